From an optimization exercise on the open Yosys and OpenROAD flow, aimed at small area, a short achievable clock period and few clock cycles; shortcuts taken in it are not production practice.
Where RTL was checked, it was by simulation tests only, not by an equivalence proof against the original.
Order is by start time. A run may have started before the one above it ended, and the first run may already hold edits.
Some runs may be left out. An edit can pass the tests and still lose a function that they never use.
Function not checked in runs 14, 15 and 27: the RTL went through the layout flow alone.

[flow/run.sh]
#!/bin/bash
# synth_recipe.tcl (not shown) runs the flow's synth.tcl, then flattens the netlist and writes it again
# the make line also repeats each setting of config.mk as NAME=value (left out here)
make -C /OpenROAD-flow-scripts/flow DESIGN_CONFIG=/design/flow/config.mk WORK_HOME=/design/flow/orfs CLKGATE_MAP_FILE= SYNTH_SCRIPT=/design/flow/synth_recipe.tcl finish
[flow/config.mk]
export PLATFORM = sky130hd
export DESIGN_NAME = CPU
export DESIGN_NICKNAME = CPU
export VERILOG_FILES = /design/flow/design.v
export SDC_FILE = /design/flow/constraint.sdc
export NUM_CORES = 4
export LEC_CHECK = 0
export CAP_MARGIN = 20
export CORE_MARGIN = 2
export CORE_UTILIZATION = 40
export SLEW_MARGIN = 20
[flow/constraint.sdc]
create_clock -name core_clock -period 40.0 [get_ports {clk}]
set_input_delay 8.0000 -clock core_clock [delete_from_list [all_inputs] [get_ports {clk}]]
set_output_delay 8.0000 -clock core_clock [all_outputs]
set_load 0.01 [all_outputs]
[flow/design.v]
module CPU (
	input signed [15:0] Mem_Data ,
	input clk ,
	input rst ,  
	output reg halt ,  
	output reg [6:0] Mem_Address ,
	output reg rd , wr, 
	output reg signed[15:0] Data_Out ,
	output reg fZ,
	output reg fO,
	output reg fN,
	output reg fC  
	);
reg signed [15:0] AC;  
reg [6:0] PC;   
reg [15:0] IR;  
reg [6:0] MAR;  
reg signed [15:0] MBR;  
reg [4:0] state;  
parameter Load = 1, Store = 2, ADD = 3, Sub = 4, Mul = 5, Div = 6, Branch = 7, BRZ = 8, Halt = 15;
reg [15:0] tempResult;
wire signed [15:0] quotM = AC / MBR;
wire [15:0] quotI = AC / IR[10:0];
always @(posedge clk) 
    begin
	if (rst) begin  
	PC <= 0;
	AC <= 0;
	state = 0;
	fZ = 0;
	fO = 0;
	fN = 0;
	fC = 0;
	rd = 0;
	wr = 0;
	halt <= 0;
	tempResult <= 0;
	end
	else
	case(state)
		0: begin 
			MAR <= PC ;
			state = 1 ;
		   end	
		1: begin
		    Mem_Address<= MAR[6:0];
		    rd = 1 ;
		    wr = 0 ;
			PC <= PC + 1 ;  
			state = 2;	
		   end
		2: state = 3; 
        3: begin 
		    MBR<= Mem_Data ;
		    state = 4;
		   end
		4: begin 
		    IR = MBR;
		    state = 5;
		   end
		5: begin
			if(IR[15:12]!=Store && IR[15:12]!=Branch && IR[15:12]!=BRZ && IR[11]!=0 )
                begin
                 MAR <= IR[6:0] ;
                 state = 6;
                end
		    else 
		        state = 8;	
		   end
		6: begin
		    Mem_Address<= MAR;
		    rd = 1;
		    wr = 0;
		    state = 7;
		   end
		7: state = 8;
		8: begin
            if(IR[15:12] == Store)
                begin 
                 MBR<= AC;
                 MAR <= IR[6:0];
                end
		    else if(IR[15:12]!=Store && IR[15:12]!=Branch && IR[15:12]!=BRZ)
		        MBR<= Mem_Data ;
		    state = 9;
		   end
		9: begin
            state = 0;  
            if(IR[15:12] == Load)
                begin
                 AC <= MBR;
                end
            else if(IR[15:12] == Store)
                begin
                 Mem_Address<= MAR[6:0];
                 Data_Out <= AC;
                 rd= 0 ; 
                 wr = 1;
                end
            else if(IR[15:12] == ADD)
                begin
                if(IR[11]==1)
                    begin
                     if(MBR> 0 && AC>0)   
                        begin
                         {fC , AC} <= AC + MBR;  
                         if (AC <= 0)
                             fO = 1 ;
                        end
                    else if(MBR < 0 && AC < 0)
                        begin 
                        {fC , AC} <= AC + MBR;  
                        if (AC>=0)
                            fO = 1 ;
                        end
                    else 
                        {fC , AC} <= AC + MBR;  
                    if(AC == 0)  
                        fZ = 1;
                    else 
						fZ=0;
                    if(AC < 0)  
                        fN = 1;
                    end
                else
                    begin
                        if(IR[10:0]> 0 && AC>0)
                            begin   
                                {fC , AC} <= AC + IR[10:0];  
                                if (AC<=0)
                                    fO = 1 ;
                            end
                        else if(IR[10:0]< 0 && AC<0)
                            begin 
                                {fC , AC} <= AC + IR[10:0];  
                                if (AC>=0)
                                    fO = 1 ;
                            end
                        else 
                            {fC , AC} <= AC + IR[10:0];  
                        if(AC == 0)  
                        fZ = 1;
                        else 
						fZ=0;
                        if(AC < 0)  
                        fN = 1;  
                        else 
								fN=0;   
                    end
                end
            else if(IR[15:12] == Sub)
                begin
                    if(IR[11] == 1)
                        begin
                            if(MBR< 0 && AC>0)
                                begin   
                                    {fC , AC} <= AC - MBR; 
                                    if (AC <= 0)
                                        fO = 1;
                                end
                            else if(MBR> 0 && AC<0)
                                begin 
                                    {fC , AC} <= AC - MBR;  
                                    if (AC >= 0)
                                        fO = 1;
                                end
                            else 
                                {fC , AC} <= AC - MBR; 
                            if(AC == 0)  
                            fZ = 1;
                            else 
								fZ=0;
                            if(AC < 0) 
                            fN = 1;
                            else 
								fN=0;
                        end
                    else 
                        begin
                            if(IR[10:0] < 0 && AC > 0)
                                begin   
                                    {fC , AC} <= AC - IR[10:0]; 
                                    if (AC <= 0)
                                        fO = 1; 
                                end
                            else if(IR[10:0] > 0 && AC < 0)
                                begin 
                                    {fC , AC} <= AC - IR[10:0];  
                                    if (AC >= 0)
                                        fO = 1;
                                end
                            else 
                                {fC , AC} <= AC - IR[10:0];  
                            if(AC == 0)  
                                fZ = 1;
                            else 
								fZ=0;
                            if(AC < 0)  
                                fN = 1;
                            else 
								fN=0;
                        end
                end
            else if(IR[15:12] == Mul)
                begin
                    if(IR[11] == 1)
                        begin
                            {tempResult , AC} <= AC * MBR;	 
                            if({tempResult , AC} != AC)
                                fO = 1;
                            if(AC == 0)  
                                fZ = 1;
                            else 
								fZ=0;
                            if(AC < 0) 
                                fN = 1;
                            else 
								fN=0;    
                        end
                    else 
                        begin
                            {tempResult , AC} <= AC *  IR[10:0];	 
                            if({tempResult , AC} != AC)
                                fO = 1;
                            if(AC == 0)  
                                fZ = 1;
                            else 
								fZ=0;
                            if(AC < 0)  
                                fN = 1;
                            else 
								fN=0;
                        end
                end
            else if(IR[15:12] == Div)
                begin
                    if(IR[11] == 1)
                        begin
                            AC <= (MBR == 0) ? 16'hFFFF : quotM;
                            if(AC == 0)
                                fZ = 1;
                             else 
								fZ=0;
                             if(AC < 0)  
                                fN = 1;
                            else 
								fN=0;    
                        end
                    else 
                        begin
                            AC <= (IR[10:0] == 0) ? 16'hFFFF : quotI;
                            if(AC == 0)  
                                fZ = 1;
                             else 
								fZ=0;
                            if(AC < 0)  
                                fN = 1;
                            else 
								fN=0;    
                        end
                end
            else if(IR[15:12] == Branch)
                begin
                    PC <= IR[6:0];
                end
            else if(IR[15:12] == BRZ)
                begin
                    if(fZ == 1)
                        PC <= IR[6:0];
                end     
            else if(IR[15:12] == Halt)
                begin
                    halt <= 1;
                    state = 10;
                end
           end
		10: state = 10;
    endcase
	end
endmodule	
==> run notes, run 1 <==
worst path required time ~40000 ps; DR pass1 iterations 7; layout cell share with drive strength beyond 1 under 10%; synth unique cells 87; CP startpoint MBR[1]$_DFFE_PP_; number of synthesized flops with an enable pin 62; Synth Flop Type edfxtp_1; crit path max fanout 25; fin cells 5558; max_slew headroom a little over a quarter; CTS max path bufs 2; Sink Count 112; CTS root buffer clkbuf_16; # DRC 0; FP Rows about 110; setup TNS 0 ps; Vias ~32000; Avg Vias per Cell 5.78; IO Port Bufs 47; count of pins over their slew limit 0; Tmin final 37070 ps; top cells by area, synth fa_1 (22%), ha_1 (16%), inv_1 (5.5%); CTS clk-pin slew, worst paths 100 ps; total of max-cap violations 0; Mapped Nets 5311; R2R Path Start MBR[1]$_DFFE_PP_; maximum number of pins on one net before global-route repair 56; later-pin clock latency in the skew report slightly above 400 ps; Setup crit end kind flop; final setup fails 0; worst setup path class flop to flop; P&R area growth vs syn 6.42%; asr flop ratio synth 0%; Die Height between 300 and 400 µm; ANT nets after route 0; Overflow after GRT 0; Hold Crit Start MAR[6]$_DFFE_PP_; status finished clean; HPWL Detailed a little over 90 mm; Post-Route Skew 21.4 ps; Layout Nets 5263; sequential area share after synthesis 8.04%; area of the multi-input gates 0.0301 mm²; H-tree levels 3; post-synth top area share 22.0%; crit path launch type flop; first-pass GRT wire length 187 mm; Initial DRC Count 3031; Cell Area, Synth 0.0356 mm²; slowest CP cell o41ai_1; Mapped Cells 4435; CTS Hold Bufs 0; post-DR wirelength/cell 21.6 µm; Die W between 300 and 400 µm; number of gates resized after CTS 0; initial antenna violation count 0; worst path arrival time 37340 ps; die area 0.0914 mm²; vias in the first global route 31500; Least-Margin Pin Slew 1100 ps; fmax 27.0 MHz; Ports 48; Starting Density 40.4%; Synth area leader fa_1; DRT Wirelength 120 mm; FF+latch area 0.00288 mm²; Max stage delay on crit path 840 ps; Final Hold Viols 0; routability congestion estimate 0.981; aggregate global-route resource usage 26.6%; Post-CTS Setup Inserts 0; placed instance count 5541; CTS tree built; synthesized flop and latch total 112; syn avg cell area roughly 8.0 µm²; Num CTS Buffers 9; crit share post-route 92.7%; fillcell total just under 9000; Hold Path Class flop to flop; most used cell, CP o21a_1; synth warn 1; core box area 0.0882 mm²; RSZ-0062 raised after global routing no
kinds of logic after synthesis:
kind of cell               Yosys count  synth area share, %
buffers and inverters              729                 7.72
AOI/OAI and AO/OA                  963                 17.9
xor gates and xnor gates           238                 5.85
adders and majority gates          859                 38.4
DFF                                112                 8.04
muxes                              110                 3.37
and+or+nand+nor                   1424                 18.7
worst max-delay path: cells and delay by family (launching register included):
family	cells	cell delay [ps]
buf+inv	7	1510
compound gates	91	21170
flops	1	370
simple gates	24	6280
xor+xnor	2	540
mux	8	2580
fa+ha+maj	16	4420
through the flow:
step                      utilization (%)  hold slack, ps  area, µm²  setup slack (ps)
after global placement               42.6             402      37600              4000
after global routing                 42.9             435      37900              80.9
final                                42.9             424      37900              2930
after CTS                            42.9             428      37900              2970
after detailed placement             42.6             406      37600              3140
after floorplan                         -             400      35600              5860
worst paths after layout:
check                        endpoint  slack [ps]  depth (start not counted)
max               AC[11]$_SDFFE_PP0P_        2930                        148
min          Mem_Address[6]$_DFFE_PP_         420                          0
max reg2reg       AC[11]$_SDFFE_PP0P_        2930                        148
min reg2reg  Mem_Address[6]$_DFFE_PP_         420                          0
cell usage in the layout, fill, tap and decap left out, drive strengths merged, types with 63 or more instances in the layout:
cell / Yosys / final
a21o: 63 / 63
a21oi: 228 / 228
mux2: 80 / 80
o21ai: 202 / 202
and2: 103 / 103
xor2: 73 / 73
nor2: 368 / 368
o21a: 98 / 98
nand2: 456 / 456
buf: 23 / 95
nand3: 77 / 77
ha: 467 / 467
xnor2: 165 / 165
nor3: 151 / 151
inv: 521 / 527
fa: 391 / 391
flip-flops by register name (all words and copies together), names as in the netlist, 7 cells and up:
signal	flops
AC	16
Data_Out	16
IR	16
MBR	16
tempResult	16
MAR	7
Mem_Address	7
PC	7
metal layers:
metal / share of wire [%] / vias to the layer above / global-route usage [%]
met5: 0 / - / 0
met4: 3.6 / 0 / 8.32
met3: 7.7 / 236 / 4.49
met2: 44 / 1198 / 42.0
met1: 45 / 15600 / 37.1
li1: - / 15100 / -
final cells by class:
cell class	instances	area share [%]
Inverter	529	5.24
Multi-Input combinational cell	3594	79.4
Tap cell	1165	3.85
Antenna cell	1	0.00660
Clock inverter	7	0.248
Clock buffer	9	0.594
Sequential cell	112	7.59
Timing Repair Buffer	141	3.09
cells in the mapped netlist (41+ instances only):
| cell | n |
|---|---|
| nor3_1 | 150 |
| and2_1 | 101 |
| nand2_1 | 456 |
| inv_1 | 521 |
| xor2_1 | 73 |
| xnor2_1 | 165 |
| a21oi_1 | 226 |
| fa_1 | 391 |
| clkbuf_1 | 177 |
| o21a_1 | 98 |
| o21ai_0 | 197 |
| mux2_2 | 80 |
| o211ai_1 | 41 |
| edfxtp_1 | 62 |
| dfxtp_1 | 50 |
| ha_1 | 467 |
| a31oi_1 | 47 |
| nor2_1 | 368 |
| nand2b_1 | 46 |
| nand3_1 | 76 |
| or3_1 | 60 |
| a21o_1 | 63 |
Testbench counts, summed over its fixed seeds: cycles 381,226.
Power of run 1 is not shown: the default activity estimate is doubtful for this run.
==> run 2, diff against run 1 <==
==> flow/design.v (replaced) <==
module CPU (
	input signed [15:0] Mem_Data ,
	input clk ,
	input rst ,  
	output reg halt ,  
	output reg [6:0] Mem_Address ,
	output reg rd , wr,
	output reg signed [15:0] Data_Out ,
	output reg fZ,
	output reg fO,
	output reg fN,
	output reg fC
	);
localparam K_NONE = 2'd0, K_INS = 2'd1, K_OPR = 2'd2;
localparam S_IDLE = 3'd0, S_WAIT = 3'd1, S_X = 3'd2, S_MD = 3'd3, S_FIX = 3'd4;
localparam OP_LOAD = 4'd1, OP_STORE = 4'd2, OP_ADD = 4'd3, OP_SUB = 4'd4,
           OP_MUL = 4'd5, OP_DIV = 4'd6, OP_BR = 4'd7, OP_BRZ = 4'd8, OP_HALT = 4'd15;
reg [15:0] AC;         
reg [15:0] T;          
reg [15:0] IR;         
reg [2:0]  st;         
reg [15:0] IB;         
reg        bv;         
reg [1:0]  a_k;        
reg [1:0]  c_k;        
reg [6:0]  fpc;        
reg [16:0] X;          
reg [16:0] R;          
reg [1:0]  cnt;        
reg        neg;        
wire [15:0] W = Mem_Data;
wire a_ins = (a_k == K_INS);
wire a_opr = (a_k == K_OPR);
wire [3:0] ir_op = IR[15:12];
wire       ir_m  = IR[11];
wire       ir_md = (ir_op == OP_MUL) || (ir_op == OP_DIV);
wire       exec  = (st == S_X) || (st == S_WAIT && a_opr);
wire [15:0] B16 = ir_m ? W : {5'b0, IR[10:0]};
wire [16:0] A17 = {ir_m & AC[15], AC};
wire [16:0] B17 = {ir_m & W[15], B16};
wire [16:0] sum = (ir_op == OP_SUB) ? A17 - B17 : A17 + B17;
wire [15:0] negAC = -AC;
wire [15:0] aa = (ir_m & AC[15]) ? negAC : AC;
wire [15:0] bb = (ir_m & W[15]) ? -W : B16;
wire        dz = (B16 == 16'd0);
wire [1:0]  sk = dz ? 2'd0 :
                 (aa[15:12] != 0) ? 2'd0 :
                 (aa[11:8]  != 0) ? 2'd1 :
                 (aa[7:4]   != 0) ? 2'd2 : 2'd3;
wire [15:0] aash = (sk == 2'd0) ? aa : (sk == 2'd1) ? {aa[11:0], 4'b0} :
                   (sk == 2'd2) ? {aa[7:0], 8'b0} : {aa[3:0], 12'b0};
reg [16:0] acc;
reg [15:0] q;
reg [17:0] s18;
reg [16:0] r2;
reg [17:0] dif;
integer j;
always @* begin
	acc = R;
	q = AC;
	for (j = 0; j < 4; j = j + 1) begin
		if (ir_op == OP_MUL) begin
			if (cnt == 2'd0 && j == 3)
				s18 = {acc[16], acc} - (q[0] ? {X[16], X} : 18'd0);
			else
				s18 = {acc[16], acc} + (q[0] ? {X[16], X} : 18'd0);
			acc = s18[17:1];
			q = {s18[0], q[15:1]};
		end else begin
			r2 = {acc[15:0], q[15]};
			dif = {1'b0, r2} - {2'b0, X[15:0]};
			acc = dif[17] ? {1'b0, r2[15:0]} : {1'b0, dif[15:0]};
			q = {q[14:0], ~dif[17]};
		end
	end
end
wire md_last = (st == S_MD) && (cnt == 2'd0);
wire hf = (exec && !ir_md) || (md_last && !(ir_op == OP_DIV && neg)) || (st == S_FIX);
wire hfree = (st == S_IDLE) || hf;
reg [15:0] AC_nx;
always @* begin
	AC_nx = AC;
	if (exec) begin
		case (ir_op)
			OP_LOAD: AC_nx = ir_m ? W : IR;
			OP_ADD, OP_SUB: AC_nx = sum[15:0];
			OP_MUL: AC_nx = B16;
			OP_DIV: AC_nx = aash;
			default: AC_nx = AC;
		endcase
	end else if (st == S_MD)
		AC_nx = q;
	else if (st == S_FIX)
		AC_nx = negAC;
end
wire ex_flags = exec && (ir_op == OP_ADD || ir_op == OP_SUB || ir_md);
wire fZ_nx = ex_flags ? (AC == 16'd0) : fZ;
wire [15:0] S = bv ? IB : W;
wire s_valid = bv || a_ins;
wire start = s_valid && hfree && !halt;
wire [3:0] s_op = S[15:12];
wire s_alu = (s_op == OP_LOAD) || (s_op == OP_ADD) || (s_op == OP_SUB) ||
             (s_op == OP_MUL) || (s_op == OP_DIV);
wire s_mem = s_alu && S[11];
wire s_store = (s_op == OP_STORE);
wire s_br = (s_op == OP_BR) || (s_op == OP_BRZ && fZ_nx);
wire s_halt = (s_op == OP_HALT);
wire yw = bv && a_ins;
wire yc = (c_k == K_INS);
wire [6:0] fpc1 = fpc - 7'd1;
wire [6:0] fpc2 = fpc - 7'd2;
wire st_hit = s_store && ((yc && S[6:0] == fpc1) || (yw && S[6:0] == (yc ? fpc2 : fpc1)));
wire flush = start && (s_br || st_hit);
wire ovf = !start && yw && !halt;    
wire kill_c = flush || ovf;
reg [6:0] fpc_b;
always @* begin
	if (start && s_br) fpc_b = S[6:0];
	else if (flush || ovf) fpc_b = fpc - {5'b0, yw} - {5'b0, yc};
	else fpc_b = fpc;
end
reg        bv_nx;
reg [2:0]  st_nx;
reg [15:0] IR_nx;
always @* begin
	bv_nx = bv;
	if (start && bv) bv_nx = a_ins && !flush;
	else if (!start && !bv && a_ins && !halt) bv_nx = 1'b1;
	st_nx = st;
	IR_nx = IR;
	if (exec && ir_md) st_nx = S_MD;
	else if (md_last) st_nx = (ir_op == OP_DIV && neg) ? S_FIX : S_IDLE;
	else if (hf) st_nx = S_IDLE;
	if (start && s_alu) begin
		st_nx = s_mem ? S_WAIT : S_X;
		IR_nx = S;
	end
end
wire [1:0] a_k_nx = (yc && kill_c) ? K_NONE : c_k;
wire halt_nx = halt || (start && s_halt);
wire [1:0] cnt_nx = (exec && ir_md) ? ((ir_op == OP_DIV) ? 2'd3 - sk : 2'd3) :
                    (st == S_MD) ? cnt - 2'd1 : cnt;
wire irnx_md = (IR_nx[15:12] == OP_MUL) || (IR_nx[15:12] == OP_DIV);
wire md_busy = (st_nx == S_MD && cnt_nx != 2'd0) ||
               ((st_nx == S_X || st_nx == S_WAIT) && irnx_md);
wire [1:0] n_nx = {1'b0, bv_nx} + {1'b0, a_k_nx == K_INS};
wire fetch_ok = !halt_nx && (n_nx == 2'd0 || (n_nx == 2'd1 && !md_busy));
always @(posedge clk) begin
	if (rst) begin
		halt <= 1'b0;
		AC <= 16'd0;
		T <= 16'd0;
		fZ <= 1'b0;
		fO <= 1'b0;
		fN <= 1'b0;
		fC <= 1'b0;
		st <= S_IDLE;
		bv <= 1'b0;
		Mem_Address <= 7'd0;
		rd <= 1'b1;
		wr <= 1'b0;
		a_k <= K_NONE;
		c_k <= K_INS;
		fpc <= 7'd1;
	end else begin
		halt <= halt_nx;
		AC <= AC_nx;
		st <= st_nx;
		IR <= IR_nx;
		bv <= bv_nx;
		if (a_ins && ((start && bv && !flush) || (!start && !bv))) IB <= W;
		cnt <= cnt_nx;
		a_k <= a_k_nx;
		if (ex_flags) begin
			fZ <= (AC == 16'd0);
			fN <= (ir_op == OP_ADD && ir_m) ? (fN | AC[15]) : AC[15];
		end
		if (exec && (ir_op == OP_ADD || ir_op == OP_SUB))
			fC <= sum[16];
		if (exec && ir_op == OP_MUL)
			fO <= fO | (T != 16'd0);
		if (exec && ir_md) begin
			R <= 17'd0;
			if (ir_op == OP_MUL)
				X <= A17;
			else
				X <= {1'b0, bb};
			neg <= ir_m & (AC[15] ^ W[15]) & !dz;
		end else if (st == S_MD) begin
			R <= acc;
			if (cnt == 2'd0 && ir_op == OP_MUL)
				T <= acc[15:0];
		end
		if (start && s_mem) begin
			Mem_Address <= S[6:0];
			rd <= 1'b1;
			wr <= 1'b0;
			c_k <= K_OPR;
			fpc <= fpc_b;
		end else if (start && s_store) begin
			Mem_Address <= S[6:0];
			Data_Out <= AC_nx;
			rd <= 1'b0;
			wr <= 1'b1;
			c_k <= K_NONE;
			fpc <= fpc_b;
		end else if (fetch_ok) begin
			Mem_Address <= fpc_b;
			rd <= 1'b1;
			wr <= 1'b0;
			c_k <= K_INS;
			fpc <= fpc_b + 7'd1;
		end else begin
			rd <= 1'b0;
			wr <= 1'b0;
			c_k <= K_NONE;
			fpc <= fpc_b;
		end
	end
end
endmodule
==> run notes, run 2 <==
number of synthesized flops with an enable pin 85 (was 62); DR pass1 iterations 8 (was 7); CTS root buffer clkbuf_16 (unchanged); flop-to-flop setup slack 26260 ps (was 2930 ps); CTS max path bufs 2 (unchanged); post-DR wirelength/cell 21.2 µm (was 21.6 µm); Setup crit end kind flop (unchanged); Synth area leader edfxtp_1 (was fa_1); Avg Vias per Cell 6.14 (was 5.78); H-tree levels 4 (was 3); Final Hold Viols 0 (unchanged); Tmin final 13740 ps (was 37070 ps); count leader, synth nand2_1 (was inv_1); ANT nets after route 0 (unchanged); die area 0.0461 mm² (was 0.0914 mm²); # DRC 0 (unchanged); Hold Path Class flop to flop (unchanged); total of max-cap violations 0 (unchanged); IO Port Bufs 47 (unchanged); Starting Density 40.4% (about the same); Cell Area, Synth 0.0178 mm² (was 0.0356 mm²); area share of and/or/nand/nor cells after synthesis 21.6% (was 18.7%); top cells by area, synth edfxtp_1 (14%), ha_1 (11%), dfxtp_1 (6.9%) (was fa_1 (22%), ha_1 (16%), inv_1 (5.5%)); adder-cell area share of the yosys netlist 12.4% (was 38.4%); layout cell share with drive strength beyond 1 5.79% (was 6.28%); synth warn 1 (unchanged); initial antenna violation count 0 (unchanged); Overflow after GRT 0 (unchanged); hold path cells 2 (was 0); P&R area growth vs syn 9.23% (was 6.42%); Crit Reg-Reg Endpoint R[13]$_SDFFCE_PP0P_ (was AC[11]$_SDFFE_PP0P_); Mapped Cells 2300 (was 4435); max_slew headroom 25.2% (was 26.6%); synthesized flop and latch total 146 (was 112); Hold Crit Start T[10]$_SDFFE_PP0P_ (was MAR[6]$_DFFE_PP_); most frequent cells in the layout nand2_1 (236), a21oi_1 (232), nor2_1 (230), ha_1 (160), o21ai_0 (147) (was inv_1 (521), ha_1 (467), nand2_1 (455), fa_1 (391), nor2_1 (366)); aggregate global-route resource usage 26.1% (was 26.6%); routability congestion estimate 0.955 (was 0.981); HPWL Detailed 47.4 mm (was 91.6 mm); RSZ-0062 raised after global routing no (unchanged); Sink Count 146 (was 112); number of gates resized after CTS 0 (unchanged); commonest non-fill, non-tap cell in the layout nand2_1 (was inv_1); largest family of logic cells by synthesized area compound AO/OA/AOI/OAI gates (was adder cells); Die W 215 µm (was 302 µm); Num CTS Buffers 17 (was 9); Post-Synth XOR/XNOR Area 9.29% (was 5.85%); Least-Margin Pin Slew 1110 ps (was 1100 ps); most instantiated cells after synthesis nand2_1 (236), a21oi_1 (233), nor2_1 (232), ha_1 (160), o21ai_0 (147) (was inv_1 (521), ha_1 (467), nand2_1 (456), fa_1 (391), nor2_1 (368)); status finished clean (unchanged); Synth Flop Type edfxtp_1 (unchanged); post-synthesis mux area share 4.70% (was 3.37%); worst path required time 40220 ps (was 40270 ps); fillcell total 4497 (was 8939); Mapped Nets 2488 (was 5311); Post-Route Skew 12.0 ps (was 21.4 ps); worst path arrival time 13960 ps (was 37340 ps); synth unique cells 102 (was 87); Reg2Reg Depth 50 (was 148); Max stage delay on crit path 900 ps (was 840 ps); Post-CTS Setup Inserts 0 (unchanged); asr flop ratio synth 0% (unchanged); FP Rows 77 (was 109); post-synthesis compound-gate area fraction 26.2% (was 17.9%); post-synth top area share 14.4% (was 22.0%); DRT Wirelength 61.4 mm (was 120 mm); CTS clk-pin slew, worst paths 60 ps (was 100 ps); syn avg cell area 7.73 µm² (was 8.03 µm²); count of pins over their slew limit 0 (unchanged); first-pass GRT wire length 95.6 mm (was 187 mm); setup TNS 0 ps (unchanged); fmax 72.8 MHz (was 27.0 MHz); vias in the first global route 16900 (was 31500); maximum number of pins on one net before global-route repair 55 (was 56); worst setup path class flop to flop (unchanged); largest registers R (17), X (17); Layout Nets 2473 (was 5263); Ports 48 (unchanged); R2R Path Start AC[0]$_SDFF_PP0_ (was MBR[1]$_DFFE_PP_); crit path launch type flop (unchanged); Die Height 215 µm (was 302 µm); core box area 0.0440 mm² (was 0.0882 mm²); sequential area share after synthesis 21.2% (was 8.04%); # diodes 0 (was 1); later-pin clock latency in the skew report 450 ps (was 410 ps); CTS tree built (unchanged); Hold EP T[10]$_SDFFE_PP0P_ (was Mem_Address[6]$_DFFE_PP_); crit share post-route 34.4% (was 92.7%); final setup fails 0 (unchanged); slowest CP cell clkinv_1 (was o41ai_1); Initial DRC Count 1802 (was 3031); Vias 17700 (was 32100); crit path max fanout 30 (was 25); CTS Hold Bufs 0 (unchanged)
## run 2: worst max-delay path, delay by kind of cell (launching register included)
family,cells,cell delay (ps)
DFF,1,860
buffers and inverters,3,1580
xor gates and xnor gates,3,570
AOI/OAI and AO/OA,25,6130
muxes,1,300
and+or+nand+nor,13,2310
adders and majority gates,5,1750
## run 2: layout make-up
type                    count  area [µm²]  area share [%]
repair buffers             75         679            3.50
flip-flops and latches    146        3770            19.4
multi-input cells        1962       13300            68.3
inverters                  83         312            1.61
clock inverters            14         223            1.15
well taps                 592         741            3.82
clock buffers              18         429            2.21
## run 2: cell families (layout without fill, tap and decap cells)
logic type | count (synthesis) | after routing
compound gates | 726 | 726
xor+xnor | 187 | 187
fa+ha+maj | 170 | 170
buf+inv | 192 | 190
flops | 146 | 146
mux | 80 | 80
simple gates | 799 | 799
## run 2: stage by stage
| stage | hold WS [ps] | area, µm² | worst slack (ps) | std cells | util (%) |
|---|---|---|---|---|---|
| 4_1_cts | 458 | 19400 | 26450 | 2889 | 44.0 |
| 5_1_grt | 479 | 19400 | 25320 | 2890 | 44.1 |
| 3_5_place_dp | 449 | 18700 | 26550 | 2857 | 42.6 |
| 2_1_floorplan | 436 | 17800 | 28510 | 2300 | - |
| 6_report | 454 | 19400 | 26260 | 2890 | 44.1 |
| 3_3_place_gp | 447 | 18700 | 26880 | 2857 | 42.5 |
## run 2: metal layers
metal	vias up	GRT usage, %	part of all wire, %
met5	-	0	0
met4	0	11.9	4.5
met3	148	3.10	6.2
met2	729	43.8	47
met1	8444	33.4	43
li1	8411	-	-
## run 2: how the worst max path moves through the flow
stage	startpoint	endpoint	slack, ps	cells after the start
global route	AC[0]$_SDFF_PP0_	R[16]$_SDFFCE_PP0P_	25320	51
global placement	AC[0]$_SDFF_PP0_	R[16]$_SDFFCE_PP0P_	26880	47
finish	AC[0]$_SDFF_PP0_	R[13]$_SDFFCE_PP0P_	26260	50
CTS	AC[0]$_SDFF_PP0_	R[16]$_SDFFCE_PP0P_	26450	48
floorplan	Mem_Data[4]	fpc[5]$_SDFF_PP0_	28510	16
detailed placement	AC[0]$_SDFF_PP0_	R[16]$_SDFFCE_PP0P_	26550	48
Testbench counts for the RTL of run 2, summed over its fixed seeds: cycles 89,337.
Power of run 2 is not shown: the default activity estimate is doubtful for this run.
==> run 3, diff against run 2 <==
--- a/flow/design.v
+++ b/flow/design.v
@@ -7,3 +7,3 @@
 	output reg rd , wr,
-	output reg signed [15:0] Data_Out ,
+	output signed [15:0] Data_Out ,
 	output reg fZ,
@@ -14,3 +14,3 @@
 localparam K_NONE = 2'd0, K_INS = 2'd1, K_OPR = 2'd2;
-localparam S_IDLE = 3'd0, S_WAIT = 3'd1, S_X = 3'd2, S_MD = 3'd3, S_FIX = 3'd4;
+localparam S_IDLE = 3'd0, S_WAIT = 3'd1, S_X = 3'd2, S_MD = 3'd3, S_FIX = 3'd4, S_ALN = 3'd5;
 localparam OP_LOAD = 4'd1, OP_STORE = 4'd2, OP_ADD = 4'd3, OP_SUB = 4'd4,
@@ -28,4 +28,6 @@
 reg [16:0] R;          
-reg [1:0]  cnt;        
+reg [3:0]  cnt;        
 reg        neg;        
+reg        dz;         
+assign Data_Out = AC;
 wire [15:0] W = Mem_Data;
@@ -33,2 +35,49 @@
 wire a_opr = (a_k == K_OPR);
+function [17:0] radd18;  
+	input [17:0] a, b;
+	input ci;
+	integer i;
+	reg c;
+	begin
+		c = ci;
+		for (i = 0; i < 18; i = i + 1) begin
+			radd18[i] = a[i] ^ b[i] ^ c;
+			c = (a[i] & b[i]) | (c & (a[i] ^ b[i]));
+		end
+	end
+endfunction
+function [16:0] radd17;  
+	input [16:0] a, b;
+	input ci;
+	integer i;
+	reg c;
+	begin
+		c = ci;
+		for (i = 0; i < 17; i = i + 1) begin
+			radd17[i] = a[i] ^ b[i] ^ c;
+			c = (a[i] & b[i]) | (c & (a[i] ^ b[i]));
+		end
+	end
+endfunction
+function [15:0] rneg16;  
+	input [15:0] a;
+	integer i;
+	reg c;
+	begin
+		c = 1'b1;
+		for (i = 0; i < 16; i = i + 1) begin
+			rneg16[i] = ~a[i] ^ c;
+			c = c & ~a[i];
+		end
+	end
+endfunction
+function [4:0] clz16;
+	input [15:0] a;
+	integer i;
+	begin
+		clz16 = 5'd16;
+		for (i = 0; i < 16; i = i + 1)
+			if (a[i]) clz16 = 5'd15 - i[4:0];
+	end
+endfunction
 wire [3:0] ir_op = IR[15:12];
@@ -36,2 +85,3 @@
 wire       ir_md = (ir_op == OP_MUL) || (ir_op == OP_DIV);
+wire       ir_div = (ir_op == OP_DIV);
 wire       exec  = (st == S_X) || (st == S_WAIT && a_opr);
@@ -40,13 +90,5 @@
 wire [16:0] B17 = {ir_m & W[15], B16};
-wire [16:0] sum = (ir_op == OP_SUB) ? A17 - B17 : A17 + B17;
-wire [15:0] negAC = -AC;
-wire [15:0] aa = (ir_m & AC[15]) ? negAC : AC;
-wire [15:0] bb = (ir_m & W[15]) ? -W : B16;
-wire        dz = (B16 == 16'd0);
-wire [1:0]  sk = dz ? 2'd0 :
-                 (aa[15:12] != 0) ? 2'd0 :
-                 (aa[11:8]  != 0) ? 2'd1 :
-                 (aa[7:4]   != 0) ? 2'd2 : 2'd3;
-wire [15:0] aash = (sk == 2'd0) ? aa : (sk == 2'd1) ? {aa[11:0], 4'b0} :
-                   (sk == 2'd2) ? {aa[7:0], 8'b0} : {aa[3:0], 12'b0};
+wire        alu_sub = (ir_op == OP_SUB);
+wire [16:0] sum = A17 + (B17 ^ {17{alu_sub}}) + {16'd0, alu_sub};
+wire [15:0] negAC = rneg16(AC);
 reg [16:0] acc;
@@ -54,4 +96,4 @@
 reg [17:0] s18;
-reg [16:0] r2;
-reg [17:0] dif;
+reg [17:0] t18;
+reg        rsub;
 integer j;
@@ -61,19 +103,19 @@
 	for (j = 0; j < 4; j = j + 1) begin
-		if (ir_op == OP_MUL) begin
-			if (cnt == 2'd0 && j == 3)
-				s18 = {acc[16], acc} - (q[0] ? {X[16], X} : 18'd0);
-			else
-				s18 = {acc[16], acc} + (q[0] ? {X[16], X} : 18'd0);
-			acc = s18[17:1];
-			q = {s18[0], q[15:1]};
-		end else begin
-			r2 = {acc[15:0], q[15]};
-			dif = {1'b0, r2} - {2'b0, X[15:0]};
-			acc = dif[17] ? {1'b0, r2[15:0]} : {1'b0, dif[15:0]};
-			q = {q[14:0], ~dif[17]};
-		end
-	end
-end
-wire md_last = (st == S_MD) && (cnt == 2'd0);
-wire hf = (exec && !ir_md) || (md_last && !(ir_op == OP_DIV && neg)) || (st == S_FIX);
+		rsub = (j == 3) && (cnt[1:0] == 2'd0);
+		t18 = q[0] ? {X[16], X} : 18'd0;
+		s18 = radd18({acc[16], acc}, t18 ^ {18{rsub}}, rsub);
+		acc = s18[17:1];
+		q = {s18[0], q[15:1]};
+	end
+end
+wire [15:0] xb = X[16] ? rneg16(X[15:0]) : X[15:0];
+wire [4:0]  la = clz16(R[15:0]);
+wire [4:0]  lb = clz16(xb);
+wire [4:0]  dd = lb - la;
+wire        qzero = (la > lb);         
+wire [15:0] xal = xb << dd[3:0];
+wire [16:0] rn = radd17(R, {1'b0, X[15:0]} ^ {17{~R[16]}}, ~R[16]);
+wire md_last = (st == S_MD) && (cnt == 4'd0);
+wire aln_done = (st == S_ALN) && (dz || qzero);
+wire hf = (exec && !ir_md) || (md_last && !(ir_div && neg)) || aln_done || (st == S_FIX);
 wire hfree = (st == S_IDLE) || hf;
@@ -87,3 +129,3 @@
 			OP_MUL: AC_nx = B16;
-			OP_DIV: AC_nx = aash;
+			OP_DIV: AC_nx = 16'd0;
 			default: AC_nx = AC;
@@ -91,3 +133,5 @@
 	end else if (st == S_MD)
-		AC_nx = q;
+		AC_nx = ir_div ? {AC[14:0], ~rn[16]} : q;
+	else if (st == S_ALN)
+		AC_nx = dz ? 16'hFFFF : AC;
 	else if (st == S_FIX)
@@ -124,2 +168,3 @@
 reg [15:0] IR_nx;
+reg [3:0]  cnt_nx;
 always @* begin
@@ -130,5 +175,15 @@
 	IR_nx = IR;
-	if (exec && ir_md) st_nx = S_MD;
-	else if (md_last) st_nx = (ir_op == OP_DIV && neg) ? S_FIX : S_IDLE;
-	else if (hf) st_nx = S_IDLE;
+	cnt_nx = cnt;
+	if (exec && ir_md) begin
+		st_nx = ir_div ? S_ALN : S_MD;
+		cnt_nx = 4'd3;
+	end else if (st == S_ALN) begin
+		st_nx = (dz || qzero) ? S_IDLE : S_MD;
+		cnt_nx = dd[3:0];
+	end else if (md_last)
+		st_nx = (ir_div && neg) ? S_FIX : S_IDLE;
+	else if (st == S_MD)
+		cnt_nx = cnt - 4'd1;
+	else if (hf)
+		st_nx = S_IDLE;
 	if (start && s_alu) begin
@@ -140,6 +195,4 @@
 wire halt_nx = halt || (start && s_halt);
-wire [1:0] cnt_nx = (exec && ir_md) ? ((ir_op == OP_DIV) ? 2'd3 - sk : 2'd3) :
-                    (st == S_MD) ? cnt - 2'd1 : cnt;
 wire irnx_md = (IR_nx[15:12] == OP_MUL) || (IR_nx[15:12] == OP_DIV);
-wire md_busy = (st_nx == S_MD && cnt_nx != 2'd0) ||
+wire md_busy = (st_nx == S_MD && cnt_nx != 4'd0) || (st_nx == S_ALN) ||
                ((st_nx == S_X || st_nx == S_WAIT) && irnx_md);
@@ -182,12 +235,22 @@
 		if (exec && ir_md) begin
-			R <= 17'd0;
-			if (ir_op == OP_MUL)
+			if (ir_div) begin
+				R <= {1'b0, (ir_m & AC[15]) ? negAC : AC};
+				X <= {ir_m & W[15], B16};
+			end else begin
+				R <= 17'd0;
 				X <= A17;
-			else
-				X <= {1'b0, bb};
-			neg <= ir_m & (AC[15] ^ W[15]) & !dz;
+			end
+			neg <= ir_m & (AC[15] ^ W[15]);
+			dz <= (B16 == 16'd0);
+		end else if (st == S_ALN) begin
+			X <= {1'b0, xal};
 		end else if (st == S_MD) begin
-			R <= acc;
-			if (cnt == 2'd0 && ir_op == OP_MUL)
-				T <= acc[15:0];
+			if (ir_div) begin
+				R <= rn;
+				X <= {1'b0, 1'b0, X[15:1]};
+			end else begin
+				R <= acc;
+				if (cnt[1:0] == 2'd0)
+					T <= acc[15:0];
+			end
 		end
@@ -201,3 +264,2 @@
 			Mem_Address <= S[6:0];
-			Data_Out <= AC_nx;
 			rd <= 1'b0;
==> run notes, run 3 <==
number of gates resized after CTS 0 (unchanged); Avg Vias per Cell 5.77 (was 6.14); CTS Hold Bufs 0 (unchanged); Mapped Nets 1673 (was 2488); P&R area growth vs syn 11.0% (was 9.23%); Tmin final 12130 ps (was 13740 ps); ANT nets after route 0 (unchanged); CTS clk-pin slew, worst paths 60 ps (about the same); max_slew headroom 34.7% (was 25.2%); post-synth top area share 16.6% (was 14.4%); # diodes 0 (unchanged); Synth Flop Type edfxtp_1 (unchanged); post-place setup slack 27450 ps (was 26550 ps); synthesized flop and latch total 133 (was 146); fin util 44.7% (was 44.1%); worst path arrival time 12440 ps (was 13960 ps); slowest CP cell or4bb_1 (was clkinv_1); cells along the critical path clkdlybuf4s50_1, mux2_4, xnor2_1, or4bb_1, a2111o_1, a21boi_0, or2_2, nand2_1, o21ai_0, a2bb2oi_1, ha_1, o21ai_0, nor3_1, a21o_1, a22oi_1, buf_4, nand2b_1, nor4_4, a31o_1, a21oi_1; aggregate global-route resource usage 24.7% (was 26.1%); fmax 82.4 MHz (was 72.8 MHz); largest registers R (17), X (17) (unchanged); Die Height 184 µm (was 215 µm); maximum number of pins on one net before global-route repair 60 (was 55); Hold Path Class flop to flop (unchanged); Synth area leader edfxtp_1 (unchanged); Starting Density 40.3% (was 40.4%); Overflow after GRT 0 (unchanged); CP delay by family, top simple AND/OR/NAND/NOR gates (was compound AO/OA/AOI/OAI gates); Worst path depth 20 (was 50); final worst slack 27870 ps (was 26260 ps); count of pins over their slew limit 0 (unchanged); CTS max path bufs 2 (unchanged); crit path launch type primary input (was flop); syn avg cell area 8.61 µm² (was 7.73 µm²); Max stage delay on crit path 510 ps (was 900 ps); CTS tree built (unchanged); synth unique cells 83 (was 102); most used cell, CP o21ai_0; Num CTS Buffers 17 (unchanged); layout cell share with drive strength beyond 1 7.45% (was 5.79%); Layout Nets 1666 (was 2473); vias in the first global route 11200 (was 16900); Vias 11300 (was 17700); Ports 48 (unchanged); DRT Wirelength 40.1 mm (was 61.4 mm); Least-Margin Pin Slew 980 ps (was 1110 ps); crit share post-route 30.3% (was 34.4%); most frequent cells in the layout nor2_1 (165), nand2_1 (162), inv_1 (122), fa_1 (82) (was nand2_1 (236), a21oi_1 (232), nor2_1 (230), ha_1 (160), o21ai_0 (147)); Setup crit end kind flop (unchanged); final setup fails 0 (unchanged); RSZ-0062 raised after global routing no (unchanged); Cell Area, Synth 0.0130 mm² (was 0.0178 mm²); Sink Count 133 (was 146); setup TNS 0 ps (unchanged); Post-Route Skew 15.2 ps (was 12.0 ps); H-tree levels 4 (unchanged); sequential area share after synthesis 26.0% (was 21.2%); IO Port Bufs 47 (unchanged); most instantiated cells after synthesis nor2_1 (166), nand2_1 (162), inv_1 (122), fa_1 (82) (was nand2_1 (236), a21oi_1 (233), nor2_1 (232), ha_1 (160), o21ai_0 (147)); Initial DRC Count 959 (was 1802); HPWL Detailed 29.8 mm (was 47.4 mm); # DRC 0 (unchanged); die area 0.0340 mm² (was 0.0461 mm²); first-pass GRT wire length 63.8 mm (was 95.6 mm); Bufs and invs on worst path 2 (was 3); status finished clean (unchanged); count leader, synth nor2_1 (was nand2_1); hold path cells 2 (unchanged); later-pin clock latency in the skew report 460 ps (was 450 ps); commonest non-fill, non-tap cell in the layout nor2_1 (was nand2_1); top cells by area, synth edfxtp_1 (17%), fa_1 (13%), dfxtp_1 (9.4%) (was edfxtp_1 (14%), ha_1 (11%), dfxtp_1 (6.9%)); synth warn 1 (unchanged); worst path required time 40310 ps (was 40220 ps); core box area 0.0323 mm² (was 0.0440 mm²); routability congestion estimate 0.903 (was 0.955); crit path max fanout 12 (was 30); total of max-cap violations 0 (unchanged); number of synthesized flops with an enable pin 72 (was 85); post-DR wirelength/cell 20.5 µm (was 21.2 µm); asr flop ratio synth 0% (unchanged); Mapped Cells 1511 (was 2300); initial antenna violation count 0 (unchanged); DR pass1 iterations 6 (was 8); Die W 184 µm (was 215 µm); fillcell total 3205 (was 4497); FP Rows 66 (was 77); Final Hold Viols 0 (unchanged); worst setup path class primary input to flop (was flop to flop); Post-CTS Setup Inserts 0 (unchanged); CTS root buffer clkbuf_16 (unchanged); Reg2Reg Depth 33 (was 50)
-- run 3: changes by cell type after synthesis, sizes merged, moves of 25 or more --
cell	before	now
a21o	38	8
a21oi	237	83
and2	48	15
fa	10	82
ha	160	62
inv	82	122
nand2	236	162
nand3	52	27
nor2	232	166
nor3	51	15
o21a	37	3
o21ai	165	81
xnor2	113	47
xor2	73	43
-- run 3: final cells by class --
class,instances,area [µm²],area share (%)
clock buffer,19,443,3.07
clock inverter,13,120,0.832
inverter,122,458,3.17
multi-input combinational,1152,8770,60.8
sequential,133,3380,23.4
tap,442,553,3.83
timing repair buffer,78,698,4.84
-- run 3: per-stage QoR --
stage | cells | instance area, µm² | hold slack [ps]
2_1_floorplan | 1511 | 13000 | 438
6_report | 1959 | 14400 | 481
3_3_place_gp | 1927 | 13900 | 455
4_1_cts | 1959 | 14400 | 484
5_1_grt | 1959 | 14400 | 499
3_5_place_dp | 1927 | 13900 | 469
-- run 3: logic make-up (layout without fill, tap and decap cells) --
logic type                 count (synthesis)  in the layout  synth area share (%)
xor gates and xnor gates                  90             90                  6.06
buffers and inverters                    226            232                  6.77
muxes                                     82             82                  7.25
adders and majority gates                144            144                  18.6
AOI/OAI and AO/OA                        360            360                  18.4
DFF                                      133            133                  26.0
and+or+nand+nor                          476            476                  16.9
-- run 3: worst paths after layout --
path,endpoint,start,slack (ps)
setup reg to reg,R[15]$_DFFE_PP_,X[0]$_DFFE_PP_,28920
hold / removal,fO$_SDFFE_PP0P_,fO$_SDFFE_PP0P_,480
hold reg to reg,fO$_SDFFE_PP0P_,fO$_SDFFE_PP0P_,480
setup / recovery,fpc[6]$_SDFF_PP0_,Mem_Data[0],27870
-- run 3: metal layers --
layer / global-route usage, % / up-vias / wire (µm)
met5: 0 / - / 0
met4: 8.77 / 0 / 1210
met3: 3.95 / 74 / 2430
met2: 39.1 / 421 / 18300
met1: 34.1 / 5506 / 18200
li1: - / 5305 / -
-- run 3: worst min-delay path, delay by kind of cell, from the launching register on --
family / cells / cell delay, ps
compound gates: 1 / 40
flops: 1 / 330
simple gates: 1 / 70
Testbench counts for the RTL of run 3, summed over its fixed seeds: cycles 91,178.
Power of run 3 is not shown: the default activity estimate is doubtful for this run.
==> run 4, diff against run 3 <==
--- a/flow/design.v
+++ b/flow/design.v
@@ -18,3 +18,3 @@
 reg [15:0] AC;         
-reg [15:0] T;          
+reg        tnz;        
 reg [15:0] IR;         
@@ -28,2 +28,3 @@
 reg [16:0] R;          
+reg        bp;         
 reg [3:0]  cnt;        
@@ -35,4 +36,4 @@
 wire a_opr = (a_k == K_OPR);
-function [17:0] radd18;  
-	input [17:0] a, b;
+function [18:0] radd19;  
+	input [18:0] a, b;
 	input ci;
@@ -42,4 +43,4 @@
 		c = ci;
-		for (i = 0; i < 18; i = i + 1) begin
-			radd18[i] = a[i] ^ b[i] ^ c;
+		for (i = 0; i < 19; i = i + 1) begin
+			radd19[i] = a[i] ^ b[i] ^ c;
 			c = (a[i] & b[i]) | (c & (a[i] ^ b[i]));
@@ -95,5 +96,6 @@
 reg [15:0] q;
-reg [17:0] s18;
-reg [17:0] t18;
-reg        rsub;
+reg        qb;
+reg [18:0] pp;
+reg [18:0] s19;
+reg        b_one, b_two, b_neg;
 integer j;
@@ -102,8 +104,12 @@
 	q = AC;
-	for (j = 0; j < 4; j = j + 1) begin
-		rsub = (j == 3) && (cnt[1:0] == 2'd0);
-		t18 = q[0] ? {X[16], X} : 18'd0;
-		s18 = radd18({acc[16], acc}, t18 ^ {18{rsub}}, rsub);
-		acc = s18[17:1];
-		q = {s18[0], q[15:1]};
+	qb = bp;
+	for (j = 0; j < 2; j = j + 1) begin
+		b_one = q[0] ^ qb;
+		b_two = (q[1] & ~q[0] & ~qb) | (~q[1] & q[0] & qb);
+		b_neg = q[1];
+		pp = ({19{b_one}} & {X[16], X[16], X}) | ({19{b_two}} & {X[16], X, 1'b0});
+		s19 = radd19({acc[16], acc[16], acc}, pp ^ {19{b_neg}}, b_neg);
+		qb = q[1];
+		acc = s19[18:2];
+		q = {s19[1:0], q[15:2]};
 	end
@@ -151,2 +157,3 @@
 wire s_halt = (s_op == OP_HALT);
+wire s_mdop = (s_op == OP_MUL) || (s_op == OP_DIV);
 wire yw = bv && a_ins;
@@ -155,2 +162,3 @@
 wire [6:0] fpc2 = fpc - 7'd2;
+wire [6:0] fpc_rw = fpc - {5'b0, yw} - {5'b0, yc};    
 wire st_hit = s_store && ((yc && S[6:0] == fpc1) || (yw && S[6:0] == (yc ? fpc2 : fpc1)));
@@ -159,8 +167,5 @@
 wire kill_c = flush || ovf;
-reg [6:0] fpc_b;
-always @* begin
-	if (start && s_br) fpc_b = S[6:0];
-	else if (flush || ovf) fpc_b = fpc - {5'b0, yw} - {5'b0, yc};
-	else fpc_b = fpc;
-end
+wire [6:0] fbase = ovf ? fpc_rw : fpc;
+wire [6:0] fbase1 = fbase + 7'd1;
+wire [6:0] s_tgt1 = S[6:0] + 7'd1;
 reg        bv_nx;
@@ -195,7 +200,8 @@
 wire halt_nx = halt || (start && s_halt);
-wire irnx_md = (IR_nx[15:12] == OP_MUL) || (IR_nx[15:12] == OP_DIV);
-wire md_busy = (st_nx == S_MD && cnt_nx != 4'd0) || (st_nx == S_ALN) ||
-               ((st_nx == S_X || st_nx == S_WAIT) && irnx_md);
+wire md_busy = (start && s_alu) ? s_mdop :
+               (((st == S_WAIT) || (st == S_X)) && ir_md) || (st == S_ALN) ||
+               (st == S_MD && cnt_nx != 4'd0);
 wire [1:0] n_nx = {1'b0, bv_nx} + {1'b0, a_k_nx == K_INS};
 wire fetch_ok = !halt_nx && (n_nx == 2'd0 || (n_nx == 2'd1 && !md_busy));
+wire use_s = start && (s_mem || s_store || s_br);    
 always @(posedge clk) begin
@@ -204,3 +210,3 @@
 		AC <= 16'd0;
-		T <= 16'd0;
+		tnz <= 1'b0;
 		fZ <= 1'b0;
@@ -233,3 +239,3 @@
 		if (exec && ir_op == OP_MUL)
-			fO <= fO | (T != 16'd0);
+			fO <= fO | tnz;
 		if (exec && ir_md) begin
@@ -242,2 +248,3 @@
 			end
+			bp <= 1'b0;
 			neg <= ir_m & (AC[15] ^ W[15]);
@@ -252,20 +259,15 @@
 				R <= acc;
+				bp <= qb;
 				if (cnt[1:0] == 2'd0)
-					T <= acc[15:0];
+					tnz <= (acc[15:0] != 16'd0);
 			end
 		end
-		if (start && s_mem) begin
+		if (use_s) begin
 			Mem_Address <= S[6:0];
-			rd <= 1'b1;
-			wr <= 1'b0;
-			c_k <= K_OPR;
-			fpc <= fpc_b;
-		end else if (start && s_store) begin
-			Mem_Address <= S[6:0];
-			rd <= 1'b0;
-			wr <= 1'b1;
-			c_k <= K_NONE;
-			fpc <= fpc_b;
+			rd <= !s_store;
+			wr <= s_store;
+			c_k <= s_mem ? K_OPR : s_store ? K_NONE : K_INS;
+			fpc <= s_br ? s_tgt1 : st_hit ? fpc_rw : fpc;
 		end else if (fetch_ok) begin
-			Mem_Address <= fpc_b;
+			Mem_Address <= fbase;
 			rd <= 1'b1;
@@ -273,3 +275,3 @@
 			c_k <= K_INS;
-			fpc <= fpc_b + 7'd1;
+			fpc <= fbase1;
 		end else begin
@@ -278,3 +280,3 @@
 			c_k <= K_NONE;
-			fpc <= fpc_b;
+			fpc <= fbase;
 		end
==> run notes, run 4 <==
status finished clean (unchanged); P&R area growth vs syn 10.1% (was 11.0%); synth warn 1 (unchanged); first-pass GRT wire length 67.8 mm (was 63.8 mm); fillcell total 3284 (was 3205); sequential area share after synthesis 23.8% (was 26.0%); Least-Margin Pin Slew 1070 ps (was 980 ps); CTS tree built (unchanged); total of max-cap violations 0 (unchanged); Mapped Cells 1543 (was 1511); FP Rows 66 (unchanged); H-tree levels 4 (unchanged); vias in the first global route 11500 (was 11200); Avg Vias per Cell 6.16 (was 5.77); Overflow after GRT 0 (unchanged); synth unique cells 107 (was 83); crit share post-route 29.0% (was 30.3%); number of synthesized flops with an enable pin 73 (was 72); syn avg cell area 8.49 µm² (was 8.61 µm²); DR pass1 iterations 5 (was 6); setup TNS 0 ps (unchanged); hold path cells 1 (was 2); Synth Flop Type edfxtp_1 (unchanged); Final Hold Viols 0 (unchanged); ANT nets after route 0 (unchanged); Reg2Reg Depth 33 (unchanged); Die Height 185 µm (was 184 µm); HPWL Detailed 31.7 mm (was 29.8 mm); crit path max fanout 19 (was 12); routability congestion estimate 0.909 (was 0.903); most frequent cells in the layout a21oi_1 (132), nand2_1 (125), nor2_1 (119), o21ai_0 (102), inv_1 (89) (was nor2_1 (165), nand2_1 (162), inv_1 (122), fa_1 (82)); CTS max path bufs 2 (unchanged); count of pins over their slew limit 0 (unchanged); commonest non-fill, non-tap cell in the layout a21oi_1 (was nor2_1); met3 routed WL 3.54 mm (was 2.43 mm); aggregate global-route resource usage 25.8% (was 24.7%); Initial DRC Count 1286 (was 959); Sink Count 119 (was 133); die area 0.0342 mm² (was 0.0340 mm²); wire length on met2 19.1 mm (was 18.3 mm); Tmin final 11610 ps (was 12130 ps); Post-Route Skew 13.1 ps (was 15.2 ps); DRT Wirelength 43.6 mm (was 40.1 mm); RSZ-0062 raised after global routing no (unchanged); post-synth top area share 16.7% (was 16.6%); cells along the critical path clkdlybuf4s50_1, mux2i_4, inv_4, xnor2_2, mux2i_1, o2111ai_1, o32ai_4, nor2_1, a221oi_1, ha_1, a41oi_1, nor2b_1, nor2_4, nor2_1, a221o_1 (was clkdlybuf4s50_1, mux2_4, xnor2_1, or4bb_1, a2111o_1, a21boi_0, or2_2, nand2_1, o21ai_0, a2bb2oi_1, ha_1, o21ai_0, nor3_1, a21o_1, a22oi_1, buf_4, nand2b_1, nor4_4, a31o_1, a21oi_1); crit path launch type primary input (unchanged); Hold Path Class flop to flop (unchanged); maximum number of pins on one net before global-route repair 73 (was 60); Bufs and invs on worst path 2 (unchanged); CTS root buffer clkbuf_16 (unchanged); flop-to-flop setup slack 29000 ps (was 28920 ps); worst path arrival time 11940 ps (was 12440 ps); most used cell, CP nor2_1 (was o21ai_0); Hold Crit Start c_k[0]$_SDFF_PP1_ (was fO$_SDFFE_PP0P_); post-DR wirelength/cell 22.1 µm (was 20.5 µm); CTS Hold Bufs 0 (unchanged); fmax 86.1 MHz (was 82.4 MHz); Synth area leader edfxtp_1 (unchanged); layout cell share with drive strength beyond 1 8.62% (was 7.45%); Ports 48 (unchanged); CP delay by family, top compound AO/OA/AOI/OAI gates (was simple AND/OR/NAND/NOR gates); Setup crit end kind flop (unchanged); largest registers R (17), X (17) (unchanged); Cell Area, Synth 0.0131 mm² (was 0.0130 mm²); worst setup path class primary input to flop (unchanged); Die W 185 µm (was 184 µm); # DRC 0 (unchanged); Mapped Nets 1674 (was 1673); worst path required time 40320 ps (was 40310 ps); asr flop ratio synth 0% (unchanged); slowest CP cell clkdlybuf4s50_1 (was or4bb_1); initial antenna violation count 0 (unchanged); Hold EP a_k[0]$_SDFF_PP0_ (was fO$_SDFFE_PP0P_); max_slew headroom 29.0% (was 34.7%); Post-CTS Setup Inserts 0 (unchanged); Crit Reg-Reg Endpoint tnz$_SDFFE_PP0P_ (was R[15]$_DFFE_PP_); CTS clk-pin slew, worst paths 60 ps (about the same); number of gates resized after CTS 0 (unchanged); most instantiated cells after synthesis a21oi_1 (133), nand2_1 (125), nor2_1 (119), o21ai_0 (102), inv_1 (89) (was nor2_1 (166), nand2_1 (162), inv_1 (122), fa_1 (82)); synthesized flop and latch total 119 (was 133); final setup fails 0 (unchanged); count leader, synth a21oi_1 (was nor2_1); Vias 12200 (was 11300); top cells by area, synth edfxtp_1 (17%), fa_1 (7.6%), dfxtp_1 (7.0%) (was edfxtp_1 (17%), fa_1 (13%), dfxtp_1 (9.4%)); later-pin clock latency in the skew report 440 ps (was 460 ps); DR top layer met4 (unchanged); core box area 0.0324 mm² (was 0.0323 mm²); Num CTS Buffers 17 (unchanged); Hold WS 466 ps (was 481 ps); Max stage delay on crit path 490 ps (was 510 ps); Layout Nets 1649 (was 1666); R2R Path Start AC[0]$_SDFFE_PP0P_ (was X[0]$_DFFE_PP_); Starting Density 40.4% (was 40.3%); wire length on met1 19.5 mm (was 18.2 mm); # diodes 0 (unchanged); IO Port Bufs 47 (unchanged)
==> run 4: per-layer routing <==
layer / vias up / global-route usage, %
met5: - / 0
met4: 0 / 9.65
met3: 91 / 5.25
met2: 545 / 38.6
met1: 5903 / 36.7
li1: 5617 / -
==> run 4: worst max-delay path by stage <==
stage	start	endpoint	slack, ps	cells after the start
after floorplan	Mem_Data[4]	IB[0]$_DFFE_PP_	28920	9
after global placement	Mem_Data[15]	fpc[3]$_SDFFE_PP0P_	28060	14
after detailed placement	Mem_Data[15]	fpc[3]$_SDFFE_PP0P_	28010	15
after CTS	Mem_Data[15]	fpc[3]$_SDFFE_PP0P_	28450	14
after global routing	Mem_Data[15]	fpc[3]$_SDFFE_PP0P_	28030	14
final	Mem_Data[3]	fpc[3]$_SDFFE_PP0P_	28390	15
==> run 4: worst reg2reg max path: cells and delay by family, from the launching register on <==
kind / cells / cell delay (ps)
AOI/OAI and AO/OA: 2 / 330
xor gates and xnor gates: 1 / 120
adders and majority gates: 21 / 7750
buffers and inverters: 5 / 460
DFF: 1 / 680
muxes: 1 / 410
and+or+nand+nor: 3 / 1120
==> run 4: logic make-up after synthesis <==
| family | Yosys count | synth area share, % |
|---|---|---|
| AO/OA/AOI/OAI | 480 | 24.4 |
| XOR/XNOR | 102 | 6.94 |
| adder cells (fa/ha/maj) | 115 | 13.8 |
| buffers and inverters | 211 | 6.60 |
| flip-flops | 119 | 23.8 |
| multiplexers | 92 | 8.82 |
| AND/OR/NAND/NOR | 424 | 15.7 |
==> run 4: cell type report <==
class	count	area [µm²]	area share [%]
Clock buffer	17	425	2.95
Multi-Input combinational cell	1213	9150	63.5
Clock inverter	15	154	1.07
Inverter	95	359	2.49
Timing Repair Buffer	72	658	4.56
Tap cell	442	553	3.84
Sequential cell	119	3120	21.6
==> run 4: through the flow <==
step	worst slack, ps	area, µm²	utilization [%]	instances
2_1_floorplan	28920	13100	-	1543
3_3_place_gp	28060	13800	42.8	1941
3_5_place_dp	28010	13800	42.8	1941
4_1_cts	28450	14400	44.5	1973
5_1_grt	28030	14400	44.5	1973
6_report	28390	14400	44.5	1973
Testbench counts for the RTL of run 4, summed over its fixed seeds: cycles 91,308.
Power of run 4 is not shown: the default activity estimate is doubtful for this run.
==> run 5, diff against run 4 <==
--- a/flow/config.mk
+++ b/flow/config.mk
@@ -9,3 +9,3 @@
 export CORE_MARGIN = 2
-export CORE_UTILIZATION = 40
+export CORE_UTILIZATION = 60
 export SLEW_MARGIN = 20
==> run notes, run 5 <==
Cell Area, Synth 0.0131 mm² (unchanged); post-synth top area share 16.7% (unchanged); cells along the critical path clkdlybuf4s50_1, mux2i_1, o41ai_2, nor2_1, a221oi_1, ha_1, a41oi_1, nor2b_1, nor2_4, nor2_1, a221o_1 (was clkdlybuf4s50_1, mux2i_4, inv_4, xnor2_2, mux2i_1, o2111ai_1, o32ai_4, nor2_1, a221oi_1, ha_1, a41oi_1, nor2b_1, nor2_4, nor2_1, a221o_1); crit share post-route 28.9% (was 29.0%); Hold Path Class flop to flop (unchanged); hold path cells 1 (unchanged); Vias 12200 (about the same); DR top layer met4 (unchanged); aggregate global-route resource usage 37.0% (was 25.8%); DR pass1 iterations 6 (was 5); worst setup path class primary input to flop (unchanged); P&R area growth vs syn 8.97% (was 10.1%); final setup fails 0 (unchanged); synthesized flop and latch total 119 (unchanged); synth warn 1 (unchanged); initial antenna violation count 0 (unchanged); CTS clk-pin slew, worst paths 60 ps (about the same); Layout Nets 1656 (was 1649); syn avg cell area 8.49 µm² (unchanged); Max stage delay on crit path 900 ps (was 490 ps); fmax 86.4 MHz (was 86.1 MHz); wire length on met1 17.6 mm (was 19.5 mm); Avg Vias per Cell 6.70 (was 6.16); worst path required time 40320 ps (about the same); top cells by area, synth edfxtp_1 (17%), fa_1 (7.6%), dfxtp_1 (7.0%) (unchanged); Post-CTS Setup Inserts 0 (unchanged); met3 routed WL 3.83 mm (was 3.54 mm); Mapped Cells 1543 (unchanged); Hold EP a_k[0]$_SDFF_PP0_ (unchanged); Bufs and invs on worst path 1 (was 2); crit path max fanout 19 (unchanged); Num CTS Buffers 17 (unchanged); later-pin clock latency in the skew report 430 ps (was 440 ps); layout cell share with drive strength beyond 1 9.17% (was 8.62%); RSZ-0062 raised after global routing no (unchanged); ANT nets after route 0 (unchanged); slowest CP cell o41ai_2 (was clkdlybuf4s50_1); flop-to-flop setup slack 29250 ps (was 29000 ps); sequential area share after synthesis 23.8% (unchanged); # DRC 0 (unchanged); HPWL Detailed 31.1 mm (was 31.7 mm); total of max-cap violations 0 (unchanged); Mapped Nets 1674 (unchanged); number of synthesized flops with an enable pin 73 (unchanged); Overflow after GRT 0 (unchanged); Initial DRC Count 1391 (was 1286); largest registers R (17), X (17) (unchanged); die area 0.0230 mm² (was 0.0342 mm²); most used cell, CP nor2_1 (unchanged); # diodes 0 (unchanged); CTS max path bufs 2 (unchanged); IO Port Bufs 47 (unchanged); synth unique cells 107 (unchanged); commonest non-fill, non-tap cell in the layout a21oi_1 (unchanged); CTS tree built (unchanged); Tmin final 11570 ps (was 11610 ps); vias in the first global route 11000 (was 11500); DRT Wirelength 42.5 mm (was 43.6 mm); Post-Route Skew 13.3 ps (was 13.1 ps); Die Height 152 µm (was 185 µm); Least-Margin Pin Slew 967 ps (was 1070 ps); CTS Hold Bufs 0 (unchanged); Synth area leader edfxtp_1 (unchanged); most frequent cells in the layout a21oi_1 (133), nand2_1 (125), nor2_1 (119), o21ai_0 (102), inv_1 (89) (was a21oi_1 (132), nand2_1 (125), nor2_1 (119), o21ai_0 (102), inv_1 (89)); Reg2Reg Depth 33 (unchanged); R2R Path Start AC[0]$_SDFFE_PP0P_ (unchanged); wire length on met2 19.6 mm (was 19.1 mm); count leader, synth a21oi_1 (unchanged); routability congestion estimate 0.956 (was 0.909); CTS root buffer clkbuf_16 (unchanged); asr flop ratio synth 0% (unchanged); worst path arrival time 11890 ps (was 11940 ps); post-DR wirelength/cell 23.4 µm (was 22.1 µm); maximum number of pins on one net before global-route repair 64 (was 73); Crit Reg-Reg Endpoint tnz$_SDFFE_PP0P_ (unchanged); Die W 152 µm (was 185 µm); Synth Flop Type edfxtp_1 (unchanged); count of pins over their slew limit 0 (unchanged); crit path launch type primary input (unchanged); Sink Count 119 (unchanged); Setup crit end kind flop (unchanged); H-tree levels 4 (unchanged); most instantiated cells after synthesis a21oi_1 (133), nand2_1 (125), nor2_1 (119), o21ai_0 (102), inv_1 (89) (unchanged); FP Rows 54 (was 66); Ports 48 (unchanged); first-pass GRT wire length 63.7 mm (was 67.8 mm); max_slew headroom 33.7% (was 29.0%); setup TNS 0 ps (unchanged); CP delay by family, top compound AO/OA/AOI/OAI gates (unchanged); Final Hold Viols 0 (unchanged); core box area 0.0216 mm² (was 0.0324 mm²); Hold Crit Start c_k[0]$_SDFF_PP1_ (unchanged); number of gates resized after CTS 0 (unchanged); Starting Density 60.6% (was 40.4%); status finished clean (unchanged)
## run 5: cell counts after synthesis
Identical to the previous run, type by type.
## run 5: per-layer routing
metal | global-route usage [%] | up-vias
met3 | 7.84 | 94
met4 | 13.8 | 0
met1 | 49.9 | 5863
met2 | 58.5 | 588
li1 | - | 5638
met5 | 0 | -
## run 5: worst reg2reg max path, delay by kind of cell (launching register included)
| kind | cells | cell delay (ps) |
|---|---|---|
| buf+inv | 5 | 490 |
| flops | 1 | 660 |
| fa+ha+maj | 21 | 7680 |
| simple gates | 3 | 950 |
| mux | 1 | 420 |
| compound gates | 2 | 330 |
| xor+xnor | 1 | 110 |
## run 5: final cells by class
class                           instances  area [µm²]
Fill cell                            1845        7350
Sequential cell                       119        3120
Tap cell                              280         350
Clock buffer                           21         503
Clock inverter                         11        80.1
Timing Repair Buffer                   79         711
Multi-Input combinational cell       1213        9150
Inverter                               95         359
## run 5: how the worst max path moves through the flow
| stage | cells after the start | end | start | slack, ps |
|---|---|---|---|---|
| after floorplan | 9 | IB[0]$_DFFE_PP_ | Mem_Data[4] | 28920 |
| final | 11 | fpc[3]$_SDFFE_PP0P_ | Mem_Data[15] | 28430 |
| after detailed placement | 11 | fpc[3]$_SDFFE_PP0P_ | Mem_Data[15] | 28040 |
| after global routing | 15 | fpc[3]$_SDFFE_PP0P_ | Mem_Data[0] | 28080 |
| after global placement | 11 | fpc[3]$_SDFFE_PP0P_ | Mem_Data[15] | 28100 |
| after CTS | 11 | fpc[3]$_SDFFE_PP0P_ | Mem_Data[15] | 28490 |
## run 5: through the flow
step / hold WS (ps) / util (%) / instances / setup WS (ps) / instance area (µm²)
after floorplan: 430 / - / 1543 / 28920 / 13100
after global placement: 463 / 63.3 / 1786 / 28100 / 13700
after detailed placement: 454 / 63.3 / 1786 / 28040 / 13700
after CTS: 473 / 66.0 / 1818 / 28490 / 14300
after global routing: 486 / 66.0 / 1818 / 28080 / 14300
final: 474 / 66.0 / 1818 / 28430 / 14300
## run 5: cells by family after synthesis
logic type      count (synthesis)  synth area share, %
xor+xnor                      102                 6.94
compound gates                480                 24.4
mux                            92                 8.82
flops                         119                 23.8
fa+ha+maj                     115                 13.8
simple gates                  424                 15.7
buf+inv                       211                 6.60
Power of run 5 is not shown: the default activity estimate is doubtful for this run.
==> run 6, diff against run 5 <==
==> flow/flow/run.sh (new file) <==
#!/bin/bash
# Standard ORFS layout, with timing repair asked to reach a setup slack of
# 29 ns against the design's clock (the SDC is unchanged).
set -euo pipefail
bash standard.sh SETUP_SLACK_MARGIN=29 finish > flow_make.log 2>&1
==> flow/standard.sh (new file) <==
#!/bin/bash
# synth_recipe.tcl (not shown) runs the flow's synth.tcl, then flattens the netlist and writes it again
# the make line also repeats each setting of config.mk as NAME=value (left out here)
make -C /OpenROAD-flow-scripts/flow DESIGN_CONFIG=/design/flow/config.mk WORK_HOME=/design/flow/orfs CLKGATE_MAP_FILE= SYNTH_SCRIPT=/design/flow/synth_recipe.tcl "${@:-finish}"
--- a/flow/config.mk
+++ b/flow/config.mk
@@ -9,3 +9,3 @@
 export CORE_MARGIN = 2
-export CORE_UTILIZATION = 60
+export CORE_UTILIZATION = 40
 export SLEW_MARGIN = 20
removed: flow/run.sh
==> run notes, run 6 <==
core box area 0.0324 mm² (was 0.0216 mm²); CTS root buffer clkbuf_16 (unchanged); # DRC 0 (unchanged); Mapped Nets 1674 (unchanged); GR Util met3 4.48% (was 7.84%); Cell Area, Synth 0.0131 mm² (unchanged); DR pass1 iterations 6 (unchanged); layout cell share with drive strength beyond 1 13.0% (was 9.17%); fmax 91.3 MHz (was 86.4 MHz); Initial DRC Count 1372 (was 1391); IO Port Bufs 47 (unchanged); CP startpoint Mem_Data[14] (was Mem_Data[15]); Synth Flop Type edfxtp_1 (unchanged); setup TNS 0 ps (unchanged); first-pass GRT wire length 69.1 mm (was 63.7 mm); # diodes 0 (unchanged); Hold Path Class flop to flop (unchanged); vias in the first global route 11600 (was 11000); Final Hold Viols 0 (unchanged); post-synth top area share 16.7% (unchanged); Num CTS Buffers 17 (unchanged); syn avg cell area 8.49 µm² (unchanged); Overflow after GRT 0 (unchanged); CTS max path bufs 2 (unchanged); worst setup path class primary input to flop (unchanged); CTS clk-pin slew, worst paths 60 ps (about the same); DRT Wirelength 45.0 mm (was 42.5 mm); Setup crit end kind flop (unchanged); HPWL Detailed 31.9 mm (was 31.1 mm); synth unique cells 107 (unchanged); Layout Nets 1683 (was 1656); R2R Path Start AC[1]$_SDFFE_PP0P_ (was AC[0]$_SDFFE_PP0P_); Hold WS 469 ps (was 474 ps); number of synthesized flops with an enable pin 73 (unchanged); Least-Margin Pin Slew 1070 ps (was 967 ps); later-pin clock latency in the skew report 440 ps (was 430 ps); met1 usage 36.9% (was 49.9%); Mapped Cells 1543 (unchanged); count leader, synth a21oi_1 (unchanged); Avg Vias per Cell 6.16 (was 6.70); crit path max fanout 7 (was 19); most used routing layer met2 (unchanged); Die W 185 µm (was 152 µm); status finished clean (unchanged); top cells by area, synth edfxtp_1 (17%), fa_1 (7.6%), dfxtp_1 (7.0%) (unchanged); Die Height 185 µm (was 152 µm); Hold Crit Start c_k[0]$_SDFF_PP1_ (unchanged); count of pins over their slew limit 0 (unchanged); RSZ-0062 raised after global routing yes (was no); crit path launch type primary input (unchanged); Synth area leader edfxtp_1 (unchanged); aggregate global-route resource usage 26.4% (was 37.0%); ANT nets after route 0 (unchanged); post-DR wirelength/cell 22.4 µm (was 23.4 µm); largest registers R (17), X (17) (unchanged); Starting Density 40.4% (was 60.6%); worst path arrival time 11330 ps (was 11890 ps); crit share post-route 27.4% (was 28.9%); Ports 48 (unchanged); die area 0.0342 mm² (was 0.0230 mm²); synthesized flop and latch total 119 (unchanged); final setup fails 0 (unchanged); Tmin final 10960 ps (was 11570 ps); most instantiated cells after synthesis a21oi_1 (133), nand2_1 (125), nor2_1 (119), o21ai_0 (102), inv_1 (89) (unchanged); Sink Count 119 (unchanged); H-tree levels 4 (unchanged); P&R area growth vs syn 14.4% (was 8.97%); CTS Hold Bufs 0 (unchanged); routability congestion estimate 0.905 (was 0.956); Vias 12400 (was 12200); total of max-cap violations 0 (unchanged); CTS tree built (unchanged); maximum number of pins on one net before global-route repair 73 (was 64); synth warn 1 (unchanged); commonest non-fill, non-tap cell in the layout a21oi_1 (unchanged); FP Rows 66 (was 54); worst path required time 40370 ps (was 40320 ps); Post-Route Skew 13.3 ps (about the same); asr flop ratio synth 0% (unchanged); initial antenna violation count 1 (was 0); most frequent cells in the layout a21oi_1 (131), nand2_1 (124), nor2_1 (118), o21ai_0 (101), inv_1 (88) (was a21oi_1 (133), nand2_1 (125), nor2_1 (119), o21ai_0 (102), inv_1 (89)); M2 GR Usage 41.2% (was 58.5%); sequential area share after synthesis 23.8% (unchanged); max_slew headroom 28.6% (was 33.7%)
-- run 6: cell type report --
type | count | area (µm²)
clock buffers | 17 | 425
clock inverters | 15 | 188
fillers | 3220 | 17400
inverters | 95 | 364
multi-input cells | 1214 | 9430
flip-flops and latches | 119 | 3120
well taps | 442 | 553
repair buffers | 105 | 900
-- run 6: what timing repair did --
| action | 4_1_cts | 5_1_grt |
|---|---|---|
| setup buffers | 21 | 14 |
| gates resized for setup | 36 | 34 |
| endpoints found under the setup margin | 20 | 23 |
| pin swaps | 9 | 13 |
| gates cloned | 1 | 0 |
-- run 6: layer usage --
metal / part of all wire, % / wire length (µm) / vias up
met1: 44 / 19900 / 6038
met5: 0 / 0 / -
met3: 7.5 / 3370 / 86
met4: 3.2 / 1430 / 0
li1: - / - / 5683
met2: 45 / 20300 / 554
-- run 6: logic make-up after synthesis --
family	count (synthesis)	share of synthesized area, %
compound gates	480	24.4
simple gates	424	15.7
buf+inv	211	6.60
flops	119	23.8
fa+ha+maj	115	13.8
xor+xnor	102	6.94
mux	92	8.82
-- run 6: worst paths after layout --
| path | end | slack [ps] | cells after the start |
|---|---|---|---|
| setup / recovery | bv$_SDFF_PP0_ | 29040 | 22 |
| setup reg to reg | tnz$_SDFFE_PP0P_ | 29260 | 33 |
| hold reg to reg | a_k[0]$_SDFF_PP0_ | 470 | 1 |
| hold / removal | a_k[0]$_SDFF_PP0_ | 470 | 1 |
-- run 6: worst max-delay path, stage by stage --
cell	delay [ps]
dlygate4sd2_1	330
mux2_2	330
and3_1	250
nand2_2	130
o41ai_4	90
buf_4	190
nor2_4	180
a221oi_4	100
buf_4	160
buf_4	130
buf_4	130
buf_4	120
buf_4	120
buf_4	120
buf_4	120
buf_4	120
buf_4	130
buf_4	130
buf_4	120
buf_4	120
buf_4	130
nor2_1	70
-- run 6: stage by stage --
| step | cells | instance area [µm²] | utilization, % | setup slack [ps] |
|---|---|---|---|---|
| after floorplan | 1543 | 13100 | - | 29000 |
| after global placement | 1939 | 13800 | 42.7 | 28090 |
| after detailed placement | 1939 | 13800 | 42.7 | 27980 |
| after CTS | 1993 | 14700 | 45.6 | 29010 |
| after global routing | 2007 | 15000 | 46.3 | 28930 |
| final | 2007 | 15000 | 46.3 | 29040 |
Power of run 6 is not shown: the default activity estimate is doubtful for this run.
==> run 7, diff against run 6 <==
--- a/flow/design.v
+++ b/flow/design.v
@@ -14,3 +14,3 @@
 localparam K_NONE = 2'd0, K_INS = 2'd1, K_OPR = 2'd2;
-localparam S_IDLE = 3'd0, S_WAIT = 3'd1, S_X = 3'd2, S_MD = 3'd3, S_FIX = 3'd4, S_ALN = 3'd5;
+localparam S_IDLE = 3'd0, S_WAIT = 3'd1, S_X = 3'd2, S_MD = 3'd3, S_ALN = 3'd5;
 localparam OP_LOAD = 4'd1, OP_STORE = 4'd2, OP_ADD = 4'd3, OP_SUB = 4'd4,
@@ -19,3 +19,3 @@
 reg        tnz;        
-reg [15:0] IR;         
+reg [4:0]  IR;         
 reg [2:0]  st;         
@@ -28,3 +28,2 @@
 reg [16:0] R;          
-reg        bp;         
 reg [3:0]  cnt;        
@@ -36,4 +35,4 @@
 wire a_opr = (a_k == K_OPR);
-function [18:0] radd19;  
-	input [18:0] a, b;
+function [17:0] radd18;  
+	input [17:0] a, b;
 	input ci;
@@ -43,4 +42,4 @@
 		c = ci;
-		for (i = 0; i < 19; i = i + 1) begin
-			radd19[i] = a[i] ^ b[i] ^ c;
+		for (i = 0; i < 18; i = i + 1) begin
+			radd18[i] = a[i] ^ b[i] ^ c;
 			c = (a[i] & b[i]) | (c & (a[i] ^ b[i]));
@@ -83,4 +82,4 @@
 endfunction
-wire [3:0] ir_op = IR[15:12];
-wire       ir_m  = IR[11];
+wire [3:0] ir_op = IR[4:1];
+wire       ir_m  = IR[0];
 wire       ir_md = (ir_op == OP_MUL) || (ir_op == OP_DIV);
@@ -88,3 +87,3 @@
 wire       exec  = (st == S_X) || (st == S_WAIT && a_opr);
-wire [15:0] B16 = ir_m ? W : {5'b0, IR[10:0]};
+wire [15:0] B16 = ir_m ? W : {5'b0, X[10:0]};
 wire [16:0] A17 = {ir_m & AC[15], AC};
@@ -93,9 +92,9 @@
 wire [16:0] sum = A17 + (B17 ^ {17{alu_sub}}) + {16'd0, alu_sub};
-wire [15:0] negAC = rneg16(AC);
+wire [15:0] negv = rneg16((st == S_ALN) ? X[15:0] : AC);
+wire [15:0] negAC = negv;
 reg [16:0] acc;
 reg [15:0] q;
-reg        qb;
-reg [18:0] pp;
-reg [18:0] s19;
-reg        b_one, b_two, b_neg;
+reg [17:0] s18;
+reg [17:0] t18;
+reg        rsub;
 integer j;
@@ -104,15 +103,11 @@
 	q = AC;
-	qb = bp;
-	for (j = 0; j < 2; j = j + 1) begin
-		b_one = q[0] ^ qb;
-		b_two = (q[1] & ~q[0] & ~qb) | (~q[1] & q[0] & qb);
-		b_neg = q[1];
-		pp = ({19{b_one}} & {X[16], X[16], X}) | ({19{b_two}} & {X[16], X, 1'b0});
-		s19 = radd19({acc[16], acc[16], acc}, pp ^ {19{b_neg}}, b_neg);
-		qb = q[1];
-		acc = s19[18:2];
-		q = {s19[1:0], q[15:2]};
-	end
-end
-wire [15:0] xb = X[16] ? rneg16(X[15:0]) : X[15:0];
+	for (j = 0; j < 4; j = j + 1) begin
+		rsub = (j == 3) && (cnt[1:0] == 2'd0);
+		t18 = q[0] ? {X[16], X} : 18'd0;
+		s18 = radd18({acc[16], acc}, t18 ^ {18{rsub}}, rsub);
+		acc = s18[17:1];
+		q = {s18[0], q[15:1]};
+	end
+end
+wire [15:0] xb = X[16] ? negv : X[15:0];
 wire [4:0]  la = clz16(R[15:0]);
@@ -125,3 +120,3 @@
 wire aln_done = (st == S_ALN) && (dz || qzero);
-wire hf = (exec && !ir_md) || (md_last && !(ir_div && neg)) || aln_done || (st == S_FIX);
+wire hf = (exec && !ir_md) || md_last || aln_done;
 wire hfree = (st == S_IDLE) || hf;
@@ -132,3 +127,3 @@
 		case (ir_op)
-			OP_LOAD: AC_nx = ir_m ? W : IR;
+			OP_LOAD: AC_nx = ir_m ? W : X[15:0];
 			OP_ADD, OP_SUB: AC_nx = sum[15:0];
@@ -138,8 +133,11 @@
 		endcase
-	end else if (st == S_MD)
-		AC_nx = ir_div ? {AC[14:0], ~rn[16]} : q;
-	else if (st == S_ALN)
+	end else if (st == S_MD) begin
+		if (!ir_div)
+			AC_nx = q;
+		else if (cnt == 4'd0 && neg)     
+			AC_nx = rn[16] ? {negAC[14:0], 1'b0} : {~AC[14:0], 1'b1};
+		else
+			AC_nx = {AC[14:0], ~rn[16]};
+	end else if (st == S_ALN)
 		AC_nx = dz ? 16'hFFFF : AC;
-	else if (st == S_FIX)
-		AC_nx = negAC;
 end
@@ -172,3 +170,3 @@
 reg [2:0]  st_nx;
-reg [15:0] IR_nx;
+reg [4:0]  IR_nx;
 reg [3:0]  cnt_nx;
@@ -188,3 +186,3 @@
 	end else if (md_last)
-		st_nx = (ir_div && neg) ? S_FIX : S_IDLE;
+		st_nx = S_IDLE;
 	else if (st == S_MD)
@@ -195,3 +193,3 @@
 		st_nx = s_mem ? S_WAIT : S_X;
-		IR_nx = S;
+		IR_nx = S[15:11];
 	end
@@ -248,3 +246,2 @@
 			end
-			bp <= 1'b0;
 			neg <= ir_m & (AC[15] ^ W[15]);
@@ -259,3 +256,2 @@
 				R <= acc;
-				bp <= qb;
 				if (cnt[1:0] == 2'd0)
@@ -264,2 +260,4 @@
 		end
+		if (start && s_alu && !s_mem)
+			X <= {1'b0, S};
 		if (use_s) begin
==> flow/run.sh (new file) <==
#!/bin/bash
# synth_recipe.tcl (not shown) runs the flow's synth.tcl, then flattens the netlist and writes it again
# the make line also repeats each setting of config.mk as NAME=value (left out here)
make -C /OpenROAD-flow-scripts/flow DESIGN_CONFIG=/design/flow/config.mk WORK_HOME=/design/flow/orfs CLKGATE_MAP_FILE= SYNTH_SCRIPT=/design/flow/synth_recipe.tcl finish
removed: flow/flow/run.sh
removed: flow/standard.sh
==> run notes, run 7 <==
CTS tree built (unchanged); most instantiated cells after synthesis nand2_1 (151), nor2_1 (147), o21ai_0 (105), a21oi_1 (102), inv_1 (98) (was a21oi_1 (133), nand2_1 (125), nor2_1 (119), o21ai_0 (102), inv_1 (89)); Tmin final 11810 ps (was 10960 ps); R2R Path Start X[0]$_DFFE_PP_ (was AC[1]$_SDFFE_PP0P_); Setup crit end kind flop (unchanged); total of max-cap violations 0 (unchanged); FP Rows 65 (was 66); Num CTS Buffers 9 (was 17); P&R area growth vs syn 9.25% (was 14.4%); status finished clean (unchanged); sequential area share after synthesis 21.6% (was 23.8%); Hold EP a_k[0]$_SDFF_PP0_ (unchanged); Vias 11800 (was 12400); top cells by area, synth edfxtp_1 (14%), fa_1 (13%), dfxtp_1 (7.2%) (was edfxtp_1 (17%), fa_1 (7.6%), dfxtp_1 (7.0%)); Post-CTS Setup Inserts 0 (was 21); CTS Hold Bufs 0 (unchanged); aggregate global-route resource usage 27.0% (was 26.4%); flop-to-flop setup slack 28320 ps (was 29260 ps); commonest non-fill, non-tap cell in the layout nand2_1 (was a21oi_1); crit path max fanout 17 (was 7); initial antenna violation count 0 (was 1); synth warn 1 (unchanged); Die W 183 µm (was 185 µm); IO Port Bufs 47 (unchanged); asr flop ratio synth 0% (unchanged); Ports 48 (unchanged); core box area 0.0315 mm² (was 0.0324 mm²); most frequent cells in the layout nand2_1 (151), nor2_1 (146), o21ai_0 (105), a21oi_1 (101), inv_1 (98) (was a21oi_1 (131), nand2_1 (124), nor2_1 (118), o21ai_0 (101), inv_1 (88)); # DRC 0 (unchanged); Cell Area, Synth 0.0128 mm² (was 0.0131 mm²); first-pass GRT wire length 68.8 mm (was 69.1 mm); Mapped Cells 1529 (was 1543); # diodes 0 (unchanged); Post-Route Skew 10.3 ps (was 13.3 ps); max_slew headroom 28.5% (was 28.6%); crit share post-route 29.5% (was 27.4%); crit path launch type primary input (unchanged); Sink Count 107 (was 119); Least-Margin Pin Slew 1070 ps (about the same); ANT nets after route 0 (unchanged); Mapped Nets 1677 (was 1674); Overflow after GRT 0 (unchanged); hold path cells 2 (was 1); DRT Wirelength 44.3 mm (was 45.0 mm); Initial DRC Count 1309 (was 1372); number of gates resized after CTS 0 (was 36); post-synth top area share 14.4% (was 16.7%); count leader, synth nand2_1 (was a21oi_1); vias in the first global route 11500 (was 11600); DR pass1 iterations 6 (unchanged); layout cell share with drive strength beyond 1 6.77% (was 13.0%); synthesized flop and latch total 107 (was 119); HPWL Detailed 33.1 mm (was 31.9 mm); setup TNS 0 ps (unchanged); Die Height 183 µm (was 185 µm); maximum number of pins on one net before global-route repair 51 (was 73); worst setup path class primary input to flop (unchanged); Hold Crit Start c_k[0]$_SDFF_PP1_ (unchanged); Max stage delay on crit path 560 ps (was 330 ps); Avg Vias per Cell 6.14 (was 6.16); die area 0.0333 mm² (was 0.0342 mm²); Starting Density 40.5% (was 40.4%); Crit Reg-Reg Endpoint tnz$_SDFFE_PP0P_ (unchanged); slowest CP cell mux2i_1 (was dlygate4sd2_1); Final Hold Viols 0 (unchanged); fmax 84.7 MHz (was 91.3 MHz); final setup fails 0 (unchanged); routability congestion estimate 0.940 (was 0.905); Synth Flop Type edfxtp_1 (unchanged); RSZ-0062 raised after global routing no (was yes); Hold Path Class flop to flop (unchanged); worst path required time 40290 ps (was 40370 ps); CTS clk-pin slew, worst paths 90 ps (was 60 ps); later-pin clock latency in the skew report 380 ps (was 440 ps); largest registers R (17), X (17) (unchanged); CTS max path bufs 2 (unchanged); Reg2Reg Depth 34 (was 33); worst path arrival time 12100 ps (was 11330 ps); Synth area leader edfxtp_1 (unchanged); Layout Nets 1665 (was 1683); number of synthesized flops with an enable pin 61 (was 73); CTS root buffer clkbuf_16 (unchanged); H-tree levels 3 (was 4); post-DR wirelength/cell 23.0 µm (was 22.4 µm); syn avg cell area 8.35 µm² (was 8.49 µm²); cells along the critical path clkdlybuf4s50_1, mux2i_1, xor2_1, nor4_1, nand2_1, a221oi_2, nor3_1, o21ai_0, or2_2, ha_1, nand4_1, a21boi_1, nand2_2, and2_1, o32ai_1 (was dlygate4sd2_1, mux2_2, and3_1, nand2_2, o41ai_4, buf_4, nor2_4, a221oi_4, buf_4, buf_4, buf_4, buf_4, buf_4, buf_4, buf_4, buf_4, buf_4, buf_4, buf_4, buf_4, buf_4, nor2_1); synth unique cells 88 (was 107); count of pins over their slew limit 0 (unchanged)
run 7: cell type report:
| cell class | count | area [µm²] |
|---|---|---|
| repair buffers | 86 | 763 |
| flip-flops and latches | 107 | 2750 |
| multi-input cells | 1214 | 9230 |
| well taps | 402 | 503 |
| clock buffers | 9 | 225 |
| fillers | 3128 | 17500 |
| inverters | 99 | 372 |
| clock inverters | 7 | 93.8 |
run 7: worst max path at each step:
| stage | end | depth (start not counted) | from | slack [ps] |
|---|---|---|---|---|
| detailed placement | fpc[5]$_SDFFE_PP0P_ | 15 | Mem_Data[5] | 27860 |
| finish | Mem_Address[4]$_SDFFE_PP0P_ | 15 | Mem_Data[5] | 28190 |
| global placement | Mem_Address[4]$_SDFFE_PP0P_ | 15 | Mem_Data[5] | 28040 |
| floorplan | Mem_Address[3]$_SDFFE_PP0P_ | 15 | Mem_Data[5] | 29100 |
| global route | fpc[5]$_SDFFE_PP0P_ | 15 | Mem_Data[4] | 27850 |
| CTS | Mem_Address[4]$_SDFFE_PP0P_ | 15 | Mem_Data[5] | 28230 |
run 7: cells by family after synthesis:
kind of cell,share of synthesized area [%]
DFF,21.6
xor gates and xnor gates,6.58
adders and majority gates,17.6
and+or+nand+nor,18.1
buffers and inverters,6.55
muxes,9.84
AOI/OAI and AO/OA,19.8
run 7: routing by layer:
metal,wire length (µm),GRT usage (%)
met4,1430,9.48
met5,0,0
met2,20000,42.3
met3,3960,4.93
met1,18900,37.3
run 7: worst max-delay path: cells and delay by family:
| family | cells | cell delay, ps |
|---|---|---|
| simple gates | 7 | 1490 |
| compound gates | 4 | 1140 |
| mux | 1 | 560 |
| buf+inv | 1 | 460 |
| fa+ha+maj | 1 | 230 |
| xor+xnor | 1 | 220 |
run 7: stage by stage:
stage / cells / hold slack, ps / utilization (%) / setup WS, ps / area, µm²
floorplan: 1529 / 412 / - / 29100 / 12800
global placement: 1908 / 456 / 43.2 / 28040 / 13600
detailed placement: 1908 / 450 / 43.2 / 27860 / 13600
CTS: 1924 / 463 / 44.2 / 28230 / 13900
global route: 1924 / 473 / 44.3 / 27850 / 13900
finish: 1924 / 463 / 44.3 / 28190 / 13900
Testbench counts for the RTL of run 7, summed over its fixed seeds: cycles 91,104.
Power of run 7 is not shown: the default activity estimate is doubtful for this run.
==> run 8, diff against run 7 <==
==> flow/flow/run.sh (new file) <==
#!/bin/bash
# Standard ORFS layout, with timing repair asked to reach a setup slack of
# 29 ns against the design's clock (the SDC is unchanged).
set -euo pipefail
bash standard.sh SETUP_SLACK_MARGIN=29 finish > flow_make.log 2>&1
==> flow/standard.sh (new file) <==
#!/bin/bash
# synth_recipe.tcl (not shown) runs the flow's synth.tcl, then flattens the netlist and writes it again
# the make line also repeats each setting of config.mk as NAME=value (left out here)
make -C /OpenROAD-flow-scripts/flow DESIGN_CONFIG=/design/flow/config.mk WORK_HOME=/design/flow/orfs CLKGATE_MAP_FILE= SYNTH_SCRIPT=/design/flow/synth_recipe.tcl "${@:-finish}"
removed: flow/run.sh
==> run notes, run 8 <==
status finished clean (unchanged); routability congestion estimate 0.940 (unchanged); area post-placement 0.0136 mm² (unchanged); hold path cells 2 (unchanged); Post-Route Skew 11.2 ps (was 10.3 ps); first-pass GRT wire length 69.7 mm (was 68.8 mm); number of synthesized flops with an enable pin 61 (unchanged); Overflow after GRT 0 (unchanged); Bufs and invs on worst path 1 (unchanged); synthesized flop and latch total 107 (unchanged); initial antenna violation count 1 (was 0); core box area 0.0315 mm² (unchanged); Sink Count 107 (unchanged); Hold Path Class flop to flop (unchanged); CTS max path bufs 2 (unchanged); HPWL Detailed 33.1 mm (unchanged); Worst path depth 14 (was 15); crit path max fanout 6 (was 17); sequential area share after synthesis 21.6% (unchanged); Die W 183 µm (unchanged); count of pins over their slew limit 0 (unchanged); commonest non-fill, non-tap cell in the layout nand2_1 (unchanged); slowest CP cell clkdlybuf4s50_1 (was mux2i_1); maximum number of pins on one net before global-route repair 51 (unchanged); top cells by area, synth edfxtp_1 (14%), fa_1 (13%), dfxtp_1 (7.2%) (unchanged); Initial DRC Count 1268 (was 1309); synth unique cells 88 (unchanged); Final Hold Viols 0 (unchanged); setup TNS 0 ps (unchanged); layout cell share with drive strength beyond 1 12.0% (was 6.77%); worst path required time 40330 ps (was 40290 ps); FP Rows 65 (unchanged); ANT nets after route 0 (unchanged); RSZ-0062 raised after global routing no (unchanged); IO Port Bufs 47 (unchanged); Cell Area, Synth 0.0128 mm² (unchanged); Starting Density 40.5% (unchanged); count leader, synth nand2_1 (unchanged); Die Height 183 µm (unchanged); Avg Vias per Cell 6.15 (was 6.14); synth warn 1 (unchanged); post-synth top area share 14.4% (unchanged); Mapped Nets 1677 (unchanged); most frequent cells in the layout nand2_1 (150), nor2_1 (145), o21ai_0 (102), a21oi_1 (99), inv_1 (97) (was nand2_1 (151), nor2_1 (146), o21ai_0 (105), a21oi_1 (101), inv_1 (98)); DRT Wirelength 45.3 mm (was 44.3 mm); Layout Nets 1686 (was 1665); Mapped Cells 1529 (unchanged); Synth area leader edfxtp_1 (unchanged); Tmin final 10810 ps (was 11810 ps); syn avg cell area 8.35 µm² (unchanged); most instantiated cells after synthesis nand2_1 (151), nor2_1 (147), o21ai_0 (105), a21oi_1 (102), inv_1 (98) (unchanged); post-place setup slack 27860 ps (unchanged); worst setup path class primary input to flop (unchanged); final setup fails 0 (unchanged); post-layout instance area 0.0145 mm² (was 0.0139 mm²); CP delay by family, top compound AO/OA/AOI/OAI gates (was simple AND/OR/NAND/NOR gates); # DRC 0 (unchanged); later-pin clock latency in the skew report 390 ps (was 380 ps); CTS root buffer clkbuf_16 (unchanged); largest registers R (17), X (17) (unchanged); H-tree levels 3 (unchanged); Synth Flop Type edfxtp_1 (unchanged); Reg2Reg Depth 34 (unchanged); asr flop ratio synth 0% (unchanged); CTS tree built (unchanged); crit share post-route 27.0% (was 29.5%); fillcell total 3064 (was 3128); crit path launch type primary input (unchanged); Least-Margin Pin Slew 1090 ps (was 1070 ps); P&R area growth vs syn 13.7% (was 9.25%); Max stage delay on crit path 500 ps (was 560 ps); Num CTS Buffers 9 (unchanged); final worst slack 29190 ps (was 28190 ps); worst path arrival time 11130 ps (was 12100 ps); total of max-cap violations 0 (unchanged); fmax 92.5 MHz (was 84.7 MHz); Setup crit end kind flop (unchanged); cells along the critical path clkdlybuf4s50_1, mux2i_4, xor2_1, o2111ai_2, a221oi_4, nor3_4, a21oi_1, o21a_1, ha_1, nand4_1, a21boi_4, nand2_2, a211o_1, nand3_1 (was clkdlybuf4s50_1, mux2i_1, xor2_1, nor4_1, nand2_1, a221oi_2, nor3_1, o21ai_0, or2_2, ha_1, nand4_1, a21boi_1, nand2_2, and2_1, o32ai_1); die area 0.0333 mm² (unchanged); vias in the first global route 11600 (was 11500); Vias 12000 (was 11800); aggregate global-route resource usage 27.4% (was 27.0%); Ports 48 (unchanged); CTS clk-pin slew, worst paths 90 ps (about the same); max_slew headroom 27.3% (was 28.5%); DR pass1 iterations 6 (unchanged); post-DR wirelength/cell 23.3 µm (was 23.0 µm)
-- run 8: worst paths after layout --
kind | to | from | slack [ps]
hold / removal | a_k[0]$_SDFF_PP0_ | c_k[0]$_SDFF_PP1_ | 460
setup reg to reg | tnz$_SDFFE_PP0P_ | X[0]$_DFFE_PP_ | 29290
hold reg to reg | a_k[0]$_SDFF_PP0_ | c_k[0]$_SDFF_PP1_ | 460
setup / recovery | fpc[2]$_SDFFE_PP0P_ | Mem_Data[2] | 29190
-- run 8: what timing repair did --
item | in CTS | in global routing
setup endpoints to repair | 52 | 41
gates cloned | 1 | 1
setup buffers | 11 | 8
pin swaps | 6 | 19
gates resized for setup | 39 | 59
hold buffers | 0 | 0
-- run 8: worst min-delay path: stages, from the launching register on --
cell,delay (ps)
dfxtp_1,320
nand2_1,50
a21oi_1,40
-- run 8: per-stage QoR --
stage	utilization (%)	hold WS, ps	cells
floorplan	-	412	1529
global placement	43.2	456	1908
detailed placement	43.2	450	1908
CTS	45.1	463	1936
global route	46.1	473	1945
finish	46.1	461	1947
-- run 8: final cells by class --
cell class                 instances  area, µm²  area share (%)
antenna                            2       5.00          0.0345
clock buffer                       9        225            1.55
clock inverter                     7       93.8           0.647
inverter                          99        372            2.56
multi-input combinational       1216       9630            66.4
sequential                       107       2750            19.0
tap                              402        503            3.47
timing repair buffer             105        927            6.39
-- run 8: metal layers --
metal	GRT usage, %	vias to the layer above	share of wire, %
met4	9.61	0	3.3
li1	-	5459	-
met3	5.19	100	7.9
met2	43.3	558	46
met1	37.5	5849	43
met5	0	-	0
-- run 8: kinds of logic (layout without fill, tap and decap cells) --
kind of cell	count (synthesis)	count (layout)	synth area share, %
AOI/OAI and AO/OA	394	394	19.8
xor gates and xnor gates	95	95	6.58
adders and majority gates	130	130	17.6
buffers and inverters	208	220	6.55
DFF	107	107	21.6
muxes	111	111	9.84
other	0	2	0
and+or+nand+nor	484	486	18.1
Power of run 8 is not shown: the default activity estimate is doubtful for this run.
==> run 9, diff against run 8 <==
==> flow/flow/run.sh (replaced) <==
#!/bin/bash
# Standard ORFS layout, with timing repair asked to reach a setup slack of
# 30 ns against the design's clock (the SDC is unchanged).
set -euo pipefail
bash standard.sh SETUP_SLACK_MARGIN=30 finish > flow_make.log 2>&1
==> run notes, run 9 <==
status finished clean (unchanged); Mapped Cells 1529 (unchanged); Tmin final 10650 ps (was 10810 ps); # DRC 0 (unchanged); FP Rows 65 (unchanged); DR pass1 iterations 6 (unchanged); Least-Margin Pin Slew 1160 ps (was 1090 ps); top cells by area, synth edfxtp_1 (14%), fa_1 (13%), dfxtp_1 (7.2%) (unchanged); synthesized flop and latch total 107 (unchanged); Cell Area, Synth 0.0128 mm² (unchanged); ANT nets after route 0 (unchanged); later-pin clock latency in the skew report 380 ps (was 390 ps); aggregate global-route resource usage 28.2% (was 27.4%); count of pins over their slew limit 0 (unchanged); Initial DRC Count 1410 (was 1268); Synth area leader edfxtp_1 (unchanged); P&R area growth vs syn 19.8% (was 13.7%); CTS max path bufs 2 (unchanged); syn avg cell area 8.35 µm² (unchanged); CTS root buffer clkbuf_16 (unchanged); Die Height 183 µm (unchanged); crit path max fanout 6 (unchanged); number of synthesized flops with an enable pin 61 (unchanged); Max stage delay on crit path 330 ps (was 500 ps); crit path launch type primary input (unchanged); synth unique cells 88 (unchanged); HPWL Detailed 33.7 mm (was 33.1 mm); H-tree levels 3 (unchanged); worst path arrival time 10900 ps (was 11130 ps); asr flop ratio synth 0% (unchanged); die area 0.0333 mm² (unchanged); largest registers R (17), X (17) (unchanged); DRT Wirelength 46.6 mm (was 45.3 mm); Mapped Nets 1677 (unchanged); Starting Density 40.5% (unchanged); setup TNS 0 ps (unchanged); worst setup path class primary input to flop (unchanged); CTS tree built (unchanged); final setup fails 0 (unchanged); crit share post-route 26.6% (was 27.0%); commonest non-fill, non-tap cell in the layout nand2_1 (unchanged); flop-to-flop setup slack 29830 ps (was 29290 ps); RSZ-0062 raised after global routing yes (was no); Vias 12400 (was 12000); worst path required time 40250 ps (was 40330 ps); Setup crit end kind flop (unchanged); count leader, synth nand2_1 (unchanged); Layout Nets 1737 (was 1686); Ports 48 (unchanged); slowest CP cell nor4_4 (was clkdlybuf4s50_1); Synth Flop Type edfxtp_1 (unchanged); initial antenna violation count 1 (unchanged); max_slew headroom 22.6% (was 27.3%); total of max-cap violations 0 (unchanged); Sink Count 107 (unchanged); Final Hold Viols 0 (unchanged); most instantiated cells after synthesis nand2_1 (151), nor2_1 (147), o21ai_0 (105), a21oi_1 (102), inv_1 (98) (unchanged); first-pass GRT wire length 71.9 mm (was 69.7 mm); vias in the first global route 12000 (was 11600); post-synth top area share 14.4% (unchanged); Post-Route Skew 23.2 ps (was 11.2 ps); synth warn 1 (unchanged); Overflow after GRT 0 (unchanged); Num CTS Buffers 9 (unchanged); cells along the critical path clkdlybuf4s15_1, mux2i_4, nor3_4, nand4_1, nor4_4, nor3_4, buf_6, a21oi_2, o21a_1, ha_4, nand4_1, a21boi_4, buf_4, nand2_4, mux2i_1, o2bb2ai_1 (was clkdlybuf4s50_1, mux2i_4, xor2_1, o2111ai_2, a221oi_4, nor3_4, a21oi_1, o21a_1, ha_1, nand4_1, a21boi_4, nand2_2, a211o_1, nand3_1); # diodes 0 (was 2); Die W 183 µm (unchanged); most frequent cells in the layout nand2_1 (146), nor2_1 (141), buf_4 (104), o21ai_0 (96), inv_1 (95) (was nand2_1 (150), nor2_1 (145), o21ai_0 (102), a21oi_1 (99), inv_1 (97)); IO Port Bufs 47 (unchanged); fmax 93.9 MHz (was 92.5 MHz); routability congestion estimate 0.937 (was 0.940); sequential area share after synthesis 21.6% (unchanged); Hold Path Class flop to flop (unchanged); layout cell share with drive strength beyond 1 19.4% (was 12.0%); CTS clk-pin slew, worst paths 80 ps (was 90 ps); Avg Vias per Cell 6.20 (was 6.15); CTS Hold Bufs 0 (unchanged); post-DR wirelength/cell 23.3 µm (about the same); core box area 0.0315 mm² (unchanged); maximum number of pins on one net before global-route repair 35 (was 51)
[run 9: path summary, 6_finish.rpt]
check,to,startpoint,cells past startpoint
worst max-delay path,Mem_Address[2]$_SDFFE_PP0P_,Mem_Data[13],16
worst min-delay path,a_k[0]$_SDFF_PP0_,c_k[0]$_SDFF_PP1_,2
worst max register to register,tnz$_SDFFE_PP0P_,X[0]$_DFFE_PP_,34
worst min register to register,a_k[0]$_SDFF_PP0_,c_k[0]$_SDFF_PP1_,2
[run 9: layout make-up]
type	instances	area [µm²]
multi-input cells	1215	9990
repair buffers	157	1370
fillers	2962	16200
clock inverters	7	73.8
well taps	402	503
clock buffers	9	225
flip-flops and latches	107	2760
inverters	99	372
[run 9: per-stage QoR]
stage	utilization, %	cell area (µm²)	instances	hold WS [ps]	setup slack [ps]
6_report	48.6	15300	1996	445	29350
5_1_grt	48.6	15300	1996	483	29210
4_1_cts	47.4	14900	1978	441	29380
3_5_place_dp	44.0	13900	1909	429	28190
3_3_place_gp	44.0	13900	1909	445	28320
2_1_floorplan	-	13100	1529	412	29340
[run 9: cells by family after synthesis]
family	after synthesis	share of synthesized area, %
AND/OR/NAND/NOR	484	18.1
multiplexers	111	9.84
adder cells (fa/ha/maj)	130	17.6
buffers and inverters	208	6.55
XOR/XNOR	95	6.58
flip-flops	107	21.6
AO/OA/AOI/OAI	394	19.8
[run 9: metal layers]
layer	GRT usage [%]	part of all wire (%)	wire length, µm	vias to the layer above
li1	-	-	-	5567
met1	37.4	42	19400	6078
met2	45.4	45	21000	610
met3	6.19	9.2	4290	122
met4	10.1	4.0	1890	2
met5	0	0.026	12	-
[run 9: timing repair]
action | CTS | global route
resized for setup | 119 | 57
setup buffers | 52 | 18
setup endpoints to repair | 89 | 73
gates cloned | 1 | 0
pin swaps | 72 | 50
[run 9: critical path: cells and delay by family]
kind	cells	cell delay, ps
fa+ha+maj	1	210
compound gates	4	700
simple gates	6	1100
mux	2	270
buf+inv	3	590
Power of run 9 is not shown: the default activity estimate is doubtful for this run.
==> run 10, diff against run 9 <==
==> flow/flow/run.sh (replaced) <==
#!/bin/bash
# Standard ORFS layout, with timing repair asked to reach a setup slack of
# 29 ns against the design's clock (the SDC is unchanged), and the ports
# buffered with buf_2 cells.
set -euo pipefail
bash standard.sh SETUP_SLACK_MARGIN=29 "BUFFER_PORTS_ARGS=-buffer_cell sky130_fd_sc_hd__buf_2" finish > flow_make.log 2>&1
==> run notes, run 10 <==
status finished clean (unchanged); CTS root buffer clkbuf_16 (unchanged); routability congestion estimate 0.937 (about the same); post-synthesis mux area share 9.84% (unchanged); Num CTS Buffers 9 (unchanged); crit path launch type primary input (unchanged); Starting Density 40.5% (unchanged); Mapped Cells 1529 (unchanged); Synth area leader edfxtp_1 (unchanged); Ports 48 (unchanged); worst path required time 40290 ps (was 40250 ps); aggregate global-route resource usage 26.8% (was 28.2%); vias in the first global route 11400 (was 12000); Final Hold Viols 0 (unchanged); Setup crit end kind flop (unchanged); setup TNS 0 ps (unchanged); fillcell total 3086 (was 2962); synth unique cells 88 (unchanged); Cell Area, Synth 0.0128 mm² (unchanged); most frequent cells in the layout nand2_1 (150), nor2_1 (145), o21ai_0 (105), a21oi_1 (100), inv_1 (98) (was nand2_1 (146), nor2_1 (141), buf_4 (104), o21ai_0 (96), inv_1 (95)); first-pass GRT wire length 68.5 mm (was 71.9 mm); sequential area share after synthesis 21.6% (unchanged); Hold WS 462 ps (was 445 ps); H-tree levels 3 (unchanged); RSZ-0062 raised after global routing no (was yes); core box area 0.0315 mm² (unchanged); number of synthesized flops with an enable pin 61 (unchanged); Post-Synth XOR/XNOR Area 6.58% (unchanged); largest registers R (17), X (17) (unchanged); area share of and/or/nand/nor cells after synthesis 18.1% (unchanged); syn avg cell area 8.35 µm² (unchanged); top cells by area, synth edfxtp_1 (14%), fa_1 (13%), dfxtp_1 (7.2%) (unchanged); initial antenna violation count 0 (was 1); most instantiated cells after synthesis nand2_1 (151), nor2_1 (147), o21ai_0 (105), a21oi_1 (102), inv_1 (98) (unchanged); Initial DRC Count 1241 (was 1410); Tmin final 10800 ps (was 10650 ps); Overflow after GRT 0 (unchanged); Die Height 183 µm (unchanged); ANT nets after route 0 (unchanged); IO Port Bufs 47 (unchanged); count of pins over their slew limit 0 (unchanged); DR pass1 iterations 9 (was 6); Post-Route Skew 17.5 ps (was 23.2 ps); max_slew headroom 25.2% (was 22.6%); synth warn 1 (unchanged); P&R area growth vs syn 9.38% (was 19.8%); area post-placement 0.0134 mm² (was 0.0139 mm²); Sink Count 107 (unchanged); Layout Nets 1676 (was 1737); crit path max fanout 17 (was 6); Least-Margin Pin Slew 1120 ps (was 1160 ps); post-synthesis compound-gate area fraction 19.8% (unchanged); HPWL Detailed 33.2 mm (was 33.7 mm); post-synth top area share 14.4% (unchanged); largest family of logic cells by synthesized area compound AO/OA/AOI/OAI gates (unchanged); # diodes 0 (unchanged); CTS Hold Bufs 0 (unchanged); fmax 92.6 MHz (was 93.9 MHz); CTS max path bufs 2 (unchanged); Mapped Nets 1677 (unchanged); Vias 12000 (was 12400); later-pin clock latency in the skew report 370 ps (was 380 ps); die area 0.0333 mm² (unchanged); CTS clk-pin slew, worst paths 80 ps (about the same); adder-cell area share of the yosys netlist 17.6% (unchanged); synthesized flop and latch total 107 (unchanged); layout cell share with drive strength beyond 1 12.5% (was 19.4%); CTS tree built (unchanged); total of max-cap violations 0 (unchanged); crit share post-route 27.0% (was 26.6%); final setup fails 0 (unchanged); worst setup path class primary input to flop (unchanged); # DRC 0 (unchanged); count leader, synth nand2_1 (unchanged); worst path arrival time 11090 ps (was 10900 ps); Avg Vias per Cell 6.18 (was 6.20); post-DR wirelength/cell 23.0 µm (was 23.3 µm); asr flop ratio synth 0% (unchanged); Hold Path Class flop to flop (unchanged); commonest non-fill, non-tap cell in the layout nand2_1 (unchanged); Synth Flop Type edfxtp_1 (unchanged); FP Rows 65 (unchanged); maximum number of pins on one net before global-route repair 51 (was 35); post-layout instance area 0.0140 mm² (was 0.0153 mm²); Die W 183 µm (unchanged); DRT Wirelength 44.5 mm (was 46.6 mm)
[run 10: changes by cell type in the layout (fill, tap and decap cells not counted), sizes merged]
cell,change
dlygate4sd2,-3
nand2,-1
clkdlybuf4s15,-3
bufinv,+1
clkdlybuf4s50,-32
buf,-21
clkinv,-1
inv,-1
[run 10: cell type report]
type	instances	area, µm²	share of cell area (%)
clock inverter	6	68.8	0.493
timing repair buffer	97	623	4.46
multi-input combinational	1214	9390	67.2
inverter	99	372	2.66
sequential	107	2760	19.7
clock buffer	10	250	1.79
tap	402	503	3.60
[run 10: worst paths after layout]
kind                startpoint                           to  slack, ps  cells past startpoint
min reg2reg  c_k[0]$_SDFF_PP1_            a_k[0]$_SDFF_PP0_        460                      2
max               Mem_Data[12]  Mem_Address[4]$_SDFFE_PP0P_      29200                     15
max reg2reg     X[0]$_DFFE_PP_             tnz$_SDFFE_PP0P_      29270                     34
min          c_k[0]$_SDFF_PP1_            a_k[0]$_SDFF_PP0_        460                      2
[run 10: kinds of logic after synthesis]
| group | count (synthesis) |
|---|---|
| fa+ha+maj | 130 |
| flops | 107 |
| xor+xnor | 95 |
| buf+inv | 208 |
| simple gates | 484 |
| mux | 111 |
| compound gates | 394 |
[run 10: repair_timing]
item / CTS / global route
buffers inserted: 1 / 9
pin swaps: 2 / 5
endpoints found under the setup margin: 17 / 18
gates resized for setup: 11 / 32
hold endpoints to repair: 0 / 0
[run 10: stage by stage]
step,utilization (%),instances,setup slack (ps)
2_1_floorplan,-,1529,29100
3_3_place_gp,42.5,1909,28430
3_5_place_dp,42.5,1909,28210
4_1_cts,43.7,1926,29010
5_1_grt,44.3,1935,29000
6_report,44.3,1935,29200
[run 10: critical path: stages]
cell	delay, ps
buf_2	140
nor3_1	80
a21oi_2	260
nor3_1	80
o21ai_0	290
nand2_2	230
nor3_2	330
o21ai_0	150
or2_2	310
ha_1	290
nand4_1	80
a21boi_4	250
nand2_4	190
and2_1	200
o32ai_1	200
[run 10: routing by layer]
layer	global-route usage (%)	share of wire, %	vias up
li1	-	-	5444
met1	36.2	42	5794
met2	42.0	45	591
met3	5.17	8.4	130
met4	11.1	4.3	0
met5	0	0	-
Power of run 10 is not shown: the default activity estimate is doubtful for this run.
==> run 11, diff against run 10 <==
==> flow/flow/run.sh (replaced) <==
#!/bin/bash
# Standard ORFS layout, with timing repair asked to reach a setup slack of
# 28 ns against the design's clock (the SDC is unchanged).
set -euo pipefail
bash standard.sh SETUP_SLACK_MARGIN=28 finish > flow_make.log 2>&1
==> run notes, run 11 <==
P&R area growth vs syn 9.61% (was 9.38%); CTS clk-pin slew, worst paths 90 ps (was 80 ps); R2R Path Start X[1]$_DFFE_PP_ (was X[0]$_DFFE_PP_); DR pass1 iterations 6 (was 9); CTS max path bufs 2 (unchanged); later-pin clock latency in the skew report 380 ps (was 370 ps); Ports 48 (unchanged); status finished clean (unchanged); Avg Vias per Cell 6.12 (was 6.18); Mapped Cells 1529 (unchanged); Reg2Reg Depth 32 (was 34); synth unique cells 88 (unchanged); HPWL Detailed 33.1 mm (was 33.2 mm); count of pins over their slew limit 0 (unchanged); worst path required time 40290 ps (about the same); maximum number of pins on one net before global-route repair 51 (unchanged); fin cells 1929 (was 1935); DRT Wirelength 44.3 mm (was 44.5 mm); die area 0.0333 mm² (unchanged); FP Rows 65 (unchanged); initial antenna violation count 0 (unchanged); synth warn 1 (unchanged); Die Height 183 µm (unchanged); Final Hold Viols 0 (unchanged); most instantiated cells after synthesis nand2_1 (151), nor2_1 (147), o21ai_0 (105), a21oi_1 (102), inv_1 (98) (unchanged); hold path cells 2 (unchanged); post-DR wirelength/cell 23.0 µm (about the same); fillcell total 3126 (was 3086); Overflow after GRT 0 (unchanged); crit path launch type primary input (unchanged); Sink Count 107 (unchanged); worst path arrival time 11880 ps (was 11090 ps); commonest non-fill, non-tap cell in the layout nand2_1 (unchanged); CP startpoint Mem_Data[5] (was Mem_Data[12]); CTS tree built (unchanged); H-tree levels 3 (unchanged); # diodes 0 (unchanged); placed instance count 1908 (was 1909); post-layout instance area 0.0140 mm² (about the same); Layout Nets 1670 (was 1676); Die W 183 µm (unchanged); Setup crit end kind flop (unchanged); sequential area share after synthesis 21.6% (unchanged); final setup fails 0 (unchanged); syn avg cell area 8.35 µm² (unchanged); first-pass GRT wire length 68.8 mm (was 68.5 mm); IO Port Bufs 47 (unchanged); Hold Path Class flop to flop (unchanged); largest registers R (17), X (17) (unchanged); ANT nets after route 0 (unchanged); synthesized flop and latch total 107 (unchanged); # DRC 0 (unchanged); top cells by area, synth edfxtp_1 (14%), fa_1 (13%), dfxtp_1 (7.2%) (unchanged); layout cell share with drive strength beyond 1 7.14% (was 12.5%); Post-Route Skew 13.3 ps (was 17.5 ps); setup TNS 0 ps (unchanged); Synth area leader edfxtp_1 (unchanged); Cell Area, Synth 0.0128 mm² (unchanged); Tmin final 11590 ps (was 10800 ps); area post-placement 0.0136 mm² (was 0.0134 mm²); routability congestion estimate 0.940 (was 0.937); RSZ-0062 raised after global routing no (unchanged); crit path max fanout 17 (unchanged); Least-Margin Pin Slew 1090 ps (was 1120 ps); Hold Crit Start c_k[0]$_SDFF_PP1_ (unchanged); total of max-cap violations 0 (unchanged); Mapped Nets 1677 (unchanged); CTS root buffer clkbuf_16 (unchanged); asr flop ratio synth 0% (unchanged); most frequent cells in the layout nand2_1 (151), nor2_1 (146), o21ai_0 (105), a21oi_1 (101), inv_1 (98) (was nand2_1 (150), nor2_1 (145), o21ai_0 (105), a21oi_1 (100), inv_1 (98)); Starting Density 40.5% (unchanged); post-synth top area share 14.4% (unchanged); Vias 11800 (was 12000); count leader, synth nand2_1 (unchanged); max_slew headroom 27.4% (was 25.2%); aggregate global-route resource usage 27.0% (was 26.8%); vias in the first global route 11500 (was 11400); fmax 86.3 MHz (was 92.6 MHz); core box area 0.0315 mm² (unchanged); worst setup path class primary input to flop (unchanged); number of synthesized flops with an enable pin 61 (unchanged); Initial DRC Count 1334 (was 1241); crit share post-route 29.0% (was 27.0%); Synth Flop Type edfxtp_1 (unchanged); Num CTS Buffers 9 (unchanged)
run 11: cell counts after synthesis:
Identical to the previous run, type by type.
run 11: kinds of logic after synthesis:
family | Yosys count | synth area share, %
AO/OA/AOI/OAI | 394 | 19.8
XOR/XNOR | 95 | 6.58
adder cells (fa/ha/maj) | 130 | 17.6
buffers and inverters | 208 | 6.55
flip-flops | 107 | 21.6
multiplexers | 111 | 9.84
AND/OR/NAND/NOR | 484 | 18.1
run 11: layout make-up:
| cell class | instances | area [µm²] | share of cell area (%) |
|---|---|---|---|
| flip-flops and latches | 107 | 2750 | 19.7 |
| repair buffers | 91 | 801 | 5.73 |
| inverters | 99 | 372 | 2.66 |
| multi-input cells | 1214 | 9240 | 66.1 |
| clock inverters | 7 | 93.8 | 0.671 |
| well taps | 402 | 503 | 3.60 |
| clock buffers | 9 | 225 | 1.61 |
run 11: per-layer routing:
metal | vias to the layer above | track usage [%] | wire, µm
met1 | 5732 | 37.3 | 19200
met2 | 570 | 42.3 | 20000
met5 | - | 0 | 0
li1 | 5417 | - | -
met3 | 94 | 4.93 | 3660
met4 | 0 | 9.48 | 1490
run 11: final timing paths:
check                           slack (ps)                           to
worst max-delay path                 28410  Mem_Address[4]$_SDFFE_PP0P_
worst min register to register         460            a_k[0]$_SDFF_PP0_
worst max register to register       28550             tnz$_SDFFE_PP0P_
worst min-delay path                   460            a_k[0]$_SDFF_PP0_
run 11: metrics by stage:
stage	hold slack, ps	utilization (%)	worst slack (ps)
6_report	465	44.4	28410
5_1_grt	473	44.4	28100
4_1_cts	463	44.2	28230
3_5_place_dp	450	43.2	27860
3_3_place_gp	456	43.2	28040
2_1_floorplan	412	-	29100
run 11: timing repair:
item	in CTS	in global routing
gates resized for setup	0	2
setup buffers	0	5
hold buffers	0	0
endpoints found under the setup margin	0	15
run 11: worst max-delay path, stage by stage:
cell	delay [ps]
clkdlybuf4s50_1	460
mux2i_1	540
xor2_1	220
nor4_1	390
nand2_1	120
a221oi_2	430
nor3_1	170
o21ai_0	230
or2_2	150
ha_1	230
nand4_1	70
a21boi_2	260
nand2_4	210
and2_1	200
o32ai_1	200
Power of run 11 is not shown: the default activity estimate is doubtful for this run.
==> run 12, diff against run 11 <==
==> flow/flow/run.sh (replaced) <==
#!/bin/bash
# Standard ORFS layout, with timing repair asked to reach a setup slack of
# 30 ns against the design's clock (the SDC is unchanged), and the ports
# buffered with buf_2 cells.
set -euo pipefail
bash standard.sh SETUP_SLACK_MARGIN=30 "BUFFER_PORTS_ARGS=-buffer_cell sky130_fd_sc_hd__buf_2" finish > flow_make.log 2>&1
--- a/flow/config.mk
+++ b/flow/config.mk
@@ -7,2 +7,3 @@
 export LEC_CHECK = 0
+export ABC_AREA = 1
 export CAP_MARGIN = 20
==> run notes, run 12 <==
status finished clean (unchanged); crit path launch type primary input (unchanged); DR pass1 iterations 6 (unchanged); Mapped Cells 1820 (was 1529); Starting Density 40.5% (about the same); Overflow after GRT 0 (unchanged); Cell Area, Synth 0.0128 mm² (about the same); crit share post-route 25.5% (was 29.0%); synth warn 1 (unchanged); Final Hold Viols 0 (unchanged); fmax 98.0 MHz (was 86.3 MHz); placed instance count 2202 (was 1908); ANT nets after route 0 (unchanged); routability congestion estimate 0.985 (was 0.940); setup TNS 0 ps (unchanged); # DRC 0 (unchanged); vias in the first global route 12400 (was 11500); area of the multi-input gates 0.00916 mm² (was 0.00924 mm²); worst setup path class primary input to flop (unchanged); layout cell share with drive strength beyond 1 17.3% (was 7.14%); initial antenna violation count 1 (was 0); top cells by area, synth edfxtp_1 (14%), nand2_1 (14%), fa_1 (13%) (was edfxtp_1 (14%), fa_1 (13%), dfxtp_1 (7.2%)); DR top layer met4 (unchanged); Sink Count 107 (unchanged); later-pin clock latency in the skew report 380 ps (about the same); synthesized flop and latch total 107 (unchanged); worst path arrival time 10510 ps (was 11880 ps); CTS Hold Bufs 0 (unchanged); Post-Route Skew 12.5 ps (was 13.3 ps); count leader, synth nand2_1 (unchanged); Die W 183 µm (about the same); FP Rows 65 (unchanged); Layout Nets 1998 (was 1670); count of pins over their slew limit 0 (unchanged); final setup fails 0 (unchanged); wire length on met2 22.0 mm (was 20.0 mm); most frequent cells in the layout nand2_1 (432), inv_1 (230), o21ai_0 (203), nor2_1 (113), a21oi_1 (77) (was nand2_1 (151), nor2_1 (146), o21ai_0 (105), a21oi_1 (101), inv_1 (98)); met3 routed WL 3.62 mm (was 3.66 mm); DRT Wirelength 46.4 mm (was 44.3 mm); asr flop ratio synth 0% (unchanged); CTS root buffer clkbuf_16 (unchanged); Avg Vias per Cell 5.71 (was 6.12); wire length on met1 19.0 mm (was 19.2 mm); Initial DRC Count 1223 (was 1334); commonest non-fill, non-tap cell in the layout nand2_1 (unchanged); fillcell total 3258 (was 3126); P&R area growth vs syn 13.3% (was 9.61%); HPWL Detailed 35.2 mm (was 33.1 mm); Vias 12900 (was 11800); Least-Margin Pin Slew 1110 ps (was 1090 ps); post-place setup slack 29020 ps (was 27860 ps); Setup crit end kind flop (unchanged); worst path required time 40310 ps (was 40290 ps); synth unique cells 60 (was 88); Mapped Nets 1968 (was 1677); die area 0.0333 mm² (about the same); max_slew headroom 26.2% (was 27.4%); Ports 48 (unchanged); FF+latch area 0.00276 mm² (was 0.00275 mm²); Hold WS 447 ps (was 465 ps); Num CTS Buffers 9 (unchanged); final worst slack 29800 ps (was 28410 ps); post-DR wirelength/cell 20.6 µm (was 23.0 µm); RSZ-0062 raised after global routing yes (was no); Die Height 183 µm (about the same); core box area 0.0315 mm² (unchanged); largest registers R (17), X (17) (unchanged); total of max-cap violations 0 (unchanged); post-synth top area share 14.4% (about the same); aggregate global-route resource usage 27.7% (was 27.0%); IO Port Bufs 47 (unchanged); fin cells 2258 (was 1929); syn avg cell area 7.01 µm² (was 8.35 µm²); Synth Flop Type edfxtp_1 (unchanged); sequential area share after synthesis 21.6% (about the same); Synth area leader edfxtp_1 (unchanged); CTS max path bufs 2 (unchanged); crit path max fanout 7 (was 17); number of synthesized flops with an enable pin 61 (unchanged); Tmin final 10200 ps (was 11590 ps); CTS tree built (unchanged); Hold Path Class flop to flop (unchanged); H-tree levels 3 (unchanged); CTS clk-pin slew, worst paths 90 ps (about the same); first-pass GRT wire length 70.7 mm (was 68.8 mm); most instantiated cells after synthesis nand2_1 (460), inv_1 (238), o21ai_0 (220), nor2_1 (116), a21oi_1 (90) (was nand2_1 (151), nor2_1 (147), o21ai_0 (105), a21oi_1 (102), inv_1 (98)); maximum number of pins on one net before global-route repair 47 (was 51)
==> run 12: cell types whose count changed after synthesis, sizes merged, moves of 15 or more <==
cell	delta
nand2	+328
inv	+158
o21ai	+132
mux2i	-90
nand3	+41
xnor2	-33
a211oi	-25
and2	-24
xor2	+22
nor2	-21
nor3	-15
==> run 12: cells by family after synthesis <==
kind of cell,Yosys count,synth area share [%]
fa+ha+maj,130,17.6
simple gates,729,24.7
buf+inv,345,10.7
flops,107,21.6
compound gates,419,19.0
mux,6,0.471
xor+xnor,84,5.88
==> run 12: what timing repair did <==
item / 4_1_cts / 5_1_grt
endpoints found under the hold margin: 0 / 0
setup buffers: 22 / 17
gates cloned: 0 / 0
pin swaps: 30 / 53
gates resized for setup: 72 / 77
endpoints found under the setup margin: 48 / 47
==> run 12: per-layer routing <==
metal	vias to the layer above	GRT usage (%)
met3	115	4.83
li1	6014	-
met5	-	0
met2	530	46.7
met4	0	10.9
met1	6231	35.4
==> run 12: worst max-delay path, stage by stage <==
cell and delay, ps:
buf_12 100, inv_12 30, o21ai_4 220, xor2_2 210, xor2_1 160, nand3b_1 90
nor2_1 110, nand3_1 80, nand2_2 90, nand2_2 60, nand2_2 80, nand2_2 70
nand2_2 80, o21ai_2 60, inv_2 70, ha_4 190, o21ai_2 50, inv_2 50
nand2_4 70, nand2_4 60, nand2_8 120, buf_4 130, nand2_2 30, nand2_1 60
nand2_1 50, a21oi_1 170
==> run 12: final timing paths <==
check             cells after the start  slack, ps                   startpoint                          end
hold reg to reg                       2        450  Mem_Address[3]$_SDFFE_PP0P_  Mem_Address[3]$_SDFFE_PP0P_
setup / recovery                     26      29800                  Mem_Data[3]          fpc[2]$_SDFFE_PP0P_
setup reg to reg                     33      30050               X[0]$_DFFE_PP_              R[15]$_DFFE_PP_
hold / removal                        2        450  Mem_Address[3]$_SDFFE_PP0P_  Mem_Address[3]$_SDFFE_PP0P_
==> run 12: area by class of cell <==
class	count	share of cell area [%]
Inverter	258	6.90
Sequential cell	107	19.1
Timing Repair Buffer	106	5.29
Tap cell	402	3.48
Multi-Input combinational cell	1368	63.3
Clock buffer	10	1.58
Antenna cell	1	0.0173
Clock inverter	6	0.337
==> run 12: per-stage QoR <==
stage,cell area [µm²],util (%)
6_report,14500,45.9
5_1_grt,14500,45.9
3_3_place_gp,13400,42.5
3_5_place_dp,13400,42.5
2_1_floorplan,12900,-
4_1_cts,14100,44.7
Power of run 12 is not shown: the default activity estimate is doubtful for this run.
==> run 13, diff against run 12 <==
==> flow/flow/run.sh (replaced) <==
#!/bin/bash
# Standard ORFS layout, with timing repair asked to reach a setup slack of
# 31 ns against the design's clock (the SDC is unchanged), and the ports
# buffered with buf_2 cells.
set -euo pipefail
bash standard.sh SETUP_SLACK_MARGIN=31 "BUFFER_PORTS_ARGS=-buffer_cell sky130_fd_sc_hd__buf_2" finish > flow_make.log 2>&1
==> run notes, run 13 <==
setup TNS 0 ps (unchanged); H-tree levels 3 (unchanged); Synth Flop Type edfxtp_1 (unchanged); synthesized flop and latch total 107 (unchanged); # DRC 0 (unchanged); Starting Density 40.5% (unchanged); worst path required time 40320 ps (was 40310 ps); IO Port Bufs 47 (unchanged); commonest non-fill, non-tap cell in the layout nand2_1 (unchanged); Ports 48 (unchanged); CTS Hold Bufs 0 (unchanged); Overflow after GRT 0 (unchanged); CTS max path bufs 2 (unchanged); core box area 0.0315 mm² (unchanged); Die W 183 µm (unchanged); maximum number of pins on one net before global-route repair 47 (unchanged); Hold Path Class flop to flop (unchanged); Avg Vias per Cell 5.71 (about the same); Layout Nets 2062 (was 1998); crit share post-route 25.5% (about the same); later-pin clock latency in the skew report 370 ps (was 380 ps); Die Height 183 µm (unchanged); top cells by area, synth edfxtp_1 (14%), nand2_1 (14%), fa_1 (13%) (unchanged); asr flop ratio synth 0% (unchanged); CTS tree built (unchanged); area of the multi-input gates 0.00969 mm² (was 0.00916 mm²); status finished clean (unchanged); first-pass GRT wire length 73.4 mm (was 70.7 mm); synth warn 1 (unchanged); RSZ-0062 raised after global routing yes (unchanged); post-DR wirelength/cell 20.9 µm (was 20.6 µm); Initial DRC Count 1230 (was 1223); largest registers R (17), X (17) (unchanged); syn avg cell area 7.01 µm² (unchanged); synth unique cells 60 (unchanged); Vias 13200 (was 12900); initial antenna violation count 1 (unchanged); die area 0.0333 mm² (unchanged); fillcell total 3119 (was 3258); aggregate global-route resource usage 28.7% (was 27.7%); routability congestion estimate 0.971 (was 0.985); Synth area leader edfxtp_1 (unchanged); CTS root buffer clkbuf_16 (unchanged); HPWL Detailed 35.5 mm (was 35.2 mm); number of synthesized flops with an enable pin 61 (unchanged); ANT nets after route 0 (unchanged); post-synth top area share 14.4% (unchanged); max_slew headroom 39.1% (was 26.2%); fmax 98.2 MHz (was 98.0 MHz); worst setup path class primary input to flop (unchanged); most frequent cells in the layout nand2_1 (418), inv_1 (204), o21ai_0 (188), nor2_1 (109), buf_4 (95) (was nand2_1 (432), inv_1 (230), o21ai_0 (203), nor2_1 (113), a21oi_1 (77)); Mapped Nets 1968 (unchanged); FF+latch area 0.00279 mm² (was 0.00276 mm²); crit path launch type primary input (unchanged); final setup fails 0 (unchanged); Num CTS Buffers 9 (unchanged); CTS clk-pin slew, worst paths 90 ps (about the same); P&R area growth vs syn 23.7% (was 13.3%); worst path arrival time 10510 ps (about the same); count of pins over their slew limit 0 (unchanged); Sink Count 107 (unchanged); DRT Wirelength 48.6 mm (was 46.4 mm); Post-Route Skew 17.1 ps (was 12.5 ps); total of max-cap violations 0 (unchanged); DR pass1 iterations 9 (was 6); crit path max fanout 3 (was 7); most instantiated cells after synthesis nand2_1 (460), inv_1 (238), o21ai_0 (220), nor2_1 (116), a21oi_1 (90) (unchanged); layout cell share with drive strength beyond 1 26.1% (was 17.3%); Tmin final 10190 ps (was 10200 ps); Least-Margin Pin Slew 906 ps (was 1110 ps); count leader, synth nand2_1 (unchanged); sequential area share after synthesis 21.6% (unchanged); Final Hold Viols 0 (unchanged); FP Rows 65 (unchanged); vias in the first global route 12400 (about the same); Cell Area, Synth 0.0128 mm² (unchanged); Mapped Cells 1820 (unchanged); Setup crit end kind flop (unchanged)
## run 13: through the flow
step / instance area [µm²] / utilization [%] / hold slack (ps) / setup WS [ps] / std cells
finish: 15800 / 50.1 / 453 / 29810 / 2322
global route: 15800 / 50.1 / 463 / 29680 / 2321
CTS: 15200 / 48.3 / 451 / 29900 / 2285
detailed placement: 13600 / 43.3 / 436 / 29030 / 2196
global placement: 13600 / 43.3 / 428 / 29150 / 2196
floorplan: 13200 / - / 421 / 29710 / 1820
## run 13: worst paths after layout
check / cells past startpoint / slack [ps] / startpoint / to
hold / removal: 2 / 450 / Mem_Address[3]$_SDFFE_PP0P_ / Mem_Address[3]$_SDFFE_PP0P_
setup / recovery: 28 / 29810 / Mem_Data[0] / bv$_SDFF_PP0_
setup reg to reg: 33 / 30070 / X[0]$_DFFE_PP_ / R[15]$_DFFE_PP_
hold reg to reg: 2 / 450 / Mem_Address[3]$_SDFFE_PP0P_ / Mem_Address[3]$_SDFFE_PP0P_
## run 13: cell families (layout without fill, tap and decap cells)
| family | count (synthesis) | in the layout | share of synthesized area, % |
|---|---|---|---|
| compound gates | 419 | 419 | 19.0 |
| buf+inv | 345 | 444 | 10.7 |
| simple gates | 729 | 729 | 24.7 |
| xor+xnor | 84 | 84 | 5.88 |
| flops | 107 | 107 | 21.6 |
| mux | 6 | 6 | 0.471 |
| other cells | 0 | 1 | 0 |
| fa+ha+maj | 130 | 130 | 17.6 |
## run 13: timing repair
item                       CTS  global route
gates resized for setup    181            70
buffers inserted            70            36
gates cloned                 3             0
setup endpoints to repair  119           109
pin swaps                   88            49
hold endpoints to repair     0             0
## run 13: per-layer routing
layer / wire (µm) / share of wire (%) / global-route usage [%]
met3: 4030 / 8.3 / 4.79
met5: 0 / 0 / 0
met4: 1900 / 3.9 / 10.1
met2: 23100 / 47 / 48.5
met1: 19600 / 40 / 37.1
## run 13: critical path: stages
cell and delay [ps]:
buf_8 80, inv_4 30, o21ai_4 170, buf_6 130, nand2_4 40, nand2_2 60
nand2_1 50, nand2_1 70, nand3b_1 90, nor2_1 40, nand3_1 70, nand2_1 60
nand2_2 80, nand2_2 60, nand2_2 80, nand2_2 60, o21ai_2 130, inv_2 70
buf_4 130, buf_6 100, buf_4 120, buf_4 120, buf_4 120, buf_4 120
buf_4 130, buf_6 100, buf_6 110, nor2_4 50
## run 13: area by class of cell
class / count / share of cell area (%)
multi-input cells: 1368 / 61.4
flip-flops and latches: 107 / 17.7
repair buffers: 170 / 9.32
inverters: 258 / 6.37
well taps: 402 / 3.19
clock buffers: 11 / 1.67
clock inverters: 5 / 0.325
diodes: 1 / 0.0159
Power of run 13 is not shown: the default activity estimate is doubtful for this run.
==> run 14, diff against run 13 <==
--- a/flow/design.v
+++ b/flow/design.v
@@ -19,2 +19,3 @@
 reg        tnz;        
+reg        tpend;      
 reg [4:0]  IR;         
@@ -201,4 +202,5 @@
                (st == S_MD && cnt_nx != 4'd0);
-wire [1:0] n_nx = {1'b0, bv_nx} + {1'b0, a_k_nx == K_INS};
-wire fetch_ok = !halt_nx && (n_nx == 2'd0 || (n_nx == 2'd1 && !md_busy));
+wire cins_nx = (a_k_nx == K_INS);
+wire fetch_ok = !halt_nx && !(bv_nx && cins_nx) && (!(bv_nx || cins_nx) || !md_busy);
+wire t_nz = tpend ? (R[15:0] != 16'd0) : tnz;
 wire use_s = start && (s_mem || s_store || s_br);    
@@ -209,2 +211,3 @@
 		tnz <= 1'b0;
+		tpend <= 1'b0;
 		fZ <= 1'b0;
@@ -237,3 +240,3 @@
 		if (exec && ir_op == OP_MUL)
-			fO <= fO | tnz;
+			fO <= fO | t_nz;
 		if (exec && ir_md) begin
@@ -247,2 +250,4 @@
 			neg <= ir_m & (AC[15] ^ W[15]);
+			tnz <= t_nz;
+			tpend <= 1'b0;
 			dz <= (B16 == 16'd0);
@@ -257,3 +262,3 @@
 				if (cnt[1:0] == 2'd0)
-					tnz <= (acc[15:0] != 16'd0);
+					tpend <= 1'b1;
 			end
==> flow/flow/run.sh (replaced) <==
#!/bin/bash
# Standard ORFS layout, with timing repair asked to reach a setup slack of
# 30 ns against the design's clock (the SDC is unchanged), and the ports
# buffered with buf_2 cells.
set -euo pipefail
bash standard.sh SETUP_SLACK_MARGIN=30 "BUFFER_PORTS_ARGS=-buffer_cell sky130_fd_sc_hd__buf_2" finish > flow_make.log 2>&1
==> run notes, run 14 <==
Num CTS Buffers 9 (unchanged); crit path max fanout 8 (was 3); count leader, synth nand2_1 (unchanged); number of synthesized flops with an enable pin 61 (unchanged); sequential area share after synthesis 21.7% (was 21.6%); Mapped Cells 1858 (was 1820); fillcell total 3225 (was 3119); Vias 12800 (was 13200); most used cell, CP fa_2 (was buf_4); later-pin clock latency in the skew report 370 ps (about the same); first-pass GRT wire length 67.7 mm (was 73.4 mm); Die Height 183 µm (about the same); Starting Density 40.5% (about the same); syn avg cell area 6.86 µm² (was 7.01 µm²); placed instance count 2228 (was 2196); Reg2Reg Depth 31 (was 33); asr flop ratio synth 0% (unchanged); CTS tree built (unchanged); RSZ-0062 raised after global routing yes (unchanged); final setup fails 0 (unchanged); HPWL Detailed 34.0 mm (was 35.5 mm); worst path required time 40130 ps (was 40320 ps); maximum number of pins on one net before global-route repair 61 (was 47); Mapped Nets 2005 (was 1968); max_slew headroom 35.1% (was 39.1%); Tmin final 10090 ps (was 10190 ps); die area 0.0333 mm² (about the same); flop-to-flop setup slack 29910 ps (was 30070 ps); Cell Area, Synth 0.0128 mm² (about the same); commonest non-fill, non-tap cell in the layout nand2_1 (unchanged); initial antenna violation count 1 (unchanged); ANT nets after route 0 (unchanged); core box area 0.0315 mm² (unchanged); Hold Crit Start fO$_SDFFE_PP0P_ (was Mem_Address[3]$_SDFFE_PP0P_); slowest CP cell edfxtp_1 (was o21ai_4); CTS max path bufs 2 (unchanged); top cells by area, synth edfxtp_1 (14%), nand2_1 (14%), fa_1 (13%) (unchanged); vias in the first global route 12000 (was 12400); DR pass1 iterations 7 (was 9); status finished clean (unchanged); FP Rows 65 (unchanged); Final Hold Viols 0 (unchanged); worst path arrival time 10220 ps (was 10510 ps); total of max-cap violations 0 (unchanged); H-tree levels 3 (unchanged); R2R Path Start X[1]$_DFFE_PP_ (was X[0]$_DFFE_PP_); hold path cells 2 (unchanged); Ports 48 (unchanged); Crit Reg-Reg Endpoint R[15]$_DFFE_PP_ (unchanged); synth unique cells 63 (was 60); Post-Route Skew 7.70 ps (was 17.1 ps); Setup crit end kind flop (unchanged); routability congestion estimate 1.01 (was 0.971); count of pins over their slew limit 0 (unchanged); Least-Margin Pin Slew 974 ps (was 906 ps); crit share post-route 25.2% (was 25.5%); largest registers R (17), X (17) (unchanged); CTS clk-pin slew, worst paths 80 ps (was 90 ps); Hold Path Class flop to flop (unchanged); layout cell share with drive strength beyond 1 16.4% (was 26.1%); CTS root buffer clkbuf_16 (unchanged); P&R area growth vs syn 13.7% (was 23.7%); Avg Vias per Cell 5.60 (was 5.71); Synth area leader edfxtp_1 (unchanged); aggregate global-route resource usage 26.2% (was 28.7%); worst setup path class flop to flop (was primary input to flop); Sink Count 108 (was 107); # diodes 0 (was 1); Initial DRC Count 1265 (was 1230); DRT Wirelength 43.8 mm (was 48.6 mm); setup TNS 0 ps (unchanged); synth warn 1 (unchanged); Die W 183 µm (about the same); Synth Flop Type edfxtp_1 (unchanged); crit path launch type flop (was primary input); post-synth top area share 14.4% (about the same); Max stage delay on crit path 640 ps (was 170 ps); IO Port Bufs 47 (unchanged); Overflow after GRT 0 (unchanged); synthesized flop and latch total 108 (was 107); fin cells 2278 (was 2322); Layout Nets 2018 (was 2062); most frequent cells in the layout nand2_1 (464), inv_1 (235), o21ai_0 (202), nor2_1 (112), a21oi_1 (90) (was nand2_1 (418), inv_1 (204), o21ai_0 (188), nor2_1 (109), buf_4 (95)); CTS Hold Bufs 0 (unchanged); # DRC 0 (unchanged); post-DR wirelength/cell 19.2 µm (was 20.9 µm); Hold EP fO$_SDFFE_PP0P_ (was Mem_Address[3]$_SDFFE_PP0P_); most instantiated cells after synthesis nand2_1 (482), inv_1 (243), o21ai_0 (218), nor2_1 (116), a21oi_1 (102) (was nand2_1 (460), inv_1 (238), o21ai_0 (220), nor2_1 (116), a21oi_1 (90)); fmax 99.1 MHz (was 98.2 MHz)
## run 14: cell count changes after synthesis, sizes merged, moves of 4 or more
cell,previous run,this run
nor3,11,15
nand2,480,497
a21oi,92,104
o21ai,240,234
clkbuf,62,74
xor2,68,58
nor4,10,5
o211ai,18,11
nor2,126,122
mux2i,6,2
nand3,69,96
## run 14: worst max path at each step
stage,end,startpoint,slack [ps]
6_report,R[15]$_DFFE_PP_,X[1]$_DFFE_PP_,29910
3_5_place_dp,X[10]$_DFFE_PP_,Mem_Data[15],28940
5_1_grt,R[15]$_DFFE_PP_,X[0]$_DFFE_PP_,29630
2_1_floorplan,R[15]$_DFFE_PP_,AC[0]$_SDFFE_PP0P_,29920
3_3_place_gp,X[10]$_DFFE_PP_,Mem_Data[14],29100
4_1_cts,R[15]$_DFFE_PP_,X[0]$_DFFE_PP_,29950
## run 14: through the flow
step | area (µm²) | setup slack (ps) | hold WS [ps] | util [%]
global placement | 13300 | 29100 | 449 | 42.4
CTS | 14100 | 29950 | 458 | 44.8
finish | 14500 | 29910 | 453 | 46.1
detailed placement | 13300 | 28940 | 445 | 42.4
global route | 14500 | 29630 | 495 | 46.1
floorplan | 12900 | 29920 | 435 | -
## run 14: logic make-up after synthesis
group,Yosys count,synth area share (%)
XOR/XNOR,75,5.15
buffers and inverters,354,10.8
AND/OR/NAND/NOR,766,25.8
adder cells (fa/ha/maj),129,17.5
multiplexers,2,0.157
flip-flops,108,21.7
AO/OA/AOI/OAI,424,18.9
## run 14: repair_timing
action / 4_1_cts / 5_1_grt
buffers inserted: 22 / 10
gates cloned: 0 / 0
pin swaps: 67 / 60
setup endpoints to repair: 66 / 48
endpoints found under the hold margin: 0 / 0
gates resized for setup: 74 / 69
## run 14: layer usage
layer	global-route usage [%]	wire [µm]	up-vias
met5	0	0	-
met4	8.55	1390	0
met3	4.55	3440	82
met2	43.9	20400	538
met1	34.2	18600	6044
li1	-	-	6090
## run 14: area by class of cell
type / instances / area (µm²) / area share, %
well taps: 402 / 503 / 3.47
clock buffers: 9 / 225 / 1.55
flip-flops and latches: 108 / 2780 / 19.1
inverters: 257 / 973 / 6.71
clock inverters: 7 / 92.6 / 0.638
repair buffers: 99 / 722 / 4.98
multi-input cells: 1396 / 9210 / 63.5
## run 14: critical path, delay by kind of cell (launching register included)
kind	cells	cell delay (ps)
simple gates	2	210
compound gates	2	310
buf+inv	5	290
flops	1	640
fa+ha+maj	22	8390
Power of run 14 is not shown: the default activity estimate is doubtful for this run.
==> run 15, diff against run 14 <==
==> flow/flow/run.sh (replaced) <==
#!/bin/bash
# Standard ORFS layout, with timing repair asked to reach a setup slack of
# 29.5 ns against the design's clock (the SDC is unchanged), and the ports
# buffered with buf_2 cells.
set -euo pipefail
bash standard.sh SETUP_SLACK_MARGIN=29.5 "BUFFER_PORTS_ARGS=-buffer_cell sky130_fd_sc_hd__buf_2" finish > flow_make.log 2>&1
==> run notes, run 15 <==
area of the multi-input gates 0.00871 mm² (was 0.00921 mm²); crit path launch type primary input (was flop); aggregate global-route resource usage 26.4% (was 26.2%); Die W 183 µm (unchanged); crit path max fanout 5 (was 8); maximum number of pins on one net before global-route repair 62 (was 61); synth unique cells 63 (unchanged); synthesized flop and latch total 108 (unchanged); commonest non-fill, non-tap cell in the layout nand2_1 (unchanged); worst path required time 40230 ps (was 40130 ps); vias in the first global route 11800 (was 12000); # diodes 0 (unchanged); syn avg cell area 6.86 µm² (unchanged); Sink Count 108 (unchanged); initial antenna violation count 0 (was 1); CTS Hold Bufs 0 (unchanged); H-tree levels 3 (unchanged); Initial DRC Count 1393 (was 1265); Mapped Nets 2005 (unchanged); count of pins over their slew limit 0 (unchanged); Setup crit end kind flop (unchanged); status finished clean (unchanged); top cells by area, synth edfxtp_1 (14%), nand2_1 (14%), fa_1 (13%) (unchanged); later-pin clock latency in the skew report 370 ps (about the same); asr flop ratio synth 0% (unchanged); Vias 12600 (was 12800); FP Rows 65 (unchanged); CTS clk-pin slew, worst paths 90 ps (was 80 ps); Synth area leader edfxtp_1 (unchanged); CP delay by family, top compound AO/OA/AOI/OAI gates (was adder cells); DR pass1 iterations 7 (unchanged); fillcell total 3297 (was 3225); Least-Margin Pin Slew 1140 ps (was 974 ps); ANT nets after route 0 (unchanged); total of max-cap violations 0 (unchanged); die area 0.0333 mm² (unchanged); Starting Density 40.5% (unchanged); CTS max path bufs 2 (unchanged); number of synthesized flops with an enable pin 61 (unchanged); CTS tree built (unchanged); final setup fails 0 (unchanged); adder-cell area share of the yosys netlist 17.5% (unchanged); fmax 96.8 MHz (was 99.1 MHz); Ports 48 (unchanged); Die Height 183 µm (unchanged); synth warn 1 (unchanged); post-synth top area share 14.4% (unchanged); layout cell share with drive strength beyond 1 10.2% (was 16.4%); post-synthesis compound-gate area fraction 18.9% (unchanged); Mapped Cells 1858 (unchanged); # DRC 0 (unchanged); max_slew headroom 23.4% (was 35.1%); HPWL Detailed 34.4 mm (was 34.0 mm); CTS root buffer clkbuf_16 (unchanged); largest registers R (17), X (17) (unchanged); Bufs and invs on worst path 1 (was 5); fin cells 2253 (was 2278); routability congestion estimate 0.954 (was 1.01); fin util 43.5% (was 46.1%); Max stage delay on crit path 440 ps (was 640 ps); most instantiated cells after synthesis nand2_1 (482), inv_1 (243), o21ai_0 (218), nor2_1 (116), a21oi_1 (102) (unchanged); area share of and/or/nand/nor cells after synthesis 25.8% (unchanged); post-synthesis mux area share 0.157% (unchanged); worst path arrival time 10560 ps (was 10220 ps); worst setup path class primary input to flop (was flop to flop); setup TNS 0 ps (unchanged); cells along the critical path buf_2, nand2_1, o21ai_1, xnor2_1, fa_1, nand3_1, nand2_1, a21oi_1, or2_2, nand2_1, a21oi_1, xor2_1, o22ai_1, nor3_1, a211oi_1; Synth Flop Type edfxtp_1 (unchanged); sequential area share after synthesis 21.7% (unchanged); Final Hold Viols 0 (unchanged); Num CTS Buffers 9 (unchanged); Post-Route Skew 11.5 ps (was 7.70 ps); Hold WS 455 ps (was 453 ps); Tmin final 10330 ps (was 10090 ps); IO Port Bufs 47 (unchanged); DRT Wirelength 43.7 mm (was 43.8 mm); P&R area growth vs syn 7.36% (was 13.7%); FF+latch area 0.00278 mm² (unchanged); slowest CP cell fa_1 (was edfxtp_1); crit share post-route 25.8% (was 25.2%); first-pass GRT wire length 68.2 mm (was 67.7 mm); RSZ-0062 raised after global routing yes (unchanged); most frequent cells in the layout nand2_1 (482), inv_1 (242), o21ai_0 (214), nor2_1 (116), a21oi_1 (102) (was nand2_1 (464), inv_1 (235), o21ai_0 (202), nor2_1 (112), a21oi_1 (90)); count leader, synth nand2_1 (unchanged); placed instance count 2231 (was 2228); Overflow after GRT 0 (unchanged); Post-Synth XOR/XNOR Area 5.15% (unchanged); core box area 0.0315 mm² (unchanged); Layout Nets 1993 (was 2018); most used cell, CP nand2_1 (was fa_2); largest family of logic cells by synthesized area simple AND/OR/NAND/NOR gates (unchanged); Cell Area, Synth 0.0128 mm² (unchanged); Hold Path Class flop to flop (unchanged); post-DR wirelength/cell 19.4 µm (was 19.2 µm); Avg Vias per Cell 5.61 (was 5.60)
-- run 15: final timing paths --
path / from / endpoint / slack [ps] / cells past startpoint
worst max-delay path: Mem_Data[1] / AC[10]$_SDFFE_PP0P_ / 29670 / 15
worst min-delay path: fO$_SDFFE_PP0P_ / fO$_SDFFE_PP0P_ / 450 / 2
worst max register to register: X[0]$_DFFE_PP_ / R[15]$_DFFE_PP_ / 29680 / 34
worst min register to register: fO$_SDFFE_PP0P_ / fO$_SDFFE_PP0P_ / 450 / 2
-- run 15: metrics by stage --
stage	worst slack [ps]	cell area (µm²)
2_1_floorplan	29400	12800
5_1_grt	29350	13700
3_3_place_gp	28960	13300
6_report	29670	13700
4_1_cts	29510	13600
3_5_place_dp	28910	13300
-- run 15: what timing repair did --
item	in CTS	in global routing
gates cloned	0	0
pin swaps	7	9
endpoints found under the setup margin	4	9
resized for setup	13	17
setup buffers	4	2
hold endpoints to repair	0	0
-- run 15: kinds of logic after synthesis --
group | count (synthesis)
and+or+nand+nor | 766
xor gates and xnor gates | 75
adders and majority gates | 129
DFF | 108
AOI/OAI and AO/OA | 424
buffers and inverters | 354
muxes | 2
-- run 15: layout make-up --
cell class                 instances  area share, %
clock buffer                      11           1.85
multi-input combinational       1396           63.6
inverter                         257           7.08
timing repair buffer              74           3.20
sequential                       108           20.3
clock inverter                     5          0.338
tap                              402           3.67
-- run 15: tightest hold or removal path: cells and delay by family (launching register included) --
kind                   cells  cell delay, ps
buffers and inverters      1              40
flip-flops                 1             320
AO/OA/AOI/OAI              1              50
-- run 15: routing by layer --
| layer | wire length (µm) | part of all wire (%) | global-route usage (%) |
|---|---|---|---|
| met1 | 18600 | 43 | 36.1 |
| met2 | 20300 | 46 | 43.8 |
| met3 | 3760 | 8.6 | 3.99 |
| met4 | 1040 | 2.4 | 6.52 |
| met5 | 0 | 0 | 0 |
Power of run 15 is not shown: the default activity estimate is doubtful for this run.
==> run 16, diff against run 15 <==
--- a/flow/design.v
+++ b/flow/design.v
@@ -145,6 +145,6 @@
 wire ex_flags = exec && (ir_op == OP_ADD || ir_op == OP_SUB || ir_md);
-wire fZ_nx = ex_flags ? (AC == 16'd0) : fZ;
+wire fZ_nx = ((st == S_WAIT || st == S_X) && (ir_op == OP_ADD || ir_op == OP_SUB || ir_md)) ?
+             (AC == 16'd0) : fZ;
 wire [15:0] S = bv ? IB : W;
 wire s_valid = bv || a_ins;
-wire start = s_valid && hfree && !halt;
 wire [3:0] s_op = S[15:12];
@@ -156,3 +156,5 @@
 wire s_halt = (s_op == OP_HALT);
-wire s_mdop = (s_op == OP_MUL) || (s_op == OP_DIV);
+wire s_nop = (s_op == 4'd0) || (s_op >= 4'd9 && s_op <= 4'd14);
+wire s_free = (s_op == OP_BR) || (s_op == OP_BRZ) || s_nop;
+wire start = s_valid && (hfree || s_free) && !halt;
 wire yw = bv && a_ins;
@@ -199,7 +201,3 @@
 wire halt_nx = halt || (start && s_halt);
-wire md_busy = (start && s_alu) ? s_mdop :
-               (((st == S_WAIT) || (st == S_X)) && ir_md) || (st == S_ALN) ||
-               (st == S_MD && cnt_nx != 4'd0);
-wire cins_nx = (a_k_nx == K_INS);
-wire fetch_ok = !halt_nx && !(bv_nx && cins_nx) && (!(bv_nx || cins_nx) || !md_busy);
+wire fetch_ok = !halt_nx;
 wire t_nz = tpend ? (R[15:0] != 16'd0) : tnz;
==> run notes, run 16 <==
slowest CP cell edfxtp_1 (was fa_1); fin cells 2224 (was 2253); Tmin final 10300 ps (was 10330 ps); Initial DRC Count 1427 (was 1393); aggregate global-route resource usage 25.6% (was 26.4%); Max stage delay on crit path 680 ps (was 440 ps); syn avg cell area 6.87 µm² (was 6.86 µm²); first-pass GRT wire length 65.6 mm (was 68.2 mm); RSZ-0062 raised after global routing yes (unchanged); count leader, synth nand2_1 (unchanged); ANT nets after route 0 (unchanged); layout cell share with drive strength beyond 1 9.68% (was 10.2%); Sink Count 108 (unchanged); CTS max path bufs 2 (unchanged); core box area 0.0308 mm² (was 0.0315 mm²); Vias 12300 (was 12600); setup TNS 0 ps (unchanged); Starting Density 40.8% (was 40.5%); Hold WS 430 ps (was 455 ps); Post-Route Skew 13.7 ps (was 11.5 ps); post-synth top area share 14.5% (was 14.4%); Hold Path Class flop to flop (unchanged); Layout Nets 1970 (was 1993); Avg Vias per Cell 5.53 (was 5.61); Mapped Cells 1833 (was 1858); DR pass1 iterations 6 (was 7); Die Height 181 µm (was 183 µm); H-tree levels 3 (unchanged); Mapped Nets 1980 (was 2005); max_slew headroom 30.4% (was 23.4%); synth warn 1 (unchanged); final setup fails 0 (unchanged); IO Port Bufs 47 (unchanged); Overflow after GRT 0 (unchanged); Ports 48 (unchanged); worst path arrival time 10430 ps (was 10560 ps); later-pin clock latency in the skew report 380 ps (was 370 ps); count of pins over their slew limit 0 (unchanged); worst path required time 40130 ps (was 40230 ps); number of synthesized flops with an enable pin 61 (unchanged); top cells by area, synth edfxtp_1 (15%), nand2_1 (14%), fa_1 (13%) (was edfxtp_1 (14%), nand2_1 (14%), fa_1 (13%)); synthesized flop and latch total 108 (unchanged); most instantiated cells after synthesis nand2_1 (459), inv_1 (240), o21ai_0 (203), nor2_1 (144), a21oi_1 (102) (was nand2_1 (482), inv_1 (243), o21ai_0 (218), nor2_1 (116), a21oi_1 (102)); Cell Area, Synth 0.0126 mm² (was 0.0128 mm²); worst setup path class flop to flop (was primary input to flop); crit path max fanout 7 (was 5); Synth area leader edfxtp_1 (unchanged); asr flop ratio synth 0% (unchanged); crit share post-route 25.7% (was 25.8%); # DRC 0 (unchanged); CTS clk-pin slew, worst paths 90 ps (about the same); Final Hold Viols 0 (unchanged); HPWL Detailed 33.3 mm (was 34.4 mm); Num CTS Buffers 9 (unchanged); # diodes 0 (unchanged); status finished clean (unchanged); routability congestion estimate 1.01 (was 0.954); most used cell, CP fa_1 (was nand2_1); P&R area growth vs syn 6.66% (was 7.36%); CTS Hold Bufs 0 (unchanged); fmax 97.1 MHz (was 96.8 MHz); post-DR wirelength/cell 18.9 µm (was 19.4 µm); most frequent cells in the layout nand2_1 (457), inv_1 (239), o21ai_0 (199), nor2_1 (142), a21oi_1 (101) (was nand2_1 (482), inv_1 (242), o21ai_0 (214), nor2_1 (116), a21oi_1 (102)); CTS tree built (unchanged); Synth Flop Type edfxtp_1 (unchanged); CTS root buffer clkbuf_16 (unchanged); Die W 181 µm (was 183 µm); vias in the first global route 11700 (was 11800); largest registers R (17), X (17) (unchanged); synth unique cells 61 (was 63); total of max-cap violations 0 (unchanged); placed instance count 2206 (was 2231); Least-Margin Pin Slew 1040 ps (was 1140 ps); Setup crit end kind flop (unchanged); DRT Wirelength 41.9 mm (was 43.7 mm); maximum number of pins on one net before global-route repair 58 (was 62); die area 0.0329 mm² (was 0.0333 mm²); FP Rows 64 (was 65); crit path launch type flop (was primary input); commonest non-fill, non-tap cell in the layout nand2_1 (unchanged); initial antenna violation count 1 (was 0); sequential area share after synthesis 22.0% (was 21.7%)
run 16: kinds of logic after synthesis:
family                     synth area share (%)
muxes                                     0.268
and+or+nand+nor                            25.1
buffers and inverters                      10.9
adders and majority gates                  17.7
DFF                                        22.0
AOI/OAI and AO/OA                          18.7
xor gates and xnor gates                   5.41
run 16: path summary, 6_finish.rpt:
path | start | end | slack [ps] | cells after the start
worst min-delay path | c_k[0]$_SDFF_PP1_ | a_k[0]$_SDFF_PP0_ | 430 | 2
worst min register to register | c_k[0]$_SDFF_PP1_ | a_k[0]$_SDFF_PP0_ | 430 | 2
worst max register to register | X[1]$_DFFE_PP_ | R[15]$_DFFE_PP_ | 29700 | 30
worst max-delay path | X[1]$_DFFE_PP_ | R[15]$_DFFE_PP_ | 29700 | 30
run 16: area by class of cell:
cell class                      instances  area [µm²]
Clock buffer                            9         225
Fill cell                            3301       17400
Inverter                              261         982
Multi-Input combinational cell       1376        8510
Sequential cell                       108        2780
Clock inverter                          7        56.3
Tap cell                              396         495
Timing Repair Buffer                   67         385
run 16: layer usage:
layer / part of all wire, % / vias to the layer above / global-route usage (%)
met4: 3.4 / 2 / 8.85
met2: 45 / 469 / 40.7
met5: 0.031 / - / 0
li1: - / 5920 / -
met1: 43 / 5838 / 35.1
met3: 8.3 / 80 / 4.79
run 16: metrics by stage:
step | worst slack (ps) | area [µm²] | utilization [%]
2_1_floorplan | 29580 | 12600 | -
3_5_place_dp | 28970 | 13100 | 42.4
3_3_place_gp | 29220 | 13100 | 42.4
4_1_cts | 29500 | 13400 | 43.4
5_1_grt | 29390 | 13400 | 43.6
6_report | 29700 | 13400 | 43.6
run 16: worst max-delay path, delay by kind of cell (launching register included):
family	cells	cell delay, ps
buf+inv	5	310
simple gates	1	140
flops	1	680
fa+ha+maj	22	8630
compound gates	2	280
run 16: repair_timing:
action | in CTS | in global routing
pin swaps | 0 | 3
cloned | 0 | 0
setup buffers | 2 | 0
endpoints found under the setup margin | 3 | 31
resized for setup | 3 | 24
Testbench counts for the RTL of run 16, summed over its fixed seeds: cycles 86,076.
Power of run 16 is not shown: the default activity estimate is doubtful for this run.
==> run 17, diff against run 16 <==
==> flow/flow/run.sh (replaced) <==
#!/bin/bash
# Standard ORFS layout, with timing repair asked to reach a setup slack of
# 30 ns against the design's clock (the SDC is unchanged), and the ports
# buffered with buf_2 cells.
set -euo pipefail
bash standard.sh SETUP_SLACK_MARGIN=30 "BUFFER_PORTS_ARGS=-buffer_cell sky130_fd_sc_hd__buf_2" finish > flow_make.log 2>&1
==> run notes, run 17 <==
CTS clk-pin slew, worst paths 90 ps (about the same); asr flop ratio synth 0% (unchanged); Synth area leader edfxtp_1 (unchanged); Sink Count 108 (unchanged); Layout Nets 1994 (was 1970); post-synthesis mux area share 0.268% (unchanged); FP Rows 64 (unchanged); placed instance count 2208 (was 2206); Avg Vias per Cell 5.58 (was 5.53); synth unique cells 61 (unchanged); aggregate global-route resource usage 26.5% (was 25.6%); Final Hold Viols 0 (unchanged); R2R Path Start X[1]$_DFFE_PP_ (unchanged); flop-to-flop setup slack 29990 ps (was 29700 ps); most instantiated cells after synthesis nand2_1 (459), inv_1 (240), o21ai_0 (203), nor2_1 (144), a21oi_1 (102) (unchanged); largest registers R (17), X (17) (unchanged); core box area 0.0308 mm² (unchanged); crit share post-route 25.0% (was 25.7%); hold path cells 2 (unchanged); count of pins over their slew limit 0 (unchanged); largest family of logic cells by synthesized area simple AND/OR/NAND/NOR gates (unchanged); count leader, synth nand2_1 (unchanged); Overflow after GRT 0 (unchanged); Num CTS Buffers 9 (unchanged); post-DR wirelength/cell 19.4 µm (was 18.9 µm); syn avg cell area 6.87 µm² (unchanged); ANT nets after route 0 (unchanged); # DRC 0 (unchanged); post-place setup slack 29370 ps (was 28970 ps); Synth Flop Type edfxtp_1 (unchanged); adder-cell area share of the yosys netlist 17.7% (unchanged); CTS tree built (unchanged); Starting Density 40.8% (unchanged); Crit Reg-Reg Endpoint R[15]$_DFFE_PP_ (unchanged); Hold Crit Start c_k[0]$_SDFF_PP1_ (unchanged); number of synthesized flops with an enable pin 61 (unchanged); die area 0.0329 mm² (unchanged); fmax 99.9 MHz (was 97.1 MHz); worst path arrival time 10150 ps (was 10430 ps); Max stage delay on crit path 610 ps (was 680 ps); Hold EP a_k[0]$_SDFF_PP0_ (unchanged); Post-Synth XOR/XNOR Area 5.41% (unchanged); DR pass1 iterations 5 (was 6); most frequent cells in the layout nand2_1 (437), inv_1 (237), o21ai_0 (190), nor2_1 (141), a21oi_1 (91) (was nand2_1 (457), inv_1 (239), o21ai_0 (199), nor2_1 (142), a21oi_1 (101)); Tmin final 10010 ps (was 10300 ps); vias in the first global route 12000 (was 11700); first-pass GRT wire length 67.8 mm (was 65.6 mm); Cell Area, Synth 0.0126 mm² (unchanged); fin cells 2248 (was 2224); post-synthesis compound-gate area fraction 18.7% (unchanged); H-tree levels 3 (unchanged); Die W 181 µm (unchanged); status finished clean (unchanged); synth warn 1 (unchanged); area share of and/or/nand/nor cells after synthesis 25.1% (unchanged); total of max-cap violations 0 (unchanged); # diodes 0 (unchanged); most used cell, CP fa_2 (was fa_1); Least-Margin Pin Slew 1080 ps (was 1040 ps); CTS root buffer clkbuf_16 (unchanged); Post-Route Skew 15.0 ps (was 13.7 ps); crit path launch type flop (unchanged); final worst slack 29990 ps (was 29700 ps); setup TNS 0 ps (unchanged); Hold Path Class flop to flop (unchanged); Setup crit end kind flop (unchanged); routability congestion estimate 0.983 (was 1.01); P&R area growth vs syn 11.7% (was 6.66%); slowest CP cell edfxtp_1 (unchanged); Die Height 181 µm (unchanged); worst setup path class flop to flop (unchanged); layout cell share with drive strength beyond 1 15.1% (was 9.68%); Ports 48 (unchanged); initial antenna violation count 0 (was 1); post-synth top area share 14.5% (unchanged); Initial DRC Count 1269 (was 1427); worst path required time 40140 ps (was 40130 ps); CTS max path bufs 2 (unchanged); max_slew headroom 28.0% (was 30.4%); Reg2Reg Depth 30 (unchanged); maximum number of pins on one net before global-route repair 57 (was 58); crit path max fanout 7 (unchanged); RSZ-0062 raised after global routing yes (unchanged); IO Port Bufs 47 (unchanged); DRT Wirelength 43.7 mm (was 41.9 mm); final setup fails 0 (unchanged); Mapped Cells 1833 (unchanged); commonest non-fill, non-tap cell in the layout nand2_1 (unchanged); Mapped Nets 1980 (unchanged); top cells by area, synth edfxtp_1 (15%), nand2_1 (14%), fa_1 (13%) (unchanged); later-pin clock latency in the skew report 380 ps (about the same); sequential area share after synthesis 22.0% (unchanged); synthesized flop and latch total 108 (unchanged); fillcell total 3193 (was 3301); Vias 12500 (was 12300); HPWL Detailed 34.1 mm (was 33.3 mm)
-- run 17: cell counts after synthesis --
No cell type changed its count.
-- run 17: worst max path at each step --
stage,start,to,slack [ps],depth (start not counted)
6_report,X[1]$_DFFE_PP_,R[15]$_DFFE_PP_,29990,30
5_1_grt,X[0]$_DFFE_PP_,R[15]$_DFFE_PP_,29730,33
4_1_cts,X[0]$_DFFE_PP_,R[15]$_DFFE_PP_,29770,33
3_5_place_dp,Mem_Data[13],IB[0]$_DFFE_PP_,29370,13
3_3_place_gp,Mem_Data[9],fC$_SDFFE_PP0P_,29450,18
2_1_floorplan,AC[0]$_SDFFE_PP0P_,R[15]$_DFFE_PP_,29920,34
-- run 17: metal layers --
layer / GRT usage, % / share of wire (%)
met2: 42.7 / 46
met4: 9.27 / 3.6
met5: 0 / 0
met1: 36.1 / 42
met3: 4.41 / 8.4
-- run 17: cells by family after synthesis --
| logic type | Yosys count |
|---|---|
| muxes | 3 |
| adders and majority gates | 129 |
| buffers and inverters | 349 |
| DFF | 108 |
| and+or+nand+nor | 744 |
| xor gates and xnor gates | 77 |
| AOI/OAI and AO/OA | 423 |
-- run 17: per-stage QoR --
| stage | utilization (%) | hold slack (ps) | cell area [µm²] |
|---|---|---|---|
| floorplan | - | 408 | 12600 |
| global placement | 42.5 | 418 | 13100 |
| detailed placement | 42.5 | 424 | 13100 |
| CTS | 44.0 | 439 | 13600 |
| global route | 45.6 | 446 | 14100 |
| finish | 45.6 | 443 | 14100 |
-- run 17: cell type report --
| class | count | area [µm²] | area share [%] |
|---|---|---|---|
| multi-input combinational | 1376 | 8890 | 63.2 |
| sequential | 108 | 2780 | 19.7 |
| inverter | 261 | 986 | 7.01 |
| timing repair buffer | 91 | 598 | 4.25 |
| tap | 396 | 495 | 3.52 |
| clock buffer | 9 | 225 | 1.60 |
| clock inverter | 7 | 97.6 | 0.694 |
-- run 17: what timing repair did --
action                                  4_1_cts  5_1_grt
hold buffers                                  0        0
buffers inserted                              5       19
pin swaps                                     3       36
resized for setup                            31       98
endpoints found under the setup margin       48       62
-- run 17: worst max-delay path: cells and delay by family (launching register included) --
| kind | cells | cell delay [ps] |
|---|---|---|
| fa+ha+maj | 22 | 8440 |
| compound gates | 2 | 240 |
| flops | 1 | 610 |
| buf+inv | 5 | 320 |
| simple gates | 1 | 130 |
Power of run 17 is not shown: the default activity estimate is doubtful for this run.
==> run 18, diff against run 17 <==
--- a/flow/design.v
+++ b/flow/design.v
@@ -49,15 +49,2 @@
 endfunction
-function [16:0] radd17;  
-	input [16:0] a, b;
-	input ci;
-	integer i;
-	reg c;
-	begin
-		c = ci;
-		for (i = 0; i < 17; i = i + 1) begin
-			radd17[i] = a[i] ^ b[i] ^ c;
-			c = (a[i] & b[i]) | (c & (a[i] ^ b[i]));
-		end
-	end
-endfunction
 function [15:0] rneg16;  
@@ -95,2 +82,6 @@
 wire [15:0] negAC = negv;
+wire        dstep = ir_div;
+wire        dsub = dstep & ~R[16];
+wire [17:0] s0 = radd18({R[16], R}, ({X[16], X} & {18{AC[0] | dstep}}) ^ {18{dsub}}, dsub);
+wire [16:0] rn = s0[16:0];
 reg [16:0] acc;
@@ -102,5 +93,5 @@
 always @* begin
-	acc = R;
-	q = AC;
-	for (j = 0; j < 4; j = j + 1) begin
+	acc = s0[17:1];
+	q = {s0[0], AC[15:1]};
+	for (j = 1; j < 4; j = j + 1) begin
 		rsub = (j == 3) && (cnt[1:0] == 2'd0);
@@ -118,3 +109,2 @@
 wire [15:0] xal = xb << dd[3:0];
-wire [16:0] rn = radd17(R, {1'b0, X[15:0]} ^ {17{~R[16]}}, ~R[16]);
 wire md_last = (st == S_MD) && (cnt == 4'd0);
==> flow/flow/run.sh (replaced) <==
#!/bin/bash
# Standard ORFS layout, with timing repair asked to reach a setup slack of
# 29.5 ns against the design's clock (the SDC is unchanged), and the ports
# buffered with buf_2 cells.
set -euo pipefail
bash standard.sh SETUP_SLACK_MARGIN=29.5 "BUFFER_PORTS_ARGS=-buffer_cell sky130_fd_sc_hd__buf_2" finish > flow_make.log 2>&1
==> run notes, run 18 <==
status finished clean (unchanged); crit path launch type flop (unchanged); Synth area leader edfxtp_1 (unchanged); Setup crit end kind flop (unchanged); CTS max path bufs 2 (unchanged); Tmin final 10740 ps (was 10010 ps); DRT Wirelength 43.9 mm (was 43.7 mm); Initial DRC Count 1399 (was 1269); worst setup path class flop to flop (unchanged); Layout Nets 1922 (was 1994); post-DR wirelength/cell 20.1 µm (was 19.4 µm); worst path arrival time 10900 ps (was 10150 ps); DR pass1 iterations 6 (was 5); count leader, synth nand2_1 (unchanged); Avg Vias per Cell 5.65 (was 5.58); Vias 12300 (was 12500); commonest non-fill, non-tap cell in the layout nand2_1 (unchanged); initial antenna violation count 0 (unchanged); layout cell share with drive strength beyond 1 13.1% (was 15.1%); later-pin clock latency in the skew report 400 ps (was 380 ps); Max stage delay on crit path 540 ps (was 610 ps); Mapped Nets 1903 (was 1980); # diodes 0 (unchanged); die area 0.0318 mm² (was 0.0329 mm²); most used cell, CP fa_2 (unchanged); first-pass GRT wire length 67.4 mm (was 67.8 mm); Mapped Cells 1772 (was 1833); Post-Route Skew 15.4 ps (was 15.0 ps); P&R area growth vs syn 10.7% (was 11.7%); most frequent cells in the layout nand2_1 (470), inv_1 (214), o21ai_0 (200), nor2_1 (121), a21oi_1 (87) (was nand2_1 (437), inv_1 (237), o21ai_0 (190), nor2_1 (141), a21oi_1 (91)); # DRC 0 (unchanged); sequential area share after synthesis 22.8% (was 22.0%); most instantiated cells after synthesis nand2_1 (475), inv_1 (221), o21ai_0 (205), nor2_1 (122), a21oi_1 (89) (was nand2_1 (459), inv_1 (240), o21ai_0 (203), nor2_1 (144), a21oi_1 (102)); post-layout instance area 0.0135 mm² (was 0.0141 mm²); fmax 93.1 MHz (was 99.9 MHz); CTS clk-pin slew, worst paths 90 ps (about the same); fin util 45.2% (was 45.6%); CTS root buffer clkbuf_16 (unchanged); Die W 178 µm (was 181 µm); IO Port Bufs 47 (unchanged); HPWL Detailed 33.9 mm (was 34.1 mm); Die Height 178 µm (was 181 µm); hold path cells 2 (unchanged); count of pins over their slew limit 0 (unchanged); Sink Count 108 (unchanged); routability congestion estimate 0.993 (was 0.983); Cell Area, Synth 0.0122 mm² (was 0.0126 mm²); asr flop ratio synth 0% (unchanged); syn avg cell area 6.87 µm² (about the same); crit share post-route 26.8% (was 25.0%); CTS tree built (unchanged); Ports 48 (unchanged); max_slew headroom 30.8% (was 28.0%); largest registers R (17), X (17) (unchanged); Final Hold Viols 0 (unchanged); synthesized flop and latch total 108 (unchanged); aggregate global-route resource usage 28.0% (was 26.5%); crit path max fanout 7 (unchanged); synth warn 1 (unchanged); Hold Path Class flop to flop (unchanged); area post-placement 0.0128 mm² (was 0.0131 mm²); setup TNS 0 ps (unchanged); fillcell total 3088 (was 3193); slowest CP cell fa_2 (was edfxtp_1); H-tree levels 3 (unchanged); ANT nets after route 0 (unchanged); final setup fails 0 (unchanged); Reg2Reg Depth 39 (was 30); total of max-cap violations 0 (unchanged); Num CTS Buffers 9 (unchanged); Least-Margin Pin Slew 1040 ps (was 1080 ps); vias in the first global route 11700 (was 12000); synth unique cells 60 (was 61); number of synthesized flops with an enable pin 61 (unchanged); RSZ-0062 raised after global routing yes (unchanged); Overflow after GRT 0 (unchanged); post-synth top area share 15.0% (was 14.5%); Synth Flop Type edfxtp_1 (unchanged); maximum number of pins on one net before global-route repair 37 (was 57); core box area 0.0298 mm² (was 0.0308 mm²); FP Rows 63 (was 64); top cells by area, synth edfxtp_1 (15%), nand2_1 (15%), fa_1 (11%) (was edfxtp_1 (15%), nand2_1 (14%), fa_1 (13%)); worst path required time 40160 ps (was 40140 ps); Starting Density 40.9% (was 40.8%)
-- run 18: cell count changes after synthesis, sizes merged, moves of 5 or more --
cell    before  now
fa          82   67
nor3        17   23
clkbuf      66   54
mux2i        3    8
nand2      477  487
a21oi      105   96
inv        258  235
xor2        59   66
a31oi       28   21
o21ai      233  225
nor2       156  131
nand4       13   22
o22ai        3    8
-- run 18: layout make-up --
cell class / count / area (µm²) / share of cell area (%)
clock buffer: 9 / 225 / 1.67
clock inverter: 7 / 86.3 / 0.641
inverter: 238 / 925 / 6.86
multi-input combinational: 1349 / 8350 / 62.0
sequential: 108 / 2770 / 20.6
tap: 390 / 488 / 3.62
timing repair buffer: 84 / 613 / 4.55
timing repair inverter: 1 / 11.3 / 0.0836
-- run 18: repair_timing --
item | CTS | global route
hold buffers | 0 | 0
gates resized for setup | 22 | 27
cloned | 3 | 1
setup buffers | 6 | 11
pin swaps | 4 | 6
endpoints found under the hold margin | 0 | 0
setup endpoints to repair | 7 | 29
-- run 18: worst max-delay path: cells and delay by family, from the launching register on --
kind	cells	cell delay (ps)
buffers and inverters	9	710
AND/OR/NAND/NOR	5	580
adder cells (fa/ha/maj)	22	8420
flip-flops	1	410
AO/OA/AOI/OAI	3	340
-- run 18: final timing paths --
path | from | slack (ps) | endpoint
max reg2reg | IR[4]$_DFFE_PP_ | 29260 | R[15]$_DFFE_PP_
max | IR[4]$_DFFE_PP_ | 29260 | R[15]$_DFFE_PP_
min | c_k[0]$_SDFF_PP1_ | 440 | a_k[0]$_SDFF_PP0_
min reg2reg | c_k[0]$_SDFF_PP1_ | 440 | a_k[0]$_SDFF_PP0_
-- run 18: cell families (layout without fill, tap and decap cells) --
logic type,after synthesis,after routing,share of synthesized area [%]
buf+inv,315,339,10.4
compound gates,409,409,19.1
fa+ha+maj,113,113,15.7
simple gates,735,735,25.2
flops,108,108,22.8
xor+xnor,84,84,6.11
mux,8,8,0.658
-- run 18: routing by layer --
metal | up-vias | part of all wire [%] | GRT usage (%)
met5 | - | 0 | 0
met4 | 0 | 3.9 | 11.2
met3 | 100 | 8.3 | 5.01
met2 | 539 | 45 | 44.0
met1 | 5863 | 43 | 37.9
li1 | 5844 | - | -
-- run 18: per-stage QoR --
stage	instances	setup WS, ps	hold WS (ps)
after floorplan	1772	29380	408
after global placement	2149	28020	434
after detailed placement	2149	27830	445
after CTS	2174	29140	452
after global routing	2186	28980	477
final	2186	29260	441
Testbench counts for the RTL of run 18, summed over its fixed seeds: cycles 86,076.
Power of run 18 is not shown: the default activity estimate is doubtful for this run.
==> run 19, diff against run 18 <==
--- a/flow/design.v
+++ b/flow/design.v
@@ -32,2 +32,3 @@
 reg        dz;         
+reg        dv;         
 assign Data_Out = AC;
@@ -82,3 +83,3 @@
 wire [15:0] negAC = negv;
-wire        dstep = ir_div;
+wire        dstep = dv;
 wire        dsub = dstep & ~R[16];
@@ -238,2 +239,3 @@
 			neg <= ir_m & (AC[15] ^ W[15]);
+			dv <= ir_div;
 			tnz <= t_nz;
==> flow/flow/run.sh (replaced) <==
#!/bin/bash
# Standard ORFS layout, with timing repair asked to reach a setup slack of
# 29 ns against the design's clock (the SDC is unchanged), and the ports
# buffered with buf_2 cells.
set -euo pipefail
bash standard.sh SETUP_SLACK_MARGIN=29 "BUFFER_PORTS_ARGS=-buffer_cell sky130_fd_sc_hd__buf_2" finish > flow_make.log 2>&1
==> run notes, run 19 <==
slowest CP cell fa_1 (was fa_2); # diodes 0 (unchanged); most used routing layer met2 (unchanged); max_slew headroom 31.3% (was 30.8%); P&R area growth vs syn 8.23% (was 10.7%); synth warn 1 (unchanged); HPWL Detailed 33.2 mm (was 33.9 mm); FP Rows 63 (unchanged); post-synth top area share 15.3% (was 15.0%); commonest non-fill, non-tap cell in the layout nand2_1 (unchanged); worst path arrival time 10740 ps (was 10900 ps); Initial DRC Count 1341 (was 1399); Hold Path Class flop to flop (unchanged); sequential area share after synthesis 23.0% (was 22.8%); syn avg cell area 6.92 µm² (was 6.87 µm²); Synth Flop Type edfxtp_1 (unchanged); synthesized flop and latch total 109 (was 108); asr flop ratio synth 0% (unchanged); Layout Nets 1910 (was 1922); ANT nets after route 0 (unchanged); Mapped Cells 1761 (was 1772); largest registers R (17), X (17) (unchanged); total of max-cap violations 0 (unchanged); routability congestion estimate 0.979 (was 0.993); initial antenna violation count 0 (unchanged); Vias 12100 (was 12300); worst setup path class flop to flop (unchanged); maximum number of pins on one net before global-route repair 70 (was 37); CTS Hold Bufs 0 (unchanged); DR pass1 iterations 6 (unchanged); later-pin clock latency in the skew report 390 ps (was 400 ps); fmax 94.2 MHz (was 93.1 MHz); crit path max fanout 10 (was 7); post-place setup slack 28900 ps (was 27830 ps); setup TNS 0 ps (unchanged); # DRC 0 (unchanged); met1 usage 37.0% (was 37.9%); first-pass GRT wire length 65.8 mm (was 67.4 mm); H-tree levels 3 (unchanged); Overflow after GRT 0 (unchanged); most used cell, CP fa_1 (was fa_2); final worst slack 29380 ps (was 29260 ps); Avg Vias per Cell 5.56 (was 5.65); CTS max path bufs 2 (unchanged); IO Port Bufs 47 (unchanged); most frequent cells in the layout nand2_1 (470), inv_1 (207), o21ai_0 (204), nor2_1 (114), a21oi_1 (94) (was nand2_1 (470), inv_1 (214), o21ai_0 (200), nor2_1 (121), a21oi_1 (87)); count leader, synth nand2_1 (unchanged); aggregate global-route resource usage 27.2% (was 28.0%); count of pins over their slew limit 0 (unchanged); worst path required time 40120 ps (was 40160 ps); Least-Margin Pin Slew 1030 ps (was 1040 ps); DRT Wirelength 42.8 mm (was 43.9 mm); Ports 48 (unchanged); GR Util met3 4.18% (was 5.01%); Starting Density 40.9% (about the same); top cells by area, synth edfxtp_1 (15%), nand2_1 (14%), fa_1 (11%) (was edfxtp_1 (15%), nand2_1 (15%), fa_1 (11%)); Max stage delay on crit path 490 ps (was 540 ps); crit share post-route 26.6% (was 26.8%); RSZ-0062 raised after global routing no (was yes); Die W 179 µm (was 178 µm); Die Height 179 µm (was 178 µm); Sink Count 109 (was 108); number of synthesized flops with an enable pin 62 (was 61); layout cell share with drive strength beyond 1 10.9% (was 13.1%); post-DR wirelength/cell 19.7 µm (was 20.1 µm); final setup fails 0 (unchanged); Tmin final 10620 ps (was 10740 ps); crit path launch type flop (unchanged); Synth area leader edfxtp_1 (unchanged); Final Hold Viols 0 (unchanged); M2 GR Usage 43.4% (was 44.0%); CTS clk-pin slew, worst paths 90 ps (about the same); Setup crit end kind flop (unchanged); CTS tree built (unchanged); most instantiated cells after synthesis nand2_1 (470), inv_1 (207), o21ai_0 (205), nor2_1 (117), a21oi_1 (96) (was nand2_1 (475), inv_1 (221), o21ai_0 (205), nor2_1 (122), a21oi_1 (89)); Cell Area, Synth 0.0122 mm² (about the same); CTS root buffer clkbuf_16 (unchanged); vias in the first global route 11500 (was 11700); core box area 0.0298 mm² (unchanged); Num CTS Buffers 9 (unchanged); Mapped Nets 1892 (was 1903); synth unique cells 58 (was 60); Post-Route Skew 12.1 ps (was 15.4 ps); status finished clean (unchanged); die area 0.0319 mm² (was 0.0318 mm²)
run 19: layout make-up:
cell class / count / area, µm²
clock buffers: 9 / 225
clock inverters: 7 / 93.8
fillers: 3181 / 16600
inverters: 234 / 883
multi-input cells: 1349 / 8240
flip-flops and latches: 109 / 2800
well taps: 390 / 488
repair buffers: 76 / 457
run 19: worst paths after layout:
check	startpoint	to	slack (ps)	depth (start not counted)
setup / recovery	dv$_DFFE_PP_	R[15]$_DFFE_PP_	29380	35
hold / removal	c_k[1]$_SDFF_PP0_	a_k[1]$_SDFF_PP0_	440	2
setup reg to reg	dv$_DFFE_PP_	R[15]$_DFFE_PP_	29380	35
hold reg to reg	c_k[1]$_SDFF_PP0_	a_k[1]$_SDFF_PP0_	440	2
run 19: cell families after synthesis:
family          synth area share [%]
buf+inv                         9.82
flops                           23.0
mux                            0.493
compound gates                  20.4
simple gates                    25.6
fa+ha+maj                       15.7
xor+xnor                        4.96
run 19: per-stage QoR:
stage               utilization (%)  cells  hold WS, ps  area, µm²
floorplan                         -   1761          408      12200
global placement               42.8   2149          420      12700
detailed placement             42.8   2149          427      12700
CTS                            43.9   2165          437      13100
global route                   44.3   2174          475      13200
finish                         44.3   2174          441      13200
run 19: worst max-delay path: cells and delay by family (launching register included):
kind	cells	cell delay, ps
AOI/OAI and AO/OA	3	420
and+or+nand+nor	2	320
adders and majority gates	22	8570
buffers and inverters	8	580
DFF	1	450
run 19: what timing repair did:
action	in CTS	in global routing
pin swaps	0	4
hold endpoints to repair	0	0
endpoints found under the setup margin	1	3
resized for setup	2	17
buffers inserted	0	8
run 19: per-layer routing:
| layer | part of all wire [%] | vias to the layer above | wire length (µm) |
|---|---|---|---|
| met4 | 3.7 | 0 | 1600 |
| met2 | 45 | 555 | 19200 |
| li1 | - | 5829 | - |
| met5 | 0 | - | 0 |
| met3 | 8.1 | 92 | 3480 |
| met1 | 43 | 5615 | 18400 |
Testbench counts for the RTL of run 19, summed over its fixed seeds: cycles 86,076.
Power of run 19 is not shown: the default activity estimate is doubtful for this run.
==> run 20, diff against run 19 <==
==> flow/flow/run.sh (replaced) <==
#!/bin/bash
# Standard ORFS layout, with timing repair asked to reach a setup slack of
# 29.5 ns against the design's clock (the SDC is unchanged), and the ports
# buffered with buf_2 cells.
set -euo pipefail
bash standard.sh SETUP_SLACK_MARGIN=29.5 "BUFFER_PORTS_ARGS=-buffer_cell sky130_fd_sc_hd__buf_2" finish > flow_make.log 2>&1
==> run notes, run 20 <==
status finished clean (unchanged); Final Hold Viols 0 (unchanged); later-pin clock latency in the skew report 380 ps (was 390 ps); asr flop ratio synth 0% (unchanged); Synth area leader edfxtp_1 (unchanged); ANT nets after route 0 (unchanged); Reg2Reg Depth 34 (was 35); synth unique cells 58 (unchanged); count of pins over their slew limit 0 (unchanged); worst path required time 40110 ps (was 40120 ps); Sink Count 109 (unchanged); count leader, synth nand2_1 (unchanged); FP Rows 63 (unchanged); Die W 179 µm (unchanged); Synth Flop Type edfxtp_1 (unchanged); number of synthesized flops with an enable pin 62 (unchanged); total of max-cap violations 0 (unchanged); Starting Density 40.9% (unchanged); Post-Route Skew 12.9 ps (was 12.1 ps); synth warn 1 (unchanged); CTS root buffer clkbuf_16 (unchanged); Vias 12200 (was 12100); largest registers R (17), X (17) (unchanged); crit path launch type flop (unchanged); slowest CP cell fa_2 (was fa_1); Least-Margin Pin Slew 1140 ps (was 1030 ps); worst setup path class flop to flop (unchanged); DRT Wirelength 43.5 mm (was 42.8 mm); crit path max fanout 3 (was 10); Cell Area, Synth 0.0122 mm² (unchanged); sequential area share after synthesis 23.0% (unchanged); hold path cells 2 (unchanged); Overflow after GRT 0 (unchanged); Num CTS Buffers 9 (unchanged); syn avg cell area 6.92 µm² (unchanged); crit share post-route 25.9% (was 26.6%); die area 0.0319 mm² (unchanged); fmax 96.6 MHz (was 94.2 MHz); DR pass1 iterations 5 (was 6); core box area 0.0298 mm² (unchanged); final setup fails 0 (unchanged); maximum number of pins on one net before global-route repair 70 (unchanged); top cells by area, synth edfxtp_1 (15%), nand2_1 (14%), fa_1 (11%) (unchanged); aggregate global-route resource usage 27.8% (was 27.2%); Ports 48 (unchanged); most instantiated cells after synthesis nand2_1 (470), inv_1 (207), o21ai_0 (205), nor2_1 (117), a21oi_1 (96) (unchanged); Setup crit end kind flop (unchanged); CTS max path bufs 2 (unchanged); synthesized flop and latch total 109 (unchanged); H-tree levels 3 (unchanged); CTS tree built (unchanged); initial antenna violation count 1 (was 0); Mapped Nets 1892 (unchanged); worst path arrival time 10460 ps (was 10740 ps); max_slew headroom 23.8% (was 31.3%); Mapped Cells 1761 (unchanged); Max stage delay on crit path 570 ps (was 490 ps); Hold WS 436 ps (was 441 ps); IO Port Bufs 47 (unchanged); layout cell share with drive strength beyond 1 11.7% (was 10.9%); fin util 44.3% (about the same); HPWL Detailed 33.6 mm (was 33.2 mm); vias in the first global route 11500 (about the same); Die Height 179 µm (unchanged); Avg Vias per Cell 5.61 (was 5.56); most used cell, CP fa_1 (unchanged); P&R area growth vs syn 8.28% (was 8.23%); first-pass GRT wire length 67.4 mm (was 65.8 mm); setup TNS 0 ps (unchanged); # DRC 0 (unchanged); CTS clk-pin slew, worst paths 90 ps (about the same); Layout Nets 1909 (was 1910); most frequent cells in the layout nand2_1 (470), inv_1 (207), o21ai_0 (203), nor2_1 (113), a21oi_1 (94) (was nand2_1 (470), inv_1 (207), o21ai_0 (204), nor2_1 (114), a21oi_1 (94)); post-DR wirelength/cell 20.0 µm (was 19.7 µm); commonest non-fill, non-tap cell in the layout nand2_1 (unchanged); Hold Path Class flop to flop (unchanged); post-synth top area share 15.3% (unchanged); Initial DRC Count 1351 (was 1341); routability congestion estimate 0.979 (about the same); # diodes 0 (unchanged); Tmin final 10350 ps (was 10620 ps); RSZ-0062 raised after global routing yes (was no)
run 20: cell count changes in the layout (fill, tap and decap cells not counted), sizes merged:
cell	previous run	this run
clkinv	9	4
inv	232	236
buf	76	75
clkbuf	9	10
run 20: worst paths after layout:
check | slack, ps | endpoint | start
min | 440 | a_k[0]$_SDFF_PP0_ | c_k[0]$_SDFF_PP1_
max reg2reg | 29650 | R[15]$_DFFE_PP_ | dv$_DFFE_PP_
max | 29650 | R[15]$_DFFE_PP_ | dv$_DFFE_PP_
min reg2reg | 440 | a_k[0]$_SDFF_PP0_ | c_k[0]$_SDFF_PP1_
run 20: cell families (layout without fill, tap and decap cells):
| family | Yosys count | count (layout) | share of synthesized area [%] |
|---|---|---|---|
| flops | 109 | 109 | 23.0 |
| xor+xnor | 69 | 69 | 4.96 |
| simple gates | 728 | 728 | 25.6 |
| fa+ha+maj | 113 | 113 | 15.7 |
| buf+inv | 303 | 325 | 9.82 |
| compound gates | 433 | 433 | 20.4 |
| mux | 6 | 6 | 0.493 |
run 20: final cells by class:
type / instances / area, µm²
clock buffers: 10 / 229
clock inverters: 6 / 62.6
fillers: 3163 / 16600
inverters: 234 / 881
multi-input cells: 1349 / 8280
flip-flops and latches: 109 / 2800
well taps: 390 / 488
repair buffers: 75 / 449
run 20: metal layers:
layer  up-vias  global-route usage (%)  wire [µm]
met5         -                       0          0
met4         0                    10.8       1720
met3        98                    3.18       3240
met2       503                    44.5      19800
met1      5750                    38.3      18800
li1       5845                       -          -
run 20: per-stage QoR:
step / setup slack, ps / std cells / cell area, µm²
final: 29650 / 2173 / 13200
after global routing: 29300 / 2173 / 13200
after CTS: 29520 / 2172 / 13200
after detailed placement: 28880 / 2149 / 12700
after global placement: 29110 / 2149 / 12700
after floorplan: 29510 / 1761 / 12200
run 20: repair_timing:
action / CTS / global route
hold endpoints to repair: 0 / 0
buffers inserted: 7 / 1
hold buffers: 0 / 0
endpoints found under the setup margin: 4 / 11
pin swaps: 5 / 3
gates resized for setup: 23 / 14
run 20: critical path: cells and delay by family, from the launching register on:
family,cells,cell delay (ps)
adders and majority gates,22,8620
buffers and inverters,7,580
DFF,1,400
AOI/OAI and AO/OA,3,290
and+or+nand+nor,2,180
Power of run 20 is not shown: the default activity estimate is doubtful for this run.
==> run 21, diff against run 20 <==
==> flow/flow/run.sh (replaced) <==
#!/bin/bash
# Standard ORFS layout, with timing repair asked to reach a setup slack of
# 30 ns against the design's clock (the SDC is unchanged), and the ports
# buffered with buf_2 cells.
set -euo pipefail
bash standard.sh SETUP_SLACK_MARGIN=30 "BUFFER_PORTS_ARGS=-buffer_cell sky130_fd_sc_hd__buf_2" finish > flow_make.log 2>&1
==> run notes, run 21 <==
CP startpoint dv$_DFFE_PP_ (unchanged); commonest non-fill, non-tap cell in the layout nand2_1 (unchanged); top cells by area, synth edfxtp_1 (15%), nand2_1 (14%), fa_1 (11%) (unchanged); most used routing layer met2 (unchanged); # DRC 0 (unchanged); Initial DRC Count 1417 (was 1351); die area 0.0319 mm² (unchanged); Starting Density 40.9% (unchanged); worst path arrival time 10140 ps (was 10460 ps); ANT nets after route 0 (unchanged); DR pass1 iterations 6 (was 5); crit path max fanout 3 (unchanged); M2 GR Usage 43.4% (was 44.5%); post-synth top area share 15.3% (unchanged); Sink Count 109 (unchanged); Overflow after GRT 0 (unchanged); most used cell, CP fa_2 (was fa_1); fmax 99.8 MHz (was 96.6 MHz); Cell Area, Synth 0.0122 mm² (unchanged); Mapped Cells 1761 (unchanged); first-pass GRT wire length 67.2 mm (was 67.4 mm); synth warn 1 (unchanged); count leader, synth nand2_1 (unchanged); synthesized flop and latch total 109 (unchanged); CTS root buffer clkbuf_16 (unchanged); GR Util met3 4.35% (was 3.18%); initial antenna violation count 0 (was 1); Die W 179 µm (unchanged); flop-to-flop setup slack 29980 ps (was 29650 ps); R2R Path Start dv$_DFFE_PP_ (unchanged); number of synthesized flops with an enable pin 62 (unchanged); CTS max path bufs 2 (unchanged); met1 usage 37.8% (was 38.3%); Hold Path Class flop to flop (unchanged); Vias 12500 (was 12200); P&R area growth vs syn 13.3% (was 8.28%); slowest CP cell fa_2 (unchanged); routability congestion estimate 0.964 (was 0.979); Max stage delay on crit path 570 ps (about the same); Synth area leader edfxtp_1 (unchanged); Hold EP a_k[0]$_SDFF_PP0_ (unchanged); FP Rows 63 (unchanged); worst setup path class flop to flop (unchanged); later-pin clock latency in the skew report 380 ps (about the same); Synth Flop Type edfxtp_1 (unchanged); aggregate global-route resource usage 27.7% (was 27.8%); Crit Reg-Reg Endpoint R[15]$_DFFE_PP_ (unchanged); Final Hold Viols 0 (unchanged); sequential area share after synthesis 23.0% (unchanged); post-DR wirelength/cell 19.9 µm (was 20.0 µm); status finished clean (unchanged); max_slew headroom 32.5% (was 23.8%); Avg Vias per Cell 5.67 (was 5.61); setup TNS 0 ps (unchanged); Ports 48 (unchanged); CTS tree built (unchanged); IO Port Bufs 47 (unchanged); Layout Nets 1937 (was 1909); HPWL Detailed 33.2 mm (was 33.6 mm); CTS Hold Bufs 0 (unchanged); vias in the first global route 11800 (was 11500); Setup crit end kind flop (unchanged); DRT Wirelength 43.8 mm (was 43.5 mm); RSZ-0062 raised after global routing yes (unchanged); asr flop ratio synth 0% (unchanged); largest registers R (17), X (17) (unchanged); # diodes 0 (unchanged); most instantiated cells after synthesis nand2_1 (470), inv_1 (207), o21ai_0 (205), nor2_1 (117), a21oi_1 (96) (unchanged); count of pins over their slew limit 0 (unchanged); final setup fails 0 (unchanged); most frequent cells in the layout nand2_1 (457), inv_1 (202), o21ai_0 (185), nor2_1 (110), a21oi_1 (85) (was nand2_1 (470), inv_1 (207), o21ai_0 (203), nor2_1 (113), a21oi_1 (94)); Die Height 179 µm (unchanged); Hold Crit Start c_k[0]$_SDFF_PP1_ (unchanged); Tmin final 10020 ps (was 10350 ps); crit share post-route 25.1% (was 25.9%); Mapped Nets 1892 (unchanged); H-tree levels 3 (unchanged); core box area 0.0298 mm² (unchanged); CTS clk-pin slew, worst paths 90 ps (about the same); hold path cells 2 (unchanged); Reg2Reg Depth 34 (unchanged); syn avg cell area 6.92 µm² (unchanged); Post-Route Skew 16.4 ps (was 12.9 ps); worst path required time 40120 ps (was 40110 ps); Least-Margin Pin Slew 1010 ps (was 1140 ps); Num CTS Buffers 9 (unchanged); crit path launch type flop (unchanged); synth unique cells 58 (unchanged); maximum number of pins on one net before global-route repair 70 (unchanged); total of max-cap violations 0 (unchanged); layout cell share with drive strength beyond 1 17.5% (was 11.7%)
-- run 21: cell counts after synthesis --
No cell type changed its count.
-- run 21: cells by family (layout without fill, tap and decap cells) --
group / after synthesis / in the layout / synth area share [%]
xor+xnor: 69 / 69 / 4.96
mux: 6 / 6 / 0.493
compound gates: 433 / 433 / 20.4
fa+ha+maj: 113 / 113 / 15.7
simple gates: 728 / 728 / 25.6
buf+inv: 303 / 353 / 9.82
flops: 109 / 109 / 23.0
-- run 21: worst max-delay path by stage --
| stage | end | slack (ps) |
|---|---|---|
| floorplan | R[15]$_DFFE_PP_ | 29860 |
| global placement | R[15]$_DFFE_PP_ | 29390 |
| detailed placement | R[15]$_DFFE_PP_ | 29130 |
| CTS | R[15]$_DFFE_PP_ | 29820 |
| global route | R[15]$_DFFE_PP_ | 29620 |
| finish | R[15]$_DFFE_PP_ | 29980 |
-- run 21: per-stage QoR --
stage          instance area [µm²]  setup WS [ps]  util (%)  hold slack [ps]  cells
6_report                     13800          29980      46.3              457   2201
5_1_grt                      13800          29620      46.3              485   2201
4_1_cts                      13300          29820      44.7              446   2175
3_5_place_dp                 12800          29130      43.0              424   2149
3_3_place_gp                 12800          29390      43.0              424   2149
2_1_floorplan                12300          29860         -              408   1761
-- run 21: per-layer routing --
layer	share of wire, %	wire length [µm]
met5	0	0
met4	4.3	1870
met3	8.8	3840
met2	44	19400
met1	43	18600
-- run 21: worst max-delay path, delay by kind of cell (launching register included) --
family	cells	cell delay (ps)
compound gates	3	290
flops	1	450
buf+inv	7	550
fa+ha+maj	22	8310
simple gates	2	150
-- run 21: area by class of cell --
cell class	count	area [µm²]
fill	3056	16000
multi-input combinational	1349	8630
sequential	109	2800
inverter	234	883
tap	390	488
clock buffer	10	250
timing repair buffer	103	689
clock inverter	6	58.8
-- run 21: what timing repair did --
item                       in CTS  in global routing
buffers inserted               10                 26
setup endpoints to repair      28                 50
pin swaps                       9                 32
resized for setup              50                 76
Power of run 21 is not shown: the default activity estimate is doubtful for this run.
==> run 22, diff against run 21 <==
--- a/flow/design.v
+++ b/flow/design.v
@@ -24,2 +24,3 @@
 reg        bv;         
+reg        ipf;        
 reg [1:0]  a_k;        
@@ -194,3 +195,5 @@
 wire t_nz = tpend ? (R[15:0] != 16'd0) : tnz;
-wire use_s = start && (s_mem || s_store || s_br);    
+wire use_s = start && ((s_mem && !(bv && ipf)) || s_store || s_br);    
+wire head_next = (st == S_MD && cnt == 4'd1) || (st == S_WAIT && c_k == K_OPR && !ir_md);
+wire epf = bv && !ipf && !start && s_mem && head_next && !halt;
 always @(posedge clk) begin
@@ -207,2 +210,3 @@
 		bv <= 1'b0;
+		ipf <= 1'b0;
 		Mem_Address <= 7'd0;
@@ -220,2 +224,4 @@
 		if (a_ins && ((start && bv && !flush) || (!start && !bv))) IB <= W;
+		if (start && bv) ipf <= 1'b0;
+		else if (epf) ipf <= 1'b1;
 		cnt <= cnt_nx;
@@ -263,2 +269,8 @@
 			fpc <= s_br ? s_tgt1 : st_hit ? fpc_rw : fpc;
+		end else if (epf) begin
+			Mem_Address <= S[6:0];
+			rd <= 1'b1;
+			wr <= 1'b0;
+			c_k <= K_OPR;
+			fpc <= fbase;
 		end else if (fetch_ok) begin
==> flow/flow/run.sh (replaced) <==
#!/bin/bash
# Standard ORFS layout, with timing repair asked to reach a setup slack of
# 29.5 ns against the design's clock (the SDC is unchanged), and the ports
# buffered with buf_2 cells.
set -euo pipefail
bash standard.sh SETUP_SLACK_MARGIN=29.5 "BUFFER_PORTS_ARGS=-buffer_cell sky130_fd_sc_hd__buf_2" finish > flow_make.log 2>&1
==> run notes, run 22 <==
status finished clean (unchanged); Avg Vias per Cell 5.64 (was 5.67); R2R Path Start dv$_DFFE_PP_ (unchanged); largest registers R (17), X (17) (unchanged); FP Rows 64 (was 63); Post-Route Skew 11.8 ps (was 16.4 ps); total of max-cap violations 0 (unchanged); Mapped Nets 1911 (was 1892); aggregate global-route resource usage 27.7% (about the same); core box area 0.0304 mm² (was 0.0298 mm²); # DRC 0 (unchanged); Least-Margin Pin Slew 1170 ps (was 1010 ps); CTS max path bufs 2 (unchanged); synth unique cells 64 (was 58); maximum number of pins on one net before global-route repair 52 (was 70); CTS tree built (unchanged); crit share post-route 25.9% (was 25.1%); die area 0.0321 mm² (was 0.0319 mm²); fmax 96.7 MHz (was 99.8 MHz); top cells by area, synth edfxtp_1 (15%), nand2_1 (14%), fa_1 (11%) (unchanged); Overflow after GRT 0 (unchanged); CTS Hold Bufs 0 (unchanged); setup TNS 0 ps (unchanged); crit path launch type flop (unchanged); flop-to-flop setup slack 29660 ps (was 29980 ps); Hold EP a_k[0]$_SDFF_PP0_ (unchanged); most instantiated cells after synthesis nand2_1 (460), inv_1 (224), o21ai_0 (220), nor2_1 (122), a21oi_1 (86) (was nand2_1 (470), inv_1 (207), o21ai_0 (205), nor2_1 (117), a21oi_1 (96)); H-tree levels 3 (unchanged); count leader, synth nand2_1 (unchanged); Starting Density 40.3% (was 40.9%); worst path arrival time 10470 ps (was 10140 ps); commonest non-fill, non-tap cell in the layout nand2_1 (unchanged); Synth area leader edfxtp_1 (unchanged); most frequent cells in the layout nand2_1 (460), inv_1 (221), o21ai_0 (214), nor2_1 (118), a21oi_1 (82) (was nand2_1 (457), inv_1 (202), o21ai_0 (185), nor2_1 (110), a21oi_1 (85)); syn avg cell area 6.90 µm² (was 6.92 µm²); ANT nets after route 0 (unchanged); worst setup path class flop to flop (unchanged); Tmin final 10340 ps (was 10020 ps); Setup crit end kind flop (unchanged); Max stage delay on crit path 570 ps (about the same); GR Util met3 3.86% (was 4.35%); asr flop ratio synth 0% (unchanged); synthesized flop and latch total 110 (was 109); IO Port Bufs 47 (unchanged); Vias 12400 (was 12500); slowest CP cell fa_2 (unchanged); CTS clk-pin slew, worst paths 90 ps (about the same); final setup fails 0 (unchanged); met1 usage 37.8% (about the same); layout cell share with drive strength beyond 1 12.0% (was 17.5%); DRT Wirelength 44.3 mm (was 43.8 mm); Reg2Reg Depth 35 (was 34); CTS root buffer clkbuf_16 (unchanged); later-pin clock latency in the skew report 380 ps (about the same); Crit Reg-Reg Endpoint R[15]$_DFFE_PP_ (unchanged); Initial DRC Count 1131 (was 1417); count of pins over their slew limit 0 (unchanged); DR pass1 iterations 6 (unchanged); number of synthesized flops with an enable pin 62 (unchanged); # diodes 0 (unchanged); sequential area share after synthesis 23.0% (about the same); Mapped Cells 1779 (was 1761); routability congestion estimate 0.995 (was 0.964); most used cell, CP fa_2 (unchanged); max_slew headroom 22.1% (was 32.5%); synth warn 1 (unchanged); post-DR wirelength/cell 20.2 µm (was 19.9 µm); post-synth top area share 15.2% (was 15.3%); Hold Path Class flop to flop (unchanged); RSZ-0062 raised after global routing yes (unchanged); Num CTS Buffers 9 (unchanged); HPWL Detailed 34.3 mm (was 33.2 mm); M2 GR Usage 43.7% (was 43.4%); Sink Count 110 (was 109); Ports 48 (unchanged); Die Height 179 µm (about the same); Die W 179 µm (about the same); Final Hold Viols 0 (unchanged); worst path required time 40130 ps (was 40120 ps); first-pass GRT wire length 66.9 mm (was 67.2 mm); crit path max fanout 4 (was 3); Layout Nets 1923 (was 1937); Cell Area, Synth 0.0123 mm² (was 0.0122 mm²); initial antenna violation count 0 (unchanged); Synth Flop Type edfxtp_1 (unchanged); vias in the first global route 11800 (about the same); P&R area growth vs syn 8.69% (was 13.3%); Hold Crit Start c_k[0]$_SDFF_PP1_ (unchanged); hold path cells 2 (unchanged); most used routing layer met2 (unchanged)
## run 22: worst max-delay path, delay by kind of cell, from the launching register on
kind	cells	cell delay (ps)
AOI/OAI and AO/OA	3	410
adders and majority gates	22	8380
buffers and inverters	7	570
DFF	1	480
and+or+nand+nor	3	230
## run 22: per-stage QoR
step           util (%)  setup WS, ps  hold WS [ps]  area, µm²  std cells
6_report           43.8         29660           462      13300       2192
5_1_grt            43.8         29370           491      13300       2192
4_1_cts            43.6         29400           463      13300       2190
3_5_place_dp       42.1         28710           450      12800       2164
3_3_place_gp       42.1         28850           447      12800       2164
2_1_floorplan         -         29510           422      12300       1779
## run 22: what timing repair did
item	CTS	global route
resized for setup	29	29
pin swaps	6	8
cloned	1	0
setup buffers	9	2
endpoints found under the setup margin	13	4
## run 22: area by class of cell
class	count	area [µm²]
Multi-Input combinational cell	1355	8370
Fill cell	3250	17100
Inverter	239	902
Tap cell	396	495
Clock buffer	9	225
Timing Repair Buffer	75	445
Timing Repair inverter	1	5.00
Sequential cell	110	2820
Clock inverter	7	71.3
## run 22: worst max-delay path by stage
| stage | startpoint | end | slack (ps) | cells after the start |
|---|---|---|---|---|
| 3_3_place_gp | dv$_DFFE_PP_ | R[15]$_DFFE_PP_ | 28850 | 35 |
| 6_report | dv$_DFFE_PP_ | R[15]$_DFFE_PP_ | 29660 | 35 |
| 5_1_grt | dv$_DFFE_PP_ | R[15]$_DFFE_PP_ | 29370 | 35 |
| 3_5_place_dp | AC[0]$_SDFFE_PP0P_ | R[15]$_DFFE_PP_ | 28710 | 33 |
| 4_1_cts | dv$_DFFE_PP_ | R[15]$_DFFE_PP_ | 29400 | 35 |
| 2_1_floorplan | AC[0]$_SDFFE_PP0P_ | R[15]$_DFFE_PP_ | 29510 | 37 |
## run 22: logic make-up after synthesis
logic type                 Yosys count  share of synthesized area, %
DFF                                110                          23.0
xor gates and xnor gates            71                          5.19
buffers and inverters              314                          10.1
and+or+nand+nor                    742                          25.6
adders and majority gates          114                          15.7
muxes                                9                         0.734
AOI/OAI and AO/OA                  419                          19.7
## run 22: metal layers
layer,part of all wire (%),wire [µm]
met1,43,19000
met2,45,19900
met3,7.7,3430
met4,4.3,1900
met5,0,0
Testbench counts for the RTL of run 22, summed over its fixed seeds: cycles 85,193.
Power of run 22 is not shown: the default activity estimate is doubtful for this run.
==> run 23, diff against run 22 <==
--- a/flow/design.v
+++ b/flow/design.v
@@ -24,3 +24,2 @@
 reg        bv;         
-reg        ipf;        
 reg [1:0]  a_k;        
@@ -195,5 +194,3 @@
 wire t_nz = tpend ? (R[15:0] != 16'd0) : tnz;
-wire use_s = start && ((s_mem && !(bv && ipf)) || s_store || s_br);    
-wire head_next = (st == S_MD && cnt == 4'd1) || (st == S_WAIT && c_k == K_OPR && !ir_md);
-wire epf = bv && !ipf && !start && s_mem && head_next && !halt;
+wire use_s = start && (s_mem || s_store || s_br);    
 always @(posedge clk) begin
@@ -210,3 +207,2 @@
 		bv <= 1'b0;
-		ipf <= 1'b0;
 		Mem_Address <= 7'd0;
@@ -224,4 +220,2 @@
 		if (a_ins && ((start && bv && !flush) || (!start && !bv))) IB <= W;
-		if (start && bv) ipf <= 1'b0;
-		else if (epf) ipf <= 1'b1;
 		cnt <= cnt_nx;
@@ -269,8 +263,2 @@
 			fpc <= s_br ? s_tgt1 : st_hit ? fpc_rw : fpc;
-		end else if (epf) begin
-			Mem_Address <= S[6:0];
-			rd <= 1'b1;
-			wr <= 1'b0;
-			c_k <= K_OPR;
-			fpc <= fbase;
 		end else if (fetch_ok) begin
--- a/flow/config.mk
+++ b/flow/config.mk
@@ -11,2 +11,3 @@
 export CORE_UTILIZATION = 40
+export GPL_TIMING_DRIVEN = 1
 export SLEW_MARGIN = 20
==> run notes, run 23 <==
DR pass1 iterations 5 (was 6); initial antenna violation count 1 (was 0); CTS clk-pin slew, worst paths 90 ps (about the same); Final Hold Viols 0 (unchanged); CTS root buffer clkbuf_16 (unchanged); worst setup path class flop to flop (unchanged); Hold Crit Start c_k[0]$_SDFF_PP1_ (unchanged); Ports 48 (unchanged); adder-cell area share of the yosys netlist 15.7% (about the same); Sink Count 109 (was 110); area post-placement 0.0127 mm² (was 0.0128 mm²); HPWL Detailed 33.6 mm (was 34.3 mm); worst path required time 40110 ps (was 40130 ps); total of max-cap violations 0 (unchanged); later-pin clock latency in the skew report 380 ps (about the same); Cell Area, Synth 0.0122 mm² (was 0.0123 mm²); maximum number of pins on one net before global-route repair 70 (was 52); DRT Wirelength 43.5 mm (was 44.3 mm); placed instance count 2149 (was 2164); Avg Vias per Cell 5.61 (was 5.64); fmax 96.6 MHz (was 96.7 MHz); most frequent cells in the layout nand2_1 (470), inv_1 (207), o21ai_0 (203), nor2_1 (113), a21oi_1 (94) (was nand2_1 (460), inv_1 (221), o21ai_0 (214), nor2_1 (118), a21oi_1 (82)); area share of and/or/nand/nor cells after synthesis 25.6% (about the same); Num CTS Buffers 9 (unchanged); IO Port Bufs 47 (unchanged); RSZ-0062 raised after global routing yes (unchanged); layout cell share with drive strength beyond 1 11.7% (was 12.0%); commonest non-fill, non-tap cell in the layout nand2_1 (unchanged); # diodes 0 (unchanged); post-layout instance area 0.0132 mm² (was 0.0133 mm²); CTS max path bufs 2 (unchanged); max_slew headroom 23.8% (was 22.1%); synthesized flop and latch total 109 (was 110); worst path arrival time 10460 ps (was 10470 ps); Die Height 179 µm (about the same); ANT nets after route 0 (unchanged); most used cell, CP fa_1 (was fa_2); crit path launch type flop (unchanged); GR Util met3 3.18% (was 3.86%); Mapped Cells 1761 (was 1779); Layout Nets 1909 (was 1923); most used routing layer met2 (unchanged); fin cells 2173 (was 2192); synth warn 1 (unchanged); largest registers R (17), X (17) (unchanged); P&R area growth vs syn 8.28% (was 8.69%); number of synthesized flops with an enable pin 62 (unchanged); Initial DRC Count 1351 (was 1131); Vias 12200 (was 12400); slowest CP cell fa_2 (unchanged); # DRC 0 (unchanged); Reg2Reg Depth 34 (was 35); Mapped Nets 1892 (was 1911); asr flop ratio synth 0% (unchanged); met1 usage 38.3% (was 37.8%); count of pins over their slew limit 0 (unchanged); syn avg cell area 6.92 µm² (was 6.90 µm²); setup TNS 0 ps (unchanged); Post-Route Skew 12.9 ps (was 11.8 ps); aggregate global-route resource usage 27.8% (was 27.7%); most instantiated cells after synthesis nand2_1 (470), inv_1 (207), o21ai_0 (205), nor2_1 (117), a21oi_1 (96) (was nand2_1 (460), inv_1 (224), o21ai_0 (220), nor2_1 (122), a21oi_1 (86)); Hold EP a_k[0]$_SDFF_PP0_ (unchanged); M2 GR Usage 44.5% (was 43.7%); Die W 179 µm (about the same); CTS tree built (unchanged); post-DR wirelength/cell 20.0 µm (was 20.2 µm); Tmin final 10350 ps (was 10340 ps); Least-Margin Pin Slew 1140 ps (was 1170 ps); Synth Flop Type edfxtp_1 (unchanged); hold path cells 2 (unchanged); post-synthesis mux area share 0.493% (was 0.734%); die area 0.0319 mm² (was 0.0321 mm²); Overflow after GRT 0 (unchanged); largest family of logic cells by synthesized area simple AND/OR/NAND/NOR gates (unchanged); FP Rows 63 (was 64); first-pass GRT wire length 67.4 mm (was 66.9 mm); crit path max fanout 3 (was 4); sequential area share after synthesis 23.0% (about the same); Max stage delay on crit path 570 ps (about the same); flop-to-flop setup slack 29650 ps (was 29660 ps); post-synthesis compound-gate area fraction 20.4% (was 19.7%); Hold Path Class flop to flop (unchanged); H-tree levels 3 (unchanged); synth unique cells 58 (was 64); Synth area leader edfxtp_1 (unchanged); post-synth top area share 15.3% (was 15.2%); crit share post-route 25.9% (about the same); top cells by area, synth edfxtp_1 (15%), nand2_1 (14%), fa_1 (11%) (unchanged); CTS Hold Bufs 0 (unchanged); count leader, synth nand2_1 (unchanged); core box area 0.0298 mm² (was 0.0304 mm²); routability congestion estimate 0.979 (was 0.995); Setup crit end kind flop (unchanged); Starting Density 40.9% (was 40.3%); status finished clean (unchanged); final setup fails 0 (unchanged); vias in the first global route 11500 (was 11800); Post-Synth XOR/XNOR Area 4.96% (was 5.19%); R2R Path Start dv$_DFFE_PP_ (unchanged); Crit Reg-Reg Endpoint R[15]$_DFFE_PP_ (unchanged)
run 23: changes by cell type in the layout (fill, tap and decap cells not counted), moves of 7 or more:
cell / before / now
a21oi_1: 82 / 94
nand2_4: 3 / 10
nand2_1: 460 / 470
fa_1: 26 / 45
inv_1: 221 / 207
o21ai_1: 15 / 24
inv_2: 14 / 23
o21ai_0: 214 / 203
nor3_1: 17 / 9
fa_2: 41 / 22
nand3_1: 70 / 53
run 23: what timing repair did:
item,in CTS,in global routing
pin swaps,5,3
buffers inserted,7,1
gates resized for setup,23,14
setup endpoints to repair,4,11
run 23: cells by family (layout without fill, tap and decap cells):
family                     Yosys count  count (layout)
and+or+nand+nor                    728             728
DFF                                109             109
AOI/OAI and AO/OA                  433             433
xor gates and xnor gates            69              69
adders and majority gates          113             113
muxes                                6               6
buffers and inverters              303             325
run 23: worst max path at each step:
| stage | startpoint | end | slack [ps] | cells after the start |
|---|---|---|---|---|
| final | dv$_DFFE_PP_ | R[15]$_DFFE_PP_ | 29650 | 34 |
| after global routing | dv$_DFFE_PP_ | R[15]$_DFFE_PP_ | 29300 | 34 |
| after CTS | R[16]$_SDFFCE_PP0P_ | R[15]$_DFFE_PP_ | 29520 | 33 |
| after detailed placement | AC[0]$_SDFFE_PP0P_ | R[15]$_DFFE_PP_ | 28880 | 32 |
| after global placement | AC[0]$_SDFFE_PP0P_ | R[15]$_DFFE_PP_ | 29110 | 32 |
| after floorplan | AC[0]$_SDFFE_PP0P_ | R[15]$_DFFE_PP_ | 29510 | 34 |
run 23: area by class of cell:
| cell class | instances | area, µm² |
|---|---|---|
| multi-input combinational | 1349 | 8280 |
| tap | 390 | 488 |
| sequential | 109 | 2800 |
| clock inverter | 6 | 62.6 |
| fill | 3163 | 16600 |
| inverter | 234 | 881 |
| clock buffer | 10 | 229 |
| timing repair buffer | 75 | 449 |
run 23: worst max-delay path, delay by kind of cell, from the launching register on:
kind                       cells  cell delay, ps
DFF                            1             400
and+or+nand+nor                2             180
buffers and inverters          7             580
adders and majority gates     22            8620
AOI/OAI and AO/OA              3             290
run 23: metrics by stage:
step           hold slack (ps)  setup slack [ps]  utilization [%]
2_1_floorplan              408             29510                -
3_3_place_gp               420             29110             42.8
3_5_place_dp               419             28880             42.8
4_1_cts                    438             29520             44.1
5_1_grt                    468             29300             44.3
6_report                   436             29650             44.3
run 23: per-layer routing:
layer / share of wire [%] / vias to the layer above
li1: - / 5845
met1: 43 / 5750
met2: 45 / 503
met3: 7.4 / 98
met4: 4.0 / 0
met5: 0 / -
Testbench counts for the RTL of run 23, summed over its fixed seeds: cycles 86,076.
Power of run 23 is not shown: the default activity estimate is doubtful for this run.
==> run 24, diff against run 23 <==
--- a/flow/config.mk
+++ b/flow/config.mk
@@ -8,6 +8,5 @@
 export ABC_AREA = 1
-export CAP_MARGIN = 20
+export CAP_MARGIN = 0
 export CORE_MARGIN = 2
 export CORE_UTILIZATION = 40
-export GPL_TIMING_DRIVEN = 1
-export SLEW_MARGIN = 20
+export SLEW_MARGIN = 0
==> run notes, run 24 <==
worst path arrival time 10460 ps (about the same); Die W 179 µm (unchanged); RSZ-0062 raised after global routing yes (unchanged); Overflow after GRT 0 (unchanged); # DRC 0 (unchanged); most used cell, CP fa_1 (unchanged); R2R Path Start dv$_DFFE_PP_ (unchanged); Synth Flop Type edfxtp_1 (unchanged); most frequent cells in the layout nand2_1 (470), inv_1 (207), o21ai_0 (203), nor2_1 (113), a21oi_1 (94) (unchanged); wire length on met1 18.8 mm (unchanged); Starting Density 40.9% (unchanged); final setup fails 0 (unchanged); Layout Nets 1909 (unchanged); Setup crit end kind flop (unchanged); core box area 0.0298 mm² (unchanged); fin util 44.3% (unchanged); CTS clk-pin slew, worst paths 90 ps (about the same); Final Hold Viols 0 (unchanged); Least-Margin Pin Slew 1140 ps (unchanged); syn avg cell area 6.92 µm² (unchanged); Crit Reg-Reg Endpoint R[15]$_DFFE_PP_ (unchanged); max_slew headroom 23.8% (unchanged); IO Port Bufs 47 (unchanged); Tmin final 10350 ps (unchanged); setup TNS 0 ps (unchanged); Post-Route Skew 12.9 ps (unchanged); asr flop ratio synth 0% (unchanged); FP Rows 63 (unchanged); most instantiated cells after synthesis nand2_1 (470), inv_1 (207), o21ai_0 (205), nor2_1 (117), a21oi_1 (96) (unchanged); Initial DRC Count 1351 (unchanged); synth unique cells 58 (unchanged); CTS max path bufs 2 (unchanged); first-pass GRT wire length 67.4 mm (unchanged); area post-placement 0.0127 mm² (unchanged); crit path launch type flop (unchanged); vias in the first global route 11500 (unchanged); Hold Path Class flop to flop (unchanged); post-synth top area share 15.3% (unchanged); maximum number of pins on one net before global-route repair 70 (unchanged); fmax 96.6 MHz (unchanged); flop-to-flop setup slack 29650 ps (about the same); worst setup path class flop to flop (unchanged); Die Height 179 µm (unchanged); layout cell share with drive strength beyond 1 11.7% (unchanged); wire length on met2 19.8 mm (unchanged); CTS tree built (unchanged); Avg Vias per Cell 5.61 (unchanged); Reg2Reg Depth 34 (unchanged); DR pass1 iterations 5 (unchanged); later-pin clock latency in the skew report 380 ps (about the same); synthesized flop and latch total 109 (unchanged); hold path cells 2 (unchanged); worst path required time 40110 ps (about the same); count leader, synth nand2_1 (unchanged); ANT nets after route 0 (unchanged); aggregate global-route resource usage 27.8% (unchanged); met3 routed WL 3.24 mm (unchanged); Cell Area, Synth 0.0122 mm² (unchanged); post-layout instance area 0.0132 mm² (unchanged); count of pins over their slew limit 0 (unchanged); Vias 12200 (unchanged); crit path max fanout 3 (unchanged); status finished clean (unchanged); P&R area growth vs syn 8.28% (unchanged); H-tree levels 3 (unchanged); Hold Crit Start c_k[0]$_SDFF_PP1_ (unchanged); largest registers R (17), X (17) (unchanged); Max stage delay on crit path 570 ps (about the same); die area 0.0319 mm² (unchanged); top cells by area, synth edfxtp_1 (15%), nand2_1 (14%), fa_1 (11%) (unchanged); synth warn 1 (unchanged); crit share post-route 25.9% (unchanged); HPWL Detailed 33.6 mm (unchanged); Synth area leader edfxtp_1 (unchanged); total of max-cap violations 0 (unchanged); Ports 48 (unchanged); CTS root buffer clkbuf_16 (unchanged); Mapped Nets 1892 (unchanged); sequential area share after synthesis 23.0% (unchanged); commonest non-fill, non-tap cell in the layout nand2_1 (unchanged); Hold EP a_k[0]$_SDFF_PP0_ (unchanged); # diodes 0 (unchanged); initial antenna violation count 1 (unchanged); Mapped Cells 1761 (unchanged); routability congestion estimate 0.979 (unchanged); Num CTS Buffers 9 (unchanged); DRT Wirelength 43.5 mm (unchanged); slowest CP cell fa_2 (unchanged); number of synthesized flops with an enable pin 62 (unchanged); post-DR wirelength/cell 20.0 µm (unchanged); Hold WS 436 ps (unchanged); Sink Count 109 (unchanged); DR top layer met4 (unchanged)
run 24: cell counts in the layout (fill, tap and decap cells not counted):
Identical to the previous run, type by type.
run 24: repair_timing:
action	CTS	global route
hold buffers	0	0
resized for setup	23	14
buffers inserted	7	1
endpoints found under the hold margin	0	0
endpoints found under the setup margin	4	11
pin swaps	5	3
run 24: area by class of cell:
cell class	count	area, µm²
tap	390	488
sequential	109	2800
timing repair buffer	75	449
multi-input combinational	1349	8280
inverter	234	881
fill	3163	16600
clock inverter	6	62.6
clock buffer	10	229
run 24: critical path: cells and delay by family (launching register included):
kind / cells / cell delay (ps)
fa+ha+maj: 22 / 8620
buf+inv: 7 / 580
flops: 1 / 400
compound gates: 3 / 290
simple gates: 2 / 180
run 24: cell families after synthesis:
| group | synth area share (%) |
|---|---|
| mux | 0.493 |
| simple gates | 25.6 |
| compound gates | 20.4 |
| buf+inv | 9.82 |
| xor+xnor | 4.96 |
| flops | 23.0 |
| fa+ha+maj | 15.7 |
run 24: metal layers:
metal  vias up  global-route usage [%]
met5         -                       0
met4         0                    10.8
met3        98                    3.18
met2       503                    44.5
met1      5750                    38.3
li1       5845                       -
run 24: worst max-delay path by stage:
stage	startpoint	end	slack (ps)	depth (start not counted)
floorplan	AC[0]$_SDFFE_PP0P_	R[15]$_DFFE_PP_	29510	34
global placement	AC[0]$_SDFFE_PP0P_	R[15]$_DFFE_PP_	29110	32
detailed placement	AC[0]$_SDFFE_PP0P_	R[15]$_DFFE_PP_	28880	32
CTS	R[16]$_SDFFCE_PP0P_	R[15]$_DFFE_PP_	29520	33
global route	dv$_DFFE_PP_	R[15]$_DFFE_PP_	29300	34
finish	dv$_DFFE_PP_	R[15]$_DFFE_PP_	29650	34
run 24: through the flow:
| stage | setup slack (ps) | cells |
|---|---|---|
| final | 29650 | 2173 |
| after global routing | 29300 | 2173 |
| after CTS | 29520 | 2172 |
| after detailed placement | 28880 | 2149 |
| after global placement | 29110 | 2149 |
| after floorplan | 29510 | 1761 |
Power of run 24 is not shown: the default activity estimate is doubtful for this run.
==> run 25, diff against run 24 <==
--- a/flow/design.v
+++ b/flow/design.v
@@ -24,2 +24,3 @@
 reg        bv;         
+reg        ipf;        
 reg [1:0]  a_k;        
@@ -194,3 +195,5 @@
 wire t_nz = tpend ? (R[15:0] != 16'd0) : tnz;
-wire use_s = start && (s_mem || s_store || s_br);    
+wire use_s = start && ((s_mem && !(bv && ipf)) || s_store || s_br);    
+wire head_next = (st == S_MD && cnt == 4'd1) || (st == S_WAIT && c_k == K_OPR && !ir_md);
+wire epf = bv && !ipf && !start && s_mem && head_next && !halt;
 always @(posedge clk) begin
@@ -207,2 +210,3 @@
 		bv <= 1'b0;
+		ipf <= 1'b0;
 		Mem_Address <= 7'd0;
@@ -220,2 +224,4 @@
 		if (a_ins && ((start && bv && !flush) || (!start && !bv))) IB <= W;
+		if (start && bv) ipf <= 1'b0;
+		else if (epf) ipf <= 1'b1;
 		cnt <= cnt_nx;
@@ -263,2 +269,8 @@
 			fpc <= s_br ? s_tgt1 : st_hit ? fpc_rw : fpc;
+		end else if (epf) begin
+			Mem_Address <= S[6:0];
+			rd <= 1'b1;
+			wr <= 1'b0;
+			c_k <= K_OPR;
+			fpc <= fbase;
 		end else if (fetch_ok) begin
==> flow/flow/run.sh (replaced) <==
#!/bin/bash
# Standard ORFS layout, with timing repair asked to reach a setup slack of
# 29.25 ns against the design's clock (the SDC is unchanged), and the ports
# buffered with buf_2 cells.
set -euo pipefail
bash standard.sh SETUP_SLACK_MARGIN=29.25 "BUFFER_PORTS_ARGS=-buffer_cell sky130_fd_sc_hd__buf_2" finish > flow_make.log 2>&1
--- a/flow/config.mk
+++ b/flow/config.mk
@@ -8,5 +8,5 @@
 export ABC_AREA = 1
-export CAP_MARGIN = 0
+export CAP_MARGIN = 20
 export CORE_MARGIN = 2
 export CORE_UTILIZATION = 40
-export SLEW_MARGIN = 0
+export SLEW_MARGIN = 20
==> run notes, run 25 <==
IO Port Bufs 47 (unchanged); fmax 96.0 MHz (was 96.6 MHz); Setup crit end kind flop (unchanged); post-synthesis compound-gate area fraction 19.7% (was 20.4%); final setup fails 0 (unchanged); max_slew headroom 27.5% (was 23.8%); Num CTS Buffers 9 (unchanged); Die W 179 µm (about the same); Ports 48 (unchanged); post-DR wirelength/cell 19.9 µm (was 20.0 µm); Avg Vias per Cell 5.68 (was 5.61); Initial DRC Count 1248 (was 1351); flop-to-flop setup slack 29610 ps (was 29650 ps); CP startpoint Mem_Data[0] (was dv$_DFFE_PP_); area of the multi-input gates 0.00834 mm² (was 0.00828 mm²); layout cell share with drive strength beyond 1 11.3% (was 11.7%); CTS clk-pin slew, worst paths 80 ps (was 90 ps); DRT Wirelength 43.6 mm (was 43.5 mm); crit path launch type primary input (was flop); HPWL Detailed 33.7 mm (was 33.6 mm); count leader, synth nand2_1 (unchanged); Post-Route Skew 16.8 ps (was 12.9 ps); routability congestion estimate 1.03 (was 0.979); status finished clean (unchanged); Layout Nets 1922 (was 1909); sequential area share after synthesis 23.0% (about the same); first-pass GRT wire length 67.7 mm (was 67.4 mm); Post-Synth XOR/XNOR Area 5.19% (was 4.96%); setup TNS 0 ps (unchanged); ANT nets after route 0 (unchanged); synth warn 1 (unchanged); Sink Count 110 (was 109); slowest CP cell fa_1 (was fa_2); Cell Area, Synth 0.0123 mm² (was 0.0122 mm²); Reg2Reg Depth 35 (was 34); synthesized flop and latch total 110 (was 109); Starting Density 40.3% (was 40.9%); Least-Margin Pin Slew 1080 ps (was 1140 ps); initial antenna violation count 0 (was 1); RSZ-0062 raised after global routing no (was yes); # DRC 0 (unchanged); number of synthesized flops with an enable pin 62 (unchanged); Overflow after GRT 0 (unchanged); area share of and/or/nand/nor cells after synthesis 25.6% (about the same); syn avg cell area 6.90 µm² (was 6.92 µm²); later-pin clock latency in the skew report 380 ps (about the same); worst setup path class primary input to flop (was flop to flop); DR pass1 iterations 6 (was 5); asr flop ratio synth 0% (unchanged); Max stage delay on crit path 430 ps (was 570 ps); FF+latch area 0.00282 mm² (was 0.00280 mm²); most used cell, CP nand2_1 (was fa_1); largest registers R (17), X (17) (unchanged); Mapped Cells 1779 (was 1761); hold path cells 2 (unchanged); P&R area growth vs syn 8.47% (was 8.28%); CTS root buffer clkbuf_16 (unchanged); most frequent cells in the layout nand2_1 (460), inv_1 (220), o21ai_0 (218), nor2_1 (118), a21oi_1 (84) (was nand2_1 (470), inv_1 (207), o21ai_0 (203), nor2_1 (113), a21oi_1 (94)); Hold WS 455 ps (was 436 ps); core box area 0.0304 mm² (was 0.0298 mm²); maximum number of pins on one net before global-route repair 52 (was 70); R2R Path Start dv$_DFFE_PP_ (unchanged); Synth area leader edfxtp_1 (unchanged); CTS max path bufs 2 (unchanged); cells along the critical path buf_2, inv_1, nand2_1, o21ai_0, nand2_1, nand2_1, inv_1, fa_1, nand3_1, nand2_1, nand3_1, nand3_1, o21ai_0, a21oi_1, o21bai_1, a22oi_1, a31oi_1; H-tree levels 3 (unchanged); top cells by area, synth edfxtp_1 (15%), nand2_1 (14%), fa_1 (11%) (unchanged); commonest non-fill, non-tap cell in the layout nand2_1 (unchanged); Synth Flop Type edfxtp_1 (unchanged); Final Hold Viols 0 (unchanged); most instantiated cells after synthesis nand2_1 (460), inv_1 (224), o21ai_0 (220), nor2_1 (122), a21oi_1 (86) (was nand2_1 (470), inv_1 (207), o21ai_0 (205), nor2_1 (117), a21oi_1 (96)); worst path arrival time 10670 ps (was 10460 ps); # diodes 0 (unchanged); post-synth top area share 15.2% (was 15.3%); die area 0.0321 mm² (was 0.0319 mm²); synth unique cells 64 (was 58); vias in the first global route 11600 (was 11500); fin util 43.7% (was 44.3%); Die Height 179 µm (about the same); total of max-cap violations 0 (unchanged); Mapped Nets 1911 (was 1892); crit share post-route 26.0% (was 25.9%); crit path max fanout 4 (was 3); worst path required time 40260 ps (was 40110 ps); largest family of logic cells by synthesized area simple AND/OR/NAND/NOR gates (unchanged); aggregate global-route resource usage 27.8% (about the same); FP Rows 64 (was 63); count of pins over their slew limit 0 (unchanged); post-synthesis mux area share 0.734% (was 0.493%); adder-cell area share of the yosys netlist 15.7% (about the same); fillcell total 3214 (was 3163); Tmin final 10410 ps (was 10350 ps); Hold Crit Start fO$_SDFFE_PP0P_ (was c_k[0]$_SDFF_PP1_); CTS tree built (unchanged); Hold Path Class flop to flop (unchanged); Vias 12400 (was 12200)
[run 25: per-layer routing]
layer | GRT usage (%) | part of all wire [%] | vias to the layer above
li1 | - | - | 5887
met1 | 37.7 | 43 | 5885
met2 | 44.6 | 46 | 573
met3 | 4.58 | 8.4 | 96
met4 | 9.95 | 3.5 | 0
met5 | 0 | 0 | -
[run 25: critical path, delay by kind of cell]
kind / cells / cell delay (ps)
and+or+nand+nor: 7 / 810
buffers and inverters: 3 / 290
AOI/OAI and AO/OA: 6 / 1140
adders and majority gates: 1 / 430
[run 25: worst paths after layout]
| check | to |
|---|---|
| min reg2reg | fO$_SDFFE_PP0P_ |
| max | AC[12]$_SDFFE_PP0P_ |
| max reg2reg | R[15]$_DFFE_PP_ |
| min | fO$_SDFFE_PP0P_ |
[run 25: kinds of logic after synthesis]
family,after synthesis
muxes,9
adders and majority gates,114
DFF,110
and+or+nand+nor,742
buffers and inverters,314
xor gates and xnor gates,71
AOI/OAI and AO/OA,419
[run 25: area by class of cell]
cell class              instances  area share, %
repair buffers                 74           3.29
well taps                     396           3.72
clock buffers                  10           1.72
multi-input cells            1355           62.7
flip-flops and latches        110           21.2
repair inverters                1         0.0376
inverters                     239           6.80
clock inverters                 6          0.517
[run 25: what timing repair did]
| action | CTS | global route |
|---|---|---|
| setup buffers | 7 | 2 |
| hold buffers | 0 | 0 |
| gates resized for setup | 18 | 29 |
| gates cloned | 1 | 0 |
| pin swaps | 5 | 7 |
| setup endpoints to repair | 3 | 3 |
[run 25: metrics by stage]
| stage | std cells | worst slack (ps) | cell area [µm²] |
|---|---|---|---|
| floorplan | 1779 | 29280 | 12300 |
| global placement | 2165 | 28910 | 12800 |
| detailed placement | 2165 | 28660 | 12800 |
| CTS | 2189 | 29270 | 13200 |
| global route | 2191 | 29280 | 13300 |
| finish | 2191 | 29590 | 13300 |
Testbench counts for the RTL of run 25, summed over its fixed seeds: cycles 85,193.
Power of run 25 is not shown: the default activity estimate is doubtful for this run.
==> run 26, diff against run 25 <==
==> flow/flow/run.sh (replaced) <==
#!/bin/bash
# Standard ORFS layout, with timing repair asked to reach a setup slack of
# 29.75 ns against the design's clock (the SDC is unchanged), and the ports
# buffered with buf_2 cells.
set -euo pipefail
bash standard.sh SETUP_SLACK_MARGIN=29.75 "BUFFER_PORTS_ARGS=-buffer_cell sky130_fd_sc_hd__buf_2" finish > flow_make.log 2>&1
==> run notes, run 26 <==
status finished clean (unchanged); post-DR wirelength/cell 19.8 µm (was 19.9 µm); core box area 0.0304 mm² (unchanged); Synth area leader edfxtp_1 (unchanged); M2 GR Usage 44.4% (was 44.6%); worst path arrival time 10340 ps (was 10670 ps); synth unique cells 64 (unchanged); initial antenna violation count 0 (unchanged); slowest CP cell fa_2 (was fa_1); synthesized flop and latch total 110 (unchanged); area of the multi-input gates 0.00845 mm² (was 0.00834 mm²); most frequent cells in the layout nand2_1 (458), inv_1 (220), o21ai_0 (211), nor2_1 (117), a21oi_1 (82) (was nand2_1 (460), inv_1 (220), o21ai_0 (218), nor2_1 (118), a21oi_1 (84)); final setup fails 0 (unchanged); setup TNS 0 ps (unchanged); Crit Reg-Reg Endpoint R[15]$_DFFE_PP_ (unchanged); crit share post-route 25.5% (was 26.0%); total of max-cap violations 0 (unchanged); Hold Path Class flop to flop (unchanged); sequential area share after synthesis 23.0% (unchanged); most used cell, CP fa_2 (was nand2_1); first-pass GRT wire length 67.0 mm (was 67.7 mm); CTS max path bufs 2 (unchanged); Least-Margin Pin Slew 1060 ps (was 1080 ps); hold path cells 2 (unchanged); Bufs and invs on worst path 7 (was 3); H-tree levels 3 (unchanged); vias in the first global route 11500 (was 11600); post-synth top area share 15.2% (unchanged); maximum number of pins on one net before global-route repair 52 (unchanged); IO Port Bufs 47 (unchanged); Hold Crit Start fO$_SDFFE_PP0P_ (unchanged); CP startpoint dv$_DFFE_PP_ (was Mem_Data[0]); Tmin final 10190 ps (was 10410 ps); GR Util met3 3.99% (was 4.58%); Max stage delay on crit path 520 ps (was 430 ps); Synth Flop Type edfxtp_1 (unchanged); count of pins over their slew limit 0 (unchanged); ANT nets after route 0 (unchanged); # DRC 0 (unchanged); top cells by area, synth edfxtp_1 (15%), nand2_1 (14%), fa_1 (11%) (unchanged); Die Height 179 µm (unchanged); asr flop ratio synth 0% (unchanged); synth warn 1 (unchanged); Num CTS Buffers 9 (unchanged); P&R area growth vs syn 9.87% (was 8.47%); aggregate global-route resource usage 27.6% (was 27.8%); Ports 48 (unchanged); R2R Path Start dv$_DFFE_PP_ (unchanged); commonest non-fill, non-tap cell in the layout nand2_1 (unchanged); most instantiated cells after synthesis nand2_1 (460), inv_1 (224), o21ai_0 (220), nor2_1 (122), a21oi_1 (86) (unchanged); fillcell total 3165 (was 3214); Sink Count 110 (unchanged); Starting Density 40.3% (unchanged); DR pass1 iterations 8 (was 6); syn avg cell area 6.90 µm² (unchanged); Die W 179 µm (unchanged); crit path launch type flop (was primary input); flop-to-flop setup slack 29810 ps (was 29610 ps); Layout Nets 1928 (was 1922); Post-Route Skew 17.5 ps (was 16.8 ps); HPWL Detailed 33.6 mm (was 33.7 mm); met1 usage 38.0% (was 37.7%); FF+latch area 0.00282 mm² (unchanged); DRT Wirelength 43.4 mm (was 43.6 mm); max_slew headroom 29.0% (was 27.5%); worst setup path class flop to flop (was primary input to flop); die area 0.0321 mm² (unchanged); number of synthesized flops with an enable pin 62 (unchanged); Overflow after GRT 0 (unchanged); routability congestion estimate 1.01 (was 1.03); Initial DRC Count 1438 (was 1248); Avg Vias per Cell 5.64 (was 5.68); CTS clk-pin slew, worst paths 90 ps (was 80 ps); CP delay by family, top adder cells (was compound AO/OA/AOI/OAI gates); RSZ-0062 raised after global routing yes (was no); fmax 98.1 MHz (was 96.0 MHz); CTS root buffer clkbuf_16 (unchanged); Vias 12400 (about the same); CTS Hold Bufs 0 (unchanged); worst path required time 40150 ps (was 40260 ps); Final Hold Viols 0 (unchanged); layout cell share with drive strength beyond 1 13.2% (was 11.3%); FP Rows 64 (unchanged); Mapped Nets 1911 (unchanged); Reg2Reg Depth 35 (unchanged); Cell Area, Synth 0.0123 mm² (unchanged); Setup crit end kind flop (unchanged); crit path max fanout 4 (unchanged); Mapped Cells 1779 (unchanged); CTS tree built (unchanged); count leader, synth nand2_1 (unchanged); # diodes 0 (unchanged); largest registers R (17), X (17) (unchanged); most used routing layer met2 (unchanged); Hold EP fO$_SDFFE_PP0P_ (unchanged); later-pin clock latency in the skew report 390 ps (was 380 ps)
[run 26: area by class of cell]
cell class / count / area share (%)
clock buffers: 9 / 1.67
multi-input cells: 1355 / 62.7
repair buffers: 80 / 3.82
well taps: 396 / 3.68
clock inverters: 7 / 0.473
inverters: 239 / 6.71
flip-flops and latches: 110 / 20.9
repair inverters: 1 / 0.0371
[run 26: through the flow]
stage | hold WS (ps) | instances | setup slack [ps] | utilization (%) | area (µm²)
global route | 493 | 2197 | 29480 | 44.3 | 13500
finish | 452 | 2197 | 29810 | 44.3 | 13500
global placement | 437 | 2164 | 29000 | 42.1 | 12800
detailed placement | 438 | 2164 | 28850 | 42.1 | 12800
floorplan | 422 | 1779 | 29620 | - | 12300
CTS | 452 | 2191 | 29710 | 43.7 | 13300
[run 26: cell families after synthesis]
group / synth area share, %
muxes: 0.734
xor gates and xnor gates: 5.19
AOI/OAI and AO/OA: 19.7
and+or+nand+nor: 25.6
DFF: 23.0
buffers and inverters: 10.1
adders and majority gates: 15.7
[run 26: worst max-delay path by stage]
stage | endpoint | slack [ps] | depth (start not counted)
global placement | R[15]$_DFFE_PP_ | 29000 | 35
floorplan | R[15]$_DFFE_PP_ | 29620 | 38
finish | R[15]$_DFFE_PP_ | 29810 | 35
global route | R[15]$_DFFE_PP_ | 29480 | 35
detailed placement | R[15]$_DFFE_PP_ | 28850 | 35
CTS | R[15]$_DFFE_PP_ | 29710 | 35
[run 26: worst reg2reg max path: cells and delay by family, from the launching register on]
| family | cells | cell delay, ps |
|---|---|---|
| AND/OR/NAND/NOR | 3 | 210 |
| AO/OA/AOI/OAI | 3 | 380 |
| adder cells (fa/ha/maj) | 22 | 8330 |
| buffers and inverters | 7 | 590 |
| flip-flops | 1 | 440 |
[run 26: what timing repair did]
item                                   4_1_cts  5_1_grt
endpoints found under the hold margin        0        0
gates resized for setup                     42       36
buffers inserted                            10        5
cloned                                       1        0
pin swaps                                    8        9
setup endpoints to repair                   28       28
[run 26: per-layer routing]
metal  part of all wire [%]  up-vias
li1                       -     5899
met1                     43     5834
met2                     46      577
met3                    8.3       92
met4                    3.2        0
met5                      0        -
Power of run 26 is not shown: the default activity estimate is doubtful for this run.
==> run 27, diff against run 26 <==
--- a/flow/design.v
+++ b/flow/design.v
@@ -33,2 +33,3 @@
 reg        dz;         
+reg        d1;         
 reg        dv;         
@@ -79,2 +80,5 @@
 wire [16:0] A17 = {ir_m & AC[15], AC};
+wire        mzero = (AC == 16'd0) || (B16 == 16'd0);
+wire        bone = (B16 == 16'd1);
+wire        bmone = ir_m && (B16 == 16'hFFFF);
 wire [16:0] B17 = {ir_m & W[15], B16};
@@ -112,3 +116,3 @@
 wire md_last = (st == S_MD) && (cnt == 4'd0);
-wire aln_done = (st == S_ALN) && (dz || qzero);
+wire aln_done = (st == S_ALN) && (dz || qzero || d1);
 wire hf = (exec && !ir_md) || md_last || aln_done;
@@ -122,4 +126,4 @@
 			OP_ADD, OP_SUB: AC_nx = sum[15:0];
-			OP_MUL: AC_nx = B16;
-			OP_DIV: AC_nx = 16'd0;
+			OP_MUL: AC_nx = mzero ? 16'd0 : B16;
+			OP_DIV: AC_nx = bmone ? negAC : bone ? AC : 16'd0;
 			default: AC_nx = AC;
@@ -176,5 +180,5 @@
 		st_nx = ir_div ? S_ALN : S_MD;
-		cnt_nx = 4'd3;
+		cnt_nx = (!ir_div && mzero) ? 4'd0 : 4'd3;
 	end else if (st == S_ALN) begin
-		st_nx = (dz || qzero) ? S_IDLE : S_MD;
+		st_nx = (dz || qzero || d1) ? S_IDLE : S_MD;
 		cnt_nx = dd[3:0];
@@ -242,3 +246,3 @@
 				R <= 17'd0;
-				X <= A17;
+				X <= mzero ? 17'd0 : A17;
 			end
@@ -249,2 +253,3 @@
 			dz <= (B16 == 16'd0);
+			d1 <= bone || bmone;
 		end else if (st == S_ALN) begin
==> run notes, run 27 <==
aggregate global-route resource usage 27.8% (was 27.6%); Reg2Reg Depth 35 (unchanged); syn avg cell area 6.84 µm² (was 6.90 µm²); IO Port Bufs 47 (unchanged); ANT nets after route 0 (unchanged); fmax 96.4 MHz (was 98.1 MHz); most used routing layer met2 (unchanged); CTS max path bufs 2 (unchanged); largest registers R (17), X (17) (unchanged); # diodes 0 (unchanged); setup TNS 0 ps (unchanged); die area 0.0330 mm² (was 0.0321 mm²); Post-Route Skew 14.6 ps (was 17.5 ps); layout cell share with drive strength beyond 1 13.6% (was 13.2%); status finished clean (unchanged); DR pass1 iterations 6 (was 8); Initial DRC Count 1457 (was 1438); later-pin clock latency in the skew report 380 ps (was 390 ps); count leader, synth nand2_1 (unchanged); most instantiated cells after synthesis nand2_1 (492), inv_1 (224), o21ai_0 (206), nor2_1 (115), a21oi_1 (97) (was nand2_1 (460), inv_1 (224), o21ai_0 (220), nor2_1 (122), a21oi_1 (86)); number of synthesized flops with an enable pin 63 (was 62); Overflow after GRT 0 (unchanged); Hold Path Class flop to flop (unchanged); CTS tree built (unchanged); Mapped Nets 1980 (was 1911); post-synth top area share 15.0% (was 15.2%); Least-Margin Pin Slew 916 ps (was 1060 ps); Mapped Cells 1848 (was 1779); Layout Nets 1992 (was 1928); Num CTS Buffers 9 (unchanged); Avg Vias per Cell 5.69 (was 5.64); asr flop ratio synth 0% (unchanged); H-tree levels 3 (unchanged); Setup crit end kind flop (unchanged); worst path arrival time 10500 ps (was 10340 ps); Max stage delay on crit path 570 ps (was 520 ps); P&R area growth vs syn 9.75% (was 9.87%); GR Util met3 4.03% (was 3.99%); met1 usage 39.5% (was 38.0%); commonest non-fill, non-tap cell in the layout nand2_1 (unchanged); synth warn 1 (unchanged); M2 GR Usage 43.7% (was 44.4%); FP Rows 65 (was 64); worst path required time 40130 ps (was 40150 ps); Cell Area, Synth 0.0126 mm² (was 0.0123 mm²); Final Hold Viols 0 (unchanged); # DRC 0 (unchanged); post-DR wirelength/cell 20.1 µm (was 19.8 µm); Synth Flop Type edfxtp_1 (unchanged); Synth area leader edfxtp_1 (unchanged); sequential area share after synthesis 22.6% (was 23.0%); CTS clk-pin slew, worst paths 80 ps (was 90 ps); final setup fails 0 (unchanged); crit path launch type flop (unchanged); count of pins over their slew limit 0 (unchanged); Die W 182 µm (was 179 µm); vias in the first global route 12100 (was 11500); HPWL Detailed 35.2 mm (was 33.6 mm); routability congestion estimate 1.03 (was 1.01); most used cell, CP fa_2 (unchanged); Starting Density 40.4% (was 40.3%); most frequent cells in the layout nand2_1 (491), inv_1 (217), o21ai_0 (199), nor2_1 (111), a21oi_1 (93) (was nand2_1 (458), inv_1 (220), o21ai_0 (211), nor2_1 (117), a21oi_1 (82)); Sink Count 111 (was 110); crit share post-route 25.9% (was 25.5%); post-layout instance area 0.0139 mm² (was 0.0135 mm²); slowest CP cell fa_2 (unchanged); synth unique cells 61 (was 64); first-pass GRT wire length 70.5 mm (was 67.0 mm); initial antenna violation count 1 (was 0); total of max-cap violations 0 (unchanged); crit path max fanout 3 (was 4); Tmin final 10370 ps (was 10190 ps); DRT Wirelength 45.6 mm (was 43.4 mm); CTS root buffer clkbuf_16 (unchanged); hold path cells 2 (unchanged); maximum number of pins on one net before global-route repair 52 (unchanged); RSZ-0062 raised after global routing yes (unchanged); worst setup path class flop to flop (unchanged); area post-placement 0.0133 mm² (was 0.0128 mm²); synthesized flop and latch total 111 (was 110); Vias 12900 (was 12400); core box area 0.0313 mm² (was 0.0304 mm²); max_slew headroom 38.8% (was 29.0%); top cells by area, synth edfxtp_1 (15%), nand2_1 (15%), fa_1 (11%) (was edfxtp_1 (15%), nand2_1 (14%), fa_1 (11%)); Ports 48 (unchanged); Die Height 182 µm (was 179 µm)
[run 27: cell types whose count changed in the layout (fill, tap and decap cells not counted), sizes merged, moves of 5 or more]
cell	previous run	this run
a22oi	6	12
a211oi	8	3
nor3	17	23
nand2	478	511
o2111ai	5	0
a21oi	88	99
nand4	20	15
o22ai	6	12
o211ai	18	33
[run 27: kinds of logic (layout without fill, tap and decap cells)]
group                      count (synthesis)  in the layout  synth area share, %
xor gates and xnor gates                  63             63                 4.36
and+or+nand+nor                          781            781                 26.8
muxes                                      9              9                0.712
buffers and inverters                    322            339                 10.0
DFF                                      111            111                 22.6
adders and majority gates                114            114                 15.3
AOI/OAI and AO/OA                        448            448                 20.3
[run 27: cell type report]
cell class,instances,area [µm²]
well taps,402,503
multi-input cells,1415,8770
clock buffers,9,225
repair buffers,81,536
fillers,3217,17400
clock inverters,7,75.1
inverters,242,913
flip-flops and latches,111,2860
[run 27: path summary, 6_finish.rpt]
kind	startpoint	endpoint	slack, ps
worst min-delay path	fO$_SDFFE_PP0P_	fO$_SDFFE_PP0P_	450
worst max-delay path	dv$_DFFE_PP_	R[15]$_DFFE_PP_	29630
worst max register to register	dv$_DFFE_PP_	R[15]$_DFFE_PP_	29630
worst min register to register	fO$_SDFFE_PP0P_	fO$_SDFFE_PP0P_	450
[run 27: routing by layer]
layer  part of all wire, %  vias up
met5                     0        -
met4                   2.7        0
met3                   9.5       86
met2                    45      623
met1                    43     6074
li1                      -     6126
[run 27: repair_timing]
action	4_1_cts	5_1_grt
pin swaps	14	7
setup endpoints to repair	24	38
resized for setup	30	30
buffers inserted	11	3
hold buffers	0	0
[run 27: critical path, delay by kind of cell (launching register included)]
family	cells	cell delay, ps
AO/OA/AOI/OAI	3	410
adder cells (fa/ha/maj)	22	8480
buffers and inverters	7	500
flip-flops	1	470
AND/OR/NAND/NOR	3	270
[run 27: per-stage QoR]
stage	hold slack [ps]	std cells	worst slack, ps	utilization [%]
6_report	450	2267	29630	44.3
4_1_cts	456	2263	29570	43.8
2_1_floorplan	422	1848	29660	-
3_3_place_gp	437	2236	29040	42.3
5_1_grt	480	2267	29310	44.3
3_5_place_dp	442	2236	28930	42.3
Power of run 27 is not shown: the default activity estimate is doubtful for this run.
==> run 28, diff against run 27 <==
--- a/flow/design.v
+++ b/flow/design.v
@@ -33,3 +33,2 @@
 reg        dz;         
-reg        d1;         
 reg        dv;         
@@ -81,4 +80,2 @@
 wire        mzero = (AC == 16'd0) || (B16 == 16'd0);
-wire        bone = (B16 == 16'd1);
-wire        bmone = ir_m && (B16 == 16'hFFFF);
 wire [16:0] B17 = {ir_m & W[15], B16};
@@ -116,3 +113,3 @@
 wire md_last = (st == S_MD) && (cnt == 4'd0);
-wire aln_done = (st == S_ALN) && (dz || qzero || d1);
+wire aln_done = (st == S_ALN) && (dz || qzero);
 wire hf = (exec && !ir_md) || md_last || aln_done;
@@ -127,3 +124,3 @@
 			OP_MUL: AC_nx = mzero ? 16'd0 : B16;
-			OP_DIV: AC_nx = bmone ? negAC : bone ? AC : 16'd0;
+			OP_DIV: AC_nx = 16'd0;
 			default: AC_nx = AC;
@@ -182,3 +179,3 @@
 	end else if (st == S_ALN) begin
-		st_nx = (dz || qzero || d1) ? S_IDLE : S_MD;
+		st_nx = (dz || qzero) ? S_IDLE : S_MD;
 		cnt_nx = dd[3:0];
@@ -253,3 +250,2 @@
 			dz <= (B16 == 16'd0);
-			d1 <= bone || bmone;
 		end else if (st == S_ALN) begin
==> run notes, run 28 <==
Mapped Nets 1945 (was 1980); asr flop ratio synth 0% (unchanged); Mapped Cells 1813 (was 1848); post-DR wirelength/cell 19.9 µm (was 20.1 µm); Overflow after GRT 0 (unchanged); largest registers R (17), X (17) (unchanged); most frequent cells in the layout nand2_1 (466), inv_1 (216), o21ai_0 (204), a21oi_1 (117), nor2_1 (114) (was nand2_1 (491), inv_1 (217), o21ai_0 (199), nor2_1 (111), a21oi_1 (93)); CTS clk-pin slew, worst paths 90 ps (was 80 ps); crit path max fanout 5 (was 3); ANT nets after route 0 (unchanged); initial antenna violation count 0 (was 1); maximum number of pins on one net before global-route repair 51 (was 52); Num CTS Buffers 9 (unchanged); Die W 180 µm (was 182 µm); status finished clean (unchanged); final setup fails 0 (unchanged); Layout Nets 1950 (was 1992); max_slew headroom 32.6% (was 38.8%); Least-Margin Pin Slew 1010 ps (was 916 ps); layout cell share with drive strength beyond 1 12.1% (was 13.6%); number of synthesized flops with an enable pin 62 (was 63); later-pin clock latency in the skew report 380 ps (about the same); sequential area share after synthesis 22.7% (was 22.6%); count of pins over their slew limit 0 (unchanged); CP delay by family, top adder cells (unchanged); Final Hold Viols 0 (unchanged); FP Rows 64 (was 65); post-synth top area share 15.0% (about the same); Max stage delay on crit path 570 ps (about the same); commonest non-fill, non-tap cell in the layout nand2_1 (unchanged); worst path required time 40100 ps (was 40130 ps); synth warn 1 (unchanged); Die Height 180 µm (was 182 µm); CTS root buffer clkbuf_16 (unchanged); die area 0.0325 mm² (was 0.0330 mm²); count leader, synth nand2_1 (unchanged); HPWL Detailed 34.3 mm (was 35.2 mm); worst setup path class flop to flop (unchanged); Initial DRC Count 1266 (was 1457); Reg2Reg Depth 33 (was 35); Setup crit end kind flop (unchanged); Starting Density 40.7% (was 40.4%); P&R area growth vs syn 8.74% (was 9.75%); Worst path depth 33 (was 35); DR pass1 iterations 5 (was 6); crit path launch type flop (unchanged); RSZ-0062 raised after global routing yes (unchanged); CTS Hold Bufs 0 (unchanged); crit share post-route 25.6% (was 25.9%); Cell Area, Synth 0.0124 mm² (was 0.0126 mm²); slowest CP cell fa_2 (unchanged); most instantiated cells after synthesis nand2_1 (468), inv_1 (220), o21ai_0 (212), a21oi_1 (120), nor2_1 (118) (was nand2_1 (492), inv_1 (224), o21ai_0 (206), nor2_1 (115), a21oi_1 (97)); CTS tree built (unchanged); setup TNS 0 ps (unchanged); Tmin final 10230 ps (was 10370 ps); Vias 12600 (was 12900); first-pass GRT wire length 67.9 mm (was 70.5 mm); syn avg cell area 6.87 µm² (was 6.84 µm²); total of max-cap violations 0 (unchanged); synthesized flop and latch total 110 (was 111); hold path cells 2 (unchanged); fmax 97.8 MHz (was 96.4 MHz); aggregate global-route resource usage 26.7% (was 27.8%); routability congestion estimate 0.978 (was 1.03); Avg Vias per Cell 5.68 (was 5.69); core box area 0.0306 mm² (was 0.0313 mm²); # diodes 0 (unchanged); Synth area leader edfxtp_1 (unchanged); Synth Flop Type edfxtp_1 (unchanged); CTS max path bufs 2 (unchanged); worst path arrival time 10330 ps (was 10500 ps); Bufs and invs on worst path 6 (was 7); vias in the first global route 11600 (was 12100); most used cell, CP fa_2 (unchanged); Sink Count 110 (was 111); H-tree levels 3 (unchanged); # DRC 0 (unchanged); top cells by area, synth edfxtp_1 (15%), nand2_1 (14%), fa_1 (11%) (was edfxtp_1 (15%), nand2_1 (15%), fa_1 (11%)); Post-Route Skew 12.3 ps (was 14.6 ps); Hold Path Class flop to flop (unchanged); synth unique cells 57 (was 61); IO Port Bufs 47 (unchanged); DRT Wirelength 44.2 mm (was 45.6 mm); Ports 48 (unchanged)
[run 28: cell count changes in the layout (fill, tap and decap cells not counted), sizes merged, moves of 6 or more]
cell	change
buf	-10
o211ai	-10
or2	-6
nand2	-21
o21ai	-10
a21oi	+23
nand4	+7
[run 28: repair_timing]
item	CTS	global route
buffers inserted	6	4
cloned	0	1
setup endpoints to repair	21	52
pin swaps	5	6
resized for setup	31	42
[run 28: layout make-up]
type / instances / area (µm²)
Clock buffer: 9 / 225
Tap cell: 396 / 495
Fill cell: 3232 / 17100
Multi-Input combinational cell: 1388 / 8580
Inverter: 238 / 898
Sequential cell: 110 / 2830
Clock inverter: 7 / 87.6
Timing Repair Buffer: 71 / 427
[run 28: kinds of logic after synthesis]
| family | Yosys count | share of synthesized area [%] |
|---|---|---|
| AOI/OAI and AO/OA | 445 | 20.2 |
| xor gates and xnor gates | 69 | 4.85 |
| adders and majority gates | 114 | 15.5 |
| buffers and inverters | 316 | 10.1 |
| DFF | 110 | 22.7 |
| muxes | 8 | 0.643 |
| and+or+nand+nor | 751 | 26.0 |
[run 28: worst paths after layout]
kind                        from         endpoint  slack [ps]
max          R[16]$_SDFFCE_PP0P_  R[15]$_DFFE_PP_       29770
min              fO$_SDFFE_PP0P_  fO$_SDFFE_PP0P_         450
max reg2reg  R[16]$_SDFFCE_PP0P_  R[15]$_DFFE_PP_       29770
min reg2reg      fO$_SDFFE_PP0P_  fO$_SDFFE_PP0P_         450
[run 28: tightest hold or removal path: stages, from the launching register on]
cell and delay, ps:
dfxtp_1 320, inv_1 40, a21oi_1 50
[run 28: per-layer routing]
metal	part of all wire, %	routed length [µm]	track usage (%)	vias to the layer above
met4	3.7	1650	10.0	0
met3	8.8	3890	4.30	105
met2	44	19500	41.5	603
met5	0	0	0	-
li1	-	-	-	5998
met1	43	19200	37.3	5905
[run 28: stage by stage]
stage | hold slack [ps] | utilization (%) | area (µm²) | cells | setup slack (ps)
2_1_floorplan | 429 | - | 12500 | 1813 | 29600
3_3_place_gp | 433 | 42.3 | 12900 | 2191 | 29130
3_5_place_dp | 440 | 42.3 | 12900 | 2191 | 28820
4_1_cts | 456 | 43.7 | 13400 | 2213 | 29560
5_1_grt | 484 | 44.3 | 13500 | 2219 | 29490
6_report | 450 | 44.3 | 13500 | 2219 | 29770
Testbench counts for the RTL of run 28, summed over its fixed seeds: cycles 83,683.
Power of run 28 is not shown: the default activity estimate is doubtful for this run.
==> run 29, diff against run 28 <==
--- a/flow/design.v
+++ b/flow/design.v
@@ -113,3 +113,4 @@
 wire md_last = (st == S_MD) && (cnt == 4'd0);
-wire aln_done = (st == S_ALN) && (dz || qzero);
+wire xone = !X[16] && (X[15:0] == 16'd1);    
+wire aln_done = (st == S_ALN) && (dz || qzero || xone);
 wire hf = (exec && !ir_md) || md_last || aln_done;
@@ -124,3 +125,3 @@
 			OP_MUL: AC_nx = mzero ? 16'd0 : B16;
-			OP_DIV: AC_nx = 16'd0;
+			OP_DIV: AC_nx = AC;
 			default: AC_nx = AC;
@@ -135,3 +136,3 @@
 	end else if (st == S_ALN)
-		AC_nx = dz ? 16'hFFFF : AC;
+		AC_nx = dz ? 16'hFFFF : xone ? AC : 16'd0;
 end
@@ -179,3 +180,3 @@
 	end else if (st == S_ALN) begin
-		st_nx = (dz || qzero) ? S_IDLE : S_MD;
+		st_nx = (dz || qzero || xone) ? S_IDLE : S_MD;
 		cnt_nx = dd[3:0];
==> run notes, run 29 <==
status finished clean (unchanged); area post-placement 0.0128 mm² (was 0.0129 mm²); initial antenna violation count 0 (unchanged); final setup fails 0 (unchanged); post-place setup slack 28830 ps (was 28820 ps); Mapped Cells 1817 (was 1813); P&R area growth vs syn 10.6% (was 8.74%); syn avg cell area 6.76 µm² (was 6.87 µm²); Final Hold Viols 0 (unchanged); Tmin final 10250 ps (was 10230 ps); total of max-cap violations 0 (unchanged); CTS Hold Bufs 0 (unchanged); post-synthesis compound-gate area fraction 20.1% (was 20.2%); area share of and/or/nand/nor cells after synthesis 25.2% (was 26.0%); Die Height 179 µm (was 180 µm); vias in the first global route 11600 (about the same); FP Rows 64 (unchanged); post-synth top area share 15.2% (was 15.0%); fillcell total 3155 (was 3232); most frequent cells in the layout nand2_1 (488), inv_1 (211), o21ai_0 (199), nor2_1 (127), a21oi_1 (88) (was nand2_1 (466), inv_1 (216), o21ai_0 (204), a21oi_1 (117), nor2_1 (114)); worst path arrival time 10390 ps (was 10330 ps); commonest non-fill, non-tap cell in the layout nand2_1 (unchanged); Die W 179 µm (was 180 µm); first-pass GRT wire length 66.5 mm (was 67.9 mm); Synth Flop Type edfxtp_1 (unchanged); Cell Area, Synth 0.0123 mm² (was 0.0124 mm²); Num CTS Buffers 9 (unchanged); asr flop ratio synth 0% (unchanged); slowest CP cell fa_1 (was fa_2); sequential area share after synthesis 23.0% (was 22.7%); crit path max fanout 5 (unchanged); CTS root buffer clkbuf_16 (unchanged); fmax 97.5 MHz (was 97.8 MHz); aggregate global-route resource usage 27.5% (was 26.7%); setup TNS 0 ps (unchanged); crit path launch type flop (unchanged); die area 0.0321 mm² (was 0.0325 mm²); Sink Count 110 (unchanged); CTS tree built (unchanged); Mapped Nets 1949 (was 1945); worst path required time 40140 ps (was 40100 ps); largest family of logic cells by synthesized area simple AND/OR/NAND/NOR gates (unchanged); Avg Vias per Cell 5.67 (was 5.68); count leader, synth nand2_1 (unchanged); # diodes 0 (unchanged); Ports 48 (unchanged); worst setup path class flop to flop (unchanged); count of pins over their slew limit 0 (unchanged); later-pin clock latency in the skew report 400 ps (was 380 ps); adder-cell area share of the yosys netlist 15.7% (was 15.5%); HPWL Detailed 33.3 mm (was 34.3 mm); Vias 12600 (about the same); maximum number of pins on one net before global-route repair 48 (was 51); synthesized flop and latch total 110 (unchanged); layout cell share with drive strength beyond 1 13.3% (was 12.1%); top cells by area, synth edfxtp_1 (15%), nand2_1 (15%), fa_1 (11%) (was edfxtp_1 (15%), nand2_1 (14%), fa_1 (11%)); Overflow after GRT 0 (unchanged); H-tree levels 3 (unchanged); Post-Synth XOR/XNOR Area 5.13% (was 4.85%); IO Port Bufs 47 (unchanged); largest registers R (17), X (17) (unchanged); Max stage delay on crit path 560 ps (was 570 ps); # DRC 0 (unchanged); number of synthesized flops with an enable pin 62 (unchanged); Setup crit end kind flop (unchanged); Synth area leader edfxtp_1 (unchanged); Starting Density 40.4% (was 40.7%); max_slew headroom 29.2% (was 32.6%); CTS clk-pin slew, worst paths 90 ps (about the same); ANT nets after route 0 (unchanged); post-layout instance area 0.0136 mm² (was 0.0135 mm²); Least-Margin Pin Slew 1060 ps (was 1010 ps); DR pass1 iterations 6 (was 5); synth unique cells 55 (was 57); routability congestion estimate 0.963 (was 0.978); most instantiated cells after synthesis nand2_1 (492), inv_1 (223), o21ai_0 (210), nor2_1 (130), a21oi_1 (96) (was nand2_1 (468), inv_1 (220), o21ai_0 (212), a21oi_1 (120), nor2_1 (118)); synth warn 1 (unchanged); final worst slack 29750 ps (was 29770 ps); RSZ-0062 raised after global routing yes (unchanged); Post-Route Skew 23.0 ps (was 12.3 ps); crit share post-route 25.6% (about the same); post-DR wirelength/cell 19.8 µm (was 19.9 µm); post-synthesis mux area share 0.652% (was 0.643%); Layout Nets 1958 (was 1950); DRT Wirelength 44.0 mm (was 44.2 mm); CTS max path bufs 2 (unchanged); most used cell, CP fa_2 (unchanged); core box area 0.0304 mm² (was 0.0306 mm²); Initial DRC Count 1481 (was 1266); Hold Path Class flop to flop (unchanged)
==> run 29: kinds of logic (layout without fill, tap and decap cells) <==
kind of cell	count (synthesis)	in the layout
AO/OA/AOI/OAI	436	436
XOR/XNOR	72	72
adder cells (fa/ha/maj)	114	114
buffers and inverters	326	340
flip-flops	110	110
multiplexers	8	8
AND/OR/NAND/NOR	751	751
==> run 29: what timing repair did <==
| item | 4_1_cts | 5_1_grt |
|---|---|---|
| setup endpoints to repair | 22 | 45 |
| buffers inserted | 5 | 13 |
| pin swaps | 5 | 37 |
| resized for setup | 41 | 72 |
==> run 29: area by class of cell <==
| class | count | area [µm²] | share of cell area, % |
|---|---|---|---|
| clock buffers | 9 | 225 | 1.66 |
| clock inverters | 7 | 96.3 | 0.709 |
| inverters | 240 | 906 | 6.67 |
| multi-input cells | 1381 | 8500 | 62.6 |
| flip-flops and latches | 110 | 2820 | 20.8 |
| well taps | 396 | 495 | 3.65 |
| repair buffers | 84 | 537 | 3.95 |
==> run 29: final timing paths <==
path | from | to | slack, ps | depth (start not counted)
min | c_k[0]$_SDFF_PP1_ | a_k[0]$_SDFF_PP0_ | 450 | 2
max reg2reg | dv$_DFFE_PP_ | R[15]$_DFFE_PP_ | 29750 | 38
min reg2reg | c_k[0]$_SDFF_PP1_ | a_k[0]$_SDFF_PP0_ | 450 | 2
max | dv$_DFFE_PP_ | R[15]$_DFFE_PP_ | 29750 | 38
==> run 29: through the flow <==
stage / hold WS (ps) / util [%] / cells
after floorplan: 422 / - / 1817
after global placement: 439 / 42.2 / 2193
after detailed placement: 438 / 42.2 / 2193
after CTS: 454 / 43.7 / 2214
after global routing: 475 / 44.7 / 2227
final: 452 / 44.7 / 2227
==> run 29: layer usage <==
metal	track usage (%)	vias to the layer above	share of wire (%)	routed length, µm
met5	0	-	0	0
met4	10.4	0	4.1	1780
met3	6.04	110	9.8	4310
met2	42.9	627	44	19400
met1	37.0	5923	42	18500
li1	-	5974	-	-
==> run 29: worst max-delay path, delay by kind of cell, from the launching register on <==
| kind | cells | cell delay, ps |
|---|---|---|
| simple gates | 3 | 180 |
| fa+ha+maj | 21 | 8140 |
| flops | 1 | 480 |
| compound gates | 3 | 430 |
| buf+inv | 11 | 750 |
Testbench counts for the RTL of run 29, summed over its fixed seeds: cycles 82,332.
Power of run 29 is not shown: the default activity estimate is doubtful for this run.

-- static timing again, ports no longer ideal --
No port has a modelled driver above. Below, the same layouts with a new extraction and two added sets of constraints.
Step 1 sets driving cells, clkbuf_16 on the clock port and buf_2 on the other inputs (assumed; they add their load-dependent delay and slew).
Step 2, shift: input delay + t, output delay - t, t = (earliest + latest rising clock arrival at the registers) / 2. This alone moves slack from input paths to output paths.
a / b / c = ideal ports / drivers / drivers and shift; a / b = the first two.
run | shift t [ns] | slack for setup (ns) | latest minus earliest clock arrival (ns) | worst register clock-pin slew, ns
run 1 | 0.451 | 2.929 / 2.929 / 2.929 | 0.022 / 0.022 | 0.10 / 0.10
run 2 | 0.494 | 26.258 / 26.258 / 26.258 | 0.013 / 0.012 | 0.07 / 0.07
run 3 | 0.499 | 27.867 / 27.898 / 27.398 | 0.015 / 0.015 | 0.07 / 0.07
run 4 | 0.484 | 28.385 / 28.415 / 27.931 | 0.014 / 0.014 | 0.06 / 0.06
run 5 | 0.472 | 28.429 / 28.456 / 27.984 | 0.013 / 0.014 | 0.07 / 0.07
run 6 | 0.485 | 29.044 / 29.067 / 28.581 | 0.013 / 0.013 | 0.07 / 0.07
run 7 | 0.428 | 28.188 / 28.214 / 27.786 | 0.010 / 0.010 | 0.09 / 0.09
run 8 | 0.433 | 29.192 / 29.222 / 28.789 | 0.012 / 0.011 | 0.09 / 0.09
run 9 | 0.419 | 29.348 / 29.369 / 28.950 | 0.023 / 0.023 | 0.09 / 0.09
run 10 | 0.416 | 29.196 / 29.223 / 28.807 | 0.018 / 0.018 | 0.09 / 0.09
run 11 | 0.428 | 28.410 / 28.437 / 28.009 | 0.013 / 0.014 | 0.09 / 0.09
run 12 | 0.418 | 29.799 / 29.786 / 29.368 | 0.012 / 0.012 | 0.09 / 0.09
run 13 | 0.415 | 29.815 / 29.810 / 29.395 | 0.018 / 0.017 | 0.09 / 0.09
run 14 | 0.417 | 29.909 / 29.909 / 29.661 | 0.008 / 0.008 | 0.08 / 0.08
run 15 | 0.417 | 29.669 / 29.677 / 29.276 | 0.011 / 0.012 | 0.09 / 0.09
run 16 | 0.424 | 29.701 / 29.701 / 29.383 | 0.013 / 0.014 | 0.09 / 0.09
run 17 | 0.426 | 29.991 / 29.991 / 29.706 | 0.015 / 0.015 | 0.09 / 0.09
run 18 | 0.441 | 29.264 / 29.264 / 29.264 | 0.015 / 0.016 | 0.09 / 0.09
run 19 | 0.433 | 29.379 / 29.379 / 29.342 | 0.012 / 0.012 | 0.09 / 0.09
run 20 | 0.419 | 29.648 / 29.648 / 29.430 | 0.013 / 0.013 | 0.09 / 0.09
run 21 | 0.423 | 29.977 / 29.977 / 29.717 | 0.017 / 0.016 | 0.09 / 0.09
run 22 | 0.422 | 29.659 / 29.659 / 29.271 | 0.012 / 0.012 | 0.09 / 0.09
run 23 | 0.419 | 29.648 / 29.648 / 29.430 | 0.013 / 0.013 | 0.09 / 0.09
run 24 | 0.419 | 29.648 / 29.648 / 29.430 | 0.013 / 0.013 | 0.09 / 0.09
run 25 | 0.427 | 29.586 / 29.607 / 29.189 | 0.017 / 0.017 | 0.09 / 0.09
run 26 | 0.427 | 29.811 / 29.811 / 29.480 | 0.017 / 0.018 | 0.09 / 0.09
run 27 | 0.424 | 29.625 / 29.625 / 29.560 | 0.015 / 0.014 | 0.09 / 0.09
run 28 | 0.416 | 29.775 / 29.775 / 29.551 | 0.013 / 0.012 | 0.09 / 0.09
run 29 | 0.432 | 29.747 / 29.747 / 29.491 | 0.023 / 0.023 | 0.10 / 0.10
After both steps setup and hold are still met in every run listed. The setup slack of run 3, which loses most, moves by +0.031 ns with the drivers and by -0.469 ns with both steps.
